What follows belongs to an exercise in optimizing a design on an open flow for small area; a production flow would make more cautious choices. Only simulation tests tie the RTL to the original design; equivalence was not proved. Runs are listed by start time; runs that overlapped did not see each other's results, and the first one shown may already differ from the original design. Some runs may be left out. An edit can pass the tests and still lose a function that they never use. In runs 12 to 21 and 23 to 26 the design's own scripts or RTL, not TritonCTS, make the clock network. The clock port is modelled as an ideal driver, which makes a skipped or thinned clock tree look cheaper than it is; a real chip needs a root buffer or a tree.

==> design.v <==
`timescale 1ns / 1ps
module uart_rx(
               input               clk          ,		 
               input               rst_n        ,	
               input               din          ,
               output  reg [7:0]    dout         ,		
               output  reg         dout_vld     
               );
parameter    	   BPS	  =	217;	 
reg   [14:0]        cnt0         ;
wire                add_cnt0     ;
wire                end_cnt0     ;
reg   [ 3:0]        cnt1         ;
wire                add_cnt1     ;
wire                end_cnt1     ;
reg                 rx0          ;	
reg                 rx1          ;	
reg                 rx2          ;	
wire                rx_en        ;
reg                 flag_add     ;
always @ (posedge clk or negedge rst_n) begin
	if(!rst_n) begin
		rx0 <= 1'b1;
        rx1 <= 1'b1;
        rx2 <= 1'b1;
	end
	else begin
		rx0 <= din;
        rx1 <= rx0;
        rx2 <= rx1;
	end
end
assign rx_en = rx2 & ~rx1;	
always @(posedge clk or negedge rst_n)begin
    if(!rst_n)begin
        cnt0 <= 0;
    end
    else if(add_cnt0)begin
        if(end_cnt0)
            cnt0 <= 0;
        else
            cnt0 <= cnt0 + 1;
    end
end
assign add_cnt0 = flag_add;
assign end_cnt0 = add_cnt0 && cnt0==BPS-1 ;
always @(posedge clk or negedge rst_n)begin 
    if(!rst_n)begin
        cnt1 <= 0;
    end
    else if(add_cnt1)begin
        if(end_cnt1)
            cnt1 <= 0;
        else
            cnt1 <= cnt1 + 1;
    end
end
assign add_cnt1 = end_cnt0;
assign end_cnt1 = add_cnt1 && cnt1==9-1 ;  
always @ (posedge clk or negedge rst_n)begin
	if(!rst_n) begin
		flag_add <= 1'b0;
	end
	else if(rx_en) begin		
		flag_add <= 1'b1;	
	end
    else if(end_cnt1) begin		
		flag_add <= 1'b0;	
	end
end
always @ (posedge clk or negedge rst_n)begin
	if(!rst_n) begin
		dout <= 8'd0;
	end
	else if(add_cnt0 && cnt0==BPS/2-1 && cnt1!=0) begin		 
	    dout[cnt1-1]<= rx2 ;
	end
end
always @ (posedge clk or negedge rst_n)begin
	if(!rst_n) begin
		dout_vld <= 1'b0;
	end
    else if(end_cnt1) begin		
		dout_vld <= 1'b1;	
	end
	else begin	
        dout_vld <= 1'b0;			
	end
end
endmodule
`timescale 1ns / 1ps
module uart_tx(
                 input             clk    ,			
                 input             rst_n  ,		
                 input [7:0]       din    ,
                 input             din_vld,	  
                 output reg        rdy    ,   
                 output reg        dout   
             );
parameter         BPS    = 217;
reg   [7:0]       tx_data_tmp;	
reg               flag_add   ;
reg   [14:0]      cnt0       ;
wire              add_cnt0   ;
wire              end_cnt0   ;
reg   [ 3:0]      cnt1       ;
wire              add_cnt1   ;
wire              end_cnt1   ;
wire  [ 9:0]      data       ;
always  @(posedge clk or negedge rst_n)begin
    if(rst_n==1'b0)begin
        flag_add <= 0;
    end
    else if(flag_add==0 && din_vld)begin
        flag_add <= 1;
    end
    else if(end_cnt1)begin
        flag_add <= 0;
    end
end
always @(posedge clk or negedge rst_n)begin
    if(!rst_n)begin
        cnt0 <= 0;
    end
    else if(add_cnt0)begin
        if(end_cnt0)
            cnt0 <= 0;
        else
            cnt0 <= cnt0 + 1;
    end
end
assign add_cnt0 = flag_add;
assign end_cnt0 = add_cnt0 && cnt0==BPS-1 ;
always @(posedge clk or negedge rst_n)begin 
    if(!rst_n)begin
        cnt1 <= 0;
    end
    else if(add_cnt1)begin
        if(end_cnt1)
            cnt1 <= 0;
        else
            cnt1 <= cnt1 + 1;
    end
end
assign add_cnt1 = end_cnt0;
assign end_cnt1 = add_cnt1 && cnt1==10-1 ;
always @ (posedge clk or negedge rst_n) begin
	if(!rst_n) begin
		tx_data_tmp <=8'd0;
	end
	else if(flag_add==1'b0 && din_vld) begin	
		tx_data_tmp <= din;	
	end
end
always @ (posedge clk or negedge rst_n) begin
	if(!rst_n) begin
		dout <= 1'b1;
	end
	else if(add_cnt0 && cnt0==1-1)begin
        dout<= data[cnt1];
    end 
end
assign  data = {1'b1,tx_data_tmp,1'b0};  
always  @(*)begin
    if(din_vld || flag_add)
        rdy = 1'b0;
    else
        rdy = 1'b1;
end
endmodule
module  uart_top(
								input  clk,
								input  rst_n,
								input  din,
								input sw8,
								output  reg  [23:0] pic_out,
								output  reg [16:0] addr,
								output  reg wr_ram,
								output  tx,
								output  reg pic_done,    
								output  reg  pic_download,    
								output  reg [7:0] rgb_led
								);
	wire   dout_vld;
	wire  [7:0] dout;
	reg [3:0] code_p;
	reg  [4:0]  cnt;
	reg  [3:0]  state;
	wire  [3:0]  code;
	wire [7:0]  temp;
	reg [23:0] pic_reg;
	parameter  monitor=0;   
	parameter  second=1 ;
	parameter  third=2 ;
	parameter   fouth=3;
	parameter   fiveth=4;
	parameter   sixth=5;
	parameter   send=6;
	parameter   stop=7;
	assign temp=(dout>8'd57)?(dout-8'd87):(dout-8'd48);
	assign code=temp[3:0];
	always  @ (posedge clk or negedge rst_n)
	    begin
			if  (!rst_n)
			   begin
			      state<=monitor;
				  wr_ram<=1;
				  pic_out<=0;
				  addr<=0;
				  pic_done<=0;
				  end
			else
	case (state)
	monitor:	begin
				   if (dout_vld)
						begin
						    wr_ram<=1;	
							pic_reg[23:20]<=code;
							state<=second;
							code_p<=code;
						end
				 else
				          state<=monitor;
					end
	second:	begin
					if (dout_vld)
							begin
								pic_reg[19:16]<=code;
								state<=third;
								rgb_led<={code_p,code};
							end
					else
							state<=second;
					end
		third:		begin
					if (dout_vld)
						begin
							pic_reg[15:12]<=code;
							state<=fouth;
							code_p<=code;
						end
					else
						state<=third;
					end
		fouth:		begin
					if (dout_vld)
						begin
							pic_reg[11:8]<=code;
							state<=fiveth;
							rgb_led<={code_p,code};
						end
					else
						state<=fouth;
					end
		fiveth:		begin
					if (dout_vld)
						begin
							pic_reg[7:4]<=code;
							state<=sixth;
							code_p<=code;
						end
					else
						state<=fiveth;
					end
        sixth:		begin
					if (dout_vld)
						begin
							pic_reg[3:0]<=code;
							state<=send;
							rgb_led<={code_p,code};
						end
					else
						state<=sixth;
					end
		send: 	 begin
						wr_ram<=0;
						pic_out<=pic_reg;
						if (addr<479)
							begin
								addr<=addr+1;								
								pic_done<=0;
								state<=monitor;
							end
			         else if (addr==479)
					        begin								 
							     addr<=0;		
								 pic_done<=1;
								 state<=stop;								
							end	 
						end
		stop:  begin
					if  (sw8==1)
					    state<=monitor;
					else
						begin
						state<=stop;
						end
				  end
		     endcase
		end
		always  @ (posedge  clk or negedge rst_n)
		    begin
				if (!rst_n)
					cnt<=0;
				else if (state==send)
				    cnt<=cnt+1;
			    else 
					cnt<=cnt;
			end
		always  @ (posedge  clk or negedge rst_n)
			begin
				if (!rst_n)
					pic_download<=1;
		   else if (cnt>=15)
					pic_download<=0;
			else
					pic_download<=1;
			end
		uart_rx #(.BPS(16)) uart_rx(
								.clk(clk),
								.rst_n(rst_n),
								.din(din),
								.dout(dout),
								.dout_vld(dout_vld)
								);
	   uart_tx #(.BPS(16)) uart_tx(
                              .clk(clk)    ,			
                              .rst_n(rst_n)  ,		
							  .din_vld(dout_vld)    ,
							  .din(dout),
							  .dout(tx),
							  .rdy()
							); 
		endmodule 
==> run.sh <==
#!/bin/bash
# synth_recipe.tcl (not shown) runs the flow's synth.tcl, then flattens the netlist and writes it again
# the make line also repeats each setting of config.mk as NAME=value (left out here)
make -C /OpenROAD-flow-scripts/flow DESIGN_CONFIG=/design/flow/config.mk WORK_HOME=/design/flow/orfs CLKGATE_MAP_FILE= SYNTH_SCRIPT=/design/flow/synth_recipe.tcl finish
==> config.mk <==
export PLATFORM = sky130hd
export DESIGN_NAME = uart_top
export DESIGN_NICKNAME = uart_top
export VERILOG_FILES = /design/flow/design.v
export SDC_FILE = /design/flow/constraint.sdc
export NUM_CORES = 4
export LEC_CHECK = 0
export CAP_MARGIN = 20
export CORE_MARGIN = 2
export CORE_UTILIZATION = 40
export SLEW_MARGIN = 20
==> constraint.sdc <==
create_clock -name core_clock -period 10.0 [get_ports {clk}]
set_input_delay 2.0000 -clock core_clock [delete_from_list [all_inputs] [get_ports {clk}]]
set_output_delay 2.0000 -clock core_clock [all_outputs]
set_load 0.01 [all_outputs]
==> reports/qor.csv, run 1 <==
stage;metric;value;unit
clock_tree;CTS H-tree lvls;4;
global_route;GR met3 Demand/Resource;4.21;%
place;Post-DP Area;7340;sq um
synth;main combinational cell family by area after synthesis;simple AND/OR/NAND/NOR gates;
synth;area share of the leading cell type in the synthesized netlist;40.5;%
clock_tree;clock sink total;149;
critical_path;Worst EP arrival;4.25;ns
synth;synthesis-stage register bit count;149;
place;Placer Congestion;0.819;
min_path;worst hold stages;0;
routing;DR iter-0 viols;192;
min_path;hold worst-path end;uart_rx.rx1;
global_route;GRT overflow;0;
place;worst slack, placed;6.04;ns
die;initial core utilization;40.4;%
critical_path;crit path launch type;register;
clock_tree;clock buffer depth;2;
global_route;pin count of the biggest net entering global routing;66;
routing;post-route ant nets;0;
critical_path;Crit path max-delay family;simple AND/OR/NAND/NOR gates;
synth;FFs w/ async S/R, synth;75.8;%
clock_tree;Worst-Skew Late Latency;0.42;ns
synth;Synth area leaders;dfrtp_1 40%, edfxtp_1 16%, nand2_1 6.6%;
timing;Final Cycle Share;39.5;%
global_route;Most Used Layer, Global Route;met2;
place;HPWL Detailed;8.82;mm
synth;Post-Syn Area;6610;sq um
global_route;GR Util met2;25.6;%
clock_tree;Inserted Clock Buffers;17;
finish;area grow syn2layout;19.4;%
synth;post-synth cell types;58;
synth;most frequent cell after synthesis;nand2_1;
timing;max-slew violation count;0;
finish;Net count, final;673;
global_route;initial antenna violation count;0;
clock_tree;CTS tree;yes;
status;status;no timing/DRC/antenna violations;
critical_path;CP max stage cell;nor4_1;
global_route;M1 GR Usage;19.1;%
routing;DRC;0;
synth;most used flip-flop cell after synthesis;dfrtp_1;
die;die area;17600;sq um
synth;Synth Area in Compound Gates;5.49;%
critical_path;max incr delay on CP;0.59;ns
clock_tree;Clk pin slew, worst setup/hold paths;0.06;ns
critical_path;WP data required;10.30;ns
die;Cell Rows;47;
clock_tree;# hold bufs at CTS;0;
job;Max-Cap Viols;0;
timing;RSZ-0062 raised after global routing;no;
routing;drt total wl;12.4;mm
timing;Worst Max-Slew Pin Slew;0.964;ns
critical_path;worst path cell trace;inv_1 -> ha_1 -> xor2_1 -> or3_1 -> ha_1 -> or3b_2 -> nor4_1 -> nand3_1 -> nor4_1 -> mux2_2;
critical_path;Buf/Inv on CP;1;
synth;Post-synth EDFFs;36;
timing;Final Hold Viols;0;
place;port bufs;56;
timing;Final min period;3.95;ns
synth;Post-synth top cells;117 x nand2_1, 107 x dfrtp_1, 36 x edfxtp_1, 32 x nor2_1, 31 x nand3_1;
synth;syn avg cell area;11.0;sq um
synth;proportion of synthesized area in mux cells;3.69;%
clock_tree;post-CTS sizing;0;
global_route;global-route wire length before repair;21.7;mm
timing;FMAX;0.253;GHz
routing;via/cell ratio;5.11;
finish;layout cells sized above 1;9.85;%
routing;first-pass iteration count of the detailed router;5;
timing;total negative slack;0;ns
critical_path;Worst R2R End;uart_rx.dout[7];
min_path;worst hold-check path type;reg2reg;
min_path;Hold Startpoint;uart_rx.rx0;
finish;ANT cells;0;
routing;WL per Instance;14.1;microns
clock_tree;CTS root buf;clkbuf_16;
die;I/O pin count;57;
synth;adder-cell share of the synthesized area;4.16;%
synth;Gate Count Post-Synth;599;
global_route;all-layer global routing usage;15.2;%
routing;vias after detailed routing;4500;
timing;Setup-failing EPs final;0;
timing;Slew headroom;35.7;%
critical_path;RR Startpoint;uart_rx.cnt1[0];
critical_path;crit-path max FO;9;
global_route;vias in the first global route;4554;
critical_path;Setup CP Type;reg2reg;
synth;Yosys Warn Count;3;
synth;post-synthesis xor/xnor area fraction;4.90;%
critical_path;FF-to-FF path depth;10;
die;core area;16300;sq um
die;Die W;133;microns
finish;cell area after layout;7890;sq um
die;Die Ht;133;microns
critical_path;R2R Setup Slk;6.05;ns
critical_path;Worst setup EP type;register;
timing;setup ws final;6.05;ns
timing;Setup Skew;0.00767;ns
synth;Post-Synth Simple-Gate Area;19.6;%
synth;sequential share of the synthesized area;59.2;%
clock_tree;Post-CTS Setup Inserts;0;
synth;Synth area leader;dfrtp_1;
==> worst max path at each step <==
stage | from | endpoint | depth (start not counted)
6_report | uart_rx.cnt1[0] | uart_rx.dout[7] | 10
5_1_grt | uart_rx.cnt1[0] | uart_rx.dout[7] | 10
4_1_cts | uart_rx.cnt1[0] | uart_rx.dout[7] | 10
3_5_place_dp | uart_rx.cnt1[0] | uart_rx.dout[7] | 10
3_3_place_gp | uart_rx.cnt1[0] | uart_rx.dout[3] | 10
2_1_floorplan | uart_rx.cnt1[0] | uart_rx.dout[3] | 10
==> cell type report <==
| class | count | area, sq um |
|---|---|---|
| multi-input cells | 402 | 2500 |
| flip-flops and latches | 149 | 3920 |
| repair buffers | 58 | 573 |
| clock inverters | 15 | 133 |
| inverters | 19 | 71.3 |
| fillers | 1508 | 8450 |
| well taps | 220 | 275 |
| clock buffers | 17 | 425 |
==> cell families after synthesis <==
group           after synthesis
simple gates                265
flops                       149
compound gates               57
buf+inv                      48
xor+xnor                     37
fa+ha+maj                    22
mux                          21
==> per-layer routing <==
layer | vias up | part of all wire (%)
met1 | 2205 | 46
met4 | 0 | 1.3
met3 | 12 | 3.0
met5 | - | 0
met2 | 84 | 50
li1 | 2199 | -
==> per-stage QoR <==
| step | utilization, % | hold WS, ns | cells |
|---|---|---|---|
| floorplan | - | 0.345 | 599 |
| global placement | 44.9 | 0.347 | 848 |
| detailed placement | 44.9 | 0.353 | 848 |
| CTS | 48.3 | 0.363 | 880 |
| global route | 48.3 | 0.367 | 880 |
| finish | 48.3 | 0.361 | 880 |
==> placed cells by master (no fill, tap or decap), types with 4 or more instances in the layout <==
cell and n:
ha_1 22, clkdlybuf4s50_1 55, inv_6 7, dfrtp_1 107
clkbuf_16 17, and4_1 5, and3_1 11, a21oi_1 10
inv_1 19, nand2_1 117, edfxtp_1 36, mux2_2 17
or3_1 5, nor4_1 18, xor2_1 12, dfstp_2 6
xnor2_1 25, nor3_1 7, nand3_1 31, nand3b_1 5
nor2_1 32, nand4_1 12, nor3b_1 4, o21ai_0 19
Power of run 1 is not shown: the default activity estimate is doubtful for this run.
==> run 2: changes to the inputs <==
==> design.v (replaced) <==
`timescale 1ns / 1ps
module uart_rx(
    input            clk,
    input            rst_n,
    input            din,
    output reg [7:0] dout,
    output reg       dout_vld
);
reg       rx0, rx1, rx2;
reg [7:0] cnt;
wire rx_en = rx2 & ~rx1;
wire idle  = cnt[7] & ~cnt[6];
wire last  = ~cnt[7] & (&cnt[6:0]);
always @(posedge clk or negedge rst_n) begin
    if (!rst_n) begin
        rx0 <= 1'b1;
        rx1 <= 1'b1;
        rx2 <= 1'b1;
    end else begin
        rx0 <= din;
        rx1 <= rx0;
        rx2 <= rx1;
    end
end
always @(posedge clk or negedge rst_n) begin
    if (!rst_n)
        cnt <= 8'd128;
    else if (rx_en && (idle || last))
        cnt <= 8'd240;
    else if (!idle)
        cnt <= cnt + 8'd1;
end
always @(posedge clk or negedge rst_n) begin
    if (!rst_n)
        dout_vld <= 1'b0;
    else
        dout_vld <= last;
end
always @(posedge clk) begin
    if (!cnt[7] && cnt[3:0] == 4'd7)
        dout[cnt[6:4]] <= rx2;
end
endmodule
`timescale 1ns / 1ps
module uart_tx(
    input            clk,
    input            rst_n,
    input      [7:0] din,
    input            din_vld,
    output reg       dout
);
reg [7:0] cnt;
wire idle = cnt[7] & cnt[5];
reg bitv;
always @(*) begin
    case (cnt[7:4])
        4'd0: bitv = 1'b0;
        4'd1: bitv = din[0];
        4'd2: bitv = din[1];
        4'd3: bitv = din[2];
        4'd4: bitv = din[3];
        4'd5: bitv = din[4];
        4'd6: bitv = din[5];
        4'd7: bitv = din[6];
        4'd8: bitv = din[7];
        default: bitv = 1'b1;
    endcase
end
always @(posedge clk or negedge rst_n) begin
    if (!rst_n)
        cnt <= 8'd160;
    else if (!idle)
        cnt <= cnt + 8'd1;
    else if (din_vld)
        cnt <= 8'd0;
end
always @(posedge clk or negedge rst_n) begin
    if (!rst_n)
        dout <= 1'b1;
    else if (cnt[3:0] == 4'd0)
        dout <= bitv;
end
endmodule
`timescale 1ns / 1ps
module uart_top(
    input             clk,
    input             rst_n,
    input             din,
    input             sw8,
    output reg [23:0] pic_out,
    output     [16:0] addr,
    output reg        wr_ram,
    output            tx,
    output reg        pic_done,
    output reg        pic_download,
    output reg [7:0]  rgb_led
);
localparam MONITOR = 3'd0, SEND = 3'd6, STOP = 3'd7;
wire       dout_vld;
wire [7:0] dout;
reg [2:0]  state;
reg [8:0]  addr_r;
reg [15:0] hold;
assign addr = {8'd0, addr_r};
wire [3:0] code = (dout > 8'd57) ? dout[3:0] + 4'd9 : dout[3:0];
wire last_addr = addr_r[8] & addr_r[7] & addr_r[6] & (&addr_r[4:0]);
always @(posedge clk or negedge rst_n) begin
    if (!rst_n) begin
        state    <= MONITOR;
        wr_ram   <= 1'b1;
        pic_out  <= 24'd0;
        addr_r   <= 9'd0;
        pic_done <= 1'b0;
    end else if (state == SEND) begin
        wr_ram   <= 1'b0;
        pic_out  <= {hold, rgb_led};
        pic_done <= last_addr;
        addr_r   <= last_addr ? 9'd0 : addr_r + 9'd1;
        state    <= last_addr ? STOP : MONITOR;
    end else if (state == STOP) begin
        if (sw8)
            state <= MONITOR;
    end else if (dout_vld) begin
        if (state == MONITOR)
            wr_ram <= 1'b1;
        state <= state + 3'd1;
    end
end
always @(posedge clk) begin
    if (dout_vld) begin
        case (state)
            3'd0, 3'd2, 3'd4: hold[3:0] <= code;
            3'd3: hold[15:8] <= rgb_led;
            3'd5: hold[7:0] <= rgb_led;
            default: ;
        endcase
        case (state)
            3'd1, 3'd3, 3'd5: rgb_led <= {hold[3:0], code};
            default: ;
        endcase
    end
end
always @(posedge clk or negedge rst_n) begin
    if (!rst_n)
        pic_download <= 1'b1;
    else
        pic_download <= ~(addr_r[4] | (&addr_r[3:0]));
end
uart_rx uart_rx(
    .clk(clk), .rst_n(rst_n), .din(din),
    .dout(dout), .dout_vld(dout_vld)
);
uart_tx uart_tx(
    .clk(clk), .rst_n(rst_n),
    .din(dout), .din_vld(dout_vld),
    .dout(tx)
);
endmodule
==> reports/qor.csv, run 2 <==
stage;metric;value;unit;change
status;status;no timing/DRC/antenna violations;;
synth;area share of the leading cell type in the synthesized netlist;29.3;%;-11 points
synth;most frequent cell after synthesis;nand2_1;;
finish;ANT cells;0;;unchanged
timing;Setup-failing EPs final;0;;unchanged
global_route;vias in the first global route;2810;;-38%
die;die area;11700;sq um;-33%
finish;Reg with most FFs;pic_out;;
global_route;initial antenna violation count;0;;unchanged
die;I/O pin count;57;;unchanged
synth;Yosys Warn Count;3;;unchanged
synth;sequential share of the synthesized area;56.8;%;-2.4 points
clock_tree;post-CTS sizing;0;;unchanged
routing;DRC;0;;unchanged
timing;Slew headroom;48.5;%;+13 points
routing;WL per Instance;13.5;microns;-4.7%
die;initial core utilization;40.5;%;+0.092 points
critical_path;R2R Setup Slk;7.79;ns;+1.74 ns
synth;Post-synth top cells;118 x nand2_1, 51 x dfrtp_1, 32 x edfxtp_1, 26 x o21ai_0;;
synth;Synth area leaders;dfrtp_1 29%, edfxtp_1 22%, nand2_1 10%;;
critical_path;CP max stage cell;dfstp_2;;
critical_path;crit path to;wr_ram;;
routing;DR iter-0 viols;151;;-21%
synth;syn avg cell area;10.2;sq um;-8.0%
job;Max-Cap Viols;0;;unchanged
finish;Net count, final;494;;-27%
critical_path;Setup CP Type;reg2out;;
global_route;global-route wire length before repair;13.9;mm;-36%
global_route;pin count of the biggest net entering global routing;61;;-7.6%
timing;FMAX;0.291;GHz;+15%
synth;FFs w/ async S/R, synth;65.2;%;-11 points
critical_path;worst path cell trace;clkdlybuf4s50_1;;
timing;max-slew violation count;0;;unchanged
critical_path;WP data required;8.00;ns;-2.30 ns
clock_tree;clock sink total;92;;-38%
synth;Synth area leader;dfrtp_1;;
synth;Post-Syn Area;4360;sq um;-34%
place;Placer Congestion;0.822;;+0.38%
die;Die W;108;microns;-18%
routing;drt total wl;8.29;mm;-33%
timing;total negative slack;0;ns;unchanged
critical_path;Worst setup EP type;primary output;;
timing;RSZ-0062 raised after global routing;no;;
timing;Setup Skew;0.0153;ns;+0.00766 ns
clock_tree;CTS tree;yes;;
critical_path;RR Startpoint;uart_rx.cnt[4];;
clock_tree;Worst-Skew Late Latency;0.37;ns;-0.05 ns
die;Cell Rows;38;;-19%
critical_path;Crit path max-delay family;flip-flops;;
routing;post-route ant nets;0;;unchanged
clock_tree;clock buffer depth;2;;unchanged
synth;Post-synth EDFFs;32;;-11%
place;port bufs;48;;-14%
min_path;worst hold-check path type;reg2reg;;
timing;Final Hold Viols;0;;unchanged
finish;Largest register FFs;24;;
die;core area;10700;sq um;-34%
routing;via/cell ratio;5.04;;-1.5%
clock_tree;Post-CTS Setup Inserts;0;;unchanged
finish;Fill cells;1022;;-32%
synth;synthesis-stage register bit count;92;;-38%
critical_path;Setup crit start;wr_ram;;
timing;Final min period;3.43;ns;-0.518 ns
routing;vias after detailed routing;3103;;-31%
critical_path;crit-path max FO;3;;-6
timing;worst hold slack;0.372;ns;+0.0111 ns
timing;Final Cycle Share;34.3;%;-5.2 points
clock_tree;Inserted Clock Buffers;9;;-8
critical_path;Worst EP arrival;1.43;ns;-2.82 ns
finish;area grow syn2layout;17.2;%;
finish;commonest non-fill, non-tap cells in the layout;118 x nand2_1, 51 x dfrtp_1, 47 x clkdlybuf4s50_1;;
critical_path;Worst R2R End;uart_rx.dout[4];;
global_route;all-layer global routing usage;15.0;%;-0.24 points
critical_path;Buf/Inv on CP;1;;unchanged
critical_path;FF-to-FF path depth;5;;-5
finish;Finished Layout Cells;616;;-30%
synth;most used flip-flop cell after synthesis;dfrtp_1;;
place;HPWL Detailed;5.63;mm;-36%
die;Die Ht;108;microns;-18%
synth;Gate Count Post-Synth;429;;-28%
critical_path;crit path launch type;register;;
timing;Worst Max-Slew Pin Slew;0.772;ns;-0.192 ns
clock_tree;CTS root buf;clkbuf_8;;
finish;layout cells sized above 1;8.61;%;-1.2 points
finish;commonest non-fill, non-tap cell in the layout;nand2_1;;
clock_tree;CTS H-tree lvls;3;;-1
global_route;GRT overflow;0;;unchanged
critical_path;max incr delay on CP;0.55;ns;-0.04 ns
critical_path;critical path depth;1;;-9
synth;post-synth cell types;49;;-16%
place;Placed Cells;600;;-29%
clock_tree;Clk pin slew, worst setup/hold paths;0.10;ns;+0.04 ns
clock_tree;# hold bufs at CTS;0;;unchanged
routing;first-pass iteration count of the detailed router;4;;-1
==> run 2: changes by cell type after synthesis, moves of 6 or more <==
cell	previous run	this run
a21oi_1	10	16
nor2_1	32	19
clkbuf_1	22	6
buf_4	0	8
o21ai_0	20	26
buf_2	1	8
nand4_1	12	5
nand3_1	31	12
xnor2_1	25	7
xor2_1	12	2
dfrtp_1	107	51
mux2_2	17	2
and3_1	11	2
nor4_1	18	4
==> run 2: metrics by stage <==
step	util, %	instance area, sq um	setup WS, ns
2_1_floorplan	-	4380	7.45
3_3_place_gp	45.7	4910	6.96
3_5_place_dp	45.7	4910	6.94
4_1_cts	47.4	5100	6.54
5_1_grt	47.5	5100	6.51
6_report	47.5	5100	6.57
==> run 2: cell type report <==
cell class / instances / area [sq um] / share of cell area [%]
sequential: 92 / 2470 / 48.5
multi-input combinational: 301 / 1710 / 33.6
timing repair buffer: 50 / 490 / 9.61
tap: 140 / 175 / 3.43
clock buffer: 9 / 124 / 2.43
clock inverter: 7 / 65.1 / 1.27
inverter: 17 / 63.8 / 1.25
==> run 2: how the worst min path moves through the flow <==
stage	endpoint	slack, ns	depth (start not counted)	start
after global placement	uart_rx.rx1	0.35	0	uart_rx.rx0
final	uart_rx.rx1	0.37	0	uart_rx.rx0
after detailed placement	uart_rx.rx1	0.35	0	uart_rx.rx0
after global routing	uart_rx.rx1	0.38	0	uart_rx.rx0
after CTS	uart_rx.rx2	0.38	0	uart_rx.rx1
after floorplan	uart_rx.rx1	0.35	0	uart_rx.rx0
==> run 2: logic make-up (layout without fill, tap and decap cells) <==
family	count (synthesis)	after routing	share of synthesized area [%]
xor gates and xnor gates	10	10	2.18
muxes	7	7	2.18
AOI/OAI and AO/OA	69	69	9.91
DFF	92	92	56.8
buffers and inverters	43	83	4.63
other	1	8	0.0861
and+or+nand+nor	188	188	18.8
adders and majority gates	19	19	5.46
==> run 2: layer usage <==
layer	share of wire [%]	wire, microns	track usage, %	up-vias
met2	45	3760	22.7	63
li1	-	-	-	1529
met4	1.8	149	5.31	0
met3	4.5	376	3.13	16
met1	48	4010	21.3	1495
met5	0	0	0	-
Power of run 2 is not shown: the default activity estimate is doubtful for this run.
==> run 3: changes to the inputs <==
--- a/design.v
+++ b/design.v
@@ -7,10 +7,11 @@
     output reg       dout_vld
 );
 reg       rx0, rx1, rx2;
-reg [7:0] cnt;
+reg [3:0] ph;
+reg [3:0] bn;
 wire rx_en = rx2 & ~rx1;
-wire idle  = cnt[7] & ~cnt[6];
-wire last  = ~cnt[7] & (&cnt[6:0]);
+wire idle  = bn[3] & ~bn[0];
+wire last  = (bn == 4'd7) & (&ph);
 always @(posedge clk or negedge rst_n) begin
     if (!rst_n) begin
         rx0 <= 1'b1;
@@ -22,13 +23,19 @@
         rx2 <= rx1;
     end
 end
+always @(posedge clk) begin
+    if (rx_en && idle)
+        ph <= 4'd0;
+    else
+        ph <= ph + 4'd1;
+end
 always @(posedge clk or negedge rst_n) begin
     if (!rst_n)
-        cnt <= 8'd128;
+        bn <= 4'd8;
     else if (rx_en && (idle || last))
-        cnt <= 8'd240;
-    else if (!idle)
-        cnt <= cnt + 8'd1;
+        bn <= 4'd15;
+    else if (!idle && (&ph))
+        bn <= bn + 4'd1;
 end
 always @(posedge clk or negedge rst_n) begin
     if (!rst_n)
@@ -37,8 +44,8 @@
         dout_vld <= last;
 end
 always @(posedge clk) begin
-    if (!cnt[7] && cnt[3:0] == 4'd7)
-        dout[cnt[6:4]] <= rx2;
+    if (!bn[3] && ph == 4'd7)
+        dout[bn[2:0]] <= rx2;
 end
 endmodule
 `timescale 1ns / 1ps
--- a/config.mk
+++ b/config.mk
@@ -5,6 +5,7 @@
 export SDC_FILE = /design/flow/constraint.sdc
 export NUM_CORES = 4
 export LEC_CHECK = 0
+export ABC_AREA = 1
 export CAP_MARGIN = 20
 export CORE_MARGIN = 2
 export CORE_UTILIZATION = 40
==> reports/qor.csv, run 3 <==
stage;metric;value;unit;change
synth;most used flip-flop cell after synthesis;dfrtp_1;;
timing;total negative slack;0;ns;unchanged
synth;most frequent cell after synthesis;nand2_1;;
critical_path;Worst EP arrival;1.43;ns;about the same
critical_path;Setup crit start;wr_ram;;
critical_path;Buf/Inv on CP;1;;unchanged
critical_path;critical path depth;1;;unchanged
synth;Gate Count Post-Synth;452;;+5.4%
routing;first-pass iteration count of the detailed router;4;;unchanged
critical_path;max incr delay on CP;0.54;ns;about the same
routing;vias after detailed routing;3012;;-2.9%
critical_path;crit path launch type;register;;
timing;max-slew violation count;0;;unchanged
synth;FFs w/ async S/R, synth;60.9;%;-4.3 points
critical_path;Setup CP Type;reg2out;;
clock_tree;Worst-Skew Late Latency;0.37;ns;about the same
timing;Slew headroom;53.1;%;+4.6 points
routing;WL per Instance;11.8;microns;-12%
die;core area;10300;sq um;-4.4%
clock_tree;CTS H-tree lvls;3;;unchanged
routing;drt total wl;7.63;mm;-7.9%
global_route;GRT overflow;0;;unchanged
clock_tree;clock sink total;92;;unchanged
die;initial core utilization;41.0;%;+0.51 points
finish;ANT cells;0;;unchanged
clock_tree;Post-CTS Setup Inserts;0;;unchanged
timing;FMAX;0.291;GHz;about the same
finish;layout cells sized above 1;7.07;%;-1.5 points
min_path;worst hold-check path type;reg2reg;;
place;port bufs;48;;unchanged
status;status;no timing/DRC/antenna violations;;
timing;Setup-failing EPs final;0;;unchanged
finish;commonest non-fill, non-tap cells in the layout;130 x nand2_1, 49 x inv_1, 47 x dfrtp_1, 47 x clkdlybuf4s50_1, 34 x nor2_1;;
timing;RSZ-0062 raised after global routing;no;;
routing;DRC;0;;unchanged
critical_path;worst path cell trace;clkdlybuf4s50_1;;
place;Placed Cells;629;;+4.8%
synth;Post-synth top cells;130 x nand2_1, 49 x inv_1, 47 x dfrtp_1, 34 x nor2_1;;
finish;multi-input logic area;1500;sq um;-12%
global_route;all-layer global routing usage;14.8;%;-0.24 points
synth;Post-Syn Area;4220;sq um;-3.2%
finish;Largest register FFs;24;;unchanged
routing;post-route ant nets;0;;unchanged
die;die area;11400;sq um;-3.0%
die;Cell Rows;37;;-2.6%
critical_path;Worst R2R End;addr_r[7];;
finish;Reg area;2450;sq um;-0.81%
die;Die W;107;microns;-1.5%
synth;synthesis-stage register bit count;92;;unchanged
clock_tree;# hold bufs at CTS;0;;unchanged
die;I/O pin count;57;;unchanged
clock_tree;post-CTS sizing;0;;unchanged
synth;sequential share of the synthesized area;58.2;%;+1.4 points
clock_tree;CTS root buf;clkbuf_8;;
timing;Final Hold Viols;0;;unchanged
die;Die Ht;107;microns;-1.5%
critical_path;CP max stage cell;dfstp_2;;
critical_path;R2R Setup Slk;7.59;ns;-0.20 ns
place;HPWL Detailed;5.54;mm;-1.5%
finish;Net count, final;527;;+6.7%
global_route;global-route wire length before repair;13.4;mm;-3.7%
critical_path;WP data required;8.00;ns;about the same
finish;Finished Layout Cells;645;;+4.7%
synth;Post-synth EDFFs;32;;unchanged
critical_path;crit-path max FO;2;;-1
clock_tree;Clk pin slew, worst setup/hold paths;0.10;ns;about the same
synth;syn avg cell area;9.33;sq um;-8.1%
critical_path;crit path to;wr_ram;;
routing;DR iter-0 viols;91;;-40%
global_route;pin count of the biggest net entering global routing;57;;-6.6%
finish;Reg with most FFs;pic_out;;
critical_path;Worst setup EP type;primary output;;
place;Placer Congestion;0.780;;-5.0%
synth;post-synth cell types;36;;-27%
critical_path;FF-to-FF path depth;9;;+4
synth;Yosys Warn Count;3;;unchanged
finish;commonest non-fill, non-tap cell in the layout;nand2_1;;
timing;Final Cycle Share;34.3;%;about the same
synth;Synth area leader;dfrtp_1;;
synth;Synth area leaders;dfrtp_1 28%, edfxtp_1 23%, nand2_1 12%;;
timing;Setup Skew;0.00755;ns;-0.00778 ns
timing;Worst Max-Slew Pin Slew;0.703;ns;-0.0687 ns
timing;Final min period;3.43;ns;+0.000100 ns
global_route;vias in the first global route;2925;;+4.1%
clock_tree;Inserted Clock Buffers;9;;unchanged
finish;Fill cells;1016;;-0.59%
global_route;initial antenna violation count;0;;unchanged
clock_tree;clock buffer depth;2;;unchanged
finish;area grow syn2layout;18.5;%;
job;Max-Cap Viols;0;;unchanged
routing;via/cell ratio;4.67;;-7.3%
critical_path;RR Startpoint;state[0];;
critical_path;Crit path max-delay family;flip-flops;;
clock_tree;CTS tree;yes;;
synth;area share of the leading cell type in the synthesized netlist;27.9;%;-1.4 points
-- run 3: cell type report --
cell class	count	area share [%]
Clock buffer	9	2.48
Clock inverter	7	1.55
Inverter	51	3.83
Multi-Input combinational cell	301	30.0
Sequential cell	92	49.1
Tap cell	136	3.40
Timing Repair Buffer	49	9.66
-- run 3: kinds of logic after synthesis --
family | share of synthesized area, %
adder cells (fa/ha/maj) | 5.64
AO/OA/AOI/OAI | 6.62
XOR/XNOR | 0.623
AND/OR/NAND/NOR | 21.9
buffers and inverters | 7.00
flip-flops | 58.2
other | 0.0889
-- run 3: per-layer routing --
| layer | GRT usage [%] | part of all wire, % | vias to the layer above |
|---|---|---|---|
| li1 | - | - | 1564 |
| met1 | 19.1 | 46 | 1383 |
| met2 | 24.5 | 48 | 53 |
| met3 | 2.37 | 3.7 | 12 |
| met4 | 6.40 | 1.9 | 0 |
| met5 | 0 | 0 | - |
-- run 3: worst min-delay path by stage --
stage	start	cells past startpoint	end
global placement	uart_rx.rx0	0	uart_rx.rx1
finish	uart_rx.rx0	0	uart_rx.rx1
detailed placement	uart_rx.rx0	0	uart_rx.rx1
CTS	uart_rx.rx0	0	uart_rx.rx1
floorplan	uart_rx.rx0	0	uart_rx.rx1
global route	uart_rx.rx0	0	uart_rx.rx1
-- run 3: stage by stage --
step           util (%)  worst slack (ns)  area (sq um)  hold slack (ns)
4_1_cts            48.6              6.54          5000            0.368
3_5_place_dp       46.7              6.96          4800            0.353
2_1_floorplan         -              7.47          4240            0.345
6_report           48.6              6.57          5000            0.365
5_1_grt            48.6              6.53          5000            0.371
3_3_place_gp       46.6              6.97          4790            0.347
Power of run 3 is not shown: the default activity estimate is doubtful for this run.
==> run 4: changes to the inputs <==
==> flow/run.sh (new file) <==
#!/bin/bash
# Standard ORFS layout with the smallest port buffers, one tie cell per
# constant value and a clock tree without dummy loads.
set -e
export BUFFER_PORTS_ARGS="-buffer_cell sky130_fd_sc_hd__buf_1"
export SKIP_REPAIR_TIE_FANOUT=1
export CTS_ARGS="-sink_clustering_enable -repair_clock_nets -dont_use_dummy_load"
bash standard.sh > standard.log 2>&1
==> standard.sh (new file) <==
#!/bin/bash
# synth_recipe.tcl (not shown) runs the flow's synth.tcl, then flattens the netlist and writes it again
# the make line also repeats each setting of config.mk as NAME=value (left out here)
make -C /OpenROAD-flow-scripts/flow DESIGN_CONFIG=/design/flow/config.mk WORK_HOME=/design/flow/orfs CLKGATE_MAP_FILE= SYNTH_SCRIPT=/design/flow/synth_recipe.tcl "${@:-finish}"
removed: run.sh
==> reports/qor.csv, run 4 <==
stage;metric;value;unit;change
synth;Yosys Warn Count;3;;unchanged
synth;main combinational cell family by area after synthesis;simple AND/OR/NAND/NOR gates;;
status;status;no timing/DRC/antenna violations;;
synth;post-synthesis xor/xnor area fraction;0.623;%;unchanged
die;Cell Rows;37;;unchanged
routing;DRC;0;;unchanged
critical_path;Crit path max-delay family;flip-flops;;
timing;Final min period;3.01;ns;-0.429 ns
critical_path;max incr delay on CP;0.53;ns;about the same
clock_tree;Inserted Clock Buffers;9;;unchanged
critical_path;Setup CP Type;reg2out;;
synth;Post-synth top cells;130 x nand2_1, 49 x inv_1, 47 x dfrtp_1, 34 x nor2_1;;
critical_path;critical path depth;1;;unchanged
routing;vias after detailed routing;3062;;+1.7%
clock_tree;CTS tree;yes;;
clock_tree;clock sink total;92;;unchanged
global_route;GRT overflow;0;;unchanged
critical_path;R2R Setup Slk;7.55;ns;-0.04 ns
critical_path;crit-path max FO;2;;unchanged
critical_path;CP max stage cell;dfstp_2;;
clock_tree;# hold bufs at CTS;0;;unchanged
die;die area;11400;sq um;unchanged
timing;FMAX;0.333;GHz;+14%
place;port bufs;48;;unchanged
finish;area grow syn2layout;9.11;%;
synth;post-synth cell types;36;;unchanged
die;I/O pin count;57;;unchanged
die;initial core utilization;41.0;%;unchanged
synth;Synth area leaders;dfrtp_1 28%, edfxtp_1 23%, nand2_1 12%;;
critical_path;worst path cell trace;buf_1;;
global_route;all-layer global routing usage;14.5;%;-0.24 points
synth;syn avg cell area;9.33;sq um;unchanged
synth;sequential share of the synthesized area;58.2;%;unchanged
synth;Post-Synth Simple-Gate Area;21.9;%;unchanged
timing;Setup Skew;0.0298;ns;+0.0223 ns
critical_path;RR Startpoint;state[0];;
critical_path;Worst R2R End;addr_r[7];;
synth;Synth Area in Compound Gates;6.62;%;unchanged
timing;Final Hold Viols;0;;unchanged
synth;Gate Count Post-Synth;452;;unchanged
die;core area;10300;sq um;unchanged
timing;Worst Max-Slew Pin Slew;0.714;ns;+0.0111 ns
critical_path;Buf/Inv on CP;1;;unchanged
finish;Net count, final;521;;-1.1%
critical_path;crit path launch type;register;;
routing;DR iter-0 viols;204;;+120%
die;Die Ht;107;microns;unchanged
place;Placer Congestion;0.826;;+5.8%
finish;commonest non-fill, non-tap cell in the layout;nand2_1;;
routing;via/cell ratio;4.84;;+3.8%
critical_path;FF-to-FF path depth;9;;unchanged
routing;drt total wl;7.81;mm;+2.3%
min_path;worst hold stages;0;;unchanged
clock_tree;Clk pin slew, worst setup/hold paths;0.08;ns;-0.02 ns
clock_tree;Post-CTS Setup Inserts;0;;unchanged
synth;adder-cell share of the synthesized area;5.64;%;unchanged
clock_tree;Worst-Skew Late Latency;0.36;ns;about the same
clock_tree;CTS H-tree lvls;3;;unchanged
die;Die W;107;microns;unchanged
critical_path;WP data required;8.00;ns;about the same
synth;area share of the leading cell type in the synthesized netlist;27.9;%;unchanged
finish;commonest non-fill, non-tap cells in the layout;130 x nand2_1, 49 x inv_1, 47 x dfrtp_1, 47 x buf_1, 34 x nor2_1;;
global_route;pin count of the biggest net entering global routing;57;;unchanged
synth;Post-Syn Area;4220;sq um;unchanged
global_route;initial antenna violation count;0;;unchanged
routing;WL per Instance;12.4;microns;+4.4%
global_route;global-route wire length before repair;13.3;mm;-0.77%
critical_path;crit path to;tx;;
synth;proportion of synthesized area in mux cells;0;%;unchanged
critical_path;Setup crit start;uart_tx.dout;;
synth;most used flip-flop cell after synthesis;dfrtp_1;;
timing;Slew headroom;52.4;%;-0.74 points
clock_tree;clock buffer depth;2;;unchanged
synth;Post-synth EDFFs;32;;unchanged
global_route;vias in the first global route;2938;;+0.44%
timing;max-slew violation count;0;;unchanged
timing;total negative slack;0;ns;unchanged
job;Max-Cap Viols;0;;unchanged
timing;RSZ-0062 raised after global routing;no;;
routing;first-pass iteration count of the detailed router;4;;unchanged
synth;FFs w/ async S/R, synth;60.9;%;unchanged
clock_tree;CTS root buf;clkbuf_8;;
synth;most frequent cell after synthesis;nand2_1;;
finish;Largest register FFs;24;;unchanged
critical_path;Worst EP arrival;1.01;ns;-0.42 ns
synth;Synth area leader;dfrtp_1;;
critical_path;Worst setup EP type;primary output;;
synth;synthesis-stage register bit count;92;;unchanged
place;HPWL Detailed;5.65;mm;+1.9%
min_path;worst hold-check path type;reg2reg;;
finish;layout cells sized above 1;5.85;%;-1.2 points
timing;worst hold slack;0.359;ns;-0.00610 ns
finish;ANT cells;0;;unchanged
timing;Setup-failing EPs final;0;;unchanged
clock_tree;post-CTS sizing;0;;unchanged
timing;Final Cycle Share;30.1;%;-4.3 points
routing;post-route ant nets;0;;unchanged
finish;Reg with most FFs;pic_out;;
-- run 4: cell counts after synthesis --
Identical to the previous run, type by type.
-- run 4: logic make-up (layout without fill, tap and decap cells) --
kind of cell | after synthesis | in the layout
adders and majority gates | 19 | 19
other | 1 | 1
xor gates and xnor gates | 3 | 3
and+or+nand+nor | 220 | 220
DFF | 92 | 92
buffers and inverters | 66 | 110
AOI/OAI and AO/OA | 51 | 51
-- run 4: worst reg2reg max path, cell delays in order, from the launching register on --
cell and delay, ns:
dfrtp_1 0.45, inv_1 0.12, ha_1 0.16, nand2_2 0.40, inv_2 0.61, nand4_1 0.27
nand2_1 0.14, nand2_1 0.05, o21ai_0 0.07, inv_1 0.06
-- run 4: layer usage --
layer / up-vias / GRT usage (%) / wire length, microns
li1: 1545 / - / -
met1: 1437 / 18.2 / 3590
met2: 74 / 24.8 / 3770
met3: 6 / 4.01 / 380
met4: 0 / 3.71 / 71
met5: - / 0 / 0
-- run 4: area by class of cell --
| type | instances | area (sq um) |
|---|---|---|
| clock buffer | 9 | 124 |
| timing repair buffer | 50 | 194 |
| sequential | 92 | 2450 |
| tap | 136 | 170 |
| inverter | 51 | 191 |
| fill | 1021 | 5680 |
| multi-input combinational | 294 | 1470 |
-- run 4: worst min-delay path by stage --
stage                startpoint     endpoint  slack, ns
floorplan           uart_rx.rx0  uart_rx.rx1       0.35
global placement    uart_rx.rx0  uart_rx.rx1       0.35
detailed placement  uart_rx.rx0  uart_rx.rx1       0.35
CTS                 uart_rx.rx0  uart_rx.rx1       0.36
global route        uart_rx.rx0  uart_rx.rx1       0.37
finish              uart_rx.rx1  uart_rx.rx2       0.36
-- run 4: stage by stage --
step	area [sq um]	setup slack, ns	utilization, %	std cells
final	4600	6.99	44.8	632
after global routing	4600	6.95	44.8	632
after CTS	4600	6.98	44.8	632
after detailed placement	4480	7.32	43.6	623
after global placement	4470	7.33	43.5	622
after floorplan	4220	7.47	-	452
Power of run 4 is not shown: the default activity estimate is doubtful for this run.
==> run 5: changes to the inputs <==
==> flow/run.sh (replaced) <==
#!/bin/bash
# ORFS layout of the design with:
#  - the standard synthesis, except that ABC maps the logic with the
#    smallest of several area scripts (abc_override.tcl),
#  - the smallest buffer on the ports,
#  - one tie cell per constant value,
#  - a clock tree without dummy loads.
set -e
FLOWDIR=$(cd "$(dirname "$0")" && pwd)
{ cat "$FLOWDIR/abc_override.tcl"; cat synth_recipe.tcl; } > synth_area.tcl
sed "s#SYNTH_SCRIPT=[^ ]*#SYNTH_SCRIPT=$PWD/synth_area.tcl#" standard.sh > standard_area.sh
grep -q "SYNTH_SCRIPT=$PWD/synth_area.tcl" standard_area.sh
export BUFFER_PORTS_ARGS="-buffer_cell sky130_fd_sc_hd__buf_1"
export SKIP_REPAIR_TIE_FANOUT=1
export ABC_FLOW_DIR="$FLOWDIR"
export CTS_ARGS="-sink_clustering_enable -repair_clock_nets -dont_use_dummy_load"
bash standard_area.sh > standard.log 2>&1
==> flow/abc_override.tcl (new file) <==
# Sourced before synth_recipe.tcl's body: maps the combinational logic with
# several area-oriented ABC scripts and keeps the smallest result. Only the
# -script argument of ORFS's abc call changes; flip-flops are mapped before
# abc runs, so the registers are those of the standard synthesis.
set ::abc_flow_dir $::env(ABC_FLOW_DIR)
proc abc {args} {
  set i [lsearch -exact $args -script]
  set lib [lindex $args [expr {[lsearch -exact $args -liberty] + 1}]]
  set scripts [list [lindex $args [expr {$i + 1}]]]
  foreach s [lsort [glob -nocomplain $::abc_flow_dir/area_*.abc]] {
    lappend scripts $s
  }
  yosys design -save pre_abc
  set best_area ""
  set best_script ""
  foreach s $scripts {
    yosys design -load pre_abc
    yosys abc {*}[lreplace $args [expr {$i + 1}] [expr {$i + 1}] $s]
    yosys opt_clean -purge
    set out [yosys tee -q -s result.string stat -liberty $lib]
    regexp {Chip area for module[^:]*:\s*([0-9.]+)} $out -> area
    puts "ABC script $s: area $area"
    if { $best_area eq "" || $area < $best_area } {
      set best_area $area
      set best_script $s
    }
  }
  puts "ABC script chosen: $best_script (area $best_area)"
  yosys design -load pre_abc
  yosys abc {*}[lreplace $args [expr {$i + 1}] [expr {$i + 1}] $best_script]
}
==> flow/area_1.abc (new file) <==
strash
&get -n
&dch -f
&nf -R 1000
&put
topo
==> flow/area_2.abc (new file) <==
strash
&get -n
&dc2
&dch -f
&nf -R 2000
&put
topo
==> flow/area_3.abc (new file) <==
strash
dch
map -a
topo
==> flow/area_4.abc (new file) <==
strash
dch -f
map -a
strash
dch -f
map -a
strash
dch -f
map -a
topo
==> reports/qor.csv, run 5 <==
stage;metric;value;unit;change
critical_path;R2R Setup Slk;7.68;ns;+0.13 ns
finish;ANT cells;0;;unchanged
clock_tree;post-CTS sizing;0;;unchanged
timing;Setup-failing EPs final;0;;unchanged
finish;Reg with most FFs;pic_out;;
job;Max-Cap Viols;0;;unchanged
routing;drt total wl;6.92;mm;-11%
global_route;GRT overflow;0;;unchanged
synth;syn avg cell area;11.3;sq um;+21%
critical_path;FF-to-FF path depth;8;;-1
place;Placer Congestion;0.769;;-6.8%
critical_path;Worst R2R End;hold[3];;
critical_path;CP max stage cell;dfstp_2;;
routing;via/cell ratio;5.01;;+3.4%
timing;max-slew violation count;0;;unchanged
timing;Slew headroom;48.5;%;-3.9 points
critical_path;RR Startpoint;uart_rx.dout[0];;
finish;commonest non-fill, non-tap cells in the layout;92 x nor2_1, 47 x dfrtp_1, 47 x buf_1;;
routing;DR iter-0 viols;137;;-33%
clock_tree;Post-CTS Setup Inserts;0;;unchanged
timing;RSZ-0062 raised after global routing;no;;
die;core area;9730;sq um;-5.3%
die;I/O pin count;57;;unchanged
place;Placed Cells;529;;-15%
critical_path;Worst EP arrival;1.02;ns;about the same
place;port bufs;48;;unchanged
synth;area share of the leading cell type in the synthesized netlist;29.5;%;+1.6 points
synth;Post-Syn Area;3990;sq um;-5.3%
synth;most used flip-flop cell after synthesis;dfrtp_1;;
min_path;Hold Startpoint;uart_rx.rx0;;
synth;Synth area leader;dfrtp_1;;
die;Die W;104;microns;-2.6%
critical_path;crit-path max FO;2;;unchanged
finish;Net count, final;430;;-17%
finish;layout cells sized above 1;5.93;%;+0.079 points
die;initial core utilization;41.0;%;about the same
synth;post-synth cell types;43;;+19%
synth;Post-Synth Simple-Gate Area;16.2;%;-5.7 points
min_path;worst hold stages;0;;unchanged
global_route;pin count of the biggest net entering global routing;57;;unchanged
clock_tree;CTS H-tree lvls;3;;unchanged
routing;first-pass iteration count of the detailed router;4;;unchanged
synth;sequential share of the synthesized area;61.5;%;+3.3 points
clock_tree;CTS tree;yes;;
clock_tree;Clk pin slew, worst setup/hold paths;0.08;ns;about the same
global_route;global-route wire length before repair;11.9;mm;-11%
routing;vias after detailed routing;2694;;-12%
global_route;initial antenna violation count;0;;unchanged
critical_path;Setup CP Type;reg2out;;
timing;Worst Max-Slew Pin Slew;0.771;ns;+0.0570 ns
place;worst slack, placed;7.24;ns;-0.0740 ns
timing;Setup Skew;0.0309;ns;+0.00113 ns
critical_path;WP data required;8.00;ns;about the same
timing;setup ws final;6.98;ns;-0.0177 ns
timing;Final Cycle Share;30.2;%;+0.18 points
timing;Final min period;3.02;ns;+0.0177 ns
synth;post-synthesis xor/xnor area fraction;2.19;%;+1.6 points
clock_tree;clock sink total;92;;unchanged
synth;Post-synth top cells;92 x nor2_1, 47 x dfrtp_1, 32 x edfxtp_1, 22 x nand2_1, 19 x ha_1;;
critical_path;max incr delay on CP;0.53;ns;about the same
synth;Synth Area in Compound Gates;8.40;%;+1.8 points
synth;Synth area leaders;dfrtp_1 29%, edfxtp_1 24%, nor2_1 8.6%;;
routing;DRC;0;;unchanged
place;Post-DP Area;4310;sq um;-3.8%
finish;Largest register FFs;24;;unchanged
die;Die Ht;104;microns;-2.6%
synth;proportion of synthesized area in mux cells;3.07;%;+3.1 points
routing;WL per Instance;12.9;microns;+4.1%
critical_path;worst path cell trace;buf_1;;
critical_path;Buf/Inv on CP;1;;unchanged
clock_tree;Worst-Skew Late Latency;0.36;ns;about the same
synth;Yosys Warn Count;3;;unchanged
synth;synthesis-stage register bit count;92;;unchanged
min_path;worst hold-check path type;reg2reg;;
timing;Final Hold Viols;0;;unchanged
synth;most frequent cell after synthesis;nor2_1;;
critical_path;crit path launch type;register;;
finish;area grow syn2layout;11.0;%;
synth;Post-synth EDFFs;32;;unchanged
global_route;all-layer global routing usage;13.6;%;-0.88 points
critical_path;Crit path max-delay family;flip-flops;;
min_path;hold worst-path end;uart_rx.rx1;;
synth;main combinational cell family by area after synthesis;simple AND/OR/NAND/NOR gates;;
die;die area;10800;sq um;-5.1%
timing;FMAX;0.331;GHz;-0.58%
place;HPWL Detailed;4.83;mm;-14%
finish;commonest non-fill, non-tap cell in the layout;nor2_1;;
synth;adder-cell share of the synthesized area;5.95;%;+0.32 points
critical_path;Worst setup EP type;primary output;;
finish;cell area after layout;4430;sq um;-3.7%
die;Cell Rows;36;;-2.7%
global_route;vias in the first global route;2514;;-14%
finish;Finished Layout Cells;538;;-15%
timing;total negative slack;0;ns;unchanged
clock_tree;CTS root buf;clkbuf_8;;
clock_tree;# hold bufs at CTS;0;;unchanged
clock_tree;clock buffer depth;2;;unchanged
synth;FFs w/ async S/R, synth;60.9;%;unchanged
routing;post-route ant nets;0;;unchanged
synth;Gate Count Post-Synth;353;;-22%
clock_tree;Inserted Clock Buffers;9;;unchanged
status;status;no timing/DRC/antenna violations;;
-- run 5: cell count changes after synthesis, sizes merged, moves of 7 or more --
cell | before | now
nand2 | 132 | 22
nor2 | 35 | 92
inv | 51 | 0
nand3 | 33 | 7
o21ai | 31 | 10
clkinv | 0 | 12
a31oi | 2 | 10
mux2 | 0 | 8
nor3 | 11 | 4
-- run 5: final cells by class --
type / instances / area (sq um)
Tap cell: 133 / 166
Timing Repair Buffer: 51 / 204
Multi-Input combinational cell: 241 / 1440
Inverter: 12 / 45.0
Clock buffer: 9 / 124
Fill cell: 953 / 5300
Sequential cell: 92 / 2450
-- run 5: per-layer routing --
metal	vias up	GRT usage (%)	share of wire, %
li1	1330	-	-
met1	1295	17.2	45
met2	61	22.3	49
met3	8	3.57	4.8
met4	0	5.69	1.0
met5	-	0	0
-- run 5: worst max path at each step --
stage	from	end	slack, ns	depth (start not counted)
floorplan	sw8	state[0]	7.39	3
global placement	sw8	state[2]	7.30	4
detailed placement	sw8	state[0]	7.24	4
CTS	wr_ram	wr_ram	6.95	1
global route	addr_r[6]	addr[6]	6.92	1
finish	wr_ram	wr_ram	6.98	1
-- run 5: worst reg2reg max path, cell delays in order (launching register included) --
cell	delay, ns
edfxtp_1	0.51
clkinv_1	0.11
ha_1	0.14
nor2_1	0.05
o2111a_1	0.22
nor3_1	0.47
a31oi_1	0.11
xor2_1	0.18
mux2_1	0.29
-- run 5: kinds of logic after synthesis --
| family | after synthesis |
|---|---|
| compound gates | 52 |
| xor+xnor | 10 |
| fa+ha+maj | 19 |
| buf+inv | 20 |
| flops | 92 |
| mux | 10 |
| other cells | 1 |
| simple gates | 149 |
-- run 5: stage by stage --
stage	hold WS, ns	util (%)
final	0.357	45.6
after global routing	0.363	45.6
after CTS	0.359	45.6
after detailed placement	0.347	44.3
after global placement	0.347	44.2
after floorplan	0.345	-
Power of run 5 is not shown: the default activity estimate is doubtful for this run.
==> run 6: changes to the inputs <==
--- a/flow/run.sh
+++ b/flow/run.sh
@@ -13,5 +13,5 @@
 export BUFFER_PORTS_ARGS="-buffer_cell sky130_fd_sc_hd__buf_1"
 export SKIP_REPAIR_TIE_FANOUT=1
 export ABC_FLOW_DIR="$FLOWDIR"
-export CTS_ARGS="-sink_clustering_enable -repair_clock_nets -dont_use_dummy_load"
+export CTS_ARGS="-sink_clustering_enable -repair_clock_nets -dont_use_dummy_load -buf_list {sky130_fd_sc_hd__clkbuf_4 sky130_fd_sc_hd__clkbuf_8}"
 bash standard_area.sh > standard.log 2>&1
==> reports/qor.csv, run 6 <==
stage;metric;value;unit;change
die;die area;10800;sq um;unchanged
critical_path;worst path cell trace;buf_1;;
synth;Synth area leader;dfrtp_1;;
timing;total negative slack;0;ns;unchanged
synth;synthesis-stage register bit count;92;;unchanged
die;I/O pin count;57;;unchanged
global_route;global-route wire length before repair;11.9;mm;unchanged
synth;most used flip-flop cell after synthesis;dfrtp_1;;
min_path;Hold Startpoint;uart_rx.rx0;;
critical_path;Worst setup EP type;primary output;;
critical_path;WP data required;8.00;ns;about the same
global_route;initial antenna violation count;0;;unchanged
timing;Final min period;3.02;ns;unchanged
global_route;vias in the first global route;2514;;unchanged
timing;RSZ-0062 raised after global routing;no;;
critical_path;Setup crit start;wr_ram;;
die;Die W;104;microns;unchanged
critical_path;Buf/Inv on CP;1;;unchanged
clock_tree;post-CTS sizing;0;;unchanged
timing;max-slew violation count;0;;unchanged
critical_path;RR Startpoint;uart_rx.dout[0];;
synth;adder-cell share of the synthesized area;5.95;%;unchanged
critical_path;crit-path max FO;2;;unchanged
die;Die Ht;104;microns;unchanged
synth;Post-synth EDFFs;32;;unchanged
synth;area share of the leading cell type in the synthesized netlist;29.5;%;unchanged
clock_tree;CTS root buf;clkbuf_8;;
clock_tree;CTS H-tree lvls;3;;unchanged
clock_tree;CTS tree;yes;;
min_path;worst hold stages;0;;unchanged
critical_path;FF-to-FF path depth;8;;unchanged
job;Max-Cap Viols;0;;unchanged
clock_tree;Worst-Skew Late Latency;0.36;ns;about the same
global_route;all-layer global routing usage;13.6;%;unchanged
timing;Worst Max-Slew Pin Slew;0.771;ns;unchanged
clock_tree;# hold bufs at CTS;0;;unchanged
timing;Final Cycle Share;30.2;%;unchanged
synth;proportion of synthesized area in mux cells;3.07;%;unchanged
global_route;pin count of the biggest net entering global routing;57;;unchanged
finish;commonest non-fill, non-tap cell in the layout;nor2_1;;
critical_path;max incr delay on CP;0.53;ns;about the same
critical_path;Setup CP Type;reg2out;;
routing;drt total wl;6.92;mm;unchanged
status;status;no timing/DRC/antenna violations;;
finish;Net count, final;430;;unchanged
synth;Synth Area in Compound Gates;8.40;%;unchanged
die;core area;9730;sq um;unchanged
timing;Setup-failing EPs final;0;;unchanged
synth;Post-Synth Simple-Gate Area;16.2;%;unchanged
synth;most frequent cell after synthesis;nor2_1;;
place;port bufs;48;;unchanged
routing;DR iter-0 viols;137;;unchanged
timing;Setup Skew;0.0309;ns;unchanged
clock_tree;Post-CTS Setup Inserts;0;;unchanged
routing;WL per Instance;12.9;microns;unchanged
global_route;GRT overflow;0;;unchanged
clock_tree;clock sink total;92;;unchanged
synth;post-synthesis xor/xnor area fraction;2.19;%;unchanged
finish;commonest non-fill, non-tap cells in the layout;92 x nor2_1, 47 x dfrtp_1, 47 x buf_1;;
synth;post-synth cell types;43;;unchanged
critical_path;Worst EP arrival;1.02;ns;about the same
min_path;worst hold-check path type;reg2reg;;
routing;via/cell ratio;5.01;;unchanged
timing;Final Hold Viols;0;;unchanged
routing;post-route ant nets;0;;unchanged
clock_tree;Inserted Clock Buffers;9;;unchanged
synth;Synth area leaders;dfrtp_1 29%, edfxtp_1 24%, nor2_1 8.6%;;
synth;FFs w/ async S/R, synth;60.9;%;unchanged
finish;Fill cells;953;;unchanged
clock_tree;clock buffer depth;2;;unchanged
synth;sequential share of the synthesized area;61.5;%;unchanged
finish;layout cells sized above 1;5.93;%;unchanged
critical_path;crit path launch type;register;;
finish;ANT cells;0;;unchanged
place;HPWL Detailed;4.83;mm;unchanged
finish;Reg with most FFs;pic_out;;
routing;first-pass iteration count of the detailed router;4;;unchanged
synth;Post-synth top cells;92 x nor2_1, 47 x dfrtp_1, 32 x edfxtp_1, 22 x nand2_1, 19 x ha_1;;
routing;DRC;0;;unchanged
synth;main combinational cell family by area after synthesis;simple AND/OR/NAND/NOR gates;;
finish;area grow syn2layout;11.0;%;unchanged
clock_tree;Clk pin slew, worst setup/hold paths;0.08;ns;about the same
synth;syn avg cell area;11.3;sq um;unchanged
synth;Post-Syn Area;3990;sq um;unchanged
die;initial core utilization;41.0;%;unchanged
synth;Gate Count Post-Synth;353;;unchanged
critical_path;Crit path max-delay family;flip-flops;;
synth;Yosys Warn Count;3;;unchanged
routing;vias after detailed routing;2694;;unchanged
critical_path;CP max stage cell;dfstp_2;;
die;Cell Rows;36;;unchanged
timing;Slew headroom;48.5;%;unchanged
finish;Largest register FFs;24;;unchanged
place;Placer Congestion;0.769;;unchanged
timing;FMAX;0.331;GHz;unchanged
critical_path;critical path depth;1;;unchanged
-- run 6: cell counts in the layout (fill, tap and decap cells not counted) --
Identical to the previous run, type by type.
-- run 6: through the flow --
step	util (%)	setup slack [ns]	instances	area, sq um	hold slack (ns)
final	45.6	6.98	538	4430	0.357
after CTS	45.6	6.95	538	4430	0.359
after global routing	45.6	6.92	538	4430	0.363
after detailed placement	44.3	7.24	529	4310	0.347
after floorplan	-	7.39	353	3990	0.345
after global placement	44.2	7.30	529	4300	0.347
-- run 6: layout make-up --
| class | count | area (sq um) | area share [%] |
|---|---|---|---|
| clock buffers | 9 | 124 | 2.80 |
| inverters | 12 | 45.0 | 1.02 |
| multi-input cells | 241 | 1440 | 32.5 |
| well taps | 133 | 166 | 3.75 |
| repair buffers | 51 | 204 | 4.60 |
| flip-flops and latches | 92 | 2450 | 55.4 |
-- run 6: worst paths after layout --
path,to,slack (ns)
hold reg to reg,uart_rx.rx1,0.36
max in group asynchronous,uart_rx.bn[0],7.73
hold / removal,uart_rx.rx1,0.36
setup / recovery,wr_ram,6.98
setup reg to reg,hold[3],7.68
min in group asynchronous,addr_r[2],1.77
-- run 6: cell families (layout without fill, tap and decap cells) --
family	Yosys count	count (layout)
multiplexers	10	10
other	1	1
XOR/XNOR	10	10
flip-flops	92	92
adder cells (fa/ha/maj)	19	19
buffers and inverters	20	72
AND/OR/NAND/NOR	149	149
AO/OA/AOI/OAI	52	52
-- run 6: routing by layer --
metal	track usage (%)	part of all wire [%]
met4	5.69	1.0
met1	17.2	45
met2	22.3	49
met3	3.57	4.8
met5	0	0
Power of run 6 is not shown: the default activity estimate is doubtful for this run.
==> run 7: changes to the inputs <==
--- a/flow/run.sh
+++ b/flow/run.sh
@@ -1,6 +1,7 @@
 #!/bin/bash
 # ORFS layout of the design with:
-#  - the standard synthesis, except that ABC maps the logic with the
+#  - the standard synthesis, except that ABC maps all the logic, adders
+#    included, with the
 #    smallest of several area scripts (abc_override.tcl),
 #  - the smallest buffer on the ports,
 #  - one tie cell per constant value,
@@ -13,5 +14,5 @@
 export BUFFER_PORTS_ARGS="-buffer_cell sky130_fd_sc_hd__buf_1"
 export SKIP_REPAIR_TIE_FANOUT=1
 export ABC_FLOW_DIR="$FLOWDIR"
-export CTS_ARGS="-sink_clustering_enable -repair_clock_nets -dont_use_dummy_load -buf_list {sky130_fd_sc_hd__clkbuf_4 sky130_fd_sc_hd__clkbuf_8}"
+export CTS_ARGS="-sink_clustering_enable -repair_clock_nets -dont_use_dummy_load"
 bash standard_area.sh > standard.log 2>&1
--- a/flow/abc_override.tcl
+++ b/flow/abc_override.tcl
@@ -2,6 +2,10 @@
 # several area-oriented ABC scripts and keeps the smallest result. Only the
 # -script argument of ORFS's abc call changes; flip-flops are mapped before
 # abc runs, so the registers are those of the standard synthesis.
+# Half and full adders are left to ABC too, instead of ORFS's extract_fa
+# turning the adders into fixed ha/fa cells first.
+proc extract_fa {args} { puts "extract_fa skipped: adders are mapped by ABC" }
+
 set ::abc_flow_dir $::env(ABC_FLOW_DIR)
 proc abc {args} {
   set i [lsearch -exact $args -script]
==> reports/qor.csv, run 7 <==
stage;metric;value;unit;change
die;initial core utilization;40.5;%;-0.51 points
synth;syn avg cell area;11.4;sq um;+1.0%
timing;Final min period;3.03;ns;+0.00747 ns
synth;Yosys Warn Count;3;;unchanged
timing;Setup Skew;0.0312;ns;+0.000278 ns
die;Cell Rows;35;;-2.8%
clock_tree;CTS root buf;clkbuf_8;;
routing;vias after detailed routing;2510;;-6.8%
timing;Slew headroom;50.4;%;+1.9 points
min_path;worst hold-check path type;reg2reg;;
die;I/O pin count;57;;unchanged
clock_tree;Inserted Clock Buffers;9;;unchanged
die;Die Ht;100;microns;-3.7%
critical_path;Crit path max-delay family;flip-flops;;
synth;Gate Count Post-Synth;323;;-8.5%
timing;Final Cycle Share;30.3;%;+0.075 points
synth;post-synth cell types;38;;-12%
clock_tree;Worst-Skew Late Latency;0.35;ns;about the same
finish;area grow syn2layout;11.4;%;
finish;Reg with most FFs;pic_out;;
synth;Synth area leader;dfrtp_1;;
finish;commonest non-fill, non-tap cell in the layout;nand2_1;;
clock_tree;Post-CTS Setup Inserts;0;;unchanged
routing;post-route ant nets;0;;unchanged
die;core area;9110;sq um;-6.4%
clock_tree;CTS tree;yes;;
synth;synthesis-stage register bit count;92;;unchanged
routing;DR iter-0 viols;92;;-33%
finish;layout cells sized above 1;6.67;%;+0.74 points
timing;Worst Max-Slew Pin Slew;0.741;ns;-0.0303 ns
place;HPWL Detailed;4.45;mm;-8.0%
global_route;global-route wire length before repair;11.3;mm;-5.0%
global_route;pin count of the biggest net entering global routing;57;;unchanged
critical_path;CP max stage cell;dfstp_2;;
finish;Net count, final;381;;-11%
critical_path;Worst setup EP type;primary output;;
critical_path;Worst EP arrival;1.03;ns;about the same
synth;FFs w/ async S/R, synth;60.9;%;unchanged
timing;max-slew violation count;0;;unchanged
timing;FMAX;0.330;GHz;-0.25%
place;Placer Congestion;0.824;;+7.1%
critical_path;R2R Setup Slk;8.04;ns;+0.36 ns
clock_tree;post-CTS sizing;0;;unchanged
global_route;GRT overflow;0;;unchanged
finish;Largest register FFs;24;;unchanged
clock_tree;Clk pin slew, worst setup/hold paths;0.09;ns;about the same
finish;ANT cells;0;;unchanged
synth;Post-synth top cells;97 x nand2_1, 47 x dfrtp_1, 32 x edfxtp_1, 24 x nor2_1, 13 x mux2_1;;
critical_path;Buf/Inv on CP;1;;unchanged
status;status;no timing/DRC/antenna violations;;
clock_tree;CTS H-tree lvls;3;;unchanged
synth;Post-Syn Area;3690;sq um;-7.6%
synth;most used flip-flop cell after synthesis;dfrtp_1;;
finish;Fill cells;865;;-9.2%
die;Die W;100;microns;-3.7%
routing;first-pass iteration count of the detailed router;4;;unchanged
synth;Synth area leaders;dfrtp_1 32%, edfxtp_1 26%, nand2_1 9.9%;;
timing;RSZ-0062 raised after global routing;no;;
job;Max-Cap Viols;0;;unchanged
die;die area;10000;sq um;-7.3%
routing;DRC;0;;unchanged
finish;commonest non-fill, non-tap cells in the layout;97 x nand2_1, 47 x dfrtp_1, 47 x buf_1;;
global_route;all-layer global routing usage;14.2;%;+0.54 points
critical_path;WP data required;8.00;ns;about the same
critical_path;worst path cell trace;buf_1;;
synth;sequential share of the synthesized area;66.5;%;+5.0 points
critical_path;max incr delay on CP;0.54;ns;about the same
critical_path;crit path launch type;register;;
place;port bufs;48;;unchanged
synth;Post-synth EDFFs;32;;unchanged
timing;Final Hold Viols;0;;unchanged
timing;worst hold slack;0.358;ns;+0.00139 ns
critical_path;Setup CP Type;reg2out;;
global_route;initial antenna violation count;0;;unchanged
clock_tree;clock buffer depth;2;;unchanged
routing;drt total wl;6.59;mm;-4.7%
timing;Setup-failing EPs final;0;;unchanged
critical_path;crit-path max FO;2;;unchanged
timing;total negative slack;0;ns;unchanged
clock_tree;clock sink total;92;;unchanged
routing;WL per Instance;13.6;microns;+5.5%
clock_tree;# hold bufs at CTS;0;;unchanged
synth;most frequent cell after synthesis;nand2_1;;
synth;area share of the leading cell type in the synthesized netlist;31.9;%;+2.4 points
global_route;vias in the first global route;2445;;-2.7%
routing;via/cell ratio;5.16;;+3.1%
==> run 7: cell types whose count changed in the layout (fill, tap and decap cells not counted), sizes merged, moves of 5 or more <==
cell / previous run / this run
nand2: 22 / 97
nor2: 92 / 24
nor3: 4 / 9
ha: 19 / 0
mux2: 8 / 13
clkinv: 12 / 5
a31oi: 10 / 5
==> run 7: through the flow <==
stage               util [%]  instances  setup slack (ns)  area (sq um)
floorplan                  -        323              7.40          3690
global placement        43.7        477              7.30          3980
detailed placement      43.7        477              7.27          3980
CTS                     45.1        486              6.94          4110
global route            45.1        486              6.92          4110
finish                  45.1        486              6.97          4110
==> run 7: area by class of cell <==
cell class	instances	area, sq um	area share (%)
Timing Repair Buffer	51	204	4.96
Inverter	5	18.8	0.457
Clock buffer	9	124	3.01
Tap cell	111	139	3.38
Multi-Input combinational cell	218	1170	28.5
Sequential cell	92	2450	59.7
==> run 7: worst paths after layout <==
path / from / end / cells past startpoint
min: uart_rx.rx0 / uart_rx.rx1 / 0
min reg2reg: uart_rx.rx0 / uart_rx.rx1 / 0
max reg2reg: uart_rx.dout[1] / hold[2] / 5
max: wr_ram / wr_ram / 1
min in group asynchronous: rst_n / addr_r[4] / 2
max in group asynchronous: rst_n / uart_rx.bn[2] / 2
==> run 7: per-layer routing <==
| layer | track usage (%) | up-vias | part of all wire, % |
|---|---|---|---|
| met2 | 24.1 | 55 | 49 |
| met4 | 5.69 | 0 | 1.4 |
| met5 | 0 | - | 0 |
| met1 | 17.6 | 1228 | 45 |
| li1 | - | 1219 | - |
| met3 | 3.20 | 8 | 3.8 |
==> run 7: cells by family (layout without fill, tap and decap cells) <==
logic type      Yosys count  count (layout)  share of synthesized area [%]
compound gates           37              37                           6.54
xor+xnor                 10              10                           2.37
buf+inv                  13              65                           2.14
flops                    92              92                           66.5
mux                      14              14                           4.58
other cells               1               1                          0.102
simple gates            156             156                           17.8
Power of run 7 is not shown: the default activity estimate is doubtful for this run.
==> run 8: changes to the inputs <==
--- a/design.v
+++ b/design.v
@@ -56,11 +56,12 @@
     input            din_vld,
     output reg       dout
 );
-reg [7:0] cnt;
-wire idle = cnt[7] & cnt[5];
+reg [3:0] ph;
+reg [3:0] bn;
+wire idle = bn[3] & bn[1];
 reg bitv;
 always @(*) begin
-    case (cnt[7:4])
+    case (bn)
         4'd0: bitv = 1'b0;
         4'd1: bitv = din[0];
         4'd2: bitv = din[1];
@@ -73,18 +74,25 @@
         default: bitv = 1'b1;
     endcase
 end
+always @(posedge clk) begin
+    if (idle && din_vld)
+        ph <= 4'd0;
+    else
+        ph <= ph + 4'd1;
+end
 always @(posedge clk or negedge rst_n) begin
     if (!rst_n)
-        cnt <= 8'd160;
-    else if (!idle)
-        cnt <= cnt + 8'd1;
-    else if (din_vld)
-        cnt <= 8'd0;
+        bn <= 4'd10;
+    else if (idle) begin
+        if (din_vld)
+            bn <= 4'd0;
+    end else if (&ph)
+        bn <= bn + 4'd1;
 end
 always @(posedge clk or negedge rst_n) begin
     if (!rst_n)
         dout <= 1'b1;
-    else if (cnt[3:0] == 4'd0)
+    else if (ph == 4'd0)
         dout <= bitv;
 end
 endmodule
==> reports/qor.csv, run 8 <==
stage;metric;value;unit;change
clock_tree;Post-CTS Setup Inserts;0;;unchanged
die;Die Ht;99.6;microns;-0.50%
finish;ANT cells;0;;unchanged
synth;Synth area leader;dfrtp_1;;
place;HPWL Detailed;4.20;mm;-5.6%
finish;commonest non-fill, non-tap cells in the layout;94 x nand2_1, 47 x buf_1, 43 x dfrtp_1;;
clock_tree;CTS H-tree lvls;3;;unchanged
finish;Largest register FFs;24;;unchanged
synth;sequential share of the synthesized area;66.6;%;+0.16 points
min_path;worst hold-check path type;reg2reg;;
critical_path;crit path launch type;register;;
routing;via/cell ratio;4.95;;-4.1%
finish;commonest non-fill, non-tap cell in the layout;nand2_1;;
clock_tree;CTS root buf;clkbuf_8;;
critical_path;WP data required;8.00;ns;about the same
synth;Post-synth top cells;94 x nand2_1, 43 x dfrtp_1, 32 x edfxtp_1, 28 x nor2_1, 19 x a21oi_1;;
clock_tree;post-CTS sizing;0;;unchanged
routing;drt total wl;6.26;mm;-5.0%
global_route;all-layer global routing usage;13.4;%;-0.73 points
synth;Post-Syn Area;3650;sq um;-1.1%
routing;post-route ant nets;0;;unchanged
die;I/O pin count;57;;unchanged
routing;first-pass iteration count of the detailed router;4;;unchanged
routing;DRC;0;;unchanged
timing;max-slew violation count;0;;unchanged
timing;Final Cycle Share;30.1;%;-0.20 points
timing;Setup-failing EPs final;0;;unchanged
die;Cell Rows;34;;-2.9%
finish;Net count, final;384;;+0.79%
finish;Reg with most FFs;pic_out;;
critical_path;RR Startpoint;state[2];;
synth;post-synth cell types;35;;-7.9%
clock_tree;Clk pin slew, worst setup/hold paths;0.07;ns;-0.02 ns
critical_path;Buf/Inv on CP;1;;unchanged
synth;Synth area leaders;dfrtp_1 29%, edfxtp_1 26%, nand2_1 9.7%;;
synth;most frequent cell after synthesis;nand2_1;;
critical_path;FF-to-FF path depth;7;;+2
timing;Final Hold Viols;0;;unchanged
finish;layout cells sized above 1;6.35;%;-0.32 points
critical_path;max incr delay on CP;0.53;ns;about the same
finish;area grow syn2layout;11.4;%;about the same
min_path;Hold Startpoint;uart_rx.rx0;;
critical_path;Setup CP Type;reg2out;;
synth;FFs w/ async S/R, synth;56.5;%;-4.3 points
critical_path;R2R Setup Slk;7.68;ns;-0.36 ns
clock_tree;clock buffer depth;2;;unchanged
place;port bufs;48;;unchanged
global_route;GRT overflow;0;;unchanged
synth;synthesis-stage register bit count;92;;unchanged
die;initial core utilization;41.5;%;+0.95 points
synth;most used flip-flop cell after synthesis;dfrtp_1;;
critical_path;crit path to;wr_ram;;
global_route;pin count of the biggest net entering global routing;53;;-7.0%
global_route;global-route wire length before repair;10.6;mm;-6.2%
routing;WL per Instance;12.9;microns;-5.0%
clock_tree;Inserted Clock Buffers;9;;unchanged
timing;Setup Skew;0.0266;ns;-0.00462 ns
timing;Final min period;3.01;ns;-0.0202 ns
clock_tree;clock sink total;92;;unchanged
die;Die W;99.6;microns;-0.50%
timing;RSZ-0062 raised after global routing;no;;
critical_path;Worst setup EP type;primary output;;
synth;Gate Count Post-Synth;325;;+0.62%
critical_path;Crit path max-delay family;flip-flops;;
critical_path;crit-path max FO;2;;unchanged
synth;Yosys Warn Count;3;;unchanged
clock_tree;CTS tree;yes;;
clock_tree;Worst-Skew Late Latency;0.35;ns;about the same
place;Placer Congestion;0.720;;-13%
critical_path;critical path depth;1;;unchanged
global_route;vias in the first global route;2214;;-9.4%
clock_tree;# hold bufs at CTS;0;;unchanged
critical_path;Setup crit start;wr_ram;;
routing;DR iter-0 viols;120;;+30%
critical_path;Worst R2R End;addr_r[7];;
critical_path;CP max stage cell;dfstp_2;;
critical_path;worst path cell trace;buf_1;;
synth;area share of the leading cell type in the synthesized netlist;29.5;%;-2.4 points
die;core area;8810;sq um;-3.3%
timing;FMAX;0.332;GHz;+0.67%
synth;Post-synth EDFFs;32;;unchanged
timing;Worst Max-Slew Pin Slew;0.666;ns;-0.0746 ns
finish;Fill cells;826;;-4.5%
routing;vias after detailed routing;2406;;-4.1%
synth;syn avg cell area;11.2;sq um;-1.7%
job;Max-Cap Viols;0;;unchanged
timing;total negative slack;0;ns;unchanged
status;status;no timing/DRC/antenna violations;;
critical_path;Worst EP arrival;1.01;ns;-0.02 ns
timing;Slew headroom;55.5;%;+5.1 points
global_route;initial antenna violation count;0;;unchanged
die;die area;9910;sq um;-1.0%
run 8: changes by cell type after synthesis, sizes merged, moves of 3 or more:
| cell | previous run | this run |
|---|---|---|
| nand3 | 9 | 6 |
| a21oi | 9 | 19 |
| nor2 | 24 | 28 |
| nor3 | 9 | 5 |
| dfxtp | 4 | 8 |
| nand2 | 97 | 94 |
| dfrtp | 47 | 43 |
run 8: metal layers:
layer | vias to the layer above | global-route usage [%] | share of wire (%)
met5 | - | 0 | 0
met4 | 0 | 5.37 | 1.2
met1 | 1147 | 17.4 | 48
met3 | 7 | 2.88 | 3.1
li1 | 1212 | - | -
met2 | 40 | 22.1 | 48
run 8: how the worst min path moves through the flow:
stage	end	cells after the start	slack (ns)
6_report	uart_rx.rx1	0	0.36
2_1_floorplan	uart_rx.rx1	0	0.35
3_3_place_gp	uart_rx.rx1	0	0.35
5_1_grt	uart_rx.rx1	0	0.36
4_1_cts	uart_rx.rx1	0	0.36
3_5_place_dp	uart_rx.rx1	0	0.35
run 8: final cells by class:
type                    instances  area (sq um)  area share [%]
flip-flops and latches         92          2430            59.8
multi-input cells             220          1150            28.2
repair buffers                 52           209            5.14
well taps                     108           135            3.32
clock buffers                   9           124            3.05
inverters                       5          18.8           0.461
run 8: worst reg2reg max path, cell delays in order, from the launching register on:
cell	delay, ns
dfrtp_1	0.43
nand2_1	0.21
nor2_4	0.57
and2_0	0.34
and3_1	0.23
and2_0	0.22
o21ai_0	0.11
a21oi_1	0.14
run 8: logic make-up after synthesis:
group	count (synthesis)	synth area share, %
AND/OR/NAND/NOR	154	17.9
flip-flops	92	66.6
AO/OA/AOI/OAI	42	6.85
buffers and inverters	13	2.16
multiplexers	12	3.70
XOR/XNOR	11	2.64
other	1	0.103
run 8: metrics by stage:
stage | area, sq um | hold WS [ns] | utilization [%] | cells | setup WS (ns)
after floorplan | 3650 | 0.345 | - | 325 | 7.36
after global placement | 3930 | 0.348 | 44.7 | 476 | 7.19
after detailed placement | 3940 | 0.349 | 44.8 | 477 | 7.11
after CTS | 4070 | 0.359 | 46.2 | 486 | 6.96
after global routing | 4070 | 0.363 | 46.2 | 486 | 6.93
final | 4070 | 0.356 | 46.2 | 486 | 6.99
Power of run 8 is not shown: the default activity estimate is doubtful for this run.
==> run 9: changes to the inputs <==
--- a/flow/run.sh
+++ b/flow/run.sh
@@ -14,5 +14,5 @@
 export BUFFER_PORTS_ARGS="-buffer_cell sky130_fd_sc_hd__buf_1"
 export SKIP_REPAIR_TIE_FANOUT=1
 export ABC_FLOW_DIR="$FLOWDIR"
-export CTS_ARGS="-sink_clustering_enable -repair_clock_nets -dont_use_dummy_load"
+export CTS_ARGS="-sink_clustering_enable -repair_clock_nets -dont_use_dummy_load -buf_list sky130_fd_sc_hd__clkbuf_16 -sink_buffer_max_cap_derate 1.0"
 bash standard_area.sh > standard.log 2>&1
==> reports/qor.csv, run 9 <==
stage;metric;value;unit;change
place;Placed Cells;477;;unchanged
timing;Final Hold Viols;0;;unchanged
synth;Post-synth EDFFs;32;;unchanged
routing;DR iter-0 viols;98;;-18%
clock_tree;Worst-Skew Late Latency;0.33;ns;-0.02 ns
timing;worst hold slack;0.354;ns;-0.00215 ns
timing;Worst Max-Slew Pin Slew;0.663;ns;-0.00339 ns
finish;Finished Layout Cells;486;;unchanged
synth;post-synth cell types;35;;unchanged
die;die area;9910;sq um;unchanged
timing;max-slew violation count;0;;unchanged
timing;total negative slack;0;ns;unchanged
die;core area;8810;sq um;unchanged
timing;Slew headroom;55.7;%;+0.23 points
synth;sequential share of the synthesized area;66.6;%;unchanged
synth;synthesis-stage register bit count;92;;unchanged
timing;RSZ-0062 raised after global routing;no;;
synth;Gate Count Post-Synth;325;;unchanged
global_route;GRT overflow;0;;unchanged
routing;first-pass iteration count of the detailed router;4;;unchanged
clock_tree;Inserted Clock Buffers;9;;unchanged
critical_path;Worst EP arrival;0.99;ns;-0.02 ns
synth;Synth area leader;dfrtp_1;;
critical_path;CP max stage cell;dfstp_2;;
critical_path;Buf/Inv on CP;1;;unchanged
timing;Final min period;2.99;ns;-0.0215 ns
timing;Final Cycle Share;29.9;%;-0.21 points
global_route;global-route wire length before repair;10.7;mm;+0.92%
synth;most frequent cell after synthesis;nand2_1;;
clock_tree;CTS tree;yes;;
status;status;no timing/DRC/antenna violations;;
clock_tree;Post-CTS Setup Inserts;0;;unchanged
routing;WL per Instance;13.0;microns;+0.73%
place;port bufs;48;;unchanged
clock_tree;clock sink total;92;;unchanged
synth;Post-synth top cells;94 x nand2_1, 43 x dfrtp_1, 32 x edfxtp_1, 28 x nor2_1, 19 x a21oi_1;;
finish;Net count, final;384;;unchanged
routing;vias after detailed routing;2406;;unchanged
synth;syn avg cell area;11.2;sq um;unchanged
min_path;worst hold-check path type;reg2reg;;
synth;Synth area leaders;dfrtp_1 29%, edfxtp_1 26%, nand2_1 9.7%;;
global_route;initial antenna violation count;0;;unchanged
finish;Largest register FFs;24;;unchanged
clock_tree;CTS root buf;clkbuf_16;;
finish;Fill cells;812;;-1.7%
clock_tree;# hold bufs at CTS;0;;unchanged
critical_path;worst path cell trace;buf_1;;
finish;Reg with most FFs;pic_out;;
routing;post-route ant nets;0;;unchanged
finish;commonest non-fill, non-tap cells in the layout;94 x nand2_1, 47 x buf_1, 43 x dfrtp_1;;
place;Placer Congestion;0.720;;unchanged
clock_tree;post-CTS sizing;0;;unchanged
critical_path;Worst setup EP type;primary output;;
global_route;pin count of the biggest net entering global routing;53;;unchanged
synth;area share of the leading cell type in the synthesized netlist;29.5;%;unchanged
finish;commonest non-fill, non-tap cell in the layout;nand2_1;;
critical_path;Setup CP Type;reg2out;;
die;I/O pin count;57;;unchanged
global_route;all-layer global routing usage;13.6;%;+0.17 points
timing;Setup-failing EPs final;0;;unchanged
timing;Setup Skew;0.0185;ns;-0.00808 ns
finish;layout cells sized above 1;6.35;%;unchanged
global_route;vias in the first global route;2223;;+0.41%
critical_path;crit path launch type;register;;
critical_path;WP data required;8.00;ns;about the same
die;Die W;99.6;microns;unchanged
synth;FFs w/ async S/R, synth;56.5;%;unchanged
routing;via/cell ratio;4.95;;unchanged
critical_path;crit-path max FO;2;;unchanged
job;Max-Cap Viols;0;;unchanged
timing;FMAX;0.335;GHz;+0.72%
finish;area grow syn2layout;14.1;%;
synth;Yosys Warn Count;3;;unchanged
critical_path;Crit path max-delay family;flip-flops;;
finish;cell area after layout;4170;sq um;+2.5%
critical_path;max incr delay on CP;0.52;ns;about the same
clock_tree;Clk pin slew, worst setup/hold paths;0.06;ns;about the same
routing;DRC;0;;unchanged
synth;most used flip-flop cell after synthesis;dfrtp_1;;
finish;ANT cells;0;;unchanged
place;HPWL Detailed;4.20;mm;unchanged
clock_tree;CTS H-tree lvls;3;;unchanged
die;Die Ht;99.6;microns;unchanged
routing;drt total wl;6.31;mm;+0.73%
clock_tree;clock buffer depth;2;;unchanged
die;initial core utilization;41.5;%;unchanged
synth;Post-Syn Area;3650;sq um;unchanged
place;Post-DP Area;3940;sq um;unchanged
die;Cell Rows;34;;unchanged
[run 9: cell count changes in the layout (fill, tap and decap cells not counted)]
| cell | delta |
|---|---|
| clkbuf_8 | -9 |
| clkbuf_16 | +9 |
[run 9: worst paths after layout]
kind / startpoint / to / slack, ns / depth (start not counted)
worst min register to register: uart_rx.rx0 / uart_rx.rx1 / 0.35 / 0
worst max register to register: state[2] / addr_r[7] / 7.69 / 7
max in group asynchronous: rst_n / addr_r[5] / 7.77 / 2
worst max-delay path: uart_tx.dout / tx / 7.01 / 1
min in group asynchronous: rst_n / pic_out[6] / 1.79 / 2
worst min-delay path: uart_rx.rx0 / uart_rx.rx1 / 0.35 / 0
[run 9: layer usage]
| metal | up-vias | track usage (%) | routed length [microns] |
|---|---|---|---|
| met4 | 0 | 5.37 | 62 |
| li1 | 1212 | - | - |
| met2 | 33 | 22.4 | 3040 |
| met1 | 1154 | 17.5 | 3030 |
| met3 | 7 | 3.09 | 178 |
| met5 | - | 0 | 0 |
[run 9: worst register-to-register path: cells and delay by family, from the launching register on]
| kind | cells | cell delay, ns |
|---|---|---|
| compound gates | 2 | 0.25 |
| flops | 1 | 0.42 |
| simple gates | 5 | 1.57 |
[run 9: per-stage QoR]
| stage | setup WS [ns] | utilization, % |
|---|---|---|
| finish | 7.01 | 47.3 |
| global route | 6.97 | 47.3 |
| CTS | 6.99 | 47.3 |
| detailed placement | 7.11 | 44.8 |
| global placement | 7.19 | 44.7 |
| floorplan | 7.36 | - |
[run 9: cell families after synthesis]
| family | synth area share [%] |
|---|---|
| compound gates | 6.85 |
| xor+xnor | 2.64 |
| buf+inv | 2.16 |
| flops | 66.6 |
| mux | 3.70 |
| other cells | 0.103 |
| simple gates | 17.9 |
[run 9: area by class of cell]
class / count / area (sq um) / area share (%)
sequential: 92 / 2430 / 58.4
multi-input combinational: 220 / 1150 / 27.5
clock buffer: 9 / 225 / 5.40
timing repair buffer: 52 / 209 / 5.01
tap: 108 / 135 / 3.24
inverter: 5 / 18.8 / 0.450
Power of run 9 is not shown: the default activity estimate is doubtful for this run.
==> run 10: changes to the inputs <==
--- a/flow/run.sh
+++ b/flow/run.sh
@@ -14,5 +14,6 @@
 export BUFFER_PORTS_ARGS="-buffer_cell sky130_fd_sc_hd__buf_1"
 export SKIP_REPAIR_TIE_FANOUT=1
 export ABC_FLOW_DIR="$FLOWDIR"
-export CTS_ARGS="-sink_clustering_enable -repair_clock_nets -dont_use_dummy_load -buf_list sky130_fd_sc_hd__clkbuf_16 -sink_buffer_max_cap_derate 1.0"
+export CTS_ARGS="-sink_clustering_enable -repair_clock_nets -dont_use_dummy_load -buf_list sky130_fd_sc_hd__clkbuf_16 -sink_clustering_size 30 -sink_clustering_max_diameter 200"
+export PRE_CTS_TCL="$FLOWDIR/pre_cts.tcl"
 bash standard_area.sh > standard.log 2>&1
==> flow/pre_cts.tcl (new file) <==
set_cts_config -sink_clustering_size 30
==> reports/qor.csv, run 10 <==
stage;metric;value;unit;change
status;status;no timing/DRC/antenna violations;;
timing;Slew headroom;55.7;%;unchanged
min_path;worst hold-check path type;reg2reg;;
timing;setup ws final;7.01;ns;unchanged
clock_tree;CTS tree;yes;;
finish;Largest register FFs;24;;unchanged
clock_tree;Clk pin slew, worst setup/hold paths;0.06;ns;about the same
routing;drt total wl;6.31;mm;unchanged
job;Max-Cap Viols;0;;unchanged
place;Placer Congestion;0.720;;unchanged
place;port bufs;48;;unchanged
synth;Post-synth EDFFs;32;;unchanged
critical_path;Buf/Inv on CP;1;;unchanged
critical_path;Worst setup EP type;primary output;;
routing;vias after detailed routing;2406;;unchanged
critical_path;Worst EP arrival;0.99;ns;about the same
global_route;GRT overflow;0;;unchanged
die;initial core utilization;41.5;%;unchanged
timing;FMAX;0.335;GHz;unchanged
critical_path;crit-path max FO;2;;unchanged
synth;most frequent cell after synthesis;nand2_1;;
finish;multi-input logic area;1150;sq um;unchanged
synth;post-synth cell types;35;;unchanged
global_route;global-route wire length before repair;10.7;mm;unchanged
synth;Gate Count Post-Synth;325;;unchanged
critical_path;max incr delay on CP;0.52;ns;about the same
critical_path;Setup CP Type;reg2out;;
finish;Fill cells;812;;unchanged
synth;Synth area leader;dfrtp_1;;
global_route;initial antenna violation count;0;;unchanged
finish;Reg with most FFs;pic_out;;
finish;layout cells sized above 1;6.35;%;unchanged
synth;area share of the leading cell type in the synthesized netlist;29.5;%;unchanged
finish;commonest non-fill, non-tap cells in the layout;94 x nand2_1, 47 x buf_1, 43 x dfrtp_1;;
synth;syn avg cell area;11.2;sq um;unchanged
global_route;all-layer global routing usage;13.6;%;unchanged
timing;Setup Skew;0.0185;ns;unchanged
routing;WL per Instance;13.0;microns;unchanged
routing;first-pass iteration count of the detailed router;4;;unchanged
routing;DRC;0;;unchanged
die;die area;9910;sq um;unchanged
global_route;vias in the first global route;2223;;unchanged
synth;Synth area leaders;dfrtp_1 29%, edfxtp_1 26%, nand2_1 9.7%;;
die;I/O pin count;57;;unchanged
clock_tree;Inserted Clock Buffers;9;;unchanged
routing;post-route ant nets;0;;unchanged
timing;Final Hold Viols;0;;unchanged
clock_tree;clock sink total;92;;unchanged
place;HPWL Detailed;4.20;mm;unchanged
synth;synthesis-stage register bit count;92;;unchanged
clock_tree;post-CTS sizing;0;;unchanged
critical_path;crit path launch type;register;;
synth;FFs w/ async S/R, synth;56.5;%;unchanged
clock_tree;Post-CTS Setup Inserts;0;;unchanged
routing;via/cell ratio;4.95;;unchanged
finish;area grow syn2layout;14.1;%;unchanged
timing;Setup-failing EPs final;0;;unchanged
die;Die Ht;99.6;microns;unchanged
die;Die W;99.6;microns;unchanged
synth;most used flip-flop cell after synthesis;dfrtp_1;;
critical_path;Crit path max-delay family;flip-flops;;
timing;total negative slack;0;ns;unchanged
routing;DR iter-0 viols;98;;unchanged
clock_tree;# hold bufs at CTS;0;;unchanged
finish;commonest non-fill, non-tap cell in the layout;nand2_1;;
global_route;pin count of the biggest net entering global routing;53;;unchanged
die;Cell Rows;34;;unchanged
finish;Reg area;2430;sq um;unchanged
critical_path;WP data required;8.00;ns;about the same
timing;Final Cycle Share;29.9;%;unchanged
timing;Worst Max-Slew Pin Slew;0.663;ns;unchanged
finish;ANT cells;0;;unchanged
synth;Post-Syn Area;3650;sq um;unchanged
critical_path;worst path cell trace;buf_1;;
clock_tree;Worst-Skew Late Latency;0.33;ns;about the same
critical_path;CP max stage cell;dfstp_2;;
timing;max-slew violation count;0;;unchanged
finish;Net count, final;384;;unchanged
synth;Yosys Warn Count;3;;unchanged
timing;Final min period;2.99;ns;unchanged
timing;RSZ-0062 raised after global routing;no;;
place;worst slack, placed;7.11;ns;unchanged
synth;sequential share of the synthesized area;66.6;%;unchanged
die;core area;8810;sq um;unchanged
synth;Post-synth top cells;94 x nand2_1, 43 x dfrtp_1, 32 x edfxtp_1, 28 x nor2_1, 19 x a21oi_1;;
[run 10: cell counts after synthesis]
Identical to the previous run, type by type.
[run 10: final cells by class]
class	count	share of cell area, %
multi-input combinational	220	27.5
sequential	92	58.4
clock buffer	9	5.40
inverter	5	0.450
tap	108	3.24
timing repair buffer	52	5.01
[run 10: through the flow]
stage          area (sq um)  hold WS (ns)  std cells  utilization (%)
4_1_cts                4170         0.356        486             47.3
3_5_place_dp           3940         0.349        477             44.8
6_report               4170         0.354        486             47.3
2_1_floorplan          3650         0.345        325                -
5_1_grt                4170         0.361        486             47.3
3_3_place_gp           3930         0.348        476             44.7
[run 10: cells by family after synthesis]
group	share of synthesized area [%]
mux	3.70
buf+inv	2.16
compound gates	6.85
xor+xnor	2.64
flops	66.6
simple gates	17.9
other cells	0.103
[run 10: worst paths after layout]
kind                                    from           to  slack, ns  depth (start not counted)
worst min-delay path             uart_rx.rx0  uart_rx.rx1       0.35                          0
worst max register to register      state[2]    addr_r[7]       7.69                          7
worst min register to register   uart_rx.rx0  uart_rx.rx1       0.35                          0
worst max-delay path            uart_tx.dout           tx       7.01                          1
min in group asynchronous              rst_n   pic_out[6]       1.79                          2
max in group asynchronous              rst_n    addr_r[5]       7.77                          2
[run 10: layer usage]
metal,global-route usage (%),part of all wire [%],vias to the layer above
met1,17.5,48,1154
met5,0,0,-
met3,3.09,2.8,7
met2,22.4,48,33
li1,-,-,1212
met4,5.37,0.98,0
Power of run 10 is not shown: the default activity estimate is doubtful for this run.
==> run 11: changes to the inputs <==
--- a/flow/run.sh
+++ b/flow/run.sh
@@ -14,6 +14,6 @@
 export BUFFER_PORTS_ARGS="-buffer_cell sky130_fd_sc_hd__buf_1"
 export SKIP_REPAIR_TIE_FANOUT=1
 export ABC_FLOW_DIR="$FLOWDIR"
-export CTS_ARGS="-sink_clustering_enable -repair_clock_nets -dont_use_dummy_load -buf_list sky130_fd_sc_hd__clkbuf_16 -sink_clustering_size 30 -sink_clustering_max_diameter 200"
+export CTS_ARGS="-sink_clustering_enable -repair_clock_nets -dont_use_dummy_load -buf_list sky130_fd_sc_hd__clkbuf_16"
 export PRE_CTS_TCL="$FLOWDIR/pre_cts.tcl"
 bash standard_area.sh > standard.log 2>&1
==> flow/pre_cts.tcl (replaced) <==
set_max_fanout 24 [current_design]
==> reports/qor.csv, run 11 <==
stage;metric;value;unit;change
critical_path;crit path to;uart_rx.rx1;;
finish;Reg with most FFs;pic_out;;
finish;layout cells sized above 1;6.77;%;+0.42 points
routing;drt total wl;6.62;mm;+4.9%
critical_path;FF-to-FF path depth;8;;+1
min_path;worst hold-check path type;reg2reg;;
synth;Synth area leaders;dfrtp_1 29%, edfxtp_1 26%, nand2_1 9.7%;;
routing;WL per Instance;13.4;microns;+3.6%
global_route;GRT overflow;0;;unchanged
clock_tree;# hold bufs at CTS;0;;unchanged
finish;ANT cells;0;;unchanged
timing;FMAX;0.266;GHz;-21%
finish;Largest register FFs;24;;unchanged
global_route;global-route wire length before repair;10.7;mm;unchanged
timing;Final Hold Viols;0;;unchanged
timing;total negative slack;0;ns;unchanged
place;HPWL Detailed;4.20;mm;unchanged
critical_path;Setup CP Type;in2async;;
critical_path;worst path cell trace;clkbuf_2 -> buf_4 -> clkdlybuf4s50_1 -> clkdlybuf4s50_1 -> buf_8;;
timing;RSZ-0062 raised after global routing;no;;
synth;area share of the leading cell type in the synthesized netlist;29.5;%;unchanged
clock_tree;Post-CTS Setup Inserts;0;;unchanged
timing;max-slew violation count;0;;unchanged
critical_path;crit path launch type;input pin;;
place;worst slack, placed;7.11;ns;unchanged
critical_path;Setup crit start;rst_n;;
routing;DRC;0;;unchanged
finish;commonest non-fill, non-tap cell in the layout;nand2_1;;
synth;FFs w/ async S/R, synth;56.5;%;unchanged
clock_tree;CTS tree;yes;;
global_route;pin count of the biggest net entering global routing;53;;unchanged
die;die area;9910;sq um;unchanged
clock_tree;Clk pin slew, worst setup/hold paths;0.05;ns;about the same
synth;Gate Count Post-Synth;325;;unchanged
critical_path;Worst R2R End;addr_r[7];;
synth;post-synth cell types;35;;unchanged
critical_path;WP data required;10.44;ns;+2.44 ns
synth;most frequent cell after synthesis;nand2_1;;
finish;area grow syn2layout;16.1;%;
critical_path;RR Startpoint;state[2];;
clock_tree;Worst-Skew Late Latency;0.33;ns;about the same
synth;sequential share of the synthesized area;66.6;%;unchanged
place;port bufs;48;;unchanged
critical_path;Buf/Inv on CP;5;;+4
critical_path;Worst EP arrival;4.20;ns;+3.21 ns
timing;Setup Skew;0.0176;ns;-0.000902 ns
synth;Post-synth top cells;94 x nand2_1, 43 x dfrtp_1, 32 x edfxtp_1, 28 x nor2_1, 19 x a21oi_1;;
clock_tree;post-CTS sizing;0;;unchanged
timing;Setup-failing EPs final;0;;unchanged
finish;Net count, final;390;;+1.6%
die;I/O pin count;57;;unchanged
global_route;all-layer global routing usage;13.6;%;unchanged
clock_tree;Inserted Clock Buffers;9;;unchanged
job;Max-Cap Viols;0;;unchanged
routing;DR iter-0 viols;95;;-3.1%
routing;post-route ant nets;0;;unchanged
global_route;initial antenna violation count;0;;unchanged
finish;commonest non-fill, non-tap cells in the layout;94 x nand2_1, 47 x buf_1, 43 x dfrtp_1;;
die;Cell Rows;34;;unchanged
synth;Post-Syn Area;3650;sq um;unchanged
place;Placer Congestion;0.720;;unchanged
min_path;worst hold stages;0;;unchanged
synth;syn avg cell area;11.2;sq um;unchanged
status;status;no timing/DRC/antenna violations;;
critical_path;cell repeated most along the worst path;clkdlybuf4s50_1;;
routing;via/cell ratio;4.92;;-0.56%
die;Die W;99.6;microns;unchanged
critical_path;Crit path max-delay family;buffers and inverters;;
synth;Yosys Warn Count;3;;unchanged
critical_path;R2R Setup Slk;6.89;ns;-0.80 ns
clock_tree;clock sink total;92;;unchanged
timing;Worst Max-Slew Pin Slew;0.892;ns;+0.229 ns
timing;setup ws final;6.24;ns;-0.772 ns
routing;first-pass iteration count of the detailed router;4;;unchanged
synth;Synth area leader;dfrtp_1;;
global_route;vias in the first global route;2223;;unchanged
critical_path;CP max stage cell;clkdlybuf4s50_1;;
die;Die Ht;99.6;microns;unchanged
timing;worst hold slack;0.354;ns;+0.0000330 ns
critical_path;critical path depth;5;;+4
critical_path;Worst setup EP type;async pin;;
routing;vias after detailed routing;2422;;+0.67%
timing;Final min period;3.76;ns;+0.772 ns
die;initial core utilization;41.5;%;unchanged
finish;post-layout util;48.1;%;+0.80 points
critical_path;crit-path max FO;16;;+14
synth;Post-synth EDFFs;32;;unchanged
timing;Final Cycle Share;37.6;%;+7.7 points
timing;Slew headroom;40.4;%;-15 points
synth;most used flip-flop cell after synthesis;dfrtp_1;;
synth;synthesis-stage register bit count;92;;unchanged
die;core area;8810;sq um;unchanged
critical_path;max incr delay on CP;0.89;ns;+0.37 ns
-- run 11: cell count changes in the layout (fill, tap and decap cells not counted) --
cell and change:
clkdlybuf4s50_1 +4, buf_8 +2
-- run 11: per-layer routing --
metal,vias to the layer above,wire (microns),global-route usage [%]
li1,1224,-,-
met1,1153,3140,17.5
met2,38,3200,22.4
met3,7,213,3.09
met4,0,62,5.37
met5,-,0,0
-- run 11: cells by family (layout without fill, tap and decap cells) --
logic type	after synthesis	in the layout	synth area share [%]
other	1	1	0.103
DFF	92	92	66.6
muxes	12	12	3.70
and+or+nand+nor	154	154	17.9
xor gates and xnor gates	11	11	2.64
AOI/OAI and AO/OA	42	42	6.85
buffers and inverters	13	72	2.16
-- run 11: area by class of cell --
| type | instances | area [sq um] |
|---|---|---|
| fill | 805 | 4570 |
| multi-input combinational | 220 | 1150 |
| sequential | 92 | 2430 |
| inverter | 5 | 18.8 |
| clock buffer | 9 | 225 |
| timing repair buffer | 58 | 279 |
| tap | 108 | 135 |
-- run 11: worst min-delay path by stage --
stage | from | endpoint
detailed placement | uart_rx.rx0 | uart_rx.rx1
global route | uart_rx.rx0 | uart_rx.rx1
floorplan | uart_rx.rx0 | uart_rx.rx1
CTS | uart_rx.rx0 | uart_rx.rx1
finish | uart_rx.rx0 | uart_rx.rx1
global placement | uart_rx.rx0 | uart_rx.rx1
-- run 11: worst reg2reg max path: stages, from the launching register on --
cell and delay [ns]:
dfrtp_1 0.42, nand2_1 0.21, nor2_4 0.25, clkdlybuf4s50_1 1.11, and2_0 0.35, and3_1 0.23, and2_0 0.22, o21ai_0 0.11
a21oi_1 0.14
-- run 11: stage by stage --
step,cell area [sq um],std cells
2_1_floorplan,3650,325
3_3_place_gp,3930,476
3_5_place_dp,3940,477
4_1_cts,4170,486
5_1_grt,4240,492
6_report,4240,492
Power of run 11 is not shown: the default activity estimate is doubtful for this run.
==> run 12: changes to the inputs <==
--- a/flow/run.sh
+++ b/flow/run.sh
@@ -14,6 +14,8 @@
 export BUFFER_PORTS_ARGS="-buffer_cell sky130_fd_sc_hd__buf_1"
 export SKIP_REPAIR_TIE_FANOUT=1
 export ABC_FLOW_DIR="$FLOWDIR"
-export CTS_ARGS="-sink_clustering_enable -repair_clock_nets -dont_use_dummy_load -buf_list sky130_fd_sc_hd__clkbuf_16"
-export PRE_CTS_TCL="$FLOWDIR/pre_cts.tcl"
+export CTS_ARGS="-sink_clustering_enable -repair_clock_nets -dont_use_dummy_load"
+export POST_CTS_TCL="$FLOWDIR/post_cts.tcl"
+export CLK_GROUPS=4
+export CLK_BUF=sky130_fd_sc_hd__clkbuf_16
 bash standard_area.sh > standard.log 2>&1
==> flow/post_cts.tcl (new file) <==
# Rebuilds the clock tree that CTS made as one level of large clock buffers
# fed straight from the clock port: the flip-flops are split into
# $::env(CLK_GROUPS) compact groups of equal size (so every register's clock
# goes through one buffer of the same kind), each driven by one
# $::env(CLK_BUF) placed at the centre of its group.
set block [ord::get_db_block]
set db [ord::get_db]
set clk_net [[$block findBTerm clk] getNet]

# flip-flop clock pins, and the buffers and nets between them and the port
set sinks {}
set tree_insts {}
set tree_nets {}
set todo [list $clk_net]
while { [llength $todo] > 0 } {
  set net [lindex $todo 0]
  set todo [lrange $todo 1 end]
  foreach it [$net getITerms] {
    if { ![$it isInputSignal] && [[$it getMTerm] getIoType] ne "INPUT" } { continue }
    set inst [$it getInst]
    set mname [[$inst getMaster] getName]
    if { [string match "sky130_fd_sc_hd__clkbuf_*" $mname] || [string match "sky130_fd_sc_hd__buf_*" $mname] || [string match "sky130_fd_sc_hd__clkinv*" $mname] } {
      lappend tree_insts $inst
      set out [[$inst findITerm [expr {[string match "*inv*" $mname] ? "Y" : "X"}]] getNet]
      lappend tree_nets $out
      lappend todo $out
    } else {
      lappend sinks $it
    }
  }
}
puts "clock tree rebuild: [llength $sinks] sinks, removing [llength $tree_insts] buffers"
foreach it $sinks { $it disconnect }
foreach inst $tree_insts { odb::dbInst_destroy $inst }
foreach net $tree_nets { odb::dbNet_destroy $net }

# split the sinks into compact groups of equal size: halves by x, then
# each half by y when four groups are asked for
set pts {}
foreach it $sinks {
  set inst [$it getInst]
  set bb [$inst getBBox]
  lappend pts [list [expr {([$bb xMin] + [$bb xMax]) / 2}] [expr {([$bb yMin] + [$bb yMax]) / 2}] $it]
}
proc split_pts { pts idx k } {
  set pts [lsort -integer -index $idx $pts]
  set n [llength $pts]
  set out {}
  for { set g 0 } { $g < $k } { incr g } {
    lappend out [lrange $pts [expr {$g * $n / $k}] [expr {($g + 1) * $n / $k - 1}]]
  }
  return $out
}
set k $::env(CLK_GROUPS)
if { $k == 4 } {
  set groups {}
  foreach half [split_pts $pts 0 2] {
    lappend groups {*}[split_pts $half 1 2]
  }
} else {
  set groups [split_pts $pts 0 $k]
}
set master [$db findMaster $::env(CLK_BUF)]
set g 0
foreach grp $groups {
  set sx 0
  set sy 0
  foreach p $grp { incr sx [lindex $p 0]; incr sy [lindex $p 1] }
  set cx [expr {$sx / [llength $grp]}]
  set cy [expr {$sy / [llength $grp]}]
  set buf [odb::dbInst_create $block $master "clkbuf_leaf_$g"]
  $buf setLocation $cx $cy
  $buf setPlacementStatus PLACED
  set net [odb::dbNet_create $block "clknet_leaf_$g"]
  $net setSigType CLOCK
  [$buf findITerm A] connect $clk_net
  [$buf findITerm X] connect $net
  foreach p $grp { [lindex $p 2] connect $net }
  puts "clock group $g: [llength $grp] sinks, buffer at $cx $cy"
  incr g
}
detailed_placement
check_placement -verbose
estimate_parasitics -placement
report_clock_skew
removed: flow/pre_cts.tcl
==> reports/qor.csv, run 12 <==
stage;metric;value;unit;change
timing;max-slew violation count;0;;unchanged
global_route;pin count of the biggest net entering global routing;53;;unchanged
synth;post-synthesis xor/xnor area fraction;2.64;%;unchanged
die;Die Ht;99.6;microns;unchanged
place;Placed Cells;477;;unchanged
finish;Largest register FFs;24;;unchanged
finish;Reg with most FFs;pic_out;;
critical_path;FF-to-FF path depth;7;;-1
critical_path;Worst setup EP type;primary output;;
critical_path;Worst EP arrival;0.83;ns;-3.37 ns
routing;Routed met2 length;3.05;mm;-4.4%
timing;Slew headroom;56.2;%;+16 points
critical_path;crit-path max FO;2;;-14
synth;area share of the leading cell type in the synthesized netlist;29.5;%;unchanged
place;HPWL Detailed;4.20;mm;unchanged
clock_tree;clock sink total;92;;unchanged
routing;DRC;0;;unchanged
synth;Synth area leader;dfrtp_1;;
min_path;Hold Startpoint;uart_rx.rx0;;
synth;Synth area leaders;dfrtp_1 29%, edfxtp_1 26%, nand2_1 9.7%;;
synth;most used flip-flop cell after synthesis;dfrtp_1;;
die;initial core utilization;41.5;%;unchanged
synth;proportion of synthesized area in mux cells;3.70;%;unchanged
synth;Post-synth EDFFs;32;;unchanged
die;I/O pin count;57;;unchanged
die;Cell Rows;34;;unchanged
synth;adder-cell share of the synthesized area;0;%;unchanged
synth;FFs w/ async S/R, synth;56.5;%;unchanged
routing;top sig layer;met4;;
global_route;initial antenna violation count;0;;unchanged
finish;Fill cells;827;;+2.7%
die;Die W;99.6;microns;unchanged
critical_path;crit path to;tx;;
synth;synthesis-stage register bit count;92;;unchanged
critical_path;RR Startpoint;state[2];;
status;status;no timing/DRC/antenna violations;;
critical_path;WP data required;8.00;ns;-2.44 ns
place;Placer Congestion;0.720;;unchanged
timing;FMAX;0.353;GHz;+33%
finish;commonest non-fill, non-tap cells in the layout;94 x nand2_1, 47 x buf_1, 43 x dfrtp_1;;
timing;RSZ-0062 raised after global routing;no;;
synth;Yosys Warn Count;3;;unchanged
global_route;GRT overflow;0;;unchanged
critical_path;max incr delay on CP;0.53;ns;-0.36 ns
critical_path;crit path launch type;register;;
min_path;worst hold-check path type;reg2reg;;
finish;Net count, final;379;;-2.8%
clock_tree;Clk pin slew, worst setup/hold paths;0.09;ns;+0.04 ns
place;port bufs;48;;unchanged
synth;main combinational cell family by area after synthesis;simple AND/OR/NAND/NOR gates;;
timing;Final Cycle Share;28.3;%;-9.3 points
synth;Gate Count Post-Synth;325;;unchanged
clock_tree;Worst-Skew Late Latency;0.15;ns;-0.18 ns
routing;WL per Instance;13.0;microns;-3.6%
timing;Setup Skew;0.00637;ns;-0.0112 ns
synth;most frequent cell after synthesis;nand2_1;;
critical_path;Setup CP Type;reg2out;;
critical_path;CP max stage cell;dfstp_2;;
routing;routed wl met3;249;microns;+17%
routing;post-route ant nets;0;;unchanged
synth;post-synth cell types;35;;unchanged
synth;syn avg cell area;11.2;sq um;unchanged
synth;Post-Syn Area;3650;sq um;unchanged
die;core area;8810;sq um;unchanged
critical_path;Setup crit start;uart_tx.dout;;
finish;layout cells sized above 1;5.09;%;-1.7 points
timing;Worst Max-Slew Pin Slew;0.656;ns;-0.235 ns
routing;DR iter-0 viols;83;;-13%
critical_path;R2R Setup Slk;7.70;ns;+0.81 ns
finish;Reg area;2430;sq um;unchanged
finish;multi-input logic area;1150;sq um;unchanged
critical_path;Buf/Inv on CP;1;;-4
synth;sequential share of the synthesized area;66.6;%;unchanged
finish;commonest non-fill, non-tap cell in the layout;nand2_1;;
timing;Setup-failing EPs final;0;;unchanged
finish;area grow syn2layout;10.7;%;
timing;Final Hold Viols;0;;unchanged
global_route;all-layer global routing usage;13.3;%;-0.28 points
routing;M1 wire length;2.88;mm;-8.5%
routing;drt total wl;6.24;mm;-5.7%
global_route;global-route wire length before repair;10.6;mm;-0.52%
routing;via/cell ratio;4.94;;+0.26%
critical_path;Crit path max-delay family;flip-flops;;
global_route;vias in the first global route;2191;;-1.4%
finish;ANT cells;0;;unchanged
finish;Finished Layout Cells;481;;-2.2%
routing;first-pass iteration count of the detailed router;4;;unchanged
die;die area;9910;sq um;unchanged
synth;Post-Synth Simple-Gate Area;17.9;%;unchanged
timing;Final min period;2.83;ns;-0.930 ns
synth;Post-synth top cells;94 x nand2_1, 43 x dfrtp_1, 32 x edfxtp_1, 28 x nor2_1, 19 x a21oi_1;;
critical_path;critical path depth;1;;-4
synth;Synth Area in Compound Gates;6.85;%;unchanged
critical_path;worst path cell trace;buf_1;;
job;Max-Cap Viols;0;;unchanged
critical_path;Worst R2R End;addr_r[7];;
routing;vias after detailed routing;2374;;-2.0%
timing;total negative slack;0;ns;unchanged
[run 12: cell types whose count changed in the layout (fill, tap and decap cells not counted), sizes merged]
cell           change
clkbuf             -5
clkdlybuf4s50      -4
buf                -2
[run 12: cells by family (layout without fill, tap and decap cells)]
logic type | count (synthesis) | after routing
and+or+nand+nor | 154 | 154
DFF | 92 | 92
AOI/OAI and AO/OA | 42 | 42
buffers and inverters | 13 | 61
muxes | 12 | 12
xor gates and xnor gates | 11 | 11
other | 1 | 1
[run 12: per-stage QoR]
step	util [%]	setup WS, ns	cell area (sq um)	hold slack [ns]
finish	45.9	7.17	4040	0.360
global route	45.9	7.13	4040	0.369
detailed placement	44.8	7.11	3940	0.349
floorplan	-	7.36	3650	0.345
global placement	44.7	7.19	3930	0.348
[run 12: layout make-up]
class                           count  share of cell area, %
Timing Repair Buffer               52                   5.17
Inverter                            5                  0.464
Buffer                              4                   2.48
Tap cell                          108                   3.34
Multi-Input combinational cell    220                   28.4
Sequential cell                    92                   60.2
[run 12: how the worst min path moves through the flow]
| stage | cells after the start | slack (ns) | to |
|---|---|---|---|
| 3_5_place_dp | 0 | 0.35 | uart_rx.rx1 |
| 5_1_grt | 0 | 0.37 | uart_rx.rx1 |
| 2_1_floorplan | 0 | 0.35 | uart_rx.rx1 |
| 3_3_place_gp | 0 | 0.35 | uart_rx.rx1 |
| 6_report | 0 | 0.36 | uart_rx.rx1 |
[run 12: metal layers]
metal,track usage [%],up-vias
met1,17.2,1131
li1,-,1201
met3,3.72,5
met2,22.7,37
met4,2.63,0
met5,0,-
Power of run 12 is not shown: the default activity estimate is doubtful for this run.
==> run 13: changes to the inputs <==
--- a/flow/run.sh
+++ b/flow/run.sh
@@ -17,5 +17,5 @@
 export CTS_ARGS="-sink_clustering_enable -repair_clock_nets -dont_use_dummy_load"
 export POST_CTS_TCL="$FLOWDIR/post_cts.tcl"
 export CLK_GROUPS=4
-export CLK_BUF=sky130_fd_sc_hd__clkbuf_16
+export CLK_BUF=sky130_fd_sc_hd__buf_12
 bash standard_area.sh > standard.log 2>&1
==> reports/qor.csv, run 13 <==
stage;metric;value;unit;change
status;status;no timing/DRC/antenna violations;;
routing;WL per Instance;12.8;microns;-1.1%
finish;Reg area;2430;sq um;unchanged
finish;Fill cells;830;;+0.36%
routing;DR iter-0 viols;81;;-2.4%
finish;area grow syn2layout;10.2;%;
synth;most frequent cell after synthesis;nand2_1;;
critical_path;worst path cell trace;buf_1;;
synth;most used flip-flop cell after synthesis;dfrtp_1;;
timing;Final Hold Viols;0;;unchanged
synth;Synth area leaders;dfrtp_1 29%, edfxtp_1 26%, nand2_1 9.7%;;
synth;Post-Syn Area;3650;sq um;unchanged
finish;layout cells sized above 1;5.09;%;unchanged
critical_path;max incr delay on CP;0.54;ns;about the same
synth;syn avg cell area;11.2;sq um;unchanged
synth;sequential share of the synthesized area;66.6;%;unchanged
place;port bufs;48;;unchanged
finish;commonest non-fill, non-tap cell in the layout;nand2_1;;
routing;DRC;0;;unchanged
routing;M1 wire length;2.91;mm;+1.0%
global_route;vias in the first global route;2183;;-0.37%
synth;Post-synth EDFFs;32;;unchanged
die;core area;8810;sq um;unchanged
place;Placer Congestion;0.720;;unchanged
timing;Setup-failing EPs final;0;;unchanged
global_route;GRT overflow;0;;unchanged
finish;multi-input logic area;1150;sq um;unchanged
synth;post-synth cell types;35;;unchanged
critical_path;crit path launch type;register;;
global_route;pin count of the biggest net entering global routing;53;;unchanged
routing;Routed met2 length;2.97;mm;-2.7%
die;Die W;99.6;microns;unchanged
critical_path;WP data required;8.00;ns;about the same
die;die area;9910;sq um;unchanged
synth;Gate Count Post-Synth;325;;unchanged
routing;vias after detailed routing;2371;;-0.13%
synth;Post-synth top cells;94 x nand2_1, 43 x dfrtp_1, 32 x edfxtp_1, 28 x nor2_1, 19 x a21oi_1;;
synth;Synth area leader;dfrtp_1;;
finish;post-layout util;45.7;%;-0.23 points
critical_path;crit-path max FO;2;;unchanged
routing;post-route ant nets;0;;unchanged
critical_path;Setup CP Type;reg2out;;
routing;first-pass iteration count of the detailed router;4;;unchanged
critical_path;CP max stage cell;dfstp_2;;
timing;total negative slack;0;ns;unchanged
critical_path;Buf/Inv on CP;1;;unchanged
clock_tree;Worst-Skew Late Latency;0.13;ns;-0.02 ns
finish;Net count, final;379;;unchanged
global_route;all-layer global routing usage;13.2;%;-0.14 points
place;HPWL Detailed;4.20;mm;unchanged
min_path;worst hold-check path type;reg2reg;;
timing;FMAX;0.356;GHz;+0.83%
finish;commonest non-fill, non-tap cells in the layout;94 x nand2_1, 47 x buf_1, 43 x dfrtp_1;;
finish;ANT cells;0;;unchanged
critical_path;Worst EP arrival;0.81;ns;-0.02 ns
synth;FFs w/ async S/R, synth;56.5;%;unchanged
synth;Yosys Warn Count;3;;unchanged
critical_path;Crit path max-delay family;flip-flops;;
die;Die Ht;99.6;microns;unchanged
timing;Worst Max-Slew Pin Slew;0.654;ns;-0.00171 ns
routing;top sig layer;met4;;
clock_tree;Clk pin slew, worst setup/hold paths;0.09;ns;about the same
die;initial core utilization;41.5;%;unchanged
global_route;global-route wire length before repair;10.5;mm;-1.2%
clock_tree;clock sink total;92;;unchanged
timing;max-slew violation count;0;;unchanged
timing;Final Cycle Share;28.1;%;-0.23 points
routing;routed wl met3;255;microns;+2.4%
finish;Largest register FFs;24;;unchanged
timing;Setup Skew;0.00622;ns;-0.000149 ns
routing;via/cell ratio;4.93;;-0.13%
finish;Reg with most FFs;pic_out;;
job;Max-Cap Viols;0;;unchanged
synth;area share of the leading cell type in the synthesized netlist;29.5;%;unchanged
critical_path;Worst setup EP type;primary output;;
die;Cell Rows;34;;unchanged
timing;RSZ-0062 raised after global routing;no;;
timing;Final min period;2.81;ns;-0.0232 ns
die;I/O pin count;57;;unchanged
routing;drt total wl;6.17;mm;-1.1%
global_route;initial antenna violation count;0;;unchanged
timing;Slew headroom;56.3;%;+0.11 points
synth;synthesis-stage register bit count;92;;unchanged
## run 13: path summary, 6_finish.rpt
check / startpoint / depth (start not counted) / slack, ns / to
worst max-delay path: wr_ram / 1 / 7.19 / wr_ram
worst max register to register: state[2] / 7 / 7.69 / addr_r[7]
worst min-delay path: uart_rx.rx0 / 0 / 0.36 / uart_rx.rx1
worst min register to register: uart_rx.rx0 / 0 / 0.36 / uart_rx.rx1
min in group asynchronous: rst_n / 2 / 1.97 / pic_out[7]
max in group asynchronous: rst_n / 2 / 7.58 / pic_out[1]
## run 13: metrics by stage
stage                     cells  hold WS [ns]  setup WS, ns  area (sq um)
after global routing        481         0.369          7.15          4020
after global placement      476         0.348          7.19          3930
final                       481         0.362          7.19          4020
after detailed placement    477         0.349          7.11          3940
after floorplan             325         0.345          7.36          3650
## run 13: final cells by class
class,count,area share (%)
Buffer,4,1.99
Timing Repair Buffer,52,5.19
Tap cell,108,3.36
Inverter,5,0.466
Multi-Input combinational cell,220,28.5
Sequential cell,92,60.5
## run 13: logic make-up after synthesis
family | share of synthesized area [%]
xor+xnor | 2.64
simple gates | 17.9
other cells | 0.103
flops | 66.6
mux | 3.70
buf+inv | 2.16
compound gates | 6.85
## run 13: worst register-to-register path: cells and delay by family (launching register included)
kind | cells | cell delay [ns]
compound gates | 2 | 0.25
flops | 1 | 0.44
simple gates | 5 | 1.56
## run 13: per-layer routing
layer	track usage [%]	up-vias
met5	0	-
met4	2.63	0
met2	22.2	45
li1	-	1202
met3	3.72	2
met1	17.2	1122
Power of run 13 is not shown: the default activity estimate is doubtful for this run.
==> run 14: changes to the inputs <==
--- a/flow/run.sh
+++ b/flow/run.sh
@@ -17,5 +17,5 @@
 export CTS_ARGS="-sink_clustering_enable -repair_clock_nets -dont_use_dummy_load"
 export POST_CTS_TCL="$FLOWDIR/post_cts.tcl"
 export CLK_GROUPS=4
-export CLK_BUF=sky130_fd_sc_hd__buf_12
+export CLK_BUF=sky130_fd_sc_hd__buf_8
 bash standard_area.sh > standard.log 2>&1
==> reports/qor.csv, run 14 <==
stage;metric;value;unit;change
timing;Final Hold Viols;0;;unchanged
routing;post-route ant nets;0;;unchanged
die;Cell Rows;34;;unchanged
die;core area;8810;sq um;unchanged
synth;Post-synth EDFFs;32;;unchanged
finish;area grow syn2layout;9.63;%;
place;HPWL Detailed;4.20;mm;unchanged
critical_path;crit path launch type;register;;
finish;layout cells sized above 1;5.09;%;unchanged
job;Max-Cap Viols;0;;unchanged
global_route;vias in the first global route;2180;;-0.14%
place;port bufs;48;;unchanged
timing;Worst Max-Slew Pin Slew;0.657;ns;+0.00239 ns
synth;Synth area leaders;dfrtp_1 29%, edfxtp_1 26%, nand2_1 9.7%;;
clock_tree;Clk pin slew, worst setup/hold paths;0.12;ns;+0.03 ns
place;Placer Congestion;0.720;;unchanged
timing;total negative slack;0;ns;unchanged
timing;Slew headroom;56.1;%;-0.16 points
critical_path;Buf/Inv on CP;1;;unchanged
finish;commonest non-fill, non-tap cell in the layout;nand2_1;;
die;Die W;99.6;microns;unchanged
global_route;all-layer global routing usage;13.2;%;-0.015 points
finish;Reg area;2430;sq um;unchanged
critical_path;WP data required;8.00;ns;about the same
clock_tree;clock sink total;92;;unchanged
critical_path;Worst EP arrival;0.83;ns;+0.02 ns
routing;DR iter-0 viols;82;;+1.2%
routing;first-pass iteration count of the detailed router;4;;unchanged
synth;area share of the leading cell type in the synthesized netlist;29.5;%;unchanged
timing;Setup-failing EPs final;0;;unchanged
finish;Net count, final;379;;unchanged
timing;max-slew violation count;0;;unchanged
global_route;GRT overflow;0;;unchanged
finish;commonest non-fill, non-tap cells in the layout;94 x nand2_1, 47 x buf_1, 43 x dfrtp_1;;
synth;synthesis-stage register bit count;92;;unchanged
critical_path;Setup CP Type;reg2out;;
critical_path;max incr delay on CP;0.55;ns;about the same
die;Die Ht;99.6;microns;unchanged
finish;Fill cells;831;;+0.12%
synth;Gate Count Post-Synth;325;;unchanged
synth;post-synth cell types;35;;unchanged
timing;Final min period;2.83;ns;+0.0241 ns
synth;sequential share of the synthesized area;66.6;%;unchanged
timing;Final Cycle Share;28.3;%;+0.24 points
synth;Post-Syn Area;3650;sq um;unchanged
routing;vias after detailed routing;2359;;-0.51%
finish;ANT cells;0;;unchanged
synth;Yosys Warn Count;3;;unchanged
critical_path;CP max stage cell;dfstp_2;;
critical_path;worst path cell trace;buf_1;;
routing;drt total wl;6.18;mm;+0.19%
critical_path;crit-path max FO;2;;unchanged
global_route;initial antenna violation count;0;;unchanged
finish;Reg with most FFs;pic_out;;
critical_path;R2R Setup Slk;7.69;ns;about the same
routing;DRC;0;;unchanged
synth;most frequent cell after synthesis;nand2_1;;
clock_tree;Worst-Skew Late Latency;0.14;ns;about the same
finish;Largest register FFs;24;;unchanged
synth;Post-synth top cells;94 x nand2_1, 43 x dfrtp_1, 32 x edfxtp_1, 28 x nor2_1, 19 x a21oi_1;;
die;initial core utilization;41.5;%;unchanged
synth;FFs w/ async S/R, synth;56.5;%;unchanged
timing;Setup Skew;0.00431;ns;-0.00191 ns
timing;RSZ-0062 raised after global routing;no;;
synth;Synth area leader;dfrtp_1;;
routing;WL per Instance;12.9;microns;+0.19%
critical_path;Crit path max-delay family;flip-flops;;
global_route;global-route wire length before repair;10.5;mm;about the same
finish;multi-input logic area;1150;sq um;unchanged
die;I/O pin count;57;;unchanged
timing;FMAX;0.353;GHz;-0.85%
critical_path;Worst setup EP type;primary output;;
status;status;no timing/DRC/antenna violations;;
die;die area;9910;sq um;unchanged
synth;most used flip-flop cell after synthesis;dfrtp_1;;
routing;via/cell ratio;4.90;;-0.51%
synth;syn avg cell area;11.2;sq um;unchanged
global_route;pin count of the biggest net entering global routing;53;;unchanged
min_path;worst hold-check path type;reg2reg;;
-- run 14: cell counts after synthesis --
Identical to the previous run, type by type.
-- run 14: path summary, 6_finish.rpt --
check | start | end | cells after the start
min in group asynchronous | rst_n | pic_out[7] | 2
min | uart_rx.rx0 | uart_rx.rx1 | 0
max reg2reg | state[2] | addr_r[7] | 7
max | wr_ram | wr_ram | 1
min reg2reg | uart_rx.rx0 | uart_rx.rx1 | 0
max in group asynchronous | rst_n | uart_tx.bn[0] | 2
-- run 14: cell families (layout without fill, tap and decap cells) --
kind of cell	count (synthesis)	count (layout)	share of synthesized area, %
other cells	1	1	0.103
flops	92	92	66.6
mux	12	12	3.70
buf+inv	13	61	2.16
simple gates	154	154	17.9
compound gates	42	42	6.85
xor+xnor	11	11	2.64
-- run 14: stage by stage --
step                util, %  setup slack (ns)  cell area (sq um)  cells  hold WS [ns]
floorplan                 -              7.36               3650    325         0.345
global placement       44.7              7.19               3930    476         0.348
detailed placement     44.8              7.11               3940    477         0.349
global route           45.5              7.13               4000    481         0.373
finish                 45.5              7.17               4000    481         0.366
-- run 14: layout make-up --
class                           instances  share of cell area [%]
Inverter                                5                   0.469
Sequential cell                        92                    60.8
Tap cell                              108                    3.38
Buffer                                  4                    1.50
Multi-Input combinational cell        220                    28.7
Timing Repair Buffer                   52                    5.22
-- run 14: routing by layer --
metal,track usage (%),up-vias,wire length (microns)
met4,2.63,0,55
met5,0,-,0
met2,22.2,33,3010
li1,-,1204,-
met3,3.72,2,198
met1,17.1,1120,2920
Power of run 14 is not shown: the default activity estimate is doubtful for this run.
==> run 15: changes to the inputs <==
--- a/flow/run.sh
+++ b/flow/run.sh
@@ -5,7 +5,9 @@
 #    smallest of several area scripts (abc_override.tcl),
 #  - the smallest buffer on the ports,
 #  - one tie cell per constant value,
-#  - a clock tree without dummy loads.
+#  - a one-level clock tree: CTS's tree is replaced by four buffers fed
+#    straight from the clock port, each driving a quarter of the
+#    flip-flops (post_cts.tcl).
 set -e
 FLOWDIR=$(cd "$(dirname "$0")" && pwd)
 { cat "$FLOWDIR/abc_override.tcl"; cat synth_recipe.tcl; } > synth_area.tcl
==> flow/area_5.abc (new file) <==
strash
dc2
drw
drf
dc2
&get -n
&dch -f
&nf -R 2000
&put
topo
==> reports/qor.csv, run 15 <==
stage;metric;value;unit;change
status;status;no timing/DRC/antenna violations;;
routing;DR iter-0 viols;66;;-20%
clock_tree;Worst-Skew Late Latency;0.15;ns;about the same
global_route;global-route wire length before repair;10.7;mm;+1.9%
finish;post-layout util;45.6;%;+0.092 points
synth;most frequent cell after synthesis;nor2_1;;
routing;DRC;0;;unchanged
critical_path;Crit path max-delay family;flip-flops;;
min_path;worst hold-check path type;reg2reg;;
routing;first-pass iteration count of the detailed router;4;;unchanged
finish;layout cells sized above 1;5.77;%;+0.68 points
die;Die W;99.4;microns;-0.18%
synth;sequential share of the synthesized area;66.9;%;+0.25 points
synth;area share of the leading cell type in the synthesized netlist;29.6;%;+0.11 points
synth;syn avg cell area;11.5;sq um;+2.5%
timing;Slew headroom;55.9;%;-0.22 points
routing;via/cell ratio;4.96;;+1.2%
synth;Post-Syn Area;3640;sq um;-0.38%
timing;Worst Max-Slew Pin Slew;0.662;ns;+0.00493 ns
synth;FFs w/ async S/R, synth;56.5;%;unchanged
die;die area;9880;sq um;-0.36%
timing;Final min period;2.84;ns;+0.00915 ns
critical_path;crit-path max FO;2;;unchanged
finish;Fill cells;832;;+0.12%
critical_path;worst path cell trace;buf_1;;
global_route;pin count of the biggest net entering global routing;53;;unchanged
timing;Setup Skew;0.0117;ns;+0.00735 ns
critical_path;Worst EP arrival;0.84;ns;about the same
synth;synthesis-stage register bit count;92;;unchanged
timing;FMAX;0.352;GHz;-0.32%
global_route;GRT overflow;0;;unchanged
synth;Post-synth top cells;97 x nor2_1, 43 x dfrtp_1, 32 x edfxtp_1, 19 x a21oi_1, 15 x nand2_1;;
synth;post-synth cell types;35;;unchanged
timing;Final Hold Viols;0;;unchanged
clock_tree;clock sink total;92;;unchanged
finish;Net count, final;370;;-2.4%
die;core area;8760;sq um;-0.48%
critical_path;FF-to-FF path depth;6;;-1
timing;Setup-failing EPs final;0;;unchanged
critical_path;critical path depth;1;;unchanged
timing;Final Cycle Share;28.4;%;+0.091 points
finish;Largest register FFs;24;;unchanged
critical_path;crit path to;wr_ram;;
critical_path;CP max stage cell;dfstp_2;;
global_route;all-layer global routing usage;13.3;%;+0.14 points
critical_path;RR Startpoint;state[2];;
die;initial core utilization;41.5;%;+0.044 points
critical_path;crit path launch type;register;;
routing;WL per Instance;13.1;microns;+1.9%
place;Placer Congestion;0.778;;+8.1%
place;HPWL Detailed;4.23;mm;+0.71%
finish;area grow syn2layout;9.73;%;about the same
timing;total negative slack;0;ns;unchanged
place;port bufs;48;;unchanged
timing;RSZ-0062 raised after global routing;no;;
synth;Yosys Warn Count;3;;unchanged
job;Max-Cap Viols;0;;unchanged
finish;ANT cells;0;;unchanged
die;Cell Rows;34;;unchanged
critical_path;R2R Setup Slk;8.16;ns;+0.47 ns
routing;post-route ant nets;0;;unchanged
place;worst slack, placed;7.09;ns;-0.0205 ns
routing;vias after detailed routing;2343;;-0.68%
synth;Gate Count Post-Synth;316;;-2.8%
die;Die Ht;99.4;microns;-0.18%
global_route;initial antenna violation count;0;;unchanged
critical_path;Worst R2R End;state[1];;
critical_path;Setup CP Type;reg2out;;
critical_path;Worst setup EP type;primary output;;
timing;max-slew violation count;0;;unchanged
synth;Post-synth EDFFs;32;;unchanged
synth;Synth area leaders;dfrtp_1 30%, edfxtp_1 26%, nor2_1 10%;;
critical_path;max incr delay on CP;0.55;ns;about the same
finish;commonest non-fill, non-tap cells in the layout;96 x nor2_1, 47 x buf_1, 43 x dfrtp_1;;
synth;Synth area leader;dfrtp_1;;
critical_path;WP data required;8.00;ns;about the same
finish;Reg with most FFs;pic_out;;
timing;setup ws final;7.16;ns;-0.00915 ns
critical_path;Setup crit start;wr_ram;;
critical_path;Buf/Inv on CP;1;;unchanged
routing;drt total wl;6.18;mm;about the same
global_route;vias in the first global route;2220;;+1.8%
die;I/O pin count;57;;unchanged
clock_tree;Clk pin slew, worst setup/hold paths;0.12;ns;about the same
finish;commonest non-fill, non-tap cell in the layout;nor2_1;;
synth;most used flip-flop cell after synthesis;dfrtp_1;;
## run 15: cell count changes after synthesis, moves of 2 or more
cell      delta
and2_0       +2
clkinv_1     -2
nand2_1     -79
nor2_1      +69
xnor2_1      -4
xor2_1       +2
## run 15: worst min path at each step
| stage | startpoint | end | slack (ns) | cells past startpoint |
|---|---|---|---|---|
| floorplan | uart_rx.rx0 | uart_rx.rx1 | 0.35 | 0 |
| global placement | uart_rx.rx0 | uart_rx.rx1 | 0.35 | 0 |
| detailed placement | uart_rx.rx0 | uart_rx.rx1 | 0.35 | 0 |
| global route | uart_rx.rx0 | uart_rx.rx1 | 0.37 | 0 |
| finish | uart_rx.rx0 | uart_rx.rx1 | 0.37 | 0 |
## run 15: through the flow
step                cell area [sq um]  std cells  hold WS, ns
detailed placement               3930        468        0.351
finish                           3990        472        0.366
global route                     3990        472        0.374
global placement                 3930        468        0.349
floorplan                        3640        316        0.345
## run 15: per-layer routing
metal / up-vias / track usage, % / wire length [microns]
li1: 1182 / - / -
met1: 1124 / 17.5 / 2920
met2: 33 / 22.6 / 2980
met3: 4 / 3.51 / 226
met4: 0 / 2.53 / 49
met5: - / 0 / 0
## run 15: final cells by class
cell class | count | area (sq um) | area share (%)
inverter | 3 | 11.3 | 0.282
sequential | 92 | 2430 | 61.0
multi-input combinational | 213 | 1140 | 28.6
buffer | 4 | 60.1 | 1.50
timing repair buffer | 52 | 211 | 5.30
tap | 108 | 135 | 3.38
## run 15: logic make-up (layout without fill, tap and decap cells)
| group | count (synthesis) | in the layout | share of synthesized area [%] |
|---|---|---|---|
| AND/OR/NAND/NOR | 149 | 149 | 17.8 |
| flip-flops | 92 | 92 | 66.9 |
| AO/OA/AOI/OAI | 40 | 40 | 6.43 |
| multiplexers | 14 | 14 | 4.64 |
| buffers and inverters | 11 | 59 | 1.96 |
| XOR/XNOR | 9 | 9 | 2.17 |
| other | 1 | 1 | 0.103 |
## run 15: worst register-to-register path: cells and delay by family (launching register included)
kind            cells  cell delay [ns]
simple gates        3             0.51
buf+inv             1             0.31
compound gates      2             0.44
flops               1             0.49
Power of run 15 is not shown: the default activity estimate is doubtful for this run.
==> run 16: changes to the inputs <==
--- a/config.mk
+++ b/config.mk
@@ -6,7 +6,7 @@
 export NUM_CORES = 4
 export LEC_CHECK = 0
 export ABC_AREA = 1
-export CAP_MARGIN = 20
+export CAP_MARGIN = 0
 export CORE_MARGIN = 2
 export CORE_UTILIZATION = 40
-export SLEW_MARGIN = 20
+export SLEW_MARGIN = 0
==> reports/qor.csv, run 16 <==
stage;metric;value;unit;change
status;status;no timing/DRC/antenna violations;;
timing;Final Cycle Share;28.4;%;about the same
clock_tree;Worst-Skew Late Latency;0.15;ns;about the same
critical_path;Worst setup EP type;primary output;;
die;initial core utilization;41.5;%;unchanged
synth;Post-synth EDFFs;32;;unchanged
critical_path;Setup CP Type;reg2out;;
min_path;hold worst-path end;uart_rx.rx1;;
critical_path;WP data required;8.00;ns;about the same
routing;via/cell ratio;4.97;;+0.13%
die;Die W;99.4;microns;unchanged
finish;ANT cells;0;;unchanged
synth;Gate Count Post-Synth;316;;unchanged
min_path;worst hold stages;0;;unchanged
critical_path;R2R Setup Slk;8.03;ns;-0.13 ns
critical_path;RR Startpoint;uart_rx.ph[0];;
critical_path;Worst R2R End;uart_rx.dout[3];;
finish;area grow syn2layout;9.59;%;
critical_path;Crit path max-delay family;flip-flops;;
finish;commonest non-fill, non-tap cell in the layout;nor2_1;;
min_path;worst hold-check path type;reg2reg;;
routing;first-pass iteration count of the detailed router;4;;unchanged
finish;Fill cells;832;;unchanged
global_route;all-layer global routing usage;13.3;%;unchanged
die;Cell Rows;34;;unchanged
die;Die Ht;99.4;microns;unchanged
synth;Synth area leaders;dfrtp_1 30%, edfxtp_1 26%, nor2_1 10%;;
timing;max-slew violation count;0;;unchanged
timing;Setup-failing EPs final;0;;unchanged
finish;post-layout util;45.5;%;-0.057 points
finish;Reg with most FFs;pic_out;;
timing;FMAX;0.352;GHz;about the same
place;Placer Congestion;0.778;;unchanged
synth;Yosys Warn Count;3;;unchanged
job;Max-Cap Viols;0;;unchanged
timing;total negative slack;0;ns;unchanged
synth;Synth area leader;dfrtp_1;;
place;port bufs;48;;unchanged
global_route;vias in the first global route;2220;;unchanged
die;core area;8760;sq um;unchanged
global_route;GRT overflow;0;;unchanged
critical_path;worst path cell trace;buf_1;;
synth;Post-synth top cells;97 x nor2_1, 43 x dfrtp_1, 32 x edfxtp_1, 19 x a21oi_1, 15 x nand2_1;;
critical_path;CP max stage cell;dfstp_2;;
critical_path;crit-path max FO;2;;unchanged
timing;worst hold slack;0.366;ns;+0.00000800 ns
synth;sequential share of the synthesized area;66.9;%;unchanged
routing;drt total wl;6.16;mm;-0.26%
finish;layout cells sized above 1;5.49;%;-0.27 points
synth;area share of the leading cell type in the synthesized netlist;29.6;%;unchanged
routing;vias after detailed routing;2346;;+0.13%
routing;WL per Instance;13.1;microns;-0.26%
synth;post-synth cell types;35;;unchanged
routing;post-route ant nets;0;;unchanged
synth;Post-Syn Area;3640;sq um;unchanged
timing;Final min period;2.84;ns;+0.0000500 ns
timing;Setup Skew;0.0117;ns;+0.00000460 ns
synth;most frequent cell after synthesis;nor2_1;;
synth;FFs w/ async S/R, synth;56.5;%;unchanged
die;I/O pin count;57;;unchanged
min_path;Hold Startpoint;uart_rx.rx0;;
critical_path;FF-to-FF path depth;2;;-4
critical_path;max incr delay on CP;0.55;ns;about the same
clock_tree;clock sink total;92;;unchanged
synth;synthesis-stage register bit count;92;;unchanged
timing;Slew headroom;24.1;%;-32 points
finish;commonest non-fill, non-tap cells in the layout;96 x nor2_1, 47 x buf_1, 43 x dfrtp_1;;
synth;syn avg cell area;11.5;sq um;unchanged
global_route;global-route wire length before repair;10.7;mm;unchanged
global_route;pin count of the biggest net entering global routing;53;;unchanged
die;die area;9880;sq um;unchanged
routing;DRC;0;;unchanged
timing;RSZ-0062 raised after global routing;no;;
timing;Worst Max-Slew Pin Slew;1.14;ns;+0.474 ns
critical_path;crit path launch type;register;;
place;HPWL Detailed;4.23;mm;unchanged
critical_path;Worst EP arrival;0.84;ns;about the same
timing;Final Hold Viols;0;;unchanged
global_route;initial antenna violation count;0;;unchanged
routing;DR iter-0 viols;72;;+9.1%
critical_path;Buf/Inv on CP;1;;unchanged
finish;Net count, final;370;;unchanged
synth;most used flip-flop cell after synthesis;dfrtp_1;;
finish;Largest register FFs;24;;unchanged
clock_tree;Clk pin slew, worst setup/hold paths;0.12;ns;about the same
==> run 16: cell counts after synthesis <==
Identical to the previous run, type by type.
==> run 16: layer usage <==
layer,vias up,track usage [%],wire length (microns)
li1,1182,-,-
met1,1121,17.5,2910
met2,39,22.6,2970
met3,4,3.51,236
met4,0,2.53,49
met5,-,0,0
==> run 16: final cells by class <==
class	count	area (sq um)	share of cell area, %
buffer	4	60.1	1.51
inverter	3	11.3	0.282
multi-input combinational	213	1140	28.5
sequential	92	2430	61.0
tap	108	135	3.39
timing repair buffer	52	211	5.30
==> run 16: how the worst max path moves through the flow <==
stage	to	cells after the start	start
6_report	wr_ram	1	wr_ram
3_5_place_dp	state[2]	5	sw8
2_1_floorplan	state[1]	3	sw8
5_1_grt	tx	1	uart_tx.dout
3_3_place_gp	state[1]	4	sw8
==> run 16: kinds of logic (layout without fill, tap and decap cells) <==
logic type	after synthesis	after routing	synth area share, %
simple gates	149	149	17.8
flops	92	92	66.9
compound gates	40	40	6.43
mux	14	14	4.64
buf+inv	11	59	1.96
xor+xnor	9	9	2.17
other cells	1	1	0.103
==> run 16: stage by stage <==
step	std cells	setup slack [ns]	instance area (sq um)
after floorplan	316	7.22	3640
after global placement	468	7.15	3930
after detailed placement	468	7.09	3930
after global routing	472	7.10	3990
final	472	7.16	3990
Power of run 16 is not shown: the default activity estimate is doubtful for this run.
==> run 17: changes to the inputs <==
--- a/flow/run.sh
+++ b/flow/run.sh
@@ -7,7 +7,8 @@
 #  - one tie cell per constant value,
 #  - a one-level clock tree: CTS's tree is replaced by four buffers fed
 #    straight from the clock port, each driving a quarter of the
-#    flip-flops (post_cts.tcl).
+#    flip-flops (post_cts.tcl); a buffer whose estimated clock slew is
+#    high is made stronger.
 set -e
 FLOWDIR=$(cd "$(dirname "$0")" && pwd)
 { cat "$FLOWDIR/abc_override.tcl"; cat synth_recipe.tcl; } > synth_area.tcl
@@ -20,4 +21,6 @@
 export POST_CTS_TCL="$FLOWDIR/post_cts.tcl"
 export CLK_GROUPS=4
 export CLK_BUF=sky130_fd_sc_hd__buf_8
+export CLK_BUF_BIG=sky130_fd_sc_hd__buf_12
+export CLK_SLEW_MAX=0.115
 bash standard_area.sh > standard.log 2>&1
--- a/flow/post_cts.tcl
+++ b/flow/post_cts.tcl
@@ -82,4 +82,24 @@
 detailed_placement
 check_placement -verbose
 estimate_parasitics -placement
+
+# a group whose clock pins' estimated slew is over $::env(CLK_SLEW_MAX) ns
+# gets the stronger $::env(CLK_BUF_BIG) instead
+set big [$db findMaster $::env(CLK_BUF_BIG)]
+for { set i 0 } { $i < $g } { incr i } {
+  set worst 0
+  foreach it [[$block findNet "clknet_leaf_$i"] getITerms] {
+    if { [[$it getMTerm] getName] ne "CLK" } { continue }
+    set s [get_property [get_pins [[$it getInst] getName]/CLK] slew_max]
+    if { $s > $worst } { set worst $s }
+  }
+  puts "clock group $i: estimated worst clock-pin slew $worst ns"
+  if { $worst > $::env(CLK_SLEW_MAX) } {
+    [$block findInst "clkbuf_leaf_$i"] swapMaster $big
+    puts "clock group $i: buffer changed to $::env(CLK_BUF_BIG)"
+  }
+}
+detailed_placement
+check_placement -verbose
+estimate_parasitics -placement
 report_clock_skew
--- a/config.mk
+++ b/config.mk
@@ -6,7 +6,7 @@
 export NUM_CORES = 4
 export LEC_CHECK = 0
 export ABC_AREA = 1
-export CAP_MARGIN = 0
+export CAP_MARGIN = 20
 export CORE_MARGIN = 2
 export CORE_UTILIZATION = 40
-export SLEW_MARGIN = 0
+export SLEW_MARGIN = 20
==> reports/qor.csv, run 17 <==
stage;metric;value;unit;change
status;status;no timing/DRC/antenna violations;;
routing;drt total wl;6.26;mm;+1.5%
synth;Post-synth EDFFs;32;;unchanged
synth;syn avg cell area;11.5;sq um;unchanged
place;HPWL Detailed;4.23;mm;unchanged
finish;Finished Layout Cells;472;;unchanged
die;Die W;99.4;microns;unchanged
clock_tree;Clk pin slew, worst setup/hold paths;0.09;ns;-0.03 ns
critical_path;Worst setup EP type;primary output;;
place;Placer Congestion;0.778;;unchanged
critical_path;worst path cell trace;buf_1;;
critical_path;crit path launch type;register;;
critical_path;Worst EP arrival;0.82;ns;-0.02 ns
timing;Slew headroom;55.6;%;+32 points
routing;Routed met2 length;3.04;mm;+2.4%
timing;worst hold slack;0.362;ns;-0.00418 ns
routing;via/cell ratio;5.00;;+0.55%
routing;post-route ant nets;0;;unchanged
synth;sequential share of the synthesized area;66.9;%;unchanged
synth;post-synthesis xor/xnor area fraction;2.17;%;unchanged
finish;layout cells sized above 1;5.77;%;+0.27 points
routing;DR iter-0 viols;92;;+28%
synth;Post-Synth Simple-Gate Area;17.8;%;unchanged
synth;Yosys Warn Count;3;;unchanged
die;I/O pin count;57;;unchanged
critical_path;Crit path max-delay family;flip-flops;;
timing;Worst Max-Slew Pin Slew;0.666;ns;-0.470 ns
routing;routed wl met3;227;microns;-3.8%
job;Max-Cap Viols;0;;unchanged
routing;top sig layer;met4;;
global_route;vias in the first global route;2242;;+0.99%
timing;Final Cycle Share;28.2;%;-0.22 points
global_route;global-route wire length before repair;10.8;mm;+0.64%
routing;first-pass iteration count of the detailed router;4;;unchanged
die;initial core utilization;41.5;%;unchanged
critical_path;CP max stage cell;dfstp_2;;
critical_path;R2R Setup Slk;8.16;ns;+0.13 ns
synth;synthesis-stage register bit count;92;;unchanged
synth;Synth area leaders;dfrtp_1 30%, edfxtp_1 26%, nor2_1 10%;;
place;port bufs;48;;unchanged
finish;Net count, final;370;;unchanged
die;Cell Rows;34;;unchanged
critical_path;Setup CP Type;reg2out;;
synth;adder-cell share of the synthesized area;0;%;unchanged
synth;Gate Count Post-Synth;316;;unchanged
synth;most used flip-flop cell after synthesis;dfrtp_1;;
global_route;GRT overflow;0;;unchanged
min_path;worst hold-check path type;reg2reg;;
routing;DRC;0;;unchanged
synth;FFs w/ async S/R, synth;56.5;%;unchanged
synth;area share of the leading cell type in the synthesized netlist;29.6;%;unchanged
routing;vias after detailed routing;2359;;+0.55%
global_route;initial antenna violation count;0;;unchanged
synth;main combinational cell family by area after synthesis;simple AND/OR/NAND/NOR gates;;
timing;Setup Skew;0.00784;ns;-0.00383 ns
clock_tree;clock sink total;92;;unchanged
clock_tree;Worst-Skew Late Latency;0.13;ns;-0.02 ns
synth;Synth Area in Compound Gates;6.43;%;unchanged
critical_path;max incr delay on CP;0.54;ns;about the same
synth;most frequent cell after synthesis;nor2_1;;
timing;Final Hold Viols;0;;unchanged
finish;area grow syn2layout;10.3;%;
synth;Post-synth top cells;97 x nor2_1, 43 x dfrtp_1, 32 x edfxtp_1, 19 x a21oi_1, 15 x nand2_1;;
timing;Setup-failing EPs final;0;;unchanged
timing;max-slew violation count;0;;unchanged
routing;WL per Instance;13.3;microns;+1.5%
timing;total negative slack;0;ns;unchanged
finish;commonest non-fill, non-tap cells in the layout;96 x nor2_1, 47 x buf_1, 43 x dfrtp_1;;
critical_path;crit-path max FO;2;;unchanged
timing;FMAX;0.355;GHz;+0.77%
die;die area;9880;sq um;unchanged
die;Die Ht;99.4;microns;unchanged
finish;commonest non-fill, non-tap cell in the layout;nor2_1;;
finish;Reg with most FFs;pic_out;;
finish;ANT cells;0;;unchanged
place;Placed Cells;468;;unchanged
finish;Largest register FFs;24;;unchanged
synth;proportion of synthesized area in mux cells;4.64;%;unchanged
synth;Synth area leader;dfrtp_1;;
die;core area;8760;sq um;unchanged
global_route;all-layer global routing usage;13.4;%;+0.090 points
timing;RSZ-0062 raised after global routing;no;;
critical_path;WP data required;8.00;ns;about the same
synth;post-synth cell types;35;;unchanged
critical_path;Buf/Inv on CP;1;;unchanged
routing;M1 wire length;2.95;mm;+1.4%
timing;Final min period;2.82;ns;-0.0218 ns
timing;setup ws final;7.18;ns;+0.0218 ns
place;worst slack, placed;7.09;ns;unchanged
global_route;pin count of the biggest net entering global routing;53;;unchanged
synth;Post-Syn Area;3640;sq um;unchanged
run 17: cell counts after synthesis:
No cell type changed its count.
run 17: area by class of cell:
type                       instances  area [sq um]
buffer                             4          80.1
inverter                           3          11.3
timing repair buffer              52           211
fill                             828          4750
sequential                        92          2430
multi-input combinational        213          1140
tap                              108           135
run 17: final timing paths:
check / from / end / depth (start not counted)
setup / recovery: wr_ram / wr_ram / 1
hold / removal: uart_rx.rx0 / uart_rx.rx1 / 0
setup reg to reg: state[2] / state[1] / 6
hold reg to reg: uart_rx.rx0 / uart_rx.rx1 / 0
max in group asynchronous: rst_n / pic_out[17] / 2
min in group asynchronous: rst_n / pic_out[6] / 2
run 17: cells by family (layout without fill, tap and decap cells):
family                    after synthesis  count (layout)
other                                   1               1
xor gates and xnor gates                9               9
muxes                                  14              14
buffers and inverters                  11              59
and+or+nand+nor                       149             149
AOI/OAI and AO/OA                      40              40
DFF                                    92              92
run 17: per-layer routing:
layer	global-route usage, %	vias to the layer above
met3	3.51	3
li1	-	1183
met1	17.3	1139
met5	0	-
met4	2.53	0
met2	23.0	34
run 17: metrics by stage:
step | instance area, sq um | util [%]
2_1_floorplan | 3640 | -
3_3_place_gp | 3930 | 44.8
3_5_place_dp | 3930 | 44.8
5_1_grt | 4010 | 45.8
6_report | 4010 | 45.8
run 17: worst register-to-register path: stages (launching register included):
cell     delay, ns
dfrtp_1       0.48
nand2_1       0.16
nor2_2        0.13
buf_4         0.31
a31oi_1       0.11
and2_0        0.22
o32a_1        0.33
Power of run 17 is not shown: the default activity estimate is doubtful for this run.
==> run 18: changes to the inputs <==
--- a/flow/run.sh
+++ b/flow/run.sh
@@ -22,5 +22,5 @@
 export CLK_GROUPS=4
 export CLK_BUF=sky130_fd_sc_hd__buf_8
 export CLK_BUF_BIG=sky130_fd_sc_hd__buf_12
-export CLK_SLEW_MAX=0.115
+export CLK_SLEW_MAX=0.120
 bash standard_area.sh > standard.log 2>&1
--- a/config.mk
+++ b/config.mk
@@ -6,7 +6,7 @@
 export NUM_CORES = 4
 export LEC_CHECK = 0
 export ABC_AREA = 1
-export CAP_MARGIN = 20
+export CAP_MARGIN = 0
 export CORE_MARGIN = 2
 export CORE_UTILIZATION = 40
-export SLEW_MARGIN = 20
+export SLEW_MARGIN = 0
==> reports/qor.csv, run 18 <==
stage;metric;value;unit;change
status;status;no timing/DRC/antenna violations;;
critical_path;Crit path max-delay family;flip-flops;;
timing;RSZ-0062 raised after global routing;no;;
critical_path;Worst setup EP type;primary output;;
finish;Largest register FFs;24;;unchanged
min_path;worst hold stages;0;;unchanged
finish;layout cells sized above 1;5.49;%;-0.27 points
synth;post-synth cell types;35;;unchanged
synth;most frequent cell after synthesis;nor2_1;;
finish;Finished Layout Cells;472;;unchanged
clock_tree;Clk pin slew, worst setup/hold paths;0.09;ns;about the same
critical_path;worst path cell trace;buf_1;;
synth;Synth area leaders;dfrtp_1 30%, edfxtp_1 26%, nor2_1 10%;;
place;HPWL Detailed;4.23;mm;unchanged
critical_path;Worst R2R End;uart_rx.dout[3];;
die;Die W;99.4;microns;unchanged
synth;syn avg cell area;11.5;sq um;unchanged
critical_path;crit path launch type;register;;
global_route;pin count of the biggest net entering global routing;53;;unchanged
finish;Reg with most FFs;pic_out;;
routing;via/cell ratio;4.98;;-0.42%
routing;drt total wl;6.23;mm;-0.46%
routing;WL per Instance;13.2;microns;-0.46%
synth;FFs w/ async S/R, synth;56.5;%;unchanged
routing;first-pass iteration count of the detailed router;6;;+2
timing;Final Cycle Share;28.2;%;about the same
synth;Post-Syn Area;3640;sq um;unchanged
finish;post-layout util;45.7;%;-0.11 points
timing;Setup-failing EPs final;0;;unchanged
min_path;Hold Startpoint;uart_rx.rx0;;
timing;Worst Max-Slew Pin Slew;1.14;ns;+0.470 ns
global_route;vias in the first global route;2238;;-0.18%
critical_path;WP data required;8.00;ns;about the same
synth;synthesis-stage register bit count;92;;unchanged
finish;ANT cells;0;;unchanged
timing;total negative slack;0;ns;unchanged
critical_path;critical path depth;1;;unchanged
timing;Final min period;2.82;ns;-0.00105 ns
timing;FMAX;0.355;GHz;about the same
routing;DRC;0;;unchanged
place;Placed Cells;468;;unchanged
job;Max-Cap Viols;0;;unchanged
finish;commonest non-fill, non-tap cell in the layout;nor2_1;;
timing;Final Hold Viols;0;;unchanged
global_route;GRT overflow;0;;unchanged
routing;vias after detailed routing;2349;;-0.42%
global_route;all-layer global routing usage;13.4;%;-0.015 points
finish;commonest non-fill, non-tap cells in the layout;96 x nor2_1, 47 x buf_1, 43 x dfrtp_1;;
timing;max-slew violation count;0;;unchanged
global_route;initial antenna violation count;0;;unchanged
place;port bufs;48;;unchanged
finish;area grow syn2layout;10.0;%;
die;core area;8760;sq um;unchanged
global_route;global-route wire length before repair;10.8;mm;about the same
critical_path;Setup CP Type;reg2out;;
critical_path;max incr delay on CP;0.54;ns;about the same
die;I/O pin count;57;;unchanged
synth;Post-synth top cells;97 x nor2_1, 43 x dfrtp_1, 32 x edfxtp_1, 19 x a21oi_1, 15 x nand2_1;;
clock_tree;clock sink total;92;;unchanged
timing;Slew headroom;24.1;%;-32 points
synth;Yosys Warn Count;3;;unchanged
die;die area;9880;sq um;unchanged
critical_path;crit-path max FO;2;;unchanged
clock_tree;Worst-Skew Late Latency;0.14;ns;about the same
synth;Gate Count Post-Synth;316;;unchanged
critical_path;CP max stage cell;dfstp_2;;
critical_path;Worst EP arrival;0.82;ns;about the same
critical_path;crit path to;wr_ram;;
synth;sequential share of the synthesized area;66.9;%;unchanged
die;initial core utilization;41.5;%;unchanged
synth;Synth area leader;dfrtp_1;;
routing;DR iter-0 viols;84;;-8.7%
min_path;worst hold-check path type;reg2reg;;
critical_path;FF-to-FF path depth;2;;-4
critical_path;Setup crit start;wr_ram;;
place;Placer Congestion;0.778;;unchanged
timing;Setup Skew;0.0109;ns;+0.00301 ns
finish;Net count, final;370;;unchanged
synth;most used flip-flop cell after synthesis;dfrtp_1;;
synth;area share of the leading cell type in the synthesized netlist;29.6;%;unchanged
critical_path;R2R Setup Slk;8.04;ns;-0.12 ns
routing;post-route ant nets;0;;unchanged
synth;Post-synth EDFFs;32;;unchanged
die;Cell Rows;34;;unchanged
critical_path;Buf/Inv on CP;1;;unchanged
die;Die Ht;99.4;microns;unchanged
critical_path;RR Startpoint;uart_rx.ph[0];;
## run 18: cells by family after synthesis
group                  Yosys count  synth area share (%)
AO/OA/AOI/OAI                   40                  6.43
XOR/XNOR                         9                  2.17
buffers and inverters           11                  1.96
flip-flops                      92                  66.9
multiplexers                    14                  4.64
other                            1                 0.103
AND/OR/NAND/NOR                149                  17.8
## run 18: worst reg2reg max path, cell delays in order (launching register included)
cell and delay (ns):
dfxtp_1 0.38, and3_1 0.27, nor3b_1 0.94
## run 18: area by class of cell
| cell class | count | area, sq um |
|---|---|---|
| buffer | 4 | 75.1 |
| fill | 828 | 4760 |
| inverter | 3 | 11.3 |
| multi-input combinational | 213 | 1140 |
| sequential | 92 | 2430 |
| tap | 108 | 135 |
| timing repair buffer | 52 | 211 |
## run 18: per-stage QoR
| stage | worst slack [ns] | hold slack [ns] | area (sq um) |
|---|---|---|---|
| 2_1_floorplan | 7.22 | 0.345 | 3640 |
| 3_3_place_gp | 7.15 | 0.349 | 3930 |
| 3_5_place_dp | 7.09 | 0.351 | 3930 |
| 5_1_grt | 7.12 | 0.370 | 4000 |
| 6_report | 7.18 | 0.362 | 4000 |
## run 18: worst min path at each step
stage,endpoint,slack [ns]
2_1_floorplan,uart_rx.rx1,0.35
3_3_place_gp,uart_rx.rx1,0.35
3_5_place_dp,uart_rx.rx1,0.35
5_1_grt,uart_rx.rx1,0.37
6_report,uart_rx.rx1,0.36
## run 18: routing by layer
layer  vias to the layer above  track usage (%)  part of all wire, %
li1                       1181                -                    -
met1                      1126             17.3                   47
met2                        39             23.0                   48
met3                         3             3.51                  3.8
met4                         0             2.53                 0.63
met5                         -                0                    0
Power of run 18 is not shown: the default activity estimate is doubtful for this run.
==> run 19: changes to the inputs <==
--- a/config.mk
+++ b/config.mk
@@ -9,4 +9,5 @@
 export CAP_MARGIN = 0
 export CORE_MARGIN = 2
 export CORE_UTILIZATION = 40
+export PLACE_DENSITY = 0.85
 export SLEW_MARGIN = 0
==> reports/qor.csv, run 19 <==
stage;metric;value;unit;change
status;status;no timing/DRC/antenna violations;;
place;Placer Congestion;0.810;;+4.1%
finish;commonest non-fill, non-tap cell in the layout;nor2_1;;
finish;commonest non-fill, non-tap cells in the layout;96 x nor2_1, 47 x buf_1, 43 x dfrtp_1;;
global_route;vias in the first global route;2303;;+2.9%
synth;Post-synth EDFFs;32;;unchanged
timing;Setup-failing EPs final;0;;unchanged
critical_path;Worst EP arrival;0.83;ns;about the same
critical_path;FF-to-FF path depth;7;;+5
timing;total negative slack;0;ns;unchanged
critical_path;critical path depth;1;;unchanged
die;I/O pin count;57;;unchanged
critical_path;crit-path max FO;2;;unchanged
synth;Synth area leader;dfrtp_1;;
synth;most used flip-flop cell after synthesis;dfrtp_1;;
min_path;worst hold-check path type;reg2reg;;
critical_path;Worst R2R End;addr_r[7];;
finish;Reg with most FFs;pic_out;;
critical_path;CP max stage cell;dfstp_2;;
routing;post-route ant nets;0;;unchanged
routing;first-pass iteration count of the detailed router;4;;-2
global_route;global-route wire length before repair;10.7;mm;-0.77%
synth;FFs w/ async S/R, synth;56.5;%;unchanged
routing;WL per Instance;13.9;microns;+5.1%
timing;worst hold slack;0.363;ns;+0.000710 ns
global_route;all-layer global routing usage;13.4;%;+0.040 points
finish;multi-input logic area;1140;sq um;unchanged
critical_path;Crit path max-delay family;flip-flops;;
timing;Final min period;2.83;ns;+0.00597 ns
synth;most frequent cell after synthesis;nor2_1;;
routing;via/cell ratio;5.14;;+3.3%
timing;Final Hold Viols;0;;unchanged
critical_path;WP data required;8.00;ns;about the same
critical_path;Buf/Inv on CP;1;;unchanged
die;Cell Rows;34;;unchanged
critical_path;worst path cell trace;buf_1;;
critical_path;crit path to;tx;;
finish;layout cells sized above 1;5.23;%;-0.26 points
timing;Worst Max-Slew Pin Slew;1.16;ns;+0.0271 ns
timing;Final Cycle Share;28.3;%;+0.060 points
finish;Net count, final;369;;-0.27%
global_route;pin count of the biggest net entering global routing;53;;unchanged
global_route;initial antenna violation count;0;;unchanged
timing;RSZ-0062 raised after global routing;no;;
clock_tree;Worst-Skew Late Latency;0.14;ns;about the same
critical_path;R2R Setup Slk;7.29;ns;-0.75 ns
routing;drt total wl;6.53;mm;+4.9%
critical_path;max incr delay on CP;0.55;ns;about the same
critical_path;RR Startpoint;state[2];;
place;HPWL Detailed;4.55;mm;+7.5%
clock_tree;Clk pin slew, worst setup/hold paths;0.11;ns;+0.02 ns
finish;Reg area;2430;sq um;unchanged
die;core area;8760;sq um;unchanged
finish;ANT cells;0;;unchanged
die;Die Ht;99.4;microns;unchanged
synth;sequential share of the synthesized area;66.9;%;unchanged
synth;Post-Syn Area;3640;sq um;unchanged
die;die area;9880;sq um;unchanged
synth;Gate Count Post-Synth;316;;unchanged
routing;DR iter-0 viols;149;;+77%
place;port bufs;48;;unchanged
clock_tree;clock sink total;92;;unchanged
synth;syn avg cell area;11.5;sq um;unchanged
routing;DRC;0;;unchanged
routing;vias after detailed routing;2422;;+3.1%
timing;FMAX;0.354;GHz;-0.21%
critical_path;Worst setup EP type;primary output;;
finish;Fill cells;788;;-4.8%
finish;area grow syn2layout;9.66;%;
die;Die W;99.4;microns;unchanged
finish;Largest register FFs;24;;unchanged
synth;synthesis-stage register bit count;92;;unchanged
synth;area share of the leading cell type in the synthesized netlist;29.6;%;unchanged
timing;Slew headroom;22.3;%;-1.8 points
die;initial core utilization;41.5;%;unchanged
job;Max-Cap Viols;0;;unchanged
global_route;GRT overflow;0;;unchanged
timing;Setup Skew;0.0141;ns;+0.00326 ns
critical_path;Setup CP Type;reg2out;;
synth;Synth area leaders;dfrtp_1 30%, edfxtp_1 26%, nor2_1 10%;;
synth;post-synth cell types;35;;unchanged
critical_path;Setup crit start;uart_tx.dout;;
timing;max-slew violation count;0;;unchanged
synth;Post-synth top cells;97 x nor2_1, 43 x dfrtp_1, 32 x edfxtp_1, 19 x a21oi_1, 15 x nand2_1;;
synth;Yosys Warn Count;3;;unchanged
critical_path;crit path launch type;register;;
## run 19: metal layers
metal,wire (microns),part of all wire [%],GRT usage [%],up-vias
met1,2800,43,16.0,1181
met4,103,1.6,4.43,0
li1,-,-,-,1177
met5,0,0,0,-
met3,263,4.0,2.39,9
met2,3370,52,24.5,55
## run 19: stage by stage
step	std cells	setup slack (ns)	instance area, sq um	utilization [%]
finish	471	7.17	3990	45.5
detailed placement	467	7.06	3920	44.7
floorplan	316	7.22	3640	-
global placement	467	7.11	3920	44.7
global route	471	6.94	3990	45.5
## run 19: final cells by class
class / count / share of cell area (%)
Tap cell: 108 / 3.39
Sequential cell: 92 / 61.0
Multi-Input combinational cell: 213 / 28.5
Buffer: 4 / 1.76
Inverter: 3 / 0.282
Timing Repair Buffer: 51 / 5.11
## run 19: how the worst min path moves through the flow
stage | slack (ns) | endpoint | startpoint | depth (start not counted)
after floorplan | 0.35 | uart_rx.rx1 | uart_rx.rx0 | 0
after global placement | 0.35 | uart_rx.rx1 | uart_rx.rx0 | 0
after detailed placement | 0.35 | uart_rx.rx1 | uart_rx.rx0 | 0
after global routing | 0.37 | uart_rx.rx1 | uart_rx.rx0 | 0
final | 0.36 | uart_rx.rx1 | uart_rx.rx0 | 0
## run 19: kinds of logic after synthesis
| family | Yosys count | synth area share [%] |
|---|---|---|
| AOI/OAI and AO/OA | 40 | 6.43 |
| xor gates and xnor gates | 9 | 2.17 |
| buffers and inverters | 11 | 1.96 |
| DFF | 92 | 66.9 |
| muxes | 14 | 4.64 |
| other | 1 | 0.103 |
| and+or+nand+nor | 149 | 17.8 |
Power of run 19 is not shown: the default activity estimate is doubtful for this run.
==> run 20: changes to the inputs <==
--- a/config.mk
+++ b/config.mk
@@ -9,5 +9,5 @@
 export CAP_MARGIN = 0
 export CORE_MARGIN = 2
 export CORE_UTILIZATION = 40
-export PLACE_DENSITY = 0.85
+export PLACE_DENSITY = 0.95
 export SLEW_MARGIN = 0
==> reports/qor.csv, run 20 <==
stage;metric;value;unit;change
synth;FFs w/ async S/R, synth;56.5;%;unchanged
finish;area grow syn2layout;9.39;%;
critical_path;Setup CP Type;reg2out;;
global_route;initial antenna violation count;0;;unchanged
global_route;pin count of the biggest net entering global routing;53;;unchanged
die;initial core utilization;41.5;%;unchanged
routing;post-route ant nets;0;;unchanged
die;Die W;99.4;microns;unchanged
global_route;global-route wire length before repair;10.8;mm;+1.2%
timing;Setup Skew;0.00794;ns;-0.00617 ns
synth;synthesis-stage register bit count;92;;unchanged
synth;post-synth cell types;35;;unchanged
critical_path;Buf/Inv on CP;1;;unchanged
routing;DRC;0;;unchanged
die;core area;8760;sq um;unchanged
die;die area;9880;sq um;unchanged
critical_path;Crit path max-delay family;flip-flops;;
synth;area share of the leading cell type in the synthesized netlist;29.6;%;unchanged
global_route;GR Util met2;25.9;%;+1.4 points
status;status;no timing/DRC/antenna violations;;
routing;DR iter-0 viols;151;;+1.3%
critical_path;worst path cell trace;buf_1;;
timing;total negative slack;0;ns;unchanged
finish;Fill cells;788;;unchanged
synth;Yosys Warn Count;3;;unchanged
global_route;vias in the first global route;2254;;-2.1%
min_path;worst hold-check path type;reg2reg;;
die;I/O pin count;57;;unchanged
synth;Synth area leader;dfrtp_1;;
place;worst slack, placed;7.05;ns;-0.0124 ns
routing;drt total wl;6.44;mm;-1.4%
synth;syn avg cell area;11.5;sq um;unchanged
synth;most frequent cell after synthesis;nor2_1;;
synth;Gate Count Post-Synth;316;;unchanged
global_route;Most Used Layer, Global Route;met2;;
critical_path;R2R Setup Slk;7.33;ns;+0.04 ns
synth;Post-synth top cells;97 x nor2_1, 43 x dfrtp_1, 32 x edfxtp_1, 19 x a21oi_1, 15 x nand2_1;;
synth;Post-Syn Area;3640;sq um;unchanged
place;port bufs;48;;unchanged
global_route;GR met3 Demand/Resource;3.72;%;+1.3 points
finish;ANT cells;0;;unchanged
timing;Slew headroom;22.5;%;+0.22 points
timing;Final Cycle Share;28.4;%;+0.17 points
critical_path;CP max stage cell;dfstp_2;;
global_route;M1 GR Usage;15.6;%;-0.42 points
synth;Synth area leaders;dfrtp_1 30%, edfxtp_1 26%, nor2_1 10%;;
routing;vias after detailed routing;2384;;-1.6%
timing;Final min period;2.84;ns;+0.0168 ns
routing;via/cell ratio;5.06;;-1.6%
finish;Net count, final;369;;unchanged
die;Die Ht;99.4;microns;unchanged
critical_path;crit-path max FO;2;;unchanged
finish;commonest non-fill, non-tap cells in the layout;96 x nor2_1, 47 x buf_1, 43 x dfrtp_1;;
global_route;GRT overflow;0;;unchanged
synth;Post-synth EDFFs;32;;unchanged
finish;Reg with most FFs;pic_out;;
die;Cell Rows;34;;unchanged
place;Placer Congestion;0.843;;+4.1%
finish;commonest non-fill, non-tap cell in the layout;nor2_1;;
critical_path;max incr delay on CP;0.55;ns;about the same
clock_tree;Worst-Skew Late Latency;0.14;ns;about the same
critical_path;Worst EP arrival;0.84;ns;about the same
synth;most used flip-flop cell after synthesis;dfrtp_1;;
timing;setup ws final;7.16;ns;-0.0168 ns
clock_tree;Clk pin slew, worst setup/hold paths;0.12;ns;about the same
global_route;all-layer global routing usage;13.7;%;+0.22 points
critical_path;crit path launch type;register;;
timing;max-slew violation count;0;;unchanged
timing;RSZ-0062 raised after global routing;no;;
place;HPWL Detailed;4.58;mm;+0.68%
synth;sequential share of the synthesized area;66.9;%;unchanged
routing;first-pass iteration count of the detailed router;4;;unchanged
timing;Final Hold Viols;0;;unchanged
timing;Worst Max-Slew Pin Slew;1.16;ns;-0.00330 ns
timing;FMAX;0.352;GHz;-0.59%
finish;Largest register FFs;24;;unchanged
job;Max-Cap Viols;0;;unchanged
critical_path;WP data required;8.00;ns;about the same
routing;WL per Instance;13.7;microns;-1.4%
finish;layout cells sized above 1;5.23;%;unchanged
clock_tree;clock sink total;92;;unchanged
timing;Setup-failing EPs final;0;;unchanged
critical_path;Worst setup EP type;primary output;;
## run 20: changes by cell type in the layout (fill, tap and decap cells not counted)
cell	delta
buf_12	-2
buf_8	+2
## run 20: metrics by stage
stage          hold slack [ns]  cells  util, %  instance area, sq um
2_1_floorplan            0.345    316        -                  3640
3_3_place_gp             0.347    467     44.7                  3920
3_5_place_dp             0.348    467     44.7                  3920
5_1_grt                  0.369    471     45.4                  3980
6_report                 0.363    471     45.4                  3980
## run 20: path summary, 6_finish.rpt
kind	from	to	cells past startpoint
max in group asynchronous	rst_n	uart_rx.bn[2]	2
worst min register to register	uart_rx.rx0	uart_rx.rx1	0
worst min-delay path	uart_rx.rx0	uart_rx.rx1	0
worst max register to register	state[2]	addr_r[7]	7
min in group asynchronous	rst_n	pic_out[5]	2
worst max-delay path	uart_tx.dout	tx	1
## run 20: logic make-up (layout without fill, tap and decap cells)
kind of cell              after synthesis  in the layout  synth area share [%]
DFF                                    92             92                  66.9
muxes                                  14             14                  4.64
buffers and inverters                  11             58                  1.96
other                                   1              1                 0.103
xor gates and xnor gates                9              9                  2.17
AOI/OAI and AO/OA                      40             40                  6.43
and+or+nand+nor                       149            149                  17.8
## run 20: layout make-up
cell class                 count  area, sq um  area share [%]
sequential                    92         2430            61.1
multi-input combinational    213         1140            28.5
timing repair buffer          51          204            5.12
tap                          108          135            3.40
buffer                         4         60.1            1.51
inverter                       3         11.3           0.283
## run 20: routing by layer
layer  wire length (microns)  vias up
li1                        -     1179
met1                    2690     1143
met2                    3460       58
met3                     248        4
met4                      44        0
met5                       0        -
Power of run 20 is not shown: the default activity estimate is doubtful for this run.
==> run 21: changes to the inputs <==
==> flow/area_6.abc (new file) <==
strash
ifraig
dc2
drw
dc2
&get -n
&dch -f
&nf -R 1000
&put
strash
&get -n
&dch -f
&nf -R 1000
&put
topo
==> flow/area_7.abc (new file) <==
strash
dc2
drw
drf
dc2
drw
drf
dc2
&get -n
&dch -f
&nf -R 2000 -p
&put
topo
==> flow/area_8.abc (new file) <==
strash
dc2
drw
drf
dc2
drw
drf
dc2
&get -n
&dch -f
&nf -R 1000
&put
topo
==> reports/qor.csv, run 21 <==
stage;metric;value;unit;change
status;status;no timing/DRC/antenna violations;;
routing;first-pass iteration count of the detailed router;5;;+1
min_path;worst hold-check path type;reg2reg;;
critical_path;WP data required;8.00;ns;about the same
global_route;pin count of the biggest net entering global routing;53;;unchanged
synth;post-synth cell types;33;;-5.7%
synth;most used flip-flop cell after synthesis;dfrtp_1;;
synth;Synth area leaders;dfrtp_1 30%, edfxtp_1 26%, mux2_1 11%;;
timing;Final Cycle Share;28.2;%;-0.26 points
die;core area;8760;sq um;unchanged
die;Cell Rows;34;;unchanged
synth;Gate Count Post-Synth;271;;-14%
place;Placed Cells;421;;-9.9%
timing;max-slew violation count;0;;unchanged
critical_path;max incr delay on CP;0.54;ns;about the same
critical_path;Setup CP Type;reg2out;;
clock_tree;Clk pin slew, worst setup/hold paths;0.09;ns;-0.03 ns
synth;synthesis-stage register bit count;92;;unchanged
die;Die W;99.3;microns;-0.12%
critical_path;CP max stage cell;dfstp_2;;
critical_path;Buf/Inv on CP;1;;unchanged
timing;Setup Skew;0.0171;ns;+0.00918 ns
timing;total negative slack;0;ns;unchanged
synth;sequential share of the synthesized area;67.0;%;+0.16 points
die;initial core utilization;41.4;%;-0.10 points
global_route;all-layer global routing usage;12.7;%;-0.95 points
synth;syn avg cell area;13.4;sq um;+16%
routing;vias after detailed routing;2226;;-6.6%
die;die area;9850;sq um;-0.23%
finish;ANT cells;0;;unchanged
global_route;global-route wire length before repair;10.2;mm;-5.5%
die;Die Ht;99.3;microns;-0.12%
synth;Post-Syn Area;3630;sq um;-0.24%
synth;FFs w/ async S/R, synth;56.5;%;unchanged
routing;drt total wl;6.08;mm;-5.6%
critical_path;FF-to-FF path depth;10;;+3
synth;Yosys Warn Count;3;;unchanged
finish;commonest non-fill, non-tap cell in the layout;buf_1;;
job;Max-Cap Viols;0;;unchanged
finish;Net count, final;323;;-12%
routing;post-route ant nets;0;;unchanged
global_route;GRT overflow;0;;unchanged
synth;Post-synth EDFFs;32;;unchanged
critical_path;critical path depth;1;;unchanged
finish;post-layout util;45.3;%;-0.071 points
routing;via/cell ratio;5.24;;+3.5%
routing;WL per Instance;14.3;microns;+4.6%
finish;Fill cells;777;;-1.4%
global_route;initial antenna violation count;0;;unchanged
critical_path;worst path cell trace;buf_1;;
clock_tree;clock sink total;92;;unchanged
global_route;vias in the first global route;2138;;-5.1%
critical_path;Crit path max-delay family;flip-flops;;
timing;Setup-failing EPs final;0;;unchanged
finish;Finished Layout Cells;425;;-9.8%
routing;DRC;0;;unchanged
place;Placer Congestion;0.779;;-7.6%
synth;most frequent cell after synthesis;dfrtp_1;;
critical_path;Worst EP arrival;0.82;ns;-0.02 ns
critical_path;Setup crit start;uart_tx.dout;;
timing;FMAX;0.355;GHz;+0.91%
critical_path;Worst setup EP type;primary output;;
critical_path;crit path launch type;register;;
finish;commonest non-fill, non-tap cells in the layout;47 x buf_1, 43 x dfrtp_1, 36 x mux2_1;;
timing;Final Hold Viols;0;;unchanged
timing;Slew headroom;20.7;%;-1.8 points
finish;layout cells sized above 1;5.68;%;+0.44 points
finish;Largest register FFs;24;;unchanged
timing;Worst Max-Slew Pin Slew;1.18;ns;+0.0211 ns
clock_tree;Worst-Skew Late Latency;0.14;ns;about the same
synth;Post-synth top cells;43 x dfrtp_1, 36 x mux2_1, 35 x nor2_1, 32 x edfxtp_1, 20 x a21oi_1;;
min_path;worst hold stages;0;;unchanged
critical_path;crit-path max FO;2;;unchanged
timing;RSZ-0062 raised after global routing;no;;
timing;Final min period;2.82;ns;-0.0257 ns
finish;Reg with most FFs;pic_out;;
die;I/O pin count;57;;unchanged
place;HPWL Detailed;4.37;mm;-4.4%
critical_path;RR Startpoint;state[2];;
synth;area share of the leading cell type in the synthesized netlist;29.6;%;+0.071 points
place;port bufs;48;;unchanged
synth;Synth area leader;dfrtp_1;;
finish;area grow syn2layout;9.48;%;about the same
routing;DR iter-0 viols;159;;+5.3%
min_path;Hold Startpoint;uart_rx.rx0;;
[run 21: final timing paths]
kind	endpoint	slack [ns]
min in group asynchronous	pic_out[21]	1.95
worst min-delay path	uart_rx.rx1	0.36
worst min register to register	uart_rx.rx1	0.36
worst max-delay path	tx	7.18
worst max register to register	state[2]	7.24
max in group asynchronous	uart_rx.bn[1]	7.57
[run 21: stage by stage]
step           setup slack [ns]  cell area [sq um]  hold WS, ns
2_1_floorplan              6.88               3630        0.345
3_3_place_gp               7.29               3900        0.349
3_5_place_dp               7.22               3900        0.350
5_1_grt                    7.02               3970        0.368
6_report                   7.18               3970        0.362
[run 21: routing by layer]
metal  track usage, %  wire length (microns)  vias up
met2             22.5                   3090       49
met5                0                      0        -
met3             3.02                    267        3
met1             16.1                   2680     1114
met4             2.32                     38        0
li1                 -                      -     1060
[run 21: layout make-up]
cell class	count	area [sq um]	area share (%)
flip-flops and latches	92	2430	61.2
multi-input cells	168	1130	28.4
repair buffers	50	196	4.94
well taps	108	135	3.40
plain buffers	4	70.1	1.76
inverters	3	11.3	0.283
[run 21: kinds of logic (layout without fill, tap and decap cells)]
kind of cell / Yosys count / after routing / synth area share (%)
xor gates and xnor gates: 11 / 11 / 2.65
DFF: 92 / 92 / 67.0
buffers and inverters: 11 / 57 / 1.96
and+or+nand+nor: 81 / 81 / 10.4
other: 1 / 1 / 0.103
muxes: 37 / 37 / 11.8
AOI/OAI and AO/OA: 38 / 38 / 6.03
Power of run 21 is not shown: the default activity estimate is doubtful for this run.
==> run 22: changes to the inputs <==
--- a/flow/run.sh
+++ b/flow/run.sh
@@ -19,6 +19,7 @@
 export ABC_FLOW_DIR="$FLOWDIR"
 export CTS_ARGS="-sink_clustering_enable -repair_clock_nets -dont_use_dummy_load"
 export POST_CTS_TCL="$FLOWDIR/post_cts.tcl"
+export PRE_GLOBAL_PLACE_TCL="$FLOWDIR/pre_gpl.tcl"
 export CLK_GROUPS=4
 export CLK_BUF=sky130_fd_sc_hd__buf_8
 export CLK_BUF_BIG=sky130_fd_sc_hd__buf_12
==> flow/clock_groups.tcl (new file) <==
# One-level clock tree: the flip-flops are split into $::env(CLK_GROUPS)
# compact groups of equal size (halves by x, then each half by y when four
# groups are asked for), each driven by one $::env(CLK_BUF) placed at the
# centre of its group and fed straight from the clock port. Any buffers
# already between the port and the flip-flops are removed first.
proc rebuild_clock_groups { prefix } {
  set block [ord::get_db_block]
  set db [ord::get_db]
  set clk_net [[$block findBTerm clk] getNet]

  # flip-flop clock pins, and the buffers and nets between them and the port
  set sinks {}
  set tree_insts {}
  set tree_nets {}
  set todo [list $clk_net]
  while { [llength $todo] > 0 } {
    set net [lindex $todo 0]
    set todo [lrange $todo 1 end]
    foreach it [$net getITerms] {
      if { [[$it getMTerm] getIoType] ne "INPUT" } { continue }
      set inst [$it getInst]
      set mname [[$inst getMaster] getName]
      if { [string match "sky130_fd_sc_hd__clkbuf_*" $mname] || [string match "sky130_fd_sc_hd__buf_*" $mname] } {
        lappend tree_insts $inst
        set out [[$inst findITerm X] getNet]
        lappend tree_nets $out
        lappend todo $out
      } else {
        lappend sinks $it
      }
    }
  }
  puts "clock tree rebuild: [llength $sinks] sinks, removing [llength $tree_insts] buffers"
  foreach it $sinks { $it disconnect }
  foreach inst $tree_insts { $inst setDoNotTouch 0; odb::dbInst_destroy $inst }
  foreach net $tree_nets { $net setDoNotTouch 0; odb::dbNet_destroy $net }

  set pts {}
  foreach it $sinks {
    set bb [[$it getInst] getBBox]
    lappend pts [list [expr {([$bb xMin] + [$bb xMax]) / 2}] [expr {([$bb yMin] + [$bb yMax]) / 2}] $it]
  }
  set k $::env(CLK_GROUPS)
  if { $k == 4 } {
    set groups {}
    foreach half [split_pts $pts 0 2] {
      lappend groups {*}[split_pts $half 1 2]
    }
  } else {
    set groups [split_pts $pts 0 $k]
  }
  set master [$db findMaster $::env(CLK_BUF)]
  set g 0
  foreach grp $groups {
    set sx 0
    set sy 0
    foreach p $grp { incr sx [lindex $p 0]; incr sy [lindex $p 1] }
    set cx [expr {$sx / [llength $grp]}]
    set cy [expr {$sy / [llength $grp]}]
    set buf [odb::dbInst_create $block $master "${prefix}_$g"]
    $buf setLocation $cx $cy
    $buf setPlacementStatus PLACED
    set net [odb::dbNet_create $block "${prefix}_net_$g"]
    $net setSigType CLOCK
    [$buf findITerm A] connect $clk_net
    [$buf findITerm X] connect $net
    foreach p $grp { [lindex $p 2] connect $net }
    puts "clock group $g: [llength $grp] sinks, buffer at $cx $cy"
    incr g
  }
  return $g
}

proc split_pts { pts idx k } {
  set pts [lsort -integer -index $idx $pts]
  set n [llength $pts]
  set out {}
  for { set g 0 } { $g < $k } { incr g } {
    lappend out [lrange $pts [expr {$g * $n / $k}] [expr {($g + 1) * $n / $k - 1}]]
  }
  return $out
}
==> flow/post_cts.tcl (replaced) <==
# After CTS: replace its clock tree by one level of buffers fed straight from
# the clock port (clock_groups.tcl); a group whose clock pins' estimated slew
# is over $::env(CLK_SLEW_MAX) ns gets the stronger $::env(CLK_BUF_BIG).
source $::env(ABC_FLOW_DIR)/clock_groups.tcl
set block [ord::get_db_block]
set db [ord::get_db]
set g [rebuild_clock_groups clkbuf_leaf]
detailed_placement
check_placement -verbose
estimate_parasitics -placement

set big [$db findMaster $::env(CLK_BUF_BIG)]
for { set i 0 } { $i < $g } { incr i } {
  set worst 0
  foreach it [[$block findNet "clkbuf_leaf_net_$i"] getITerms] {
    if { [[$it getMTerm] getName] ne "CLK" } { continue }
    set s [get_property [get_pins [[$it getInst] getName]/CLK] slew_max]
    if { $s > $worst } { set worst $s }
  }
  puts "clock group $i: estimated worst clock-pin slew $worst ns"
  if { $worst > $::env(CLK_SLEW_MAX) } {
    [$block findInst "clkbuf_leaf_$i"] swapMaster $big
    puts "clock group $i: buffer changed to $::env(CLK_BUF_BIG)"
  }
}
detailed_placement
check_placement -verbose
estimate_parasitics -placement
report_clock_skew
==> flow/pre_gpl.tcl (new file) <==
# Before global placement: group the flip-flops by their first placement
# and give each group its clock buffer, so that placement pulls each group
# together around its buffer. CTS's tree is replaced after CTS
# (post_cts.tcl) by the same kind of tree, regrouped on the final positions.
source $::env(ABC_FLOW_DIR)/clock_groups.tcl
set n [rebuild_clock_groups clkpre]
for { set i 0 } { $i < $n } { incr i } {
  [[ord::get_db_block] findInst "clkpre_$i"] setDoNotTouch 1
  [[ord::get_db_block] findNet "clkpre_net_$i"] setDoNotTouch 1
}
==> reports/qor.csv, run 22 <==
stage;metric;value;unit;change
synth;synthesis-stage register bit count;92;;unchanged
synth;area share of the leading cell type in the synthesized netlist;29.6;%;unchanged
place;Placed Cells;425;;+0.95%
synth;Post-synth EDFFs;32;;unchanged
synth;post-synth cell types;33;;unchanged
status;status;did not finish;;
place;Placer Congestion;0.796;;+2.2%
die;I/O pin count;57;;unchanged
synth;FFs w/ async S/R, synth;56.5;%;unchanged
synth;sequential share of the synthesized area;67.0;%;unchanged
synth;syn avg cell area;13.4;sq um;unchanged
status;Stop stage;clock tree synthesis;;
synth;Synth area leader;dfrtp_1;;
die;initial core utilization;41.4;%;unchanged
synth;Yosys Warn Count;3;;unchanged
synth;Post-synth top cells;43 x dfrtp_1, 36 x mux2_1, 35 x nor2_1, 32 x edfxtp_1, 20 x a21oi_1;;
synth;Post-Syn Area;3630;sq um;unchanged
place;HPWL Detailed;4.75;mm;+8.7%
die;Cell Rows;34;;unchanged
die;Die Ht;99.3;microns;unchanged
status;stop err;[ERROR ODB-0370] Attempt to disconnect term A of dont_touch instance clkpre_3;;
synth;Synth area leaders;dfrtp_1 30%, edfxtp_1 26%, mux2_1 11%;;
die;Die W;99.3;microns;unchanged
synth;Gate Count Post-Synth;271;;unchanged
synth;most frequent cell after synthesis;dfrtp_1;;
synth;most used flip-flop cell after synthesis;dfrtp_1;;
place;port bufs;48;;unchanged
==> run 22: kinds of logic after synthesis <==
family / count (synthesis) / synth area share, %
buf+inv: 11 / 1.96
mux: 37 / 11.8
xor+xnor: 11 / 2.65
flops: 92 / 67.0
compound gates: 38 / 6.03
simple gates: 81 / 10.4
other cells: 1 / 0.103
==> run 22: worst max path at each step <==
stage | endpoint | cells past startpoint | slack (ns)
3_5_place_dp | state[2] | 7 | 7.20
3_3_place_gp | state[2] | 7 | 7.28
2_1_floorplan | state[2] | 9 | 6.88
==> run 22: through the flow <==
step	setup slack, ns	hold WS (ns)	cell area [sq um]
3_5_place_dp	7.20	0.347	3960
3_3_place_gp	7.28	0.349	3960
2_1_floorplan	6.88	0.345	3630
==> run 23: changes to the inputs <==
--- a/flow/run.sh
+++ b/flow/run.sh
@@ -20,6 +20,7 @@
 export CTS_ARGS="-sink_clustering_enable -repair_clock_nets -dont_use_dummy_load"
 export POST_CTS_TCL="$FLOWDIR/post_cts.tcl"
 export PRE_GLOBAL_PLACE_TCL="$FLOWDIR/pre_gpl.tcl"
+export PRE_CTS_TCL="$FLOWDIR/pre_cts.tcl"
 export CLK_GROUPS=4
 export CLK_BUF=sky130_fd_sc_hd__buf_8
 export CLK_BUF_BIG=sky130_fd_sc_hd__buf_12
==> flow/pre_cts.tcl (new file) <==
# Let CTS change the clock buffers placed before global placement
# (pre_gpl.tcl); its tree is replaced after CTS anyway (post_cts.tcl).
set block [ord::get_db_block]
foreach inst [$block getInsts] {
  if { [string match "clkpre_*" [$inst getName]] } { $inst setDoNotTouch 0 }
}
foreach net [$block getNets] {
  if { [string match "clkpre_*" [$net getName]] } { $net setDoNotTouch 0 }
}
==> reports/qor.csv, run 23 <==
stage;metric;value;unit;change
status;status;no timing/DRC/antenna violations;;
finish;Largest register FFs;24;;
synth;Gate Count Post-Synth;271;;unchanged
synth;most used flip-flop cell after synthesis;dfrtp_1;;
synth;syn avg cell area;13.4;sq um;unchanged
timing;Setup Skew;0.0149;ns;
timing;Final Hold Viols;0;;
global_route;global-route wire length before repair;10.4;mm;
place;Placer Congestion;0.796;;unchanged
synth;Post-synth EDFFs;32;;unchanged
place;HPWL Detailed;4.75;mm;unchanged
clock_tree;Clk pin slew, worst setup/hold paths;0.11;ns;
timing;Final min period;2.83;ns;
timing;total negative slack;0;ns;
critical_path;crit path launch type;register;;
global_route;GRT overflow;0;;
job;Max-Cap Viols;0;;
global_route;initial antenna violation count;0;;
routing;first-pass iteration count of the detailed router;4;;
die;die area;9850;sq um;
synth;most frequent cell after synthesis;dfrtp_1;;
finish;commonest non-fill, non-tap cell in the layout;buf_1;;
critical_path;RR Startpoint;state[2];;
finish;Reg area;2430;sq um;
die;core area;8760;sq um;
timing;RSZ-0062 raised after global routing;no;;
critical_path;WP data required;8.00;ns;
timing;Setup-failing EPs final;0;;
timing;FMAX;0.353;GHz;
routing;drt total wl;6.37;mm;
synth;post-synth cell types;33;;unchanged
critical_path;crit-path max FO;2;;
synth;Synth area leaders;dfrtp_1 30%, edfxtp_1 26%, mux2_1 11%;;
global_route;vias in the first global route;2167;;
finish;Fill cells;761;;
die;Cell Rows;34;;unchanged
critical_path;Setup crit start;wr_ram;;
finish;Net count, final;323;;
timing;Final Cycle Share;28.3;%;
routing;DR iter-0 viols;191;;
finish;area grow syn2layout;9.34;%;
clock_tree;Worst-Skew Late Latency;0.14;ns;
synth;Post-synth top cells;43 x dfrtp_1, 36 x mux2_1, 35 x nor2_1, 32 x edfxtp_1, 20 x a21oi_1;;
critical_path;Crit path max-delay family;flip-flops;;
synth;Synth area leader;dfrtp_1;;
routing;vias after detailed routing;2233;;
finish;multi-input logic area;1130;sq um;
die;I/O pin count;57;;unchanged
routing;DRC;0;;
synth;Post-Syn Area;3630;sq um;unchanged
routing;WL per Instance;15.0;microns;
critical_path;CP max stage cell;dfstp_2;;
global_route;all-layer global routing usage;13.1;%;
routing;via/cell ratio;5.25;;
synth;synthesis-stage register bit count;92;;unchanged
finish;Reg with most FFs;pic_out;;
critical_path;worst path cell trace;buf_1;;
synth;Yosys Warn Count;3;;unchanged
min_path;worst hold-check path type;reg2reg;;
routing;post-route ant nets;0;;
finish;ANT cells;0;;
finish;layout cells sized above 1;5.68;%;
timing;Worst Max-Slew Pin Slew;1.22;ns;
synth;sequential share of the synthesized area;67.0;%;unchanged
critical_path;Setup CP Type;reg2out;;
global_route;pin count of the biggest net entering global routing;53;;
min_path;Hold Startpoint;uart_rx.rx0;;
synth;FFs w/ async S/R, synth;56.5;%;unchanged
critical_path;Buf/Inv on CP;1;;
finish;commonest non-fill, non-tap cells in the layout;47 x buf_1, 43 x dfrtp_1, 36 x mux2_1;;
critical_path;Worst setup EP type;primary output;;
timing;Slew headroom;18.0;%;
die;Die W;99.3;microns;unchanged
timing;max-slew violation count;0;;
critical_path;max incr delay on CP;0.55;ns;
critical_path;Worst EP arrival;0.83;ns;
place;port bufs;48;;unchanged
die;Die Ht;99.3;microns;unchanged
synth;area share of the leading cell type in the synthesized netlist;29.6;%;unchanged
die;initial core utilization;41.4;%;unchanged
==> run 23: per-layer routing <==
metal | wire, microns | track usage (%) | share of wire, %
met4 | 51 | 2.53 | 0.80
met3 | 279 | 3.02 | 4.4
met5 | 0 | 0 | 0
met1 | 2650 | 16.1 | 42
met2 | 3390 | 23.5 | 53
==> run 23: through the flow <==
stage	setup slack [ns]	util, %	instances	hold slack (ns)	cell area [sq um]
after global routing	7.02	45.3	425	0.368	3970
final	7.17	45.3	425	0.363	3970
after global placement	7.28	45.2	425	0.349	3960
after floorplan	6.88	-	271	0.345	3630
after detailed placement	7.20	45.2	425	0.347	3960
==> run 23: final timing paths <==
kind	to	slack [ns]	depth (start not counted)
max reg2reg	state[2]	7.31	10
max	wr_ram	7.17	1
max in group asynchronous	state[1]	7.59	2
min reg2reg	uart_rx.rx1	0.36	0
min in group asynchronous	pic_out[1]	1.97	2
min	uart_rx.rx1	0.36	0
==> run 23: layout make-up <==
class                      count  share of cell area (%)
timing repair buffer          50                    4.95
inverter                       3                   0.284
multi-input combinational    168                    28.4
sequential                    92                    61.3
tap                          108                    3.40
buffer                         4                    1.64
==> run 23: logic make-up after synthesis <==
kind of cell / share of synthesized area, %
DFF: 67.0
muxes: 11.8
buffers and inverters: 1.96
AOI/OAI and AO/OA: 6.03
xor gates and xnor gates: 2.65
other: 0.103
and+or+nand+nor: 10.4
Power of run 23 is not shown: the default activity estimate is doubtful for this run.
==> run 24: changes to the inputs <==
--- a/flow/run.sh
+++ b/flow/run.sh
@@ -21,8 +21,8 @@
 export POST_CTS_TCL="$FLOWDIR/post_cts.tcl"
 export PRE_GLOBAL_PLACE_TCL="$FLOWDIR/pre_gpl.tcl"
 export PRE_CTS_TCL="$FLOWDIR/pre_cts.tcl"
-export CLK_GROUPS=4
-export CLK_BUF=sky130_fd_sc_hd__buf_8
-export CLK_BUF_BIG=sky130_fd_sc_hd__buf_12
+export CLK_GROUPS=3
+export CLK_BUF=sky130_fd_sc_hd__buf_12
+export CLK_BUF_BIG=sky130_fd_sc_hd__buf_16
 export CLK_SLEW_MAX=0.120
 bash standard_area.sh > standard.log 2>&1
==> reports/qor.csv, run 24 <==
stage;metric;value;unit;change
status;status;no timing/DRC/antenna violations;;
die;initial core utilization;41.4;%;unchanged
place;Placer Congestion;0.765;;-3.9%
critical_path;Worst setup EP type;primary output;;
routing;first-pass iteration count of the detailed router;5;;+1
timing;Slew headroom;18.5;%;+0.55 points
critical_path;Buf/Inv on CP;1;;unchanged
routing;DRC;0;;unchanged
critical_path;R2R Setup Slk;7.24;ns;-0.07 ns
min_path;Hold Startpoint;uart_rx.rx0;;
synth;Synth area leader;dfrtp_1;;
min_path;worst hold-check path type;reg2reg;;
place;worst slack, placed;7.20;ns;+0.00168 ns
job;Max-Cap Viols;0;;unchanged
routing;vias after detailed routing;2230;;-0.13%
synth;Synth area leaders;dfrtp_1 30%, edfxtp_1 26%, mux2_1 11%;;
critical_path;Setup CP Type;reg2out;;
timing;worst hold slack;0.363;ns;+0.000277 ns
timing;setup ws final;7.16;ns;-0.0108 ns
global_route;all-layer global routing usage;12.5;%;-0.55 points
synth;Post-Syn Area;3630;sq um;unchanged
timing;Worst Max-Slew Pin Slew;1.22;ns;-0.00144 ns
finish;Reg with most FFs;pic_out;;
routing;post-route ant nets;0;;unchanged
timing;max-slew violation count;0;;unchanged
place;Post-DP Area;3960;sq um;unchanged
synth;Gate Count Post-Synth;271;;unchanged
timing;RSZ-0062 raised after global routing;no;;
synth;sequential share of the synthesized area;67.0;%;unchanged
routing;drt total wl;6.13;mm;-3.7%
place;port bufs;48;;unchanged
finish;cell area after layout;3970;sq um;about the same
critical_path;worst path cell trace;buf_1;;
timing;FMAX;0.352;GHz;-0.38%
finish;Net count, final;322;;-0.31%
critical_path;Worst EP arrival;0.84;ns;about the same
global_route;GR met3 Demand/Resource;2.04;%;-0.98 points
timing;total negative slack;0;ns;unchanged
timing;Final Cycle Share;28.4;%;+0.11 points
critical_path;crit path launch type;register;;
die;core area;8760;sq um;unchanged
finish;commonest non-fill, non-tap cell in the layout;buf_1;;
synth;syn avg cell area;13.4;sq um;unchanged
critical_path;Crit path max-delay family;flip-flops;;
global_route;initial antenna violation count;0;;unchanged
clock_tree;Clk pin slew, worst setup/hold paths;0.11;ns;about the same
synth;area share of the leading cell type in the synthesized netlist;29.6;%;unchanged
global_route;global-route wire length before repair;10.2;mm;-2.5%
global_route;GRT overflow;0;;unchanged
critical_path;RR Startpoint;state[2];;
critical_path;WP data required;8.00;ns;about the same
finish;commonest non-fill, non-tap cells in the layout;47 x buf_1, 43 x dfrtp_1, 36 x mux2_1;;
global_route;vias in the first global route;2134;;-1.5%
finish;layout cells sized above 1;5.38;%;-0.30 points
synth;most frequent cell after synthesis;dfrtp_1;;
timing;Final min period;2.84;ns;+0.0108 ns
critical_path;crit-path max FO;2;;unchanged
synth;FFs w/ async S/R, synth;56.5;%;unchanged
critical_path;Worst R2R End;state[2];;
synth;post-synth cell types;33;;unchanged
die;Cell Rows;34;;unchanged
clock_tree;Worst-Skew Late Latency;0.15;ns;about the same
min_path;worst hold stages;0;;unchanged
finish;Largest register FFs;24;;unchanged
global_route;M1 GR Usage;15.3;%;-0.77 points
synth;Post-synth top cells;43 x dfrtp_1, 36 x mux2_1, 35 x nor2_1, 32 x edfxtp_1, 20 x a21oi_1;;
routing;DR iter-0 viols;175;;-8.4%
global_route;GR Util met2;23.4;%;-0.16 points
min_path;hold worst-path end;uart_rx.rx1;;
routing;via/cell ratio;5.26;;+0.10%
finish;area grow syn2layout;9.41;%;about the same
timing;Final Hold Viols;0;;unchanged
die;die area;9850;sq um;unchanged
synth;Yosys Warn Count;3;;unchanged
die;I/O pin count;57;;unchanged
timing;Setup Skew;0.00972;ns;-0.00517 ns
finish;ANT cells;0;;unchanged
place;HPWL Detailed;4.71;mm;-0.83%
critical_path;FF-to-FF path depth;10;;unchanged
critical_path;max incr delay on CP;0.55;ns;about the same
critical_path;CP max stage cell;dfstp_2;;
timing;Setup-failing EPs final;0;;unchanged
routing;WL per Instance;14.5;microns;-3.5%
synth;Post-synth EDFFs;32;;unchanged
global_route;Most Used Layer, Global Route;met2;;
synth;most used flip-flop cell after synthesis;dfrtp_1;;
die;Die Ht;99.3;microns;unchanged
die;Die W;99.3;microns;unchanged
synth;synthesis-stage register bit count;92;;unchanged
global_route;pin count of the biggest net entering global routing;53;;unchanged
run 24: changes by cell type in the layout (fill, tap and decap cells not counted):
cell	before	now
buf_12	1	2
buf_8	3	0
buf_16	0	1
run 24: logic make-up after synthesis:
| family | count (synthesis) | synth area share, % |
|---|---|---|
| flops | 92 | 67.0 |
| simple gates | 81 | 10.4 |
| compound gates | 38 | 6.03 |
| mux | 37 | 11.8 |
| xor+xnor | 11 | 2.65 |
| buf+inv | 11 | 1.96 |
| other cells | 1 | 0.103 |
run 24: final cells by class:
cell class / count / area [sq um]
timing repair buffer: 50 / 196
buffer: 3 / 67.6
inverter: 3 / 11.3
tap: 108 / 135
fill: 770 / 4790
multi-input combinational: 168 / 1130
sequential: 92 / 2430
run 24: metal layers:
layer / vias up / routed length, microns / part of all wire [%]
li1: 1057 / - / -
met1: 1107 / 2570 / 42
met2: 62 / 3280 / 53
met3: 4 / 240 / 3.9
met4: 0 / 44 / 0.72
met5: - / 0 / 0
run 24: worst max-delay path by stage:
stage	startpoint	end	slack, ns	depth (start not counted)
finish	uart_tx.dout	tx	7.16	1
global route	state[2]	state[2]	7.03	10
global placement	sw8	state[2]	7.29	7
detailed placement	sw8	state[2]	7.20	7
floorplan	state[2]	state[2]	6.88	9
run 24: through the flow:
step                      utilization (%)  std cells
after floorplan                         -        271
after global routing                 45.3        424
final                                45.3        424
after detailed placement             45.2        424
after global placement               45.2        424
Power of run 24 is not shown: the default activity estimate is doubtful for this run.
==> run 25: changes to the inputs <==
--- a/flow/run.sh
+++ b/flow/run.sh
@@ -21,8 +21,8 @@
 export POST_CTS_TCL="$FLOWDIR/post_cts.tcl"
 export PRE_GLOBAL_PLACE_TCL="$FLOWDIR/pre_gpl.tcl"
 export PRE_CTS_TCL="$FLOWDIR/pre_cts.tcl"
-export CLK_GROUPS=3
-export CLK_BUF=sky130_fd_sc_hd__buf_12
-export CLK_BUF_BIG=sky130_fd_sc_hd__buf_16
+export CLK_GROUPS=4
+export CLK_BUF=sky130_fd_sc_hd__buf_8
+export CLK_BUF_BIG=sky130_fd_sc_hd__buf_12
 export CLK_SLEW_MAX=0.120
 bash standard_area.sh > standard.log 2>&1
--- a/config.mk
+++ b/config.mk
@@ -8,6 +8,6 @@
 export ABC_AREA = 1
 export CAP_MARGIN = 0
 export CORE_MARGIN = 2
-export CORE_UTILIZATION = 40
+export CORE_UTILIZATION = 70
 export PLACE_DENSITY = 0.95
 export SLEW_MARGIN = 0
==> reports/qor.csv, run 25 <==
stage;metric;value;unit;change
timing;Setup-failing EPs final;0;;unchanged
place;port bufs;48;;unchanged
critical_path;CP max stage cell;dfstp_2;;
timing;RSZ-0062 raised after global routing;no;;
die;die area;5780;sq um;-41%
synth;Gate Count Post-Synth;271;;unchanged
timing;Setup Skew;0.00748;ns;-0.00225 ns
timing;Final min period;2.84;ns;-0.000570 ns
routing;vias after detailed routing;2297;;+3.0%
die;Die W;76.0;microns;-23%
finish;Reg with most FFs;pic_out;;
routing;post-route ant nets;0;;unchanged
routing;DR iter-0 viols;142;;-19%
synth;most used flip-flop cell after synthesis;dfrtp_1;;
synth;area share of the leading cell type in the synthesized netlist;29.6;%;unchanged
critical_path;R2R Setup Slk;7.17;ns;-0.07 ns
timing;Worst Max-Slew Pin Slew;1.27;ns;+0.0521 ns
finish;Net count, final;323;;+0.31%
die;initial core utilization;72.0;%;+31 points
critical_path;RR Startpoint;state[2];;
timing;Final Cycle Share;28.4;%;about the same
global_route;vias in the first global route;2337;;+9.5%
routing;via/cell ratio;5.94;;+13%
finish;Finished Layout Cells;387;;-8.7%
timing;Final Hold Viols;0;;unchanged
finish;layout cells sized above 1;5.68;%;+0.30 points
global_route;global-route wire length before repair;11.3;mm;+11%
place;worst slack, placed;7.21;ns;+0.00684 ns
critical_path;Buf/Inv on CP;1;;unchanged
synth;Post-Syn Area;3630;sq um;unchanged
timing;max-slew violation count;0;;unchanged
die;I/O pin count;57;;unchanged
clock_tree;Clk pin slew, worst setup/hold paths;0.11;ns;about the same
min_path;worst hold-check path type;reg2reg;;
status;status;no timing/DRC/antenna violations;;
synth;FFs w/ async S/R, synth;56.5;%;unchanged
synth;syn avg cell area;13.4;sq um;unchanged
global_route;pin count of the biggest net entering global routing;53;;unchanged
timing;FMAX;0.352;GHz;about the same
critical_path;Worst setup EP type;primary output;;
finish;commonest non-fill, non-tap cell in the layout;buf_1;;
global_route;GRT overflow;0;;unchanged
critical_path;crit-path max FO;2;;unchanged
critical_path;WP data required;8.00;ns;about the same
synth;sequential share of the synthesized area;67.0;%;unchanged
synth;Yosys Warn Count;3;;unchanged
timing;total negative slack;0;ns;unchanged
synth;most frequent cell after synthesis;dfrtp_1;;
global_route;all-layer global routing usage;25.0;%;+13 points
routing;WL per Instance;17.4;microns;+20%
die;Die Ht;76.0;microns;-23%
finish;ANT cells;0;;unchanged
routing;first-pass iteration count of the detailed router;5;;unchanged
synth;Synth area leader;dfrtp_1;;
min_path;worst hold stages;0;;unchanged
critical_path;crit path launch type;register;;
critical_path;max incr delay on CP;0.56;ns;about the same
min_path;Hold Startpoint;uart_rx.rx0;;
synth;Synth area leaders;dfrtp_1 30%, edfxtp_1 26%, mux2_1 11%;;
critical_path;Worst R2R End;state[2];;
synth;Post-synth top cells;43 x dfrtp_1, 36 x mux2_1, 35 x nor2_1, 32 x edfxtp_1, 20 x a21oi_1;;
timing;setup ws final;7.16;ns;+0.000570 ns
clock_tree;Worst-Skew Late Latency;0.14;ns;about the same
synth;synthesis-stage register bit count;92;;unchanged
critical_path;Crit path max-delay family;flip-flops;;
timing;Slew headroom;14.6;%;-3.9 points
place;Placed Cells;387;;-8.7%
die;core area;5040;sq um;-42%
die;Cell Rows;26;;-24%
routing;DRC;0;;unchanged
critical_path;FF-to-FF path depth;10;;unchanged
place;HPWL Detailed;4.46;mm;-5.4%
finish;commonest non-fill, non-tap cells in the layout;47 x buf_1, 43 x dfrtp_1, 36 x mux2_1;;
critical_path;Setup CP Type;reg2out;;
critical_path;Worst EP arrival;0.84;ns;about the same
min_path;hold worst-path end;uart_rx.rx1;;
synth;Post-synth EDFFs;32;;unchanged
global_route;initial antenna violation count;0;;unchanged
finish;Largest register FFs;24;;unchanged
job;Max-Cap Viols;0;;unchanged
critical_path;worst path cell trace;buf_1;;
routing;drt total wl;6.73;mm;+9.8%
finish;post-layout util;77.7;%;+32 points
finish;area grow syn2layout;7.89;%;
place;Placer Congestion;0.835;;+9.2%
synth;post-synth cell types;33;;unchanged
==> run 25: cell count changes in the layout (fill, tap and decap cells not counted), sizes merged <==
cell,delta
buf,+1
==> run 25: metrics by stage <==
stage | hold slack, ns | area, sq um
after floorplan | 0.345 | 3630
after global routing | 0.375 | 3920
final | 0.365 | 3920
after global placement | 0.347 | 3920
after detailed placement | 0.350 | 3920
==> run 25: how the worst max path moves through the flow <==
| stage | end | cells past startpoint | startpoint | slack (ns) |
|---|---|---|---|---|
| after floorplan | state[2] | 9 | state[2] | 6.88 |
| after global routing | state[2] | 10 | state[2] | 6.95 |
| final | wr_ram | 1 | wr_ram | 7.16 |
| after global placement | state[2] | 7 | sw8 | 7.29 |
| after detailed placement | state[0] | 6 | sw8 | 7.21 |
==> run 25: per-layer routing <==
| layer | share of wire (%) | global-route usage [%] |
|---|---|---|
| met1 | 38 | 30.9 |
| met2 | 55 | 44.4 |
| met3 | 4.4 | 3.91 |
| met4 | 2.6 | 10.4 |
| met5 | 0 | 0 |
==> run 25: final cells by class <==
type / instances / area, sq um
timing repair buffer: 50 / 196
buffer: 4 / 60.1
inverter: 3 / 11.3
tap: 70 / 87.6
sequential: 92 / 2430
multi-input combinational: 168 / 1130
fill: 295 / 1130
==> run 25: cells by family after synthesis <==
logic type	synth area share, %
compound gates	6.03
xor+xnor	2.65
buf+inv	1.96
flops	67.0
mux	11.8
other cells	0.103
simple gates	10.4
Power of run 25 is not shown: the default activity estimate is doubtful for this run.
==> run 26: changes to the inputs <==
--- a/config.mk
+++ b/config.mk
@@ -8,6 +8,6 @@
 export ABC_AREA = 1
 export CAP_MARGIN = 0
 export CORE_MARGIN = 2
-export CORE_UTILIZATION = 70
+export CORE_UTILIZATION = 55
 export PLACE_DENSITY = 0.95
 export SLEW_MARGIN = 0
==> reports/qor.csv, run 26 <==
stage;metric;value;unit;change
synth;FFs w/ async S/R, synth;56.5;%;unchanged
timing;RSZ-0062 raised after global routing;no;;
routing;DR iter-0 viols;164;;+15%
finish;Largest register FFs;24;;unchanged
finish;cell area after layout;3940;sq um;+0.54%
synth;Gate Count Post-Synth;271;;unchanged
critical_path;Worst setup EP type;primary output;;
die;Die W;85.2;microns;+12%
global_route;all-layer global routing usage;19.5;%;-5.6 points
die;I/O pin count;57;;unchanged
timing;FMAX;0.353;GHz;+0.31%
clock_tree;Worst-Skew Late Latency;0.14;ns;about the same
routing;WL per Instance;16.9;microns;-3.0%
status;status;no timing/DRC/antenna violations;;
synth;Post-synth top cells;43 x dfrtp_1, 36 x mux2_1, 35 x nor2_1, 32 x edfxtp_1, 20 x a21oi_1;;
finish;Net count, final;324;;+0.31%
critical_path;Buf/Inv on CP;1;;unchanged
place;port bufs;48;;unchanged
routing;routed wl met3;325;microns;+11%
place;Post-DP Area;3930;sq um;+0.42%
job;Max-Cap Viols;0;;unchanged
routing;drt total wl;6.66;mm;-1.0%
synth;syn avg cell area;13.4;sq um;unchanged
timing;Final Hold Viols;0;;unchanged
place;HPWL Detailed;4.71;mm;+5.5%
finish;Fill cells;469;;+59%
critical_path;max incr delay on CP;0.54;ns;-0.02 ns
finish;commonest non-fill, non-tap cell in the layout;buf_1;;
finish;post-layout util;62.0;%;-16 points
finish;layout cells sized above 1;5.97;%;+0.30 points
die;initial core utilization;57.2;%;-15 points
critical_path;Crit path max-delay family;flip-flops;;
timing;Final Cycle Share;28.3;%;-0.087 points
synth;sequential share of the synthesized area;67.0;%;unchanged
routing;via/cell ratio;5.83;;-1.9%
global_route;pin count of the biggest net entering global routing;53;;unchanged
critical_path;Worst EP arrival;0.83;ns;about the same
critical_path;CP max stage cell;dfstp_2;;
critical_path;worst path cell trace;buf_1;;
die;Cell Rows;29;;+12%
critical_path;crit-path max FO;2;;unchanged
min_path;worst hold-check path type;reg2reg;;
synth;area share of the leading cell type in the synthesized netlist;29.6;%;unchanged
clock_tree;Clk pin slew, worst setup/hold paths;0.12;ns;about the same
synth;Yosys Warn Count;3;;unchanged
place;worst slack, placed;7.25;ns;+0.0423 ns
finish;Reg with most FFs;pic_out;;
die;core area;6350;sq um;+26%
routing;post-route ant nets;0;;unchanged
global_route;GRT overflow;0;;unchanged
die;Die Ht;85.2;microns;+12%
routing;first-pass iteration count of the detailed router;4;;-1
finish;commonest non-fill, non-tap cells in the layout;47 x buf_1, 43 x dfrtp_1, 36 x mux2_1;;
synth;post-synth cell types;33;;unchanged
synth;Synth area leader;dfrtp_1;;
synth;most frequent cell after synthesis;dfrtp_1;;
timing;Setup Skew;0.0170;ns;+0.00953 ns
synth;synthesis-stage register bit count;92;;unchanged
timing;Final min period;2.83;ns;-0.00869 ns
timing;Setup-failing EPs final;0;;unchanged
place;Placer Congestion;0.828;;-0.78%
routing;vias after detailed routing;2301;;+0.17%
critical_path;crit path launch type;register;;
routing;top sig layer;met4;;
finish;Reg area;2430;sq um;unchanged
die;die area;7270;sq um;+26%
timing;setup ws final;7.17;ns;+0.00869 ns
synth;Synth area leaders;dfrtp_1 30%, edfxtp_1 26%, mux2_1 11%;;
timing;Slew headroom;18.5;%;+3.9 points
timing;max-slew violation count;0;;unchanged
timing;total negative slack;0;ns;unchanged
global_route;initial antenna violation count;0;;unchanged
global_route;vias in the first global route;2334;;-0.13%
critical_path;Setup CP Type;reg2out;;
timing;Worst Max-Slew Pin Slew;1.22;ns;-0.0518 ns
critical_path;WP data required;8.00;ns;about the same
synth;Post-synth EDFFs;32;;unchanged
routing;Routed met2 length;3.57;mm;-3.2%
finish;ANT cells;0;;unchanged
routing;DRC;0;;unchanged
global_route;global-route wire length before repair;11.1;mm;-2.4%
finish;area grow syn2layout;8.48;%;
routing;M1 wire length;2.62;mm;+2.0%
synth;Post-Syn Area;3630;sq um;unchanged
finish;multi-input logic area;1130;sq um;unchanged
synth;most used flip-flop cell after synthesis;dfrtp_1;;
## run 26: kinds of logic after synthesis
group / count (synthesis) / synth area share [%]
other cells: 1 / 0.103
compound gates: 38 / 6.03
flops: 92 / 67.0
mux: 37 / 11.8
buf+inv: 11 / 1.96
simple gates: 81 / 10.4
xor+xnor: 11 / 2.65
## run 26: final timing paths
kind | startpoint | end | slack (ns) | cells past startpoint
max | wr_ram | wr_ram | 7.17 | 1
min | uart_rx.rx0 | uart_rx.rx1 | 0.37 | 0
max reg2reg | state[2] | state[2] | 7.27 | 10
min reg2reg | uart_rx.rx0 | uart_rx.rx1 | 0.37 | 0
max in group asynchronous | rst_n | pic_out[16] | 7.59 | 2
min in group asynchronous | rst_n | pic_out[17] | 1.97 | 2
## run 26: area by class of cell
cell class / count / share of cell area [%]
flip-flops and latches: 92 / 61.8
multi-input cells: 168 / 28.6
repair buffers: 51 / 5.18
well taps: 77 / 2.45
plain buffers: 4 / 1.65
inverters: 3 / 0.286
## run 26: per-layer routing
layer | track usage, % | vias up
met1 | 22.5 | 1141
met2 | 34.9 | 84
met5 | 0 | -
met4 | 6.64 | 0
li1 | - | 1060
met3 | 5.06 | 16
## run 26: through the flow
stage	instances	hold WS [ns]
floorplan	271	0.345
detailed placement	395	0.349
global placement	395	0.347
global route	395	0.371
finish	395	0.366
Power of run 26 is not shown: the default activity estimate is doubtful for this run.

==> what the ideal ports hide <==
How much do the figures lean on ideal ports? The routed layouts below were timed once more, with nothing changed but the port constraints.
Step 1, drivers: a clkbuf_16 drives clk and a buf_2 each remaining input, both assumed.
Step 2, shift: input delay + t, output delay - t, t = (earliest + latest rising clock arrival at the registers) / 2. This alone moves slack from input paths to output paths.
Three values: no drivers, after step 1, after step 2; two values: the first two.
run | t, ns | setup slack, ns | hold WS [ns] | latest minus earliest clock arrival (ns) | slew at the worst register clock pin (ns)
run 1 | 0.456 | 6.047 / 6.047 / 6.047 | 0.361 / 0.361 / 0.361 | 0.007 / 0.007 | 0.07 / 0.07
run 2 | 0.391 | 6.565 / 6.534 / 6.906 | 0.372 / 0.372 / 0.372 | 0.017 / 0.017 | 0.11 / 0.11
run 3 | 0.394 | 6.565 / 6.537 / 6.931 | 0.365 / 0.365 / 0.365 | 0.010 / 0.010 | 0.10 / 0.10
run 4 | 0.365 | 6.994 / 6.966 / 7.331 | 0.359 / 0.359 / 0.359 | 0.039 / 0.040 | 0.10 / 0.10
run 5 | 0.376 | 6.976 / 6.946 / 7.233 | 0.357 / 0.357 / 0.357 | 0.032 / 0.032 | 0.10 / 0.10
run 6 | 0.376 | 6.976 / 6.946 / 7.233 | 0.357 / 0.357 / 0.357 | 0.032 / 0.032 | 0.10 / 0.10
run 7 | 0.369 | 6.969 / 6.939 / 7.286 | 0.358 / 0.358 / 0.358 | 0.032 / 0.032 | 0.10 / 0.10
run 8 | 0.363 | 6.989 / 6.963 / 7.093 | 0.356 / 0.356 / 0.356 | 0.027 / 0.026 | 0.09 / 0.09
run 9 | 0.353 | 7.011 / 6.976 / 7.092 | 0.354 / 0.354 / 0.354 | 0.018 / 0.018 | 0.07 / 0.07
run 10 | 0.353 | 7.011 / 6.976 / 7.092 | 0.354 / 0.354 / 0.354 | 0.018 / 0.018 | 0.07 / 0.07
run 11 | 0.353 | 6.238 / 6.248 / 5.895 | 0.354 / 0.354 / 0.354 | 0.018 / 0.018 | 0.07 / 0.07
run 12 | 0.230 | 7.168 / 7.089 / 7.096 | 0.360 / 0.360 / 0.360 | 0.008 / 0.008 | 0.09 / 0.09
run 13 | 0.208 | 7.191 / 7.109 / 7.099 | 0.362 / 0.362 / 0.362 | 0.006 / 0.006 | 0.09 / 0.09
run 14 | 0.214 | 7.167 / 7.095 / 7.103 | 0.366 / 0.366 / 0.366 | 0.005 / 0.004 | 0.12 / 0.12
run 15 | 0.214 | 7.158 / 7.084 / 7.094 | 0.366 / 0.366 / 0.366 | 0.014 / 0.014 | 0.12 / 0.12
run 16 | 0.214 | 7.158 / 7.084 / 7.097 | 0.366 / 0.366 / 0.366 | 0.014 / 0.014 | 0.12 / 0.12
run 17 | 0.207 | 7.180 / 7.098 / 7.090 | 0.362 / 0.362 / 0.362 | 0.010 / 0.010 | 0.09 / 0.09
run 18 | 0.211 | 7.181 / 7.100 / 7.086 | 0.362 / 0.362 / 0.362 | 0.014 / 0.014 | 0.11 / 0.11
run 19 | 0.207 | 7.175 / 7.097 / 7.042 | 0.363 / 0.363 / 0.363 | 0.015 / 0.015 | 0.11 / 0.11
run 20 | 0.212 | 7.158 / 7.085 / 7.027 | 0.363 / 0.363 / 0.363 | 0.008 / 0.008 | 0.12 / 0.12
run 21 | 0.208 | 7.184 / 7.108 / 7.222 | 0.362 / 0.362 / 0.362 | 0.017 / 0.017 | 0.12 / 0.12
run 23 | 0.205 | 7.169 / 7.096 / 7.119 | 0.363 / 0.363 / 0.363 | 0.015 / 0.015 | 0.11 / 0.11
run 24 | 0.210 | 7.158 / 7.089 / 7.186 | 0.363 / 0.363 / 0.363 | 0.009 / 0.010 | 0.11 / 0.11
run 25 | 0.207 | 7.159 / 7.089 / 7.169 | 0.365 / 0.365 / 0.365 | 0.009 / 0.009 | 0.12 / 0.12
run 26 | 0.208 | 7.167 / 7.092 / 7.191 | 0.366 / 0.366 / 0.366 | 0.017 / 0.017 | 0.12 / 0.12
After both steps every run listed still meets setup and hold. For run 11, which loses most, drivers alone change the setup slack by +0.010 ns; drivers and shift together by -0.343 ns. Setup slack includes reset recovery checks.
